Context: an optimization exercise on an open-source flow, tuned for small area. The choices shown serve that exercise and are no tape-out recipe.
RTL that was checked went through simulation tests only; none was proved equivalent to the original.
Runs are listed by start time; runs that overlapped did not see each other's results, and the first one shown may already differ from the original design.
The series may have gaps, and a smaller design here may also do less where the tests do not look.
The RTL of runs 3, 4, 8, 9, 11 and 12 was laid out without a check of its function.
No activity file was given, so power comes from the tool's default toggle rates.

==> flow/design.v <==
module jpc_regfile (
    input  wire                          clk,
    input  wire                          rst,
    input  wire                          r1_idx_op_I,
    input  wire [4:0]                    r1_idx_I,
    input  wire                          r1_idx_valid_I,
    output wire                          r1_idx_ready_O,
    input  wire                          r1_rdata_ready_I,
    output wire [32-1:0] r1_rdata_O,
    output wire                          r1_rdata_valid_O,
    output wire                          r1_wdata_ready_O,
    input  wire [32-1:0] r1_wdata_I,
    input  wire                          r1_wdata_valid_I
);
    reg [32-1:0] regs[31:0];
    reg [3-1:0] r1_state;
    reg r1_idx_ready;
    reg [32-1:0] r1_rdata;
    reg r1_rdata_valid;
    reg r1_wdata_ready;
    assign r1_idx_ready_O   = r1_idx_ready;
    assign r1_rdata_O       = r1_rdata;
    assign r1_rdata_valid_O = r1_rdata_valid;
    assign r1_wdata_ready_O = r1_wdata_ready;
    integer i;
    always @(posedge clk or posedge rst) begin
        if (rst) begin
            for (i = 0; i < 32; i = i + 1) begin
                regs[i] <= {32{1'b0}};
            end
            r1_idx_ready   <= 1'b1;
            r1_rdata       <= {32{1'b0}};
            r1_rdata_valid <= 1'b0;
            r1_wdata_ready <= 1'b1;
            r1_state <= 3'b001;
        end else
        begin
            case (r1_state)
            3'b000: begin
                r1_idx_ready   <= 1'b1;
                r1_rdata       <= {32{1'b0}};
                r1_rdata_valid <= 1'b0;
                r1_wdata_ready <= 1'b1;
                r1_state <= 3'b001;
            end
            3'b001: begin
                if ( r1_idx_valid_I ) begin
                    r1_idx_ready   <= 1'b0;  
                    if ( r1_idx_op_I == 1'b0 ) begin
                        if ( r1_rdata_ready_I ) begin
                            r1_rdata       <= regs[r1_idx_I];
                            r1_rdata_valid <= 1'b1;
                            r1_state <= 3'b000;
                        end else begin
                            r1_rdata       <= r1_rdata;
                            r1_rdata_valid <= 1'b0;
                            r1_state <= 3'b010;
                        end
                    end else if ( r1_idx_op_I == 1'b1 ) begin
                        if ( r1_wdata_valid_I ) begin
                            if ( r1_idx_I != 5'd0 ) begin
                                regs[r1_idx_I] <= r1_wdata_I;
                            end
                            r1_state <= 3'b000;
                        end else begin
                            r1_state <= 3'b011;
                        end
                    end
                end else begin
                    r1_state <= 3'b001;
                end
            end
            3'b010: begin
                if (r1_rdata_ready_I) begin
                    r1_rdata       <= regs[r1_idx_I];
                    r1_rdata_valid <= 1'b1;
                    r1_state       <= 3'b000;
                end else begin
                    r1_rdata_valid <= 1'b0;
                    r1_state       <= 3'b010;
                end
            end
            3'b011: begin
                if (r1_wdata_valid_I) begin
                    if ( r1_idx_I != 5'd0 ) begin
                        regs[r1_idx_I] <= r1_wdata_I;
                    end
                    r1_state       <= 3'b000;
                end else begin
                    r1_state       <= 3'b011;
                end
            end
            default: begin
                r1_state <= 3'b000;
            end
            endcase
        end
    end
endmodule
==> flow/constraint.sdc <==
create_clock -name core_clock -period 5.0 [get_ports {clk}]
set_input_delay 1.0000 -clock core_clock [delete_from_list [all_inputs] [get_ports {clk}]]
set_output_delay 1.0000 -clock core_clock [all_outputs]
set_load 0.01 [all_outputs]
==> flow/config.mk <==
export PLATFORM = sky130hd
export DESIGN_NAME = jpc_regfile
export DESIGN_NICKNAME = jpc_regfile
export VERILOG_FILES = /design/flow/design.v
export SDC_FILE = /design/flow/constraint.sdc
export NUM_CORES = 4
export LEC_CHECK = 0
export CAP_MARGIN = 20
export CORE_MARGIN = 2
export CORE_UTILIZATION = 40
export SLEW_MARGIN = 20
==> flow/run.sh <==
#!/bin/bash
# synth_recipe.tcl (not shown) runs the flow's synth.tcl, then flattens the netlist and writes it again
# the make line also repeats each setting of config.mk as NAME=value (left out here)
make -C /OpenROAD-flow-scripts/flow DESIGN_CONFIG=/design/flow/config.mk WORK_HOME=/design/flow/orfs CLKGATE_MAP_FILE= SYNTH_SCRIPT=/design/flow/synth_recipe.tcl finish
==> impl_metrics.ini, run 1 <==
[critical_path]
cp.required_ns = 5.59
critical_path.startpoint_type = input pin
critical_path_peak_fanout = 18
critical_path_arrival_ns = 3.90
setup.worst_path.end_class = register
setup_cp_type = in2reg

[finish]
fill_cells = 10100
leading_cell_type_in_the_layout_fill_and_taps_excluded = sky130_fd_sc_hd__dfrtp_1
finalNetCount = 3441
final_layout_size_suffix_gt1_share_pct = 38.1
area.growth.synth_to_final_pct = 14.0
most-common-layout-cells = 1026 x sky130_fd_sc_hd__dfrtp_1, 888 x sky130_fd_sc_hd__mux2_2, 343 x sky130_fd_sc_hd__a22oi_1
final_cell_count_no_fill = 4987

[yosys]
cell_count_after_synthesis = 3357
synth_top_cell_by_area = sky130_fd_sc_hd__dfrtp_1
yosysWarningCount = 2
synth_fp_nets = 3404
synthTopCellsByArea = sky130_fd_sc_hd__dfrtp_1 57%, sky130_fd_sc_hd__mux2_2 22%, sky130_fd_sc_hd__a22oi_1 5.7%
syn_area_um2 = 45300
synth_largest_type_area_fraction_pct = 56.6
netlist_cell_types = 67
synthesis.area_per_instance_um2 = 13.5
synth-main-ff-cell = sky130_fd_sc_hd__dfrtp_1
synth.yosys.seq_area_share_pct = 56.7
synth_edf_count = 0
async_set_reset_flop_share_out_of_synthesis_pct = 100
synth-seq-cells = 1028

[placement]
routabilityCongestion = 0.853
hpwl_um = 97400
placed_cells_incl_taps = 4781
io_buffers = 76
dp_slack_ns = 1.02

[cts]
post_cts.resized_instances = 0
cts_setup_buffers = 0
cts.reportedPaths.clkPinSlew_ns = 0.06
insertion_delay_ns = 0.73
cts.sink_count = 1028
tritoncts = built
cts.htree.levels = 3
numCtsBuffers = 110
hold_buffers = 0
ctsRootBufferMaster = sky130_fd_sc_hd__clkbuf_16
cts.path.max_buffers = 3

[status]
status = complete, no violations

[global_route]
grt_first_pass_wirelength_um = 230000
number_of_antenna_violations_at_the_first_check_in_global_routing = 2
pin_count_of_the_biggest_net_entering_global_routing = 131
grt_remaining_overflow = 0
gr-usage-all-layers_pct = 27.5
number_of_global_route_vias_before_repair = 30700

[sta]
setup_total_negative_slack_ns = 0
final_min_period_over_clock_period_pct = 66.1
skew_ns = 0.0421
rsz0062_at_grt = false
worst_pin_slew_ns = 1.15
hold_viol_final = 0
slew_violations = 0
max_freq_mhz = 302
min_period_ns = 3.31
timing.final.ws_setup_ns = 1.69
relSlewSlack_pct = 23.1
finalSetupViolCount = 0

[route]
detail_route.wl_per_cell_um = 32.1
via_per_inst = 6.17
antenna_violating_nets_post_route = 0
detailroute.via_count = 30800
drt_iter0_markers = 3315
drc = 0
wl_um = 160000
drt_pass1_iterations = 5

[floorplanning]
floorplan.initialDensity_pct = 40.3
dieArea_um2 = 116000
boundaryPins = 78
core_area_um2 = 112000
die_h_um = 341
std_cell_rows = 123
die_w_um = 341

[pwr]
power.leakage_nw = 25.1
power-per-cell-area_nw_per_um2 = 415
peakVddDrop_uv = 315

[min_path]
worstHoldPathType = reg2reg

[job]
cap_violations = 0
final timing paths:
path,start,endpoint,slack [ns],cells after the start
setup / recovery,r1_idx_I[2],regs[12][11]$_DFFE_PP0P_,1.69,7
hold reg to reg,regs[1][0]$_DFFE_PP0P_,regs[1][0]$_DFFE_PP0P_,0.49,1
min in group asynchronous,rst,regs[27][11]$_DFFE_PP0P_,0.91,2
max in group asynchronous,rst,regs[27][8]$_DFFE_PP0P_,2.74,4
hold / removal,regs[1][0]$_DFFE_PP0P_,regs[1][0]$_DFFE_PP0P_,0.49,1
setup reg to reg,r1_state[0]$_DFF_PP1_,regs[13][10]$_DFFE_PP0P_,1.98,7
registers in the layout (all words and copies together) (netlist names):
name and flops:
r1_rdata_valid 1, r1_rdata 32, regs 992, r1_idx_ready 1
r1_state 2
critical path, cell delays in order:
cell,delay [ns]
sky130_fd_sc_hd__buf_2,0.37
sky130_fd_sc_hd__buf_4,0.27
sky130_fd_sc_hd__nand2_1,0.48
sky130_fd_sc_hd__nor2_4,0.99
sky130_fd_sc_hd__nand2_2,0.10
sky130_fd_sc_hd__buf_4,0.32
sky130_fd_sc_hd__mux2_2,0.33
logic make-up after synthesis:
logic type | after synthesis | share of synthesized area, %
flip-flops | 1028 | 56.7
AND/OR/NAND/NOR | 424 | 5.09
other | 1 | 0.00827
multiplexers | 1042 | 25.8
buffers and inverters | 321 | 3.33
adder cells (fa/ha/maj) | 4 | 0.110
AO/OA/AOI/OAI | 537 | 8.94
layer usage:
metal | global-route usage, % | wire length, um | up-vias
met2 | 42.9 | 73400 | 1293
met4 | 10.2 | 5980 | 0
li1 | - | - | 12600
met5 | 0 | 0 | -
met1 | 37.9 | 68100 | 16600
met3 | 5.55 | 12400 | 327
cell type report:
cell class / instances / area, um^2 / area share (%)
multi-input cells: 2008 / 18300 / 35.5
diodes: 2 / 5.00 / 0.00968
clock buffers: 183 / 3340 / 6.46
clock inverters: 20 / 218 / 0.421
flip-flops and latches: 1028 / 25700 / 49.8
inverters: 8 / 33.8 / 0.0654
repair buffers: 238 / 2150 / 4.16
well taps: 1500 / 1880 / 3.63
synthesized netlist by cell type, types with 3 or more instances:
library cell                count
sky130_fd_sc_hd__dfrtp_1     1026
sky130_fd_sc_hd__nand3_1       37
sky130_fd_sc_hd__nor2_1        42
sky130_fd_sc_hd__mux2_1       115
sky130_fd_sc_hd__nand3b_1       5
sky130_fd_sc_hd__o21ai_0       17
sky130_fd_sc_hd__a2bb2oi_1      4
sky130_fd_sc_hd__clkbuf_1     124
sky130_fd_sc_hd__ha_1           4
sky130_fd_sc_hd__a22o_1        25
sky130_fd_sc_hd__a222oi_1       4
sky130_fd_sc_hd__buf_6          5
sky130_fd_sc_hd__nor3b_1        4
sky130_fd_sc_hd__a31oi_1       10
sky130_fd_sc_hd__o21ai_1       11
sky130_fd_sc_hd__a2111oi_2     11
sky130_fd_sc_hd__a21oi_1       39
sky130_fd_sc_hd__nor2b_1        8
sky130_fd_sc_hd__o211ai_1       6
sky130_fd_sc_hd__o221ai_1       5
sky130_fd_sc_hd__mux2i_1       39
sky130_fd_sc_hd__a211oi_1       3
sky130_fd_sc_hd__nor3_1        23
sky130_fd_sc_hd__buf_4         17
sky130_fd_sc_hd__and2_1         5
sky130_fd_sc_hd__and3_1        51
sky130_fd_sc_hd__a221oi_1      12
sky130_fd_sc_hd__a2111oi_0      9
sky130_fd_sc_hd__buf_1          5
sky130_fd_sc_hd__buf_2        162
sky130_fd_sc_hd__nand2_1      126
sky130_fd_sc_hd__a32oi_1       23
sky130_fd_sc_hd__nor2_4         9
sky130_fd_sc_hd__nand2b_1       5
sky130_fd_sc_hd__nand4_1       55
sky130_fd_sc_hd__nor2_2        17
sky130_fd_sc_hd__a22oi_1      343
sky130_fd_sc_hd__nor4_1        16
sky130_fd_sc_hd__o22ai_1        4
sky130_fd_sc_hd__mux2_2       888
sky130_fd_sc_hd__inv_1          8
through the flow:
step	hold slack, ns	util [%]	total power [mW]	area (um^2)
4_1_cts	0.486	46.0	21.5	51700
3_5_place_dp	0.473	42.8	13.5	48200
6_report	0.486	45.9	21.4	51700
3_3_place_gp	0.466	42.8	13.3	48200
5_1_grt	0.499	45.9	22.2	51700
2_1_floorplan	0.449	-	12.4	45300
power by group:
group	total (mW)	leakage (nW)	internal, mW	switching (mW)
logic	2.85	9.25	1.39	1.46
registers	10.5	14.1	9.74	0.753
clock network	8.09	1.74	4.64	3.45
==> run 2: changes to the inputs <==
==> flow/design.v (replaced) <==
module jpc_regfile (
    input  wire                          clk,
    input  wire                          rst,
    input  wire                          r1_idx_op_I,
    input  wire [4:0]                    r1_idx_I,
    input  wire                          r1_idx_valid_I,
    output wire                          r1_idx_ready_O,
    input  wire                          r1_rdata_ready_I,
    output wire [32-1:0] r1_rdata_O,
    output wire                          r1_rdata_valid_O,
    output wire                          r1_wdata_ready_O,
    input  wire [32-1:0] r1_wdata_I,
    input  wire                          r1_wdata_valid_I
);
    localparam W = 32;
    reg rdy, pr, pw, rv;
    wire acc     = rdy & r1_idx_valid_I;
    wire rd_fire = ((acc & ~r1_idx_op_I) | pr) & r1_rdata_ready_I;
    wire wr_fire = ((acc &  r1_idx_op_I) | pw) & r1_wdata_valid_I;
    always @(posedge clk or posedge rst) begin
        if (rst) begin
            rdy <= 1'b1;
            pr  <= 1'b0;
            pw  <= 1'b0;
            rv  <= 1'b0;
        end else begin
            rdy <= (rdy & ~r1_idx_valid_I) | (~rdy & ~pr & ~pw);
            pr  <= ((acc & ~r1_idx_op_I) | pr) & ~r1_rdata_ready_I;
            pw  <= ((acc &  r1_idx_op_I) | pw) & ~r1_wdata_valid_I;
            rv  <= rd_fire;
        end
    end
    assign r1_idx_ready_O   = rdy;
    assign r1_rdata_valid_O = rv;
    assign r1_wdata_ready_O = 1'b1;
    reg par;
    always @(posedge clk or posedge rst) begin
        if (rst) par <= 1'b0;
        else     par <= ~par;
    end
    wire [W-1:0] col = r1_wdata_I ^ {W{par}};
    reg  [W-1:0] regs  [1:31];
    reg  [31:1]  valid;
    reg  [4:0]   idx_q;
    wire [31:1]  wr;      
    wire [31:1]  hold;    
    always @(posedge clk) idx_q <= r1_idx_I;
    genvar i;
    generate
        for (i = 1; i < 32; i = i + 1) begin : g_reg
            assign wr[i]   = wr_fire & (r1_idx_I == i);
            assign hold[i] = valid[i] & ~wr[i];
            always @(posedge clk)
                regs[i] <= ~((regs[i] | {W{wr[i]}}) & (col | {W{hold[i]}}));
            always @(posedge clk or posedge rst) begin
                if (rst) valid[i] <= 1'b0;
                else     valid[i] <= valid[i] | wr[i];
            end
        end
    endgenerate
    wire [31:1] sel;
    wire [W-1:0] terms [1:31];
    generate
        for (i = 1; i < 32; i = i + 1) begin : g_sel
            assign sel[i]   = valid[i] & (idx_q == i);
            assign terms[i] = regs[i] & {W{sel[i]}};
        end
    endgenerate
    reg [W-1:0] rsel;
    integer k;
    always @(*) begin
        rsel = {W{1'b0}};
        for (k = 1; k < 32; k = k + 1)
            rsel = rsel | terms[k];
    end
    wire psel = par & (|sel);
    assign r1_rdata_O = rsel ^ {W{psel}};
endmodule
==> impl_metrics.ini, run 2 <==
[critical_path]
setup_cp_type = reg2out
critical_path_arrival_ns = 4.10
setup.worst_path.end_class = output pin
critPathLaunch = idx_q[3]$_DFF_P_
cp.required_ns = 4.00
critical_path.reg2reg.startpoint = rdy$_DFF_PP1_
critical_path_peak_fanout = 13
critical_path.startpoint_type = register

[pwr]
peakVddDrop_uv = 296
power.leakage_nw = 16.9
power-per-cell-area_nw_per_um2 = 508

[route]
drt_iter0_markers = 5294
detail_route.wl_per_cell_um = 34.0
wl_um = 160000
drc = 0
antenna_violating_nets_post_route = 0
detailroute.via_count = 33200
via_per_inst = 7.04
drt_pass1_iterations = 8

[finish]
finalNetCount = 3508
leading_cell_type_in_the_layout_fill_and_taps_excluded = sky130_fd_sc_hd__dfxtp_1
largest-register = regs
final_cell_area_um2 = 43200
most-common-layout-cells = 993 x sky130_fd_sc_hd__dfxtp_1, 992 x sky130_fd_sc_hd__o22ai_1, 302 x sky130_fd_sc_hd__a22oi_1
largest_reg_flops = 992
fill_cells = 8423
area.growth.synth_to_final_pct = 18.9
final_layout_size_suffix_gt1_share_pct = 17.3
reg.largest.list = regs: 992 flops, valid: 31 flops, idx_q: 5 flops

[min_path]
hold_start = regs[28][28]$_DFF_P_
worstHoldPathType = reg2reg

[sta]
min_period_ns = 5.10
slew_violations = 0
worst_pin_slew_ns = 1.14
max_freq_mhz = 196
rsz0062_at_grt = true
finalSetupViolCount = 1
final_min_period_over_clock_period_pct = 102
timing.final.ws_setup_ns = -0.0999
relSlewSlack_pct = 24.1
hold_viol_final = 0
skew_ns = 0.0195

[yosys]
synthesis.area_per_instance_um2 = 10.3
synth_common_cells = 997 x sky130_fd_sc_hd__dfxtp_1, 992 x sky130_fd_sc_hd__o22ai_1, 427 x sky130_fd_sc_hd__clkbuf_1
cell_count_after_synthesis = 3533
synth-seq-cells = 1033
async_set_reset_flop_share_out_of_synthesis_pct = 3.48
synth_largest_type_area_fraction_pct = 54.9
synth-main-ff-cell = sky130_fd_sc_hd__dfxtp_1
netlist_cell_types = 40
synth_fp_nets = 3576
synth_most_common_cell = sky130_fd_sc_hd__dfxtp_1
yosysWarningCount = 2
synthTopCellsByArea = sky130_fd_sc_hd__dfxtp_1 55%, sky130_fd_sc_hd__o22ai_1 17%, sky130_fd_sc_hd__a22oi_1 6.3%
synth_edf_count = 0
syn_area_um2 = 36400
synth.yosys.seq_area_share_pct = 57.3
synth_top_cell_by_area = sky130_fd_sc_hd__dfxtp_1

[placement]
io_buffers = 76
dp_slack_ns = -0.141
hpwl_um = 94400
placed_area_um2 = 39300
routabilityCongestion = 0.991

[cts]
cts.htree.levels = 3
tritoncts = built
ctsRootBufferMaster = sky130_fd_sc_hd__clkbuf_16
cts.sink_count = 1033
cts.path.max_buffers = 3
numCtsBuffers = 102
cts.reportedPaths.clkPinSlew_ns = 0.06
insertion_delay_ns = 0.69
hold_buffers = 0

[global_route]
number_of_antenna_violations_at_the_first_check_in_global_routing = 6
gr-usage-all-layers_pct = 33.0
grt_first_pass_wirelength_um = 225000
number_of_global_route_vias_before_repair = 30800
pin_count_of_the_biggest_net_entering_global_routing = 50
grt_remaining_overflow = 0

[floorplanning]
core_area_um2 = 90000
std_cell_rows = 110
boundaryPins = 78
floorplan.initialDensity_pct = 40.4
die_w_um = 306
die_h_um = 306
dieArea_um2 = 93400

[job]
cap_violations = 0

[status]
status = finished with violations
violations = setup timing
run 2: cell count changes after synthesis, moves of 122 or more:
| cell | previous run | this run |
|---|---|---|
| sky130_fd_sc_hd__mux2_2 | 888 | 0 |
| sky130_fd_sc_hd__nand2_1 | 126 | 4 |
| sky130_fd_sc_hd__o22ai_1 | 4 | 992 |
| sky130_fd_sc_hd__clkbuf_1 | 124 | 427 |
| sky130_fd_sc_hd__and3_1 | 51 | 231 |
| sky130_fd_sc_hd__dfxtp_1 | 0 | 997 |
| sky130_fd_sc_hd__buf_2 | 162 | 26 |
| sky130_fd_sc_hd__dfrtp_1 | 1026 | 35 |
run 2: final timing paths:
check | endpoint | slack [ns] | depth (start not counted)
setup / recovery | r1_rdata_O[3] | -0.1 | 10
hold / removal | regs[28][28]$_DFF_P_ | 0.45 | 1
setup reg to reg | regs[15][24]$_DFF_P_ | 1.76 | 6
hold reg to reg | regs[28][28]$_DFF_P_ | 0.45 | 1
max in group asynchronous | par$_DFF_PP0_ | 3.84 | 3
min in group asynchronous | pw$_DFF_PP0_ | 0.75 | 3
run 2: timing repair:
action,CTS,global route
gates resized for setup,81,54
pin swaps,8,11
buffers inserted,1,3
setup endpoints to repair,32,28
gates cloned,1,1
run 2: kinds of logic (layout without fill, tap and decap cells):
logic type                Yosys count  count (layout)  synth area share, %
buffers and inverters             475             480                 5.39
other                               1               3               0.0103
AOI/OAI and AO/OA                1405            1405                 26.5
xor gates and xnor gates           64              64                 1.54
DFF                              1033            1033                 57.3
and+or+nand+nor                   555             557                 9.22
run 2: layout make-up:
type                       count  area, um^2  share of cell area (%)
clock buffer                 150        3030                    7.00
antenna                        2        5.00                  0.0116
clock inverter                29         308                   0.712
sequential                  1033       20900                    48.3
timing repair buffer         298        2750                    6.36
multi-input combinational   2027       14800                    34.2
tap                         1176        1470                    3.40
inverter                       3        11.3                  0.0260
run 2: stage by stage:
step	setup TNS, ns	total power, mW	hold WS, ns	std cells	utilization (%)
final	-0.0999	22.0	0.447	4718	48.0
after detailed placement	-0.169	14.2	0.440	4530	43.6
after global placement	-0.130	14.1	0.433	4530	43.6
after floorplan	0	12.6	0.426	3533	-
after CTS	-0.00198	21.8	0.448	4711	47.7
after global routing	-0.0255	22.6	0.456	4717	48.0
run 2: worst max-delay path, stage by stage, from the launching register on:
cell and delay (ns):
sky130_fd_sc_hd__dfxtp_4 0.40, sky130_fd_sc_hd__buf_4 0.19, sky130_fd_sc_hd__nor2b_1 0.19, sky130_fd_sc_hd__and3_4 0.21, sky130_fd_sc_hd__buf_12 0.16, sky130_fd_sc_hd__a2111oi_0 0.82, sky130_fd_sc_hd__nand3_1 0.22, sky130_fd_sc_hd__nor4_1 0.34
sky130_fd_sc_hd__buf_4 0.19, sky130_fd_sc_hd__xor2_1 0.14, sky130_fd_sc_hd__clkdlybuf4s50_1 0.55
run 2: power breakdown:
| group | total (mW) | leakage [nW] | internal (mW) | switching [mW] |
|---|---|---|---|---|
| combinational | 3.39 | 6.44 | 1.47 | 1.92 |
| clock | 7.70 | 1.64 | 4.35 | 3.36 |
| sequential | 10.9 | 8.86 | 9.96 | 0.918 |
run 2: layer usage:
metal,wire length [um],up-vias,track usage (%),share of wire [%]
li1,-,13700,-,-
met1,62700,16600,44.1,39
met2,67600,2379,48.5,42
met3,20200,541,9.08,13
met4,9960,0,17.5,6.2
met5,0,-,0,0
==> run 3: changes to the inputs <==
--- a/flow/design.v
+++ b/flow/design.v
@@ -42,8 +42,6 @@
     reg  [W-1:0] regs  [1:31];
     reg  [31:1]  valid;
-    reg  [4:0]   idx_q;
     wire [31:1]  wr;      
     wire [31:1]  hold;    
-    always @(posedge clk) idx_q <= r1_idx_I;
     genvar i;
     generate
@@ -63,5 +61,5 @@
     generate
         for (i = 1; i < 32; i = i + 1) begin : g_sel
-            assign sel[i]   = valid[i] & (idx_q == i);
+            assign sel[i]   = valid[i] & (r1_idx_I == i);
             assign terms[i] = regs[i] & {W{sel[i]}};
         end
@@ -75,4 +73,6 @@
     end
     wire psel = par & (|sel);
-    assign r1_rdata_O = rsel ^ {W{psel}};
+    reg [W-1:0] rdata_q;
+    always @(posedge clk) rdata_q <= rsel ^ {W{psel}};
+    assign r1_rdata_O = rdata_q;
 endmodule
--- a/flow/config.mk
+++ b/flow/config.mk
@@ -8,4 +8,5 @@
 export CAP_MARGIN = 20
 export CORE_MARGIN = 2
-export CORE_UTILIZATION = 40
+export CORE_UTILIZATION = 65
+export CTS_BUF_LIST = sky130_fd_sc_hd__clkbuf_4 sky130_fd_sc_hd__clkbuf_8
 export SLEW_MARGIN = 20
==> impl_metrics.ini, run 3 <==
[status]
status = complete, no violations

[cts]
numCtsBuffers = 161
cts.reportedPaths.clkPinSlew_ns = 0.06
ctsRootBufferMaster = sky130_fd_sc_hd__clkbuf_8
insertion_delay_ns = 0.84
post_cts.resized_instances = 0
cts.sink_count = 1060
cts.path.max_buffers = 3
hold_buffers = 0
cts.htree.levels = 4
tritoncts = built
cts_setup_buffers = 0

[yosys]
syn_area_um2 = 37200
synth_common_cells = 1024 x sky130_fd_sc_hd__dfxtp_1, 992 x sky130_fd_sc_hd__o22ai_1, 431 x sky130_fd_sc_hd__clkbuf_1
synthTopCellsByArea = sky130_fd_sc_hd__dfxtp_1 55%, sky130_fd_sc_hd__o22ai_1 17%, sky130_fd_sc_hd__nand3_1 4.8%
cell_count_after_synthesis = 3726
netlist_cell_types = 52
synth-seq-cells = 1060
synth_top_cell_by_area = sky130_fd_sc_hd__dfxtp_1
synth_largest_type_area_fraction_pct = 55.0
synthesis.area_per_instance_um2 = 10.0
synth-main-ff-cell = sky130_fd_sc_hd__dfxtp_1
synth_most_common_cell = sky130_fd_sc_hd__dfxtp_1
async_set_reset_flop_share_out_of_synthesis_pct = 3.40
synth_fp_nets = 3769
synth.yosys.seq_area_share_pct = 57.5
yosysWarningCount = 2
synth_edf_count = 0

[pwr]
peakVddDrop_uv = 319
power_frac_comb_pct = 14.0
power_frac_clock_pct = 35.1
power-per-cell-area_nw_per_um2 = 514
switching_power_mw = 6.20
swShare_pct = 28.2
power.leakage_nw = 16.3
internal_power_mw = 15.8
pwr-share-seq_pct = 51.0

[critical_path]
critical_path_arrival_ns = 4.33
setup.worst_path.end_class = register
slowest_delay_ns = 0.79
cp_slowest_cell = sky130_fd_sc_hd__nor3_1
cp.required_ns = 5.69
worst-r2r-cell-count = 7
path_delay_family = buffers and inverters
worstSetupPathDepth = 10
critical_path_peak_fanout = 20
cp_cell_sequence = clkdlybuf4s50_1, buf_4, nor3b_2, buf_4, and2_1, buf_4, a22o_1, nor3_1, nand4_1, xnor2_1
path_buf_inv = 4
critical_path.startpoint_type = input pin
critPathMostFrequentCell = sky130_fd_sc_hd__buf_4
setup_cp_type = in2reg

[global_route]
pin_count_of_the_biggest_net_entering_global_routing = 46
gr-usage-all-layers_pct = 49.8
number_of_antenna_violations_at_the_first_check_in_global_routing = 3
grt_remaining_overflow = 0
grt_first_pass_wirelength_um = 220000
number_of_global_route_vias_before_repair = 34200

[route]
drc = 0
wl_met1_um = 51500
wl_um = 151000
detail_route.wl_per_cell_um = 33.3
met3_wl_um = 21800
via_per_inst = 7.73
wl_met2_um = 63400
antenna_violating_nets_post_route = 0
drt_pass1_iterations = 10
detailroute.via_count = 35100
maxUsedRoutingLayer = met5
drt_iter0_markers = 5943

[sta]
final_min_period_over_clock_period_pct = 72.9
slew_violations = 0
setup_total_negative_slack_ns = 0
timing.final.ws_setup_ns = 1.36
skew_ns = 0.0330
min_period_ns = 3.64
max_freq_mhz = 275
rsz0062_at_grt = false
fin_hold_ws_ns = 0.452
relSlewSlack_pct = 20.9
worst_pin_slew_ns = 1.18
hold_viol_final = 0
finalSetupViolCount = 0

[placement]
io_buffers = 76
hpwl_um = 90000
routabilityCongestion = 1.04
dp_slack_ns = 0.588

[floorplanning]
die_w_um = 243
floorplan.initialDensity_pct = 65.9
boundaryPins = 78
dieArea_um2 = 59200
std_cell_rows = 87
die_h_um = 243
core_area_um2 = 56500

[finish]
most-common-layout-cells = 1024 x sky130_fd_sc_hd__dfxtp_1, 992 x sky130_fd_sc_hd__o22ai_1, 356 x sky130_fd_sc_hd__nand3_1
final_layout_size_suffix_gt1_share_pct = 16.4
leading_cell_type_in_the_layout_fill_and_taps_excluded = sky130_fd_sc_hd__dfxtp_1
largest-register = regs
largest_reg_flops = 992
area.growth.synth_to_final_pct = 15.0
reg.largest.list = regs: 992 flops, rdata_q: 32 flops, valid: 31 flops
utilization_pct = 75.8
finalNetCount = 3696
fill_cells = 3880

[min_path]
worstHoldPathType = reg2reg
hold_depth = 1

[job]
cap_violations = 0
==> run 3: metal layers <==
metal	track usage, %	vias up
met3	16.4	769
met4	42.0	2
li1	-	14300
met1	60.0	16800
met5	0	-
met2	72.2	3175
==> run 3: area by class of cell <==
| cell class | instances | area (um^2) | area share [%] |
|---|---|---|---|
| Clock buffer | 263 | 3290 | 7.69 |
| Timing Repair Buffer | 249 | 2160 | 5.05 |
| Antenna cell | 3 | 7.51 | 0.0175 |
| Tap cell | 756 | 946 | 2.21 |
| Inverter | 4 | 15.0 | 0.0350 |
| Sequential cell | 1060 | 21400 | 50.0 |
| Clock inverter | 26 | 244 | 0.570 |
| Multi-Input combinational cell | 2177 | 14800 | 34.5 |
==> run 3: cells by family (layout without fill, tap and decap cells) <==
logic type / after synthesis / in the layout / share of synthesized area (%)
AOI/OAI and AO/OA: 1281 / 1281 / 23.2
DFF: 1060 / 1060 / 57.5
and+or+nand+nor: 831 / 831 / 12.6
buffers and inverters: 489 / 542 / 5.16
xor gates and xnor gates: 64 / 64 / 1.51
other: 1 / 4 / 0.0101
==> run 3: power groups by stage <==
stage               sequential [mW]  combinational (mW)  clock, mW
floorplan                      11.1                1.92          0
global placement               11.2                2.79          0
detailed placement             11.3                2.93          0
CTS                            11.1                2.94       7.67
global route                   11.4                3.18       8.07
finish                         11.2                3.08       7.72
==> run 3: final timing paths <==
check                                       endpoint           startpoint  slack (ns)
worst max-delay path             rdata_q[22]$_DFF_P_          r1_idx_I[4]        1.36
worst min-delay path             regs[2][31]$_DFF_P_  regs[2][31]$_DFF_P_        0.45
worst max register to register  regs[30][14]$_DFF_P_        rdy$_DFF_PP1_        1.81
worst min register to register   regs[2][31]$_DFF_P_  regs[2][31]$_DFF_P_        0.45
max in group asynchronous              par$_DFF_PP0_                  rst        3.69
min in group asynchronous         valid[7]$_DFF_PP0_                  rst        0.67
==> run 3: stage by stage <==
stage / instances / total power [mW] / area (um^2)
after floorplan: 3726 / 13.0 / 37200
after global placement: 4242 / 14.0 / 39200
after detailed placement: 4243 / 14.2 / 39200
after CTS: 4532 / 21.8 / 42700
after global routing: 4537 / 22.6 / 42800
final: 4538 / 22.0 / 42800
==> run 4: changes to the inputs <==
--- a/flow/config.mk
+++ b/flow/config.mk
@@ -8,5 +8,5 @@
 export CAP_MARGIN = 20
 export CORE_MARGIN = 2
-export CORE_UTILIZATION = 65
+export CORE_UTILIZATION = 40
 export CTS_BUF_LIST = sky130_fd_sc_hd__clkbuf_4 sky130_fd_sc_hd__clkbuf_8
 export SLEW_MARGIN = 20
==> impl_metrics.ini, run 4 <==
[critical_path]
worstSetupPathDepth = 8
cp_cell_sequence = clkdlybuf4s50_1, and3_1, and2_1, nor4_1, nand4_1, o21ai_2, buf_4, xnor2_1
cp_slowest_cell = sky130_fd_sc_hd__and2_1
slowest_delay_ns = 1.01
critPathLaunch = r1_idx_I[2]
setup.worst_path.end_class = register
path_buf_inv = 2
path_delay_family = simple AND/OR/NAND/NOR gates
worst-r2r-cell-count = 9
regToRegEndpoint = regs[10][21]$_DFF_P_
cp.required_ns = 5.69
r2r_slack_ns = 1.92
critical_path_peak_fanout = 22
critical_path.startpoint_type = input pin
critical_path.reg2reg.startpoint = rdy$_DFF_PP1_
cp-endpoint = rdata_q[6]$_DFF_P_
setup_cp_type = in2reg
critical_path_arrival_ns = 4.46

[global_route]
gr-usage-all-layers_pct = 28.7
grt_most_used_layer = met2
grt_first_pass_wirelength_um = 206000
pin_count_of_the_biggest_net_entering_global_routing = 67
grt_remaining_overflow = 0
gr-usage-met1_pct = 39.2
number_of_global_route_vias_before_repair = 31000
global_route_met3_usage_pct = 5.93
gr-usage-met2_pct = 42.7
number_of_antenna_violations_at_the_first_check_in_global_routing = 5

[finish]
reg.largest.list = regs: 992 flops, rdata_q: 32 flops, valid: 31 flops
most-common-layout-cells = 1024 x sky130_fd_sc_hd__dfxtp_1, 992 x sky130_fd_sc_hd__o22ai_1, 356 x sky130_fd_sc_hd__nand3_1
finalNetCount = 3704
leading_cell_type_in_the_layout_fill_and_taps_excluded = sky130_fd_sc_hd__dfxtp_1
largest-register = regs
largest_reg_flops = 992
final_layout_size_suffix_gt1_share_pct = 16.6
utilization_pct = 47.6
final_cell_area_um2 = 43800
area.growth.synth_to_final_pct = 17.5

[sta]
final_min_period_over_clock_period_pct = 75.3
rsz0062_at_grt = false
hold_viol_final = 0
fin_hold_ws_ns = 0.448
slew_violations = 0
max_freq_mhz = 265
min_period_ns = 3.77
timing.final.ws_setup_ns = 1.23
setup_total_negative_slack_ns = 0
worst_pin_slew_ns = 1.18
relSlewSlack_pct = 21.3
finalSetupViolCount = 0
skew_ns = 0.0380

[yosys]
synthTopCellsByArea = sky130_fd_sc_hd__dfxtp_1 55%, sky130_fd_sc_hd__o22ai_1 17%, sky130_fd_sc_hd__nand3_1 4.8%
synth-main-ff-cell = sky130_fd_sc_hd__dfxtp_1
synth_edf_count = 0
syn_area_um2 = 37200
synth_top_cell_by_area = sky130_fd_sc_hd__dfxtp_1
synth_most_common_cell = sky130_fd_sc_hd__dfxtp_1
async_set_reset_flop_share_out_of_synthesis_pct = 3.40
synth-seq-cells = 1060
yosysWarningCount = 2
synthesis.area_per_instance_um2 = 10.0
synth.yosys.seq_area_share_pct = 57.5
cell_count_after_synthesis = 3726
synth_common_cells = 1024 x sky130_fd_sc_hd__dfxtp_1, 992 x sky130_fd_sc_hd__o22ai_1, 431 x sky130_fd_sc_hd__clkbuf_1
synth_fp_nets = 3769
synth_largest_type_area_fraction_pct = 55.0
netlist_cell_types = 52

[route]
via_per_inst = 6.56
wl_um = 140000
detailroute.via_count = 33000
drt_iter0_markers = 4397
detail_route.wl_per_cell_um = 27.8
drc = 0
drt_pass1_iterations = 6
antenna_violating_nets_post_route = 0

[cts]
ctsRootBufferMaster = sky130_fd_sc_hd__clkbuf_8
cts.path.max_buffers = 3
post_cts.resized_instances = 0
tritoncts = built
insertion_delay_ns = 0.84
cts.reportedPaths.clkPinSlew_ns = 0.06
cts_setup_buffers = 0
cts.htree.levels = 4
hold_buffers = 0
numCtsBuffers = 166
cts.sink_count = 1060

[placement]
placed_area_um2 = 39900
routabilityCongestion = 0.907
hpwl_um = 87800
dp_slack_ns = 0.561
io_buffers = 76

[pwr]
power.leakage_nw = 16.5
peakVddDrop_uv = 243
power-per-cell-area_nw_per_um2 = 502

[floorplanning]
boundaryPins = 78
die_w_um = 309
floorplan.initialDensity_pct = 40.5
dieArea_um2 = 95600
std_cell_rows = 111
die_h_um = 309
core_area_um2 = 91900

[min_path]
worstHoldPathType = reg2reg

[status]
status = complete, no violations

[job]
cap_violations = 0
[run 4: cell counts after synthesis]
Identical to the previous run, type by type.
[run 4: layout make-up]
cell class	count	area [um^2]
fillers	8726	48200
flip-flops and latches	1060	21400
multi-input cells	2177	14700
clock buffers	276	3420
repair buffers	252	2440
well taps	1243	1560
clock inverters	19	180
inverters	4	15.0
diodes	2	5.00
[run 4: metrics by stage]
step	power, mW	instances
CTS	21.9	5023
floorplan	13.0	3726
detailed placement	14.2	4728
global route	22.8	5033
finish	22.0	5033
global placement	14.0	4727
[run 4: kinds of logic (layout without fill, tap and decap cells)]
group / count (synthesis) / in the layout / synth area share [%]
XOR/XNOR: 64 / 64 / 1.51
buffers and inverters: 489 / 551 / 5.16
AND/OR/NAND/NOR: 831 / 831 / 12.6
AO/OA/AOI/OAI: 1281 / 1281 / 23.2
other: 1 / 3 / 0.0101
flip-flops: 1060 / 1060 / 57.5
[run 4: power by group]
part | internal [mW] | total [mW] | leakage (nW) | switching, mW
Combinational | 1.30 | 2.96 | 5.46 | 1.65
Sequential | 10.2 | 11.2 | 9.09 | 0.934
Clock | 4.40 | 7.85 | 1.91 | 3.45
Total | 15.9 | 22.0 | 16.5 | 6.03
[run 4: how the worst min path moves through the flow]
stage,from,endpoint,slack [ns],cells after the start
4_1_cts,regs[18][9]$_DFF_P_,regs[18][9]$_DFF_P_,0.45,1
2_1_floorplan,regs[18][10]$_DFF_P_,regs[18][10]$_DFF_P_,0.43,1
5_1_grt,regs[2][17]$_DFF_P_,regs[2][17]$_DFF_P_,0.46,1
6_report,regs[5][18]$_DFF_P_,regs[5][18]$_DFF_P_,0.45,1
3_3_place_gp,regs[5][31]$_DFF_P_,regs[5][31]$_DFF_P_,0.43,1
3_5_place_dp,regs[2][25]$_DFF_P_,regs[2][25]$_DFF_P_,0.44,1
[run 4: per-layer routing]
metal | part of all wire (%) | vias up | wire length (um)
li1 | - | 14300 | -
met1 | 42 | 16600 | 58500
met2 | 44 | 1823 | 61200
met3 | 9.7 | 321 | 13600
met4 | 4.8 | 2 | 6660
met5 | 0.0086 | - | 12
==> run 5: changes to the inputs <==
--- a/flow/design.v
+++ b/flow/design.v
@@ -48,7 +48,10 @@
         for (i = 1; i < 32; i = i + 1) begin : g_reg
             assign wr[i]   = wr_fire & (r1_idx_I == i);
-            assign hold[i] = valid[i] & ~wr[i];
+            assign hold[i] = ~wr[i];
+            wire [W-1:0] nxt;
+            jpc_regfile_wrow #(.W(W)) u_wrow (
+                .q(regs[i]), .wr(wr[i]), .hold(hold[i]), .col(col), .d(nxt));
             always @(posedge clk)
-                regs[i] <= ~((regs[i] | {W{wr[i]}}) & (col | {W{hold[i]}}));
+                regs[i] <= nxt;
             always @(posedge clk or posedge rst) begin
                 if (rst) valid[i] <= 1'b0;
@@ -58,18 +61,18 @@
     endgenerate
     wire [31:1] sel;
-    wire [W-1:0] terms [1:31];
+    wire [W-1:0] rsel;
     generate
         for (i = 1; i < 32; i = i + 1) begin : g_sel
-            assign sel[i]   = valid[i] & (r1_idx_I == i);
-            assign terms[i] = regs[i] & {W{sel[i]}};
+            assign sel[i] = valid[i] & (r1_idx_I == i);
+        end
+        for (i = 0; i < W; i = i + 1) begin : g_rbit
+            wire [31:1] col_bits;
+            genvar r;
+            for (r = 1; r < 32; r = r + 1) begin : g_r
+                assign col_bits[r] = regs[r][i];
+            end
+            jpc_regfile_rdbit u_rd (.d(col_bits), .sel(sel), .q(rsel[i]));
         end
     endgenerate
-    reg [W-1:0] rsel;
-    integer k;
-    always @(*) begin
-        rsel = {W{1'b0}};
-        for (k = 1; k < 32; k = k + 1)
-            rsel = rsel | terms[k];
-    end
     wire psel = par & (|sel);
     reg [W-1:0] rdata_q;
@@ -77,2 +80,34 @@
     assign r1_rdata_O = rdata_q;
 endmodule
+module jpc_regfile_rdbit (
+    input  wire [31:1] d,
+    input  wire [31:1] sel,
+    output wire        q
+);
+    wire [10:0] t;
+    genvar g;
+    generate
+        for (g = 0; g < 10; g = g + 1) begin : g_grp
+            jpc_regfile_aoi3 u_aoi (
+                .d(d[3*g+3:3*g+1]), .s(sel[3*g+3:3*g+1]), .y(t[g]));
+        end
+    endgenerate
+    assign t[10] = ~(d[31] & sel[31]);
+    assign q = ~(&t);
+endmodule
+module jpc_regfile_aoi3 (
+    input  wire [2:0] d,
+    input  wire [2:0] s,
+    output wire       y
+);
+    assign y = ~|(d & s);
+endmodule
+module jpc_regfile_wrow #(parameter W = 32) (
+    input  wire [W-1:0] q,
+    input  wire         wr,
+    input  wire         hold,
+    input  wire [W-1:0] col,
+    output wire [W-1:0] d
+);
+    assign d = ~((q | {W{wr}}) & (col | {W{hold}}));
+endmodule
==> flow/flow/run.sh (new file) <==
#!/bin/bash
# Layout: the standard ORFS flow (standard.sh, unchanged synthesis), with a
# clock tree built without dummy loads from one buffer type, and the smallest
# buffer on every port. Full tool output goes to standard.log here; ORFS's own
# per-step logs stay under orfs/logs/.
set -euo pipefail
CTS="-sink_clustering_enable -repair_clock_nets -dont_use_dummy_load -buf_list sky130_fd_sc_hd__clkbuf_8 -sink_clustering_size 20 -sink_clustering_max_diameter 60"
bash standard.sh "CTS_ARGS=$CTS" "BUFFER_PORTS_ARGS=-buffer_cell sky130_fd_sc_hd__buf_1" finish > standard.log 2>&1
==> flow/standard.sh (new file) <==
#!/bin/bash
# synth_recipe.tcl (not shown) runs the flow's synth.tcl, then flattens the netlist and writes it again
# the make line also repeats each setting of config.mk as NAME=value (left out here)
make -C /OpenROAD-flow-scripts/flow DESIGN_CONFIG=/design/flow/config.mk WORK_HOME=/design/flow/orfs CLKGATE_MAP_FILE= SYNTH_SCRIPT=/design/flow/synth_recipe.tcl "${@:-finish}"
--- a/flow/config.mk
+++ b/flow/config.mk
@@ -8,5 +8,6 @@
 export CAP_MARGIN = 20
 export CORE_MARGIN = 2
-export CORE_UTILIZATION = 40
-export CTS_BUF_LIST = sky130_fd_sc_hd__clkbuf_4 sky130_fd_sc_hd__clkbuf_8
+export CORE_UTILIZATION = 60
 export SLEW_MARGIN = 20
+export SYNTH_HIERARCHICAL = 1
+export SYNTH_MINIMUM_KEEP_SIZE = 0
removed: flow/run.sh
==> impl_metrics.ini, run 5 <==
[yosys]
yosysWarningCount = 9
synth.yosys.seq_area_share_pct = 61.1
synth_top_cell_by_area = sky130_fd_sc_hd__dfxtp_1
synth_edf_count = 0
netlist_cell_types = 42
cell_count_after_synthesis = 2969
synth-seq-cells = 1060
syn_area_um2 = 35000
synthTopCellsByArea = sky130_fd_sc_hd__dfxtp_1 59%, sky130_fd_sc_hd__o22ai_1 18%, sky130_fd_sc_hd__a222oi_1 9.1%
synth_fp_nets = 3012
synthesis.area_per_instance_um2 = 11.8
synth_most_common_cell = sky130_fd_sc_hd__dfxtp_1
synth_largest_type_area_fraction_pct = 58.5
synth-main-ff-cell = sky130_fd_sc_hd__dfxtp_1
async_set_reset_flop_share_out_of_synthesis_pct = 3.40
synth_common_cells = 1024 x sky130_fd_sc_hd__dfxtp_1, 992 x sky130_fd_sc_hd__o22ai_1, 320 x sky130_fd_sc_hd__a222oi_1

[route]
drt_iter0_markers = 4991
detailroute.via_count = 29500
detail_route.wl_per_cell_um = 31.5
drc = 0
drt_pass1_iterations = 14
via_per_inst = 7.75
antenna_violating_nets_post_route = 0
wl_um = 120000

[cts]
tritoncts = built
hold_buffers = 0
insertion_delay_ns = 0.77
ctsRootBufferMaster = sky130_fd_sc_hd__clkbuf_8
post_cts.resized_instances = 0
cts.sink_count = 1060
cts.reportedPaths.clkPinSlew_ns = 0.12
numCtsBuffers = 61
cts.htree.levels = 2
cts.path.max_buffers = 3
cts_setup_buffers = 0

[pwr]
peakVddDrop_uv = 332
power-per-cell-area_nw_per_um2 = 422
power.leakage_nw = 13.7
design_power_total_mw = 15.5

[sta]
slew_violations = 0
final_min_period_over_clock_period_pct = 69.2
min_period_ns = 3.46
finalSetupViolCount = 0
hold_viol_final = 0
skew_ns = 0.0633
relSlewSlack_pct = 17.4
max_freq_mhz = 289
worst_pin_slew_ns = 1.24
timing.final.ws_setup_ns = 1.54
setup_total_negative_slack_ns = 0
rsz0062_at_grt = false

[floorplanning]
core_area_um2 = 57700
dieArea_um2 = 60300
floorplan.initialDensity_pct = 60.7
die_w_um = 246
std_cell_rows = 88
boundaryPins = 78
die_h_um = 246

[critical_path]
critical_path.reg2reg.startpoint = rdy$_DFF_PP1_
critical_path_peak_fanout = 19
setup.worst_path.end_class = register
critical_path.startpoint_type = input pin
cp-endpoint = rdata_q[1]$_DFF_P_
critPathLaunch = r1_idx_I[1]
r2r_slack_ns = 1.71
worst-r2r-cell-count = 9
critical_path_arrival_ns = 4.07
cp.required_ns = 5.61
setup_cp_type = in2reg
regToRegEndpoint = regs[15][26]$_DFF_P_

[global_route]
number_of_antenna_violations_at_the_first_check_in_global_routing = 3
gr-usage-all-layers_pct = 38.6
gr-usage-met1_pct = 53.4
grt_first_pass_wirelength_um = 178000
grt_most_used_layer = met2
gr-usage-met2_pct = 58.9
global_route_met3_usage_pct = 7.54
number_of_global_route_vias_before_repair = 28100
pin_count_of_the_biggest_net_entering_global_routing = 37
grt_remaining_overflow = 0

[finish]
largest-register = regs
final_layout_size_suffix_gt1_share_pct = 7.85
leading_cell_type_in_the_layout_fill_and_taps_excluded = sky130_fd_sc_hd__dfxtp_1
final_cell_area_um2 = 36700
utilization_pct = 63.6
reg.largest.list = regs: 992 flops, rdata_q: 32 flops, valid: 31 flops
finalNetCount = 3078
area.growth.synth_to_final_pct = 4.81
largest_reg_flops = 992
most-common-layout-cells = 1024 x sky130_fd_sc_hd__dfxtp_1, 992 x sky130_fd_sc_hd__o22ai_1, 320 x sky130_fd_sc_hd__a222oi_1

[placement]
placed_area_um2 = 35800
routabilityCongestion = 0.920
dp_slack_ns = 0.899
hpwl_um = 71600
io_buffers = 76

[min_path]
worstHoldPathType = in2async

[status]
status = complete, no violations

[job]
cap_violations = 0
[run 5: cell types whose count changed after synthesis, moves of 33 or more]
| cell | before | now |
|---|---|---|
| sky130_fd_sc_hd__and3_1 | 76 | 31 |
| sky130_fd_sc_hd__nand3_1 | 356 | 5 |
| sky130_fd_sc_hd__nor2b_1 | 41 | 8 |
| sky130_fd_sc_hd__a222oi_1 | 31 | 320 |
| sky130_fd_sc_hd__nand4_1 | 107 | 64 |
| sky130_fd_sc_hd__a22oi_1 | 114 | 1 |
| sky130_fd_sc_hd__a22o_1 | 122 | 1 |
| sky130_fd_sc_hd__clkbuf_1 | 431 | 9 |
| sky130_fd_sc_hd__buf_6 | 3 | 96 |
| sky130_fd_sc_hd__buf_2 | 29 | 67 |
| sky130_fd_sc_hd__nand2b_1 | 3 | 37 |
| sky130_fd_sc_hd__nor3_1 | 61 | 3 |
[run 5: area by class of cell]
cell class                 count  area, um^2
multi-input combinational   1671       12100
inverter                      34         128
tap                          765         957
antenna                        1        2.50
sequential                  1060       21400
timing repair buffer         207        1320
fill                        4677       21000
clock buffer                  61         840
[run 5: worst max-delay path: stages]
cell and delay (ns):
sky130_fd_sc_hd__buf_1 0.51, sky130_fd_sc_hd__nor3b_1 0.20, sky130_fd_sc_hd__and3_1 0.67, sky130_fd_sc_hd__buf_4 0.44
sky130_fd_sc_hd__a222oi_1 0.37, sky130_fd_sc_hd__nand4_1 0.33, sky130_fd_sc_hd__a2111o_1 0.39, sky130_fd_sc_hd__xnor2_1 0.14
[run 5: stage by stage]
step	std cells	hold WS, ns
floorplan	2969	0.421
global placement	3735	0.428
detailed placement	3735	0.436
CTS	3796	0.305
global route	3799	0.361
finish	3799	0.314
[run 5: power by group]
| group | total (mW) | internal, mW | switching (mW) |
|---|---|---|---|
| Combinational | 1.38 | 0.685 | 0.697 |
| Sequential | 10.5 | 9.78 | 0.735 |
| Clock | 3.58 | 1.09 | 2.49 |
| Total | 15.5 | 11.6 | 3.92 |
[run 5: kinds of logic after synthesis]
kind of cell	synth area share, %
compound gates	28.2
flops	61.1
simple gates	3.84
buf+inv	5.19
xor+xnor	1.60
mux	0.0857
other cells	0.0107
[run 5: per-layer routing]
| layer | vias up | wire, um |
|---|---|---|
| met4 | 0 | 5120 |
| met2 | 1988 | 53400 |
| met3 | 337 | 13100 |
| li1 | 12500 | - |
| met1 | 14600 | 48000 |
| met5 | - | 0 |
[run 5: per-module statistics from Yosys (local to each module, per instance), excerpt]
module / area (um^2) / flops+latches
jpc_regfile_rdbit: 27.5 / 0
jpc_regfile_aoi3: 10.0 / 0
jpc_regfile: 23200 / 1060
[run 5: how the worst min path moves through the flow]
| stage | end | depth (start not counted) | from | slack, ns |
|---|---|---|---|---|
| 3_3_place_gp | regs[13][1]$_DFF_P_ | 1 | regs[13][1]$_DFF_P_ | 0.43 |
| 6_report | valid[3]$_DFF_PP0_ | 3 | rst | 0.31 |
| 3_5_place_dp | regs[4][0]$_DFF_P_ | 1 | regs[4][0]$_DFF_P_ | 0.44 |
| 2_1_floorplan | regs[10][0]$_DFF_P_ | 1 | regs[10][0]$_DFF_P_ | 0.42 |
| 4_1_cts | valid[3]$_DFF_PP0_ | 3 | rst | 0.31 |
| 5_1_grt | valid[1]$_DFF_PP0_ | 3 | rst | 0.36 |
==> run 6: changes to the inputs <==
--- a/flow/flow/run.sh
+++ b/flow/flow/run.sh
@@ -5,4 +5,4 @@
 # per-step logs stay under orfs/logs/.
 set -euo pipefail
-CTS="-sink_clustering_enable -repair_clock_nets -dont_use_dummy_load -buf_list sky130_fd_sc_hd__clkbuf_8 -sink_clustering_size 20 -sink_clustering_max_diameter 60"
+CTS="-sink_clustering_enable -repair_clock_nets -dont_use_dummy_load -buf_list sky130_fd_sc_hd__clkbuf_16 -sink_clustering_size 30 -sink_clustering_max_diameter 60"
 bash standard.sh "CTS_ARGS=$CTS" "BUFFER_PORTS_ARGS=-buffer_cell sky130_fd_sc_hd__buf_1" finish > standard.log 2>&1
--- a/flow/config.mk
+++ b/flow/config.mk
@@ -8,5 +8,5 @@
 export CAP_MARGIN = 20
 export CORE_MARGIN = 2
-export CORE_UTILIZATION = 60
+export CORE_UTILIZATION = 40
 export SLEW_MARGIN = 20
 export SYNTH_HIERARCHICAL = 1
==> impl_metrics.ini, run 6 <==
[cts]
cts.reportedPaths.clkPinSlew_ns = 0.11
numCtsBuffers = 59
cts.htree.levels = 2
tritoncts = built
hold_buffers = 0
insertion_delay_ns = 0.67
post_cts.resized_instances = 0
ctsRootBufferMaster = sky130_fd_sc_hd__clkbuf_16
cts.path.max_buffers = 3
cts_setup_buffers = 0
cts.sink_count = 1060

[yosys]
synth_edf_count = 0
synth_common_cells = 1024 x sky130_fd_sc_hd__dfxtp_1, 992 x sky130_fd_sc_hd__o22ai_1, 320 x sky130_fd_sc_hd__a222oi_1
synth_top_cell_by_area = sky130_fd_sc_hd__dfxtp_1
synth-main-ff-cell = sky130_fd_sc_hd__dfxtp_1
synth-seq-cells = 1060
yosysWarningCount = 9
syn_area_um2 = 35000
synthesis.area_per_instance_um2 = 11.8
synth_fp_nets = 3012
async_set_reset_flop_share_out_of_synthesis_pct = 3.40
cell_count_after_synthesis = 2969
synthTopCellsByArea = sky130_fd_sc_hd__dfxtp_1 59%, sky130_fd_sc_hd__o22ai_1 18%, sky130_fd_sc_hd__a222oi_1 9.1%
synth_most_common_cell = sky130_fd_sc_hd__dfxtp_1
synth.yosys.seq_area_share_pct = 61.1
netlist_cell_types = 42
synth_largest_type_area_fraction_pct = 58.5

[finish]
final_cell_area_um2 = 37900
area.growth.synth_to_final_pct = 8.15
largest-register = regs
reg.largest.list = regs: 992 flops, rdata_q: 32 flops, valid: 31 flops
most-common-layout-cells = 1024 x sky130_fd_sc_hd__dfxtp_1, 992 x sky130_fd_sc_hd__o22ai_1, 320 x sky130_fd_sc_hd__a222oi_1
finalNetCount = 3081
num_antenna_cells = 0
final_layout_size_suffix_gt1_share_pct = 7.84
largest_reg_flops = 992
leading_cell_type_in_the_layout_fill_and_taps_excluded = sky130_fd_sc_hd__dfxtp_1

[critical_path]
critical_path_peak_fanout = 22
critical_path.startpoint_type = input pin
setup_cp_type = in2reg
worst-r2r-cell-count = 8
cp_cell_sequence = buf_1, nor2_1, and3_1, buf_4, a222oi_1, nand4_1, a2111o_1, xnor2_1
path_buf_inv = 2
critical_path.reg2reg.startpoint = rdy$_DFF_PP1_
regToRegEndpoint = regs[4][1]$_DFF_P_
critical_path_arrival_ns = 4.04
cp.required_ns = 5.50
slowest_delay_ns = 0.63
r2r_slack_ns = 1.65
cp_slowest_cell = sky130_fd_sc_hd__and3_1
setup.worst_path.end_class = register
path_delay_family = simple AND/OR/NAND/NOR gates

[sta]
min_period_ns = 3.54
slew_violations = 0
max_freq_mhz = 283
final_min_period_over_clock_period_pct = 70.8
setup_total_negative_slack_ns = 0
hold_viol_final = 0
relSlewSlack_pct = 20.8
rsz0062_at_grt = false
worst_pin_slew_ns = 1.19
skew_ns = 0.0897
finalSetupViolCount = 0

[route]
drc = 0
wl_um = 129000
drt_iter0_markers = 5131
detail_route.wl_per_cell_um = 30.9
via_per_inst = 7.13
drt_pass1_iterations = 10
detailroute.via_count = 29900
antenna_violating_nets_post_route = 0

[floorplanning]
std_cell_rows = 108
core_area_um2 = 86800
die_h_um = 300
floorplan.initialDensity_pct = 40.4
boundaryPins = 78
die_w_um = 300
dieArea_um2 = 90000

[global_route]
number_of_global_route_vias_before_repair = 29200
gr-usage-all-layers_pct = 27.5
pin_count_of_the_biggest_net_entering_global_routing = 37
grt_first_pass_wirelength_um = 190000
grt_remaining_overflow = 0
number_of_antenna_violations_at_the_first_check_in_global_routing = 2

[pwr]
power_frac_comb_pct = 8.4
design_power_total_mw = 16.7
internal_power_mw = 12.6
power.leakage_nw = 14.1
switching_power_mw = 4.16
peakVddDrop_uv = 298
power_frac_clock_pct = 28.4
swShare_pct = 24.9
pwr-share-seq_pct = 63.2
power-per-cell-area_nw_per_um2 = 441

[placement]
placed_area_um2 = 36400
hpwl_um = 78200
routabilityCongestion = 0.906
io_buffers = 76

[job]
cap_violations = 0

[status]
status = complete, no violations

[min_path]
worstHoldPathType = in2async
-- run 6: cell counts after synthesis --
Identical to the previous run, type by type.
-- run 6: power groups by stage --
stage                     logic [mW]  registers [mW]  clock network (mW)
after global routing            1.52            10.7                5.10
after CTS                       1.38            10.5                4.79
final                           1.40            10.6                4.75
after detailed placement        1.38            10.7                   0
after global placement          1.29            10.7                   0
after floorplan                0.992            10.5                   0
-- run 6: how the worst max path moves through the flow --
stage / start / to / slack, ns / cells past startpoint
final: r1_idx_I[0] / rdata_q[23]$_DFF_P_ / 1.46 / 8
after global routing: r1_idx_I[0] / rdata_q[3]$_DFF_P_ / 1.41 / 8
after CTS: r1_idx_I[0] / rdata_q[23]$_DFF_P_ / 1.55 / 7
after detailed placement: r1_idx_I[0] / rdata_q[5]$_DFF_P_ / 0.88 / 7
after global placement: r1_idx_I[0] / rdata_q[11]$_DFF_P_ / 0.91 / 7
after floorplan: r1_idx_I[0] / rdata_q[0]$_DFF_P_ / 1.22 / 8
-- run 6: worst reg2reg max path: stages (launching register included) --
cell and delay [ns]:
sky130_fd_sc_hd__dfstp_2 0.58, sky130_fd_sc_hd__a31oi_1 0.12, sky130_fd_sc_hd__nand2b_1 0.23, sky130_fd_sc_hd__nor4_1 0.66
sky130_fd_sc_hd__nand2_1 0.13, sky130_fd_sc_hd__buf_4 0.33, sky130_fd_sc_hd__inv_1 0.52, sky130_fd_sc_hd__buf_4 0.44
sky130_fd_sc_hd__o22ai_1 0.16
-- run 6: cell type report --
type	instances	area (um^2)
Multi-Input combinational cell	1671	12100
Clock buffer	59	1480
Sequential cell	1060	21400
Fill cell	8070	48900
Tap cell	1155	1450
Timing Repair Buffer	212	1370
Inverter	34	128
-- run 6: kinds of logic after synthesis --
| group | after synthesis | share of synthesized area, % |
|---|---|---|
| other | 1 | 0.0107 |
| buffers and inverters | 238 | 5.19 |
| xor gates and xnor gates | 64 | 1.60 |
| AOI/OAI and AO/OA | 1357 | 28.2 |
| DFF | 1060 | 61.1 |
| muxes | 3 | 0.0857 |
| and+or+nand+nor | 246 | 3.84 |
-- run 6: layer usage --
| metal | share of wire, % | vias up | wire length (um) | GRT usage, % |
|---|---|---|---|---|
| li1 | - | 12500 | - | - |
| met1 | 39 | 14900 | 50600 | 36.3 |
| met2 | 45 | 2081 | 58300 | 43.3 |
| met3 | 11 | 385 | 14400 | 5.83 |
| met4 | 4.7 | 2 | 6080 | 12.7 |
| met5 | 0.0077 | - | 10 | 0 |
-- run 6: per-stage QoR --
step           utilization [%]  cells  setup WS [ns]  hold WS [ns]
3_5_place_dp              42.0   4132          0.879         0.437
4_1_cts                   43.7   4191           1.55         0.405
2_1_floorplan                -   2969           1.22         0.421
6_report                  43.7   4191           1.46         0.407
3_3_place_gp              42.0   4132          0.914         0.429
5_1_grt                   43.7   4191           1.41         0.456
-- run 6: per-module statistics from Yosys, one instance, submodules excluded, a selection --
module             cells inside  cell area [um^2]  copies in the design
jpc_regfile                1343             23200                     1
jpc_regfile_rdbit             4              27.5                    32
jpc_regfile_aoi3              1              10.0                   320
==> run 7: changes to the inputs <==
--- a/flow/flow/run.sh
+++ b/flow/flow/run.sh
@@ -5,4 +5,4 @@
 # per-step logs stay under orfs/logs/.
 set -euo pipefail
-CTS="-sink_clustering_enable -repair_clock_nets -dont_use_dummy_load -buf_list sky130_fd_sc_hd__clkbuf_16 -sink_clustering_size 30 -sink_clustering_max_diameter 60"
+CTS="-sink_clustering_enable -repair_clock_nets -dont_use_dummy_load -buf_list sky130_fd_sc_hd__clkbuf_8 -sink_clustering_size 16 -sink_clustering_max_diameter 45"
 bash standard.sh "CTS_ARGS=$CTS" "BUFFER_PORTS_ARGS=-buffer_cell sky130_fd_sc_hd__buf_1" finish > standard.log 2>&1
--- a/flow/config.mk
+++ b/flow/config.mk
@@ -8,5 +8,5 @@
 export CAP_MARGIN = 20
 export CORE_MARGIN = 2
-export CORE_UTILIZATION = 40
+export CORE_UTILIZATION = 60
 export SLEW_MARGIN = 20
 export SYNTH_HIERARCHICAL = 1
==> impl_metrics.ini, run 7 <==
[finish]
reg.largest.list = regs: 992 flops, rdata_q: 32 flops, valid: 31 flops
finalNetCount = 3125
leading_cell_type_in_the_layout_fill_and_taps_excluded = sky130_fd_sc_hd__dfxtp_1
largest_reg_flops = 992
most-common-layout-cells = 1024 x sky130_fd_sc_hd__dfxtp_1, 992 x sky130_fd_sc_hd__o22ai_1, 320 x sky130_fd_sc_hd__a222oi_1
area.growth.synth_to_final_pct = 6.66
largest-register = regs
final_layout_size_suffix_gt1_share_pct = 9.25
final_cell_area_um2 = 37400

[global_route]
number_of_global_route_vias_before_repair = 28600
grt_first_pass_wirelength_um = 179000
grt_remaining_overflow = 0
number_of_antenna_violations_at_the_first_check_in_global_routing = 3
pin_count_of_the_biggest_net_entering_global_routing = 37
gr-usage-all-layers_pct = 39.0

[cts]
cts.reportedPaths.clkPinSlew_ns = 0.10
numCtsBuffers = 108
ctsRootBufferMaster = sky130_fd_sc_hd__clkbuf_8
post_cts.resized_instances = 0
insertion_delay_ns = 0.77
cts_setup_buffers = 0
hold_buffers = 0
cts.sink_count = 1060
cts.path.max_buffers = 3
cts.htree.levels = 3
tritoncts = built

[yosys]
cell_count_after_synthesis = 2969
synth_largest_type_area_fraction_pct = 58.5
synth-main-ff-cell = sky130_fd_sc_hd__dfxtp_1
synthTopCellsByArea = sky130_fd_sc_hd__dfxtp_1 59%, sky130_fd_sc_hd__o22ai_1 18%, sky130_fd_sc_hd__a222oi_1 9.1%
async_set_reset_flop_share_out_of_synthesis_pct = 3.40
yosysWarningCount = 9
synth.yosys.seq_area_share_pct = 61.1
synth_common_cells = 1024 x sky130_fd_sc_hd__dfxtp_1, 992 x sky130_fd_sc_hd__o22ai_1, 320 x sky130_fd_sc_hd__a222oi_1
synth_most_common_cell = sky130_fd_sc_hd__dfxtp_1
syn_area_um2 = 35000
synth_edf_count = 0
netlist_cell_types = 42
synthesis.area_per_instance_um2 = 11.8
synth_top_cell_by_area = sky130_fd_sc_hd__dfxtp_1
synth_fp_nets = 3012
synth-seq-cells = 1060

[critical_path]
critical_path_peak_fanout = 23
critical_path.reg2reg.startpoint = rdy$_DFF_PP1_
worst-r2r-cell-count = 9
setup.worst_path.end_class = register
r2r_slack_ns = 1.70
setup_cp_type = in2reg
critical_path_arrival_ns = 4.08
cp.required_ns = 5.52
regToRegEndpoint = regs[15][29]$_DFF_P_
critical_path.startpoint_type = input pin

[sta]
worst_pin_slew_ns = 1.26
setup_total_negative_slack_ns = 0
rsz0062_at_grt = false
timing.final.ws_setup_ns = 1.44
skew_ns = 0.108
min_period_ns = 3.56
hold_viol_final = 0
max_freq_mhz = 281
slew_violations = 0
final_min_period_over_clock_period_pct = 71.1
finalSetupViolCount = 0
relSlewSlack_pct = 15.8

[floorplanning]
std_cell_rows = 88
core_area_um2 = 57700
die_w_um = 246
dieArea_um2 = 60300
floorplan.initialDensity_pct = 60.7
die_h_um = 246
boundaryPins = 78

[pwr]
pwr-share-seq_pct = 63.7
power_frac_comb_pct = 8.4
switching_power_mw = 4.14
swShare_pct = 25.0
power-per-cell-area_nw_per_um2 = 442
internal_power_mw = 12.4
power_frac_clock_pct = 27.9
peakVddDrop_uv = 295
power.leakage_nw = 14.1

[placement]
routabilityCongestion = 0.920
io_buffers = 76
placed_area_um2 = 35800
hpwl_um = 71600
dp_slack_ns = 0.899

[min_path]
worstHoldPathType = in2async

[route]
met3_wl_um = 13600
via_per_inst = 7.74
maxUsedRoutingLayer = met5
wl_met1_um = 47900
drt_pass1_iterations = 13
detailroute.via_count = 29800
drt_iter0_markers = 4914
antenna_violating_nets_post_route = 0
drc = 0
wl_um = 120000
wl_met2_um = 53100
detail_route.wl_per_cell_um = 31.3

[job]
cap_violations = 0

[status]
status = complete, no violations
-- run 7: cell counts after synthesis --
No cell type changed its count.
-- run 7: stage by stage --
| step | hold WS, ns | util [%] | power (mW) | instances |
|---|---|---|---|---|
| after floorplan | 0.421 | - | 11.5 | 2969 |
| after global placement | 0.428 | 62.1 | 11.9 | 3735 |
| after detailed placement | 0.436 | 62.1 | 12.0 | 3735 |
| after CTS | 0.328 | 64.7 | 16.5 | 3843 |
| after global routing | 0.363 | 64.8 | 17.1 | 3846 |
| final | 0.359 | 64.8 | 16.5 | 3846 |
-- run 7: modules after synthesis (local to each module, per instance), a selection --
module | cells inside | cell area, um^2
jpc_regfile_aoi3 | 1 | 10.0
jpc_regfile | 1343 | 23200
jpc_regfile_rdbit | 4 | 27.5
-- run 7: worst max path at each step --
| stage | from | endpoint | slack (ns) | cells past startpoint |
|---|---|---|---|---|
| 3_5_place_dp | r1_idx_I[1] | rdata_q[1]$_DFF_P_ | 0.90 | 8 |
| 3_3_place_gp | r1_idx_I[1] | rdata_q[26]$_DFF_P_ | 0.91 | 8 |
| 2_1_floorplan | r1_idx_I[0] | rdata_q[0]$_DFF_P_ | 1.22 | 8 |
| 4_1_cts | r1_idx_I[1] | rdata_q[26]$_DFF_P_ | 1.60 | 8 |
| 6_report | r1_idx_I[1] | rdata_q[26]$_DFF_P_ | 1.44 | 8 |
| 5_1_grt | r1_idx_I[1] | rdata_q[0]$_DFF_P_ | 1.39 | 8 |
-- run 7: logic make-up (layout without fill, tap and decap cells) --
kind of cell | after synthesis | in the layout | share of synthesized area [%]
xor gates and xnor gates | 64 | 64 | 1.60
AOI/OAI and AO/OA | 1357 | 1357 | 28.2
DFF | 1060 | 1060 | 61.1
other | 1 | 2 | 0.0107
buffers and inverters | 238 | 349 | 5.19
and+or+nand+nor | 246 | 246 | 3.84
muxes | 3 | 3 | 0.0857
-- run 7: worst max-delay path, stage by stage --
cell and delay, ns:
sky130_fd_sc_hd__buf_1 0.52, sky130_fd_sc_hd__nor3b_1 0.20, sky130_fd_sc_hd__and3_1 0.49, sky130_fd_sc_hd__buf_4 0.39
sky130_fd_sc_hd__a222oi_1 0.53, sky130_fd_sc_hd__nand4_1 0.34, sky130_fd_sc_hd__a2111o_1 0.44, sky130_fd_sc_hd__xnor2_1 0.13
-- run 7: cell type report --
class                           instances  area (um^2)
Sequential cell                      1060        21400
Fill cell                            4638        20300
Timing Repair Buffer                  207         1320
Antenna cell                            1         2.50
Tap cell                              765          957
Multi-Input combinational cell       1671        12100
Clock buffer                          108         1490
Inverter                               34          128
-- run 7: routing by layer --
layer / global-route usage [%] / vias to the layer above
li1: - / 12600
met1: 53.7 / 14800
met2: 59.1 / 2017
met3: 8.17 / 387
met4: 17.6 / 2
met5: 0 / -
-- run 7: power by group through the flow --
stage / logic [mW] / registers (mW) / clock network (mW)
CTS: 1.36 / 10.5 / 4.64
global route: 1.50 / 10.7 / 4.97
global placement: 1.28 / 10.6 / 0
detailed placement: 1.36 / 10.7 / 0
floorplan: 0.992 / 10.5 / 0
finish: 1.38 / 10.5 / 4.61
==> run 8: changes to the inputs <==
==> flow/design.v (replaced) <==
module jpc_regfile (
    input  wire                          clk,
    input  wire                          rst,
    input  wire                          r1_idx_op_I,
    input  wire [4:0]                    r1_idx_I,
    input  wire                          r1_idx_valid_I,
    output wire                          r1_idx_ready_O,
    input  wire                          r1_rdata_ready_I,
    output wire [32-1:0] r1_rdata_O,
    output wire                          r1_rdata_valid_O,
    output wire                          r1_wdata_ready_O,
    input  wire [32-1:0] r1_wdata_I,
    input  wire                          r1_wdata_valid_I
);
    localparam W = 32;
    reg rdy, pr, pw, rv;
    wire acc     = rdy & r1_idx_valid_I;
    wire rd_fire = ((acc & ~r1_idx_op_I) | pr) & r1_rdata_ready_I;
    wire wr_fire = ((acc &  r1_idx_op_I) | pw) & r1_wdata_valid_I;
    always @(posedge clk or posedge rst) begin
        if (rst) begin
            rdy <= 1'b1;
            pr  <= 1'b0;
            pw  <= 1'b0;
            rv  <= 1'b0;
        end else begin
            rdy <= (rdy & ~r1_idx_valid_I) | (~rdy & ~pr & ~pw);
            pr  <= ((acc & ~r1_idx_op_I) | pr) & ~r1_rdata_ready_I;
            pw  <= ((acc &  r1_idx_op_I) | pw) & ~r1_wdata_valid_I;
            rv  <= rd_fire;
        end
    end
    assign r1_idx_ready_O   = rdy;
    assign r1_rdata_valid_O = rv;
    assign r1_wdata_ready_O = 1'b1;
    reg [4:0] tc;        
    always @(posedge clk or posedge rst) begin
        if (rst)               tc <= 5'd0;
        else if (tc == 5'd30)  tc <= 5'd0;
        else                   tc <= tc + 5'd1;
    end
    function [4:0] mod31;
        input [4:0] a;
        input [4:0] b;
        reg   [5:0] s;
        begin
            s = a + b;
            if (s >= 6'd62)      mod31 = s - 6'd62;
            else if (s >= 6'd31) mod31 = s - 6'd31;
            else                 mod31 = s[4:0];
        end
    endfunction
    wire [4:0] pos_now  = mod31(r1_idx_I, tc);          
    wire [4:0] pos_next = mod31(r1_idx_I, tc + 5'd1);   
    wire       wr_reg  = wr_fire & (r1_idx_I != 5'd0);   
    wire       ins_now = wr_reg & ~pos_next[0];      
    reg        ins_pend;                            
    reg  [3:0] ins_k;                               
    reg  [W-1:0] wbuf;
    always @(posedge clk or posedge rst) begin
        if (rst) ins_pend <= 1'b0;
        else     ins_pend <= wr_reg & pos_next[0];
    end
    always @(posedge clk) begin
        ins_k <= pos_next[4:1] + 4'd1;
        wbuf  <= r1_wdata_I;
    end
    wire [3:0] wk   = ins_pend ? ins_k : pos_next[4:1];
    wire       wany = ins_now | ins_pend;
    wire [W-1:0] wdata = ins_pend ? wbuf : r1_wdata_I;
    wire [W-1:0] col = ~(wdata ^ {W{wk[0]}});
    reg  [W-1:0] ring [0:30];
    wire [15:0]  ld;
    wire [15:0]  keep;
    genvar p;
    generate
        for (p = 0; p < 31; p = p + 1) begin : g_pos
            if (p % 2 == 1) begin : g_copy
                always @(posedge clk)
                    ring[p] <= ring[p-1];
            end else begin : g_load
                assign ld[p/2]   = wany & (wk == p/2);
                assign keep[p/2] = ~ld[p/2];
                wire [W-1:0] nxt;
                jpc_regfile_ldrow #(.W(W)) u_ld (
                    .q(ring[(p + 30) % 31]), .ld(ld[p/2]), .keep(keep[p/2]),
                    .col(col), .d(nxt));
                always @(posedge clk)
                    ring[p] <= nxt;
            end
        end
    endgenerate
    reg  [31:1] valid;
    genvar i;
    generate
        for (i = 1; i < 32; i = i + 1) begin : g_valid
            always @(posedge clk or posedge rst) begin
                if (rst)                              valid[i] <= 1'b0;
                else if (wr_fire && r1_idx_I == i)    valid[i] <= 1'b1;
            end
        end
    endgenerate
    wire        rvalid = (r1_idx_I != 5'd0) & valid[r1_idx_I];
    wire [30:0] sel;
    wire [W-1:0] rsel;
    generate
        for (p = 0; p < 31; p = p + 1) begin : g_sel
            assign sel[p] = rvalid & (pos_now == p);
        end
        for (i = 0; i < W; i = i + 1) begin : g_rbit
            wire [30:0] col_bits;
            for (p = 0; p < 31; p = p + 1) begin : g_r
                assign col_bits[p] = ring[p][i];
            end
            jpc_regfile_rdbit u_rd (.d(col_bits), .sel(sel), .q(rsel[i]));
        end
    endgenerate
    reg [W-1:0] rdata_q;
    always @(posedge clk) rdata_q <= rsel ^ {W{rvalid & pos_now[1]}};
    assign r1_rdata_O = rdata_q;
endmodule
module jpc_regfile_ldrow #(parameter W = 32) (
    input  wire [W-1:0] q,
    input  wire         ld,
    input  wire         keep,
    input  wire [W-1:0] col,
    output wire [W-1:0] d
);
    assign d = ~((q | {W{ld}}) & (col | {W{keep}}));
endmodule
module jpc_regfile_rdbit (
    input  wire [30:0] d,
    input  wire [30:0] sel,
    output wire        q
);
    wire [10:0] t;
    genvar g;
    generate
        for (g = 0; g < 10; g = g + 1) begin : g_grp
            jpc_regfile_aoi3 u_aoi (
                .d(d[3*g+2:3*g]), .s(sel[3*g+2:3*g]), .y(t[g]));
        end
    endgenerate
    assign t[10] = ~(d[30] & sel[30]);
    assign q = ~(&t);
endmodule
module jpc_regfile_aoi3 (
    input  wire [2:0] d,
    input  wire [2:0] s,
    output wire       y
);
    assign y = ~|(d & s);
endmodule
==> impl_metrics.ini, run 8 <==
[sta]
worst_pin_slew_ns = 1.13
relSlewSlack_pct = 24.3
skew_ns = 0.0855
final_min_period_over_clock_period_pct = 90.6
finalSetupViolCount = 0
slew_violations = 0
rsz0062_at_grt = false
hold_viol_final = 0
min_period_ns = 4.53
setup_total_negative_slack_ns = 0
max_freq_mhz = 221

[critical_path]
critical_path.startpoint_type = input pin
cp.required_ns = 5.58
setup_cp_type = in2reg
worst-r2r-cell-count = 17
r2r_slack_ns = 0.48
regToRegEndpoint = rdata_q[13]$_DFF_P_
critical_path_arrival_ns = 5.10
setup.worst_path.end_class = register
critical_path_peak_fanout = 13
critical_path.reg2reg.startpoint = tc[0]$_DFF_PP0_

[cts]
ctsRootBufferMaster = sky130_fd_sc_hd__clkbuf_8
hold_buffers = 0
tritoncts = built
numCtsBuffers = 102
cts_setup_buffers = 0
cts.sink_count = 1101
cts.htree.levels = 3
cts.reportedPaths.clkPinSlew_ns = 0.08
cts.path.max_buffers = 3
insertion_delay_ns = 0.75
post_cts.resized_instances = 0

[pwr]
power.leakage_nw = 15.0
peakVddDrop_uv = 433
power-per-cell-area_nw_per_um2 = 527

[min_path]
hold_depth = 0
hold_start = ring[10][1]$_DFF_P_
worstHoldPathType = reg2reg
terminating_pin_of_the_worst_hold_path = ring[11][1]$_DFF_P_

[finish]
finalNetCount = 2975
utilization_pct = 70.0
area.growth.synth_to_final_pct = 14.7
reg.largest.list = ring: 992 flops, rdata_q: 32 flops, wbuf: 32 flops
final_layout_size_suffix_gt1_share_pct = 15.4
most-common-layout-cells = 1060 x sky130_fd_sc_hd__dfxtp_1, 512 x sky130_fd_sc_hd__o22ai_1, 320 x sky130_fd_sc_hd__a222oi_1
final_cell_area_um2 = 38700
largest-register = ring
largest_reg_flops = 992
leading_cell_type_in_the_layout_fill_and_taps_excluded = sky130_fd_sc_hd__dfxtp_1
fill_cells = 4095

[status]
status = complete, no violations

[yosys]
syn_area_um2 = 33700
synth-seq-cells = 1101
synth_most_common_cell = sky130_fd_sc_hd__dfxtp_1
synth.yosys.seq_area_share_pct = 65.9
async_set_reset_flop_share_out_of_synthesis_pct = 3.72
netlist_cell_types = 75
synth_edf_count = 0
synth_fp_nets = 2672
synthTopCellsByArea = sky130_fd_sc_hd__dfxtp_1 63%, sky130_fd_sc_hd__a222oi_1 9.5%, sky130_fd_sc_hd__o22ai_1 9.5%
synth_top_cell_by_area = sky130_fd_sc_hd__dfxtp_1
synth-main-ff-cell = sky130_fd_sc_hd__dfxtp_1
synth_common_cells = 1060 x sky130_fd_sc_hd__dfxtp_1, 512 x sky130_fd_sc_hd__o22ai_1, 320 x sky130_fd_sc_hd__a222oi_1
cell_count_after_synthesis = 2604
yosysWarningCount = 9
synth_largest_type_area_fraction_pct = 62.9
synthesis.area_per_instance_um2 = 13.0

[route]
wl_um = 117000
drc = 0
via_per_inst = 7.35
antenna_violating_nets_post_route = 0
detailroute.via_count = 26900
drt_pass1_iterations = 11
detail_route.wl_per_cell_um = 32.2
drt_iter0_markers = 5190

[placement]
routabilityCongestion = 0.895
hpwl_um = 71800
placed_area_um2 = 37200
io_buffers = 76

[global_route]
number_of_global_route_vias_before_repair = 26300
grt_remaining_overflow = 0
grt_first_pass_wirelength_um = 170000
gr-usage-all-layers_pct = 39.9
pin_count_of_the_biggest_net_entering_global_routing = 42
number_of_antenna_violations_at_the_first_check_in_global_routing = 0

[floorplanning]
core_area_um2 = 55300
std_cell_rows = 86
floorplan.initialDensity_pct = 61.0
die_h_um = 241
die_w_um = 241
boundaryPins = 78
dieArea_um2 = 58200

[job]
cap_violations = 0
[run 8: layer usage]
metal / GRT usage (%) / routed length [um] / part of all wire, %
met1: 51.6 / 44700 / 38
met2: 61.3 / 52200 / 44
met3: 10.9 / 14100 / 12
met4: 20.8 / 6490 / 5.5
met5: 0 / 0 / 0
[run 8: critical path, stage by stage]
cell and delay, ns:
sky130_fd_sc_hd__buf_1 0.10, sky130_fd_sc_hd__buf_4 0.24, sky130_fd_sc_hd__ha_1 0.22, sky130_fd_sc_hd__inv_1 0.06
sky130_fd_sc_hd__fa_1 0.51, sky130_fd_sc_hd__inv_1 0.16, sky130_fd_sc_hd__ha_1 0.24, sky130_fd_sc_hd__nand2_1 0.10
sky130_fd_sc_hd__o31ai_2 0.46, sky130_fd_sc_hd__a211oi_1 0.26, sky130_fd_sc_hd__o41a_1 0.46, sky130_fd_sc_hd__nor2_2 0.43
sky130_fd_sc_hd__and2_4 0.45, sky130_fd_sc_hd__buf_4 0.28, sky130_fd_sc_hd__o22ai_1 0.11
[run 8: worst max-delay path by stage]
stage	from	to	slack [ns]	cells past startpoint
floorplan	r1_idx_I[0]	rdata_q[10]$_DFF_P_	0.11	16
global placement	r1_idx_I[0]	rdata_q[18]$_DFF_P_	-0.32	16
detailed placement	r1_idx_I[0]	ring[2][10]$_DFF_P_	-0.19	15
CTS	tc[0]$_DFF_PP0_	rdata_q[31]$_DFF_P_	0.55	16
global route	tc[0]$_DFF_PP0_	rdata_q[7]$_DFF_P_	0.23	18
finish	r1_idx_I[0]	ring[2][3]$_DFF_P_	0.47	15
[run 8: area by class of cell]
cell class | count | area, um^2 | share of cell area (%)
multi-input cells | 1363 | 10800 | 27.9
clock buffers | 102 | 1400 | 3.63
diodes | 1 | 2.50 | 0.00646
inverters | 18 | 67.6 | 0.175
repair buffers | 321 | 3230 | 8.35
well taps | 748 | 936 | 2.42
flip-flops and latches | 1101 | 22200 | 57.5
[run 8: logic make-up (layout without fill, tap and decap cells)]
group	Yosys count	count (layout)	share of synthesized area (%)
xor+xnor	78	78	2.09
simple gates	262	262	4.22
flops	1101	1101	65.9
compound gates	948	948	21.9
fa+ha+maj	25	25	0.971
other cells	1	2	0.0111
buf+inv	140	441	3.08
mux	49	49	1.78
[run 8: per-module statistics from Yosys, one instance, submodules excluded, a selection]
module / area [um^2] / cells
jpc_regfile_rdbit: 27.5 / 4
jpc_regfile: 25600 / 1548
jpc_regfile_aoi3: 10.0 / 1
[run 8: through the flow]
stage / setup WS [ns] / std cells / hold slack (ns) / power [mW]
3_5_place_dp: -0.189 / 3549 / 0.335 / 15.8
5_1_grt: 0.232 / 3653 / 0.303 / 21.1
4_1_cts: 0.548 / 3651 / 0.299 / 20.3
3_3_place_gp: -0.320 / 3545 / 0.332 / 15.6
2_1_floorplan: 0.113 / 2604 / 0.330 / 14.4
6_report: 0.472 / 3654 / 0.290 / 20.4
[run 8: power breakdown]
part	total (mW)	internal, mW	switching [mW]
clock network	4.58	1.81	2.77
logic	2.75	1.25	1.50
registers	13.1	11.5	1.54
total	20.4	14.6	5.81
==> run 9: changes to the inputs <==
--- a/flow/design.v
+++ b/flow/design.v
@@ -51,5 +51,4 @@
         end
     endfunction
-    wire [4:0] pos_now  = mod31(r1_idx_I, tc);          
     wire [4:0] pos_next = mod31(r1_idx_I, tc + 5'd1);   
     wire       wr_reg  = wr_fire & (r1_idx_I != 5'd0);   
@@ -101,10 +100,15 @@
         end
     endgenerate
-    wire        rvalid = (r1_idx_I != 5'd0) & valid[r1_idx_I];
+    reg  [4:0]  rpos;      
+    reg         rvalid;    
+    always @(posedge clk) begin
+        rpos   <= pos_next;
+        rvalid <= (r1_idx_I != 5'd0) & valid[r1_idx_I];
+    end
     wire [30:0] sel;
     wire [W-1:0] rsel;
     generate
         for (p = 0; p < 31; p = p + 1) begin : g_sel
-            assign sel[p] = rvalid & (pos_now == p);
+            assign sel[p] = rvalid & (rpos == p);
         end
         for (i = 0; i < W; i = i + 1) begin : g_rbit
@@ -116,7 +120,5 @@
         end
     endgenerate
-    reg [W-1:0] rdata_q;
-    always @(posedge clk) rdata_q <= rsel ^ {W{rvalid & pos_now[1]}};
-    assign r1_rdata_O = rdata_q;
+    assign r1_rdata_O = rsel ^ {W{rvalid & rpos[1]}};
 endmodule
 module jpc_regfile_ldrow #(parameter W = 32) (
==> impl_metrics.ini, run 9 <==
[pwr]
power_frac_clock_pct = 22.9
design_power_total_mw = 19.4
pwr-share-seq_pct = 64.3
internal_power_mw = 14.0
power-per-cell-area_nw_per_um2 = 529
power_frac_comb_pct = 12.8
switching_power_mw = 5.44
power.leakage_nw = 13.9
swShare_pct = 28.0
peakVddDrop_uv = 313

[finish]
area.growth.synth_to_final_pct = 11.0
final_layout_size_suffix_gt1_share_pct = 12.1
most-common-layout-cells = 1034 x sky130_fd_sc_hd__dfxtp_1, 512 x sky130_fd_sc_hd__o22ai_1, 320 x sky130_fd_sc_hd__a222oi_1
reg.largest.list = ring: 992 flops, wbuf: 32 flops, valid: 31 flops
leading_cell_type_in_the_layout_fill_and_taps_excluded = sky130_fd_sc_hd__dfxtp_1
largest-register = ring
finalNetCount = 2820
largest_reg_flops = 992

[route]
via_per_inst = 7.52
detail_route.wl_per_cell_um = 33.0
detailroute.via_count = 26000
drc = 0
drt_pass1_iterations = 15
wl_um = 114000
antenna_violating_nets_post_route = 0
drt_iter0_markers = 4706

[critical_path]
path_buf_inv = 2
cp_cell_sequence = nand2b_1, nor2_4, buf_12, a222oi_1, nand4_1, a2111o_1, xnor2_1, buf_1
critical_path_peak_fanout = 24
slowest_delay_ns = 0.67
setup_cp_type = reg2out
setup.worst_path.end_class = output pin
critical_path.startpoint_type = register
critical_path.reg2reg.startpoint = tc[0]$_DFF_PP0_
regToRegEndpoint = ring[30][26]$_DFF_P_
cp_slowest_cell = sky130_fd_sc_hd__nand2b_1
r2r_slack_ns = 0.54
path_delay_family = simple AND/OR/NAND/NOR gates
critical_path_arrival_ns = 3.74
worst-r2r-cell-count = 13
cp.required_ns = 4.00

[job]
cap_violations = 0

[yosys]
synth.yosys.seq_area_share_pct = 65.6
synth-main-ff-cell = sky130_fd_sc_hd__dfxtp_1
netlist_cell_types = 71
async_set_reset_flop_share_out_of_synthesis_pct = 3.81
synthTopCellsByArea = sky130_fd_sc_hd__dfxtp_1 62%, sky130_fd_sc_hd__a222oi_1 9.7%, sky130_fd_sc_hd__o22ai_1 9.7%
synth_common_cells = 1034 x sky130_fd_sc_hd__dfxtp_1, 512 x sky130_fd_sc_hd__o22ai_1, 320 x sky130_fd_sc_hd__a222oi_1
synthesis.area_per_instance_um2 = 12.9
synth_fp_nets = 2626
synth_most_common_cell = sky130_fd_sc_hd__dfxtp_1
syn_area_um2 = 33100
synth_top_cell_by_area = sky130_fd_sc_hd__dfxtp_1
yosysWarningCount = 9
cell_count_after_synthesis = 2566
synth_largest_type_area_fraction_pct = 62.5
synth_edf_count = 0
synth-seq-cells = 1075

[sta]
setup_total_negative_slack_ns = 0
hold_viol_final = 0
slew_violations = 0
relSlewSlack_pct = 25.9
min_period_ns = 4.74
rsz0062_at_grt = false
final_min_period_over_clock_period_pct = 94.8
finalSetupViolCount = 0
worst_pin_slew_ns = 1.11
max_freq_mhz = 211
skew_ns = 0.0795
timing.final.ws_setup_ns = 0.261

[cts]
insertion_delay_ns = 0.73
hold_buffers = 0
cts.path.max_buffers = 3
post_cts.resized_instances = 0
cts.htree.levels = 3
cts_setup_buffers = 0
ctsRootBufferMaster = sky130_fd_sc_hd__clkbuf_8
tritoncts = built
cts.sink_count = 1075
cts.reportedPaths.clkPinSlew_ns = 0.10
numCtsBuffers = 100

[min_path]
terminating_pin_of_the_worst_hold_path = ring[13][28]$_DFF_P_
hold_start = ring[12][28]$_DFF_P_
worstHoldPathType = reg2reg
hold_depth = 0

[floorplanning]
floorplan.initialDensity_pct = 60.4
dieArea_um2 = 57100
std_cell_rows = 86
core_area_um2 = 54900
boundaryPins = 78
die_h_um = 239
die_w_um = 239

[placement]
routabilityCongestion = 0.875
hpwl_um = 67100
io_buffers = 76
dp_slack_ns = 0.103

[global_route]
pin_count_of_the_biggest_net_entering_global_routing = 50
number_of_antenna_violations_at_the_first_check_in_global_routing = 2
number_of_global_route_vias_before_repair = 25900
grt_first_pass_wirelength_um = 166000
gr-usage-all-layers_pct = 39.4
grt_remaining_overflow = 0

[status]
status = complete, no violations
==> run 9: cell types whose count changed in the layout (fill, tap and decap cells not counted), moves of 15 or more <==
| cell | before | now |
|---|---|---|
| sky130_fd_sc_hd__nand2_2 | 16 | 1 |
| sky130_fd_sc_hd__xnor2_1 | 37 | 57 |
| sky130_fd_sc_hd__buf_12 | 82 | 46 |
| sky130_fd_sc_hd__xor2_1 | 38 | 6 |
| sky130_fd_sc_hd__nor2_4 | 16 | 31 |
| sky130_fd_sc_hd__nor3_4 | 17 | 2 |
| sky130_fd_sc_hd__buf_4 | 157 | 96 |
| sky130_fd_sc_hd__and2_2 | 15 | 0 |
| sky130_fd_sc_hd__dfxtp_1 | 1060 | 1034 |
==> run 9: Yosys stat by module, one instance, submodules excluded, excerpt <==
| module | flops+latches | copies in the design | cell area (um^2) | cells inside |
|---|---|---|---|---|
| jpc_regfile | 1075 | 1 | 25000 | 1510 |
| jpc_regfile_aoi3 | 0 | 320 | 10.0 | 1 |
| jpc_regfile_rdbit | 0 | 32 | 27.5 | 4 |
==> run 9: through the flow <==
stage / area (um^2) / std cells / hold slack, ns / util (%)
2_1_floorplan: 33100 / 2566 / 0.330 / -
3_3_place_gp: 35300 / 3358 / 0.333 / 64.3
5_1_grt: 36800 / 3463 / 0.309 / 67.0
6_report: 36800 / 3463 / 0.298 / 67.0
4_1_cts: 36800 / 3462 / 0.305 / 67.0
3_5_place_dp: 35400 / 3362 / 0.336 / 64.5
==> run 9: worst max path at each step <==
stage | to | start | cells after the start
after global routing | r1_rdata_O[7] | rpos[2]$_DFF_P_ | 9
after CTS | r1_rdata_O[13] | rpos[3]$_DFF_P_ | 8
after detailed placement | ring[30][19]$_DFF_P_ | r1_idx_I[0] | 12
after floorplan | ring[0][10]$_DFF_P_ | r1_idx_I[0] | 12
after global placement | ring[30][21]$_DFF_P_ | r1_idx_I[0] | 12
final | r1_rdata_O[13] | rpos[3]$_DFF_P_ | 8
==> run 9: cell type report <==
cell class                 instances  area [um^2]
sequential                      1075        21700
fill                            4163        18100
multi-input combinational       1349        10800
timing repair buffer             220         1980
clock buffer                     100         1380
tap                              704          881
inverter                          14         55.1
antenna                            1         2.50
==> run 9: cell families (layout without fill, tap and decap cells) <==
group	Yosys count	after routing	synth area share, %
and+or+nand+nor	247	247	3.79
xor gates and xnor gates	74	74	2.21
DFF	1075	1075	65.6
muxes	42	42	1.53
AOI/OAI and AO/OA	968	968	23.0
other	1	2	0.0113
buffers and inverters	142	334	3.16
adders and majority gates	17	17	0.665
==> run 9: power by group through the flow <==
stage	Sequential, mW	Combinational (mW)	Clock, mW
2_1_floorplan	12.2	1.68	0
3_3_place_gp	12.5	2.37	0
3_5_place_dp	12.6	2.45	0
4_1_cts	12.4	2.46	4.49
5_1_grt	12.7	2.67	4.81
6_report	12.5	2.50	4.45
==> run 9: layer usage <==
layer / GRT usage [%] / vias up / routed length, um
met5: 0 / - / 0
met4: 19.7 / 0 / 6260
met3: 11.2 / 400 / 14600
met2: 58.8 / 1860 / 49100
met1: 52.7 / 12900 / 44400
li1: - / 10900 / -
==> run 10: changes to the inputs <==
==> flow/design.v: back to that of run 5 <==
--- a/flow/flow/run.sh
+++ b/flow/flow/run.sh
@@ -5,4 +5,4 @@
 # per-step logs stay under orfs/logs/.
 set -euo pipefail
-CTS="-sink_clustering_enable -repair_clock_nets -dont_use_dummy_load -buf_list sky130_fd_sc_hd__clkbuf_8 -sink_clustering_size 16 -sink_clustering_max_diameter 45"
+CTS="-sink_clustering_enable -repair_clock_nets -dont_use_dummy_load -buf_list sky130_fd_sc_hd__clkbuf_8 -sink_clustering_size 18 -sink_clustering_max_diameter 60"
 bash standard.sh "CTS_ARGS=$CTS" "BUFFER_PORTS_ARGS=-buffer_cell sky130_fd_sc_hd__buf_1" finish > standard.log 2>&1
==> impl_metrics.ini, run 10 <==
[cts]
post_cts.resized_instances = 0
cts.path.max_buffers = 3
numCtsBuffers = 70
insertion_delay_ns = 0.71
hold_buffers = 0
cts_setup_buffers = 0
cts.htree.levels = 3
cts.reportedPaths.clkPinSlew_ns = 0.10
cts.sink_count = 1060
tritoncts = built
ctsRootBufferMaster = sky130_fd_sc_hd__clkbuf_8

[sta]
rsz0062_at_grt = false
min_period_ns = 3.57
fin_hold_ws_ns = 0.396
max_freq_mhz = 280
slew_violations = 0
relSlewSlack_pct = 17.5
final_min_period_over_clock_period_pct = 71.3
timing.final.ws_setup_ns = 1.43
finalSetupViolCount = 0
hold_viol_final = 0
setup_total_negative_slack_ns = 0
skew_ns = 0.0659
worst_pin_slew_ns = 1.24

[critical_path]
setup.worst_path.end_class = register
cp_cell_sequence = buf_1, and3b_1, and3_1, a222oi_1, nand4_1, a2111o_1, xnor2_1
path_buf_inv = 1
critical_path.startpoint_type = input pin
path_delay_family = simple AND/OR/NAND/NOR gates
critical_path_arrival_ns = 4.08
setup_cp_type = in2reg
cp_slowest_cell = sky130_fd_sc_hd__a222oi_1
critical_path_peak_fanout = 20
slowest_delay_ns = 0.72
cp.required_ns = 5.51

[global_route]
grt_first_pass_wirelength_um = 178000
gr-usage-all-layers_pct = 38.8
number_of_antenna_violations_at_the_first_check_in_global_routing = 3
grt_remaining_overflow = 0
pin_count_of_the_biggest_net_entering_global_routing = 37
number_of_global_route_vias_before_repair = 28200

[yosys]
synthTopCellsByArea = sky130_fd_sc_hd__dfxtp_1 59%, sky130_fd_sc_hd__o22ai_1 18%, sky130_fd_sc_hd__a222oi_1 9.1%
async_set_reset_flop_share_out_of_synthesis_pct = 3.40
synth_largest_type_area_fraction_pct = 58.5
synth-main-ff-cell = sky130_fd_sc_hd__dfxtp_1
synth.yosys.seq_area_share_pct = 61.1
netlist_cell_types = 42
yosysWarningCount = 9
synth_fp_nets = 3012
synthesis.area_per_instance_um2 = 11.8
synth-seq-cells = 1060
syn_area_um2 = 35000
cell_count_after_synthesis = 2969
synth_common_cells = 1024 x sky130_fd_sc_hd__dfxtp_1, 992 x sky130_fd_sc_hd__o22ai_1, 320 x sky130_fd_sc_hd__a222oi_1
synth_most_common_cell = sky130_fd_sc_hd__dfxtp_1
synth_edf_count = 0
synth_top_cell_by_area = sky130_fd_sc_hd__dfxtp_1

[placement]
dp_slack_ns = 0.899
routabilityCongestion = 0.920
hpwl_um = 71600
placed_cells_incl_taps = 3735
io_buffers = 76

[finish]
reg.largest.list = regs: 992 flops, rdata_q: 32 flops, valid: 31 flops
area.growth.synth_to_final_pct = 5.21
final_layout_size_suffix_gt1_share_pct = 8.12
largest-register = regs
largest_reg_flops = 992
most-common-layout-cells = 1024 x sky130_fd_sc_hd__dfxtp_1, 992 x sky130_fd_sc_hd__o22ai_1, 320 x sky130_fd_sc_hd__a222oi_1
final_cell_count_no_fill = 3809
leading_cell_type_in_the_layout_fill_and_taps_excluded = sky130_fd_sc_hd__dfxtp_1
finalNetCount = 3088

[floorplanning]
std_cell_rows = 88
die_w_um = 246
dieArea_um2 = 60300
die_h_um = 246
core_area_um2 = 57700
boundaryPins = 78
floorplan.initialDensity_pct = 60.7

[route]
drt_pass1_iterations = 14
detailroute.via_count = 29400
wl_um = 120000
antenna_violating_nets_post_route = 0
via_per_inst = 7.73
drt_iter0_markers = 4735
drc = 0
detail_route.wl_per_cell_um = 31.5

[pwr]
design_power_total_mw = 15.7
peakVddDrop_uv = 322
power.leakage_nw = 13.8
power-per-cell-area_nw_per_um2 = 426

[status]
status = complete, no violations

[min_path]
worstHoldPathType = in2async

[job]
cap_violations = 0
==> run 10: changes by cell type after synthesis, sizes merged, moves of 32 or more <==
cell,delta
buf,+79
mux2i,-32
nor2,-34
o21bai,-33
o22ai,+480
xnor2,-35
==> run 10: routing by layer <==
| layer | vias to the layer above | GRT usage (%) | part of all wire, % |
|---|---|---|---|
| met4 | 0 | 18.0 | 4.4 |
| li1 | 12500 | - | - |
| met2 | 1897 | 58.8 | 45 |
| met5 | - | 0 | 0 |
| met1 | 14700 | 53.0 | 40 |
| met3 | 343 | 8.49 | 11 |
==> run 10: modules after synthesis, one instance, submodules excluded, a selection <==
module	cells inside	copies in the design	cell area [um^2]	flip-flops and latches
jpc_regfile_aoi3	1	320	10.0	0
jpc_regfile_rdbit	4	32	27.5	0
jpc_regfile	1343	1	23200	1060
==> run 10: kinds of logic (layout without fill, tap and decap cells) <==
logic type,count (synthesis),count (layout),share of synthesized area [%]
other cells,1,2,0.0107
simple gates,246,246,3.84
compound gates,1357,1357,28.2
buf+inv,238,312,5.19
flops,1060,1060,61.1
xor+xnor,64,64,1.60
mux,3,3,0.0857
==> run 10: final cells by class <==
class                   count  area, um^2
multi-input cells        1671       12100
well taps                 765         957
repair buffers            208        1340
inverters                  34         128
clock buffers              70         963
fillers                  4660       20800
flip-flops and latches   1060       21400
diodes                      1        2.50
==> run 10: final timing paths <==
check	end	slack [ns]	start	cells past startpoint
setup reg to reg	regs[15][29]$_DFF_P_	1.71	rdy$_DFF_PP1_	9
max in group asynchronous	valid[27]$_DFF_PP0_	4.21	rst	3
hold / removal	valid[3]$_DFF_PP0_	0.40	rst	3
setup / recovery	rdata_q[24]$_DFF_P_	1.43	r1_idx_I[1]	7
min in group core_clock	regs[18][30]$_DFF_P_	0.45	regs[18][30]$_DFF_P_	1
hold reg to reg	regs[18][30]$_DFF_P_	0.45	regs[18][30]$_DFF_P_	1
==> run 10: through the flow <==
stage	instance area, um^2	utilization [%]
final	36900	63.9
after global routing	36900	63.9
after CTS	36800	63.8
after detailed placement	35800	62.1
after global placement	35800	62.1
after floorplan	35000	-
==> run 10: power breakdown <==
group | total (mW) | switching (mW) | internal (mW) | leakage (nW)
Combinational | 1.38 | 0.697 | 0.685 | 3.71
Sequential | 10.5 | 0.735 | 9.78 | 9.57
Clock | 3.80 | 2.54 | 1.27 | 0.503
==> run 10: worst register-to-register path: cells and delay by family (launching register included) <==
kind / cells / cell delay (ns)
DFF: 1 / 0.57
AOI/OAI and AO/OA: 2 / 0.26
buffers and inverters: 3 / 1.45
and+or+nand+nor: 4 / 0.93
==> run 11: changes to the inputs <==
==> flow/design.v (replaced) <==
module jpc_regfile (
    input  wire                          clk,
    input  wire                          rst,
    input  wire                          r1_idx_op_I,
    input  wire [4:0]                    r1_idx_I,
    input  wire                          r1_idx_valid_I,
    output wire                          r1_idx_ready_O,
    input  wire                          r1_rdata_ready_I,
    output wire [32-1:0] r1_rdata_O,
    output wire                          r1_rdata_valid_O,
    output wire                          r1_wdata_ready_O,
    input  wire [32-1:0] r1_wdata_I,
    input  wire                          r1_wdata_valid_I
);
    localparam W = 32;
    reg rdy, pr, pw, rv;
    wire acc     = rdy & r1_idx_valid_I;
    wire rd_fire = ((acc & ~r1_idx_op_I) | pr) & r1_rdata_ready_I;
    wire wr_fire = ((acc &  r1_idx_op_I) | pw) & r1_wdata_valid_I;
    always @(posedge clk or posedge rst) begin
        if (rst) begin
            rdy <= 1'b1;
            pr  <= 1'b0;
            pw  <= 1'b0;
            rv  <= 1'b0;
        end else begin
            rdy <= (rdy & ~r1_idx_valid_I) | (~rdy & ~pr & ~pw);
            pr  <= ((acc & ~r1_idx_op_I) | pr) & ~r1_rdata_ready_I;
            pw  <= ((acc &  r1_idx_op_I) | pw) & ~r1_wdata_valid_I;
            rv  <= rd_fire;
        end
    end
    assign r1_idx_ready_O   = rdy;
    assign r1_rdata_valid_O = rv;
    assign r1_wdata_ready_O = 1'b1;
    reg [4:0] tc;        
    always @(posedge clk or posedge rst) begin
        if (rst)               tc <= 5'd0;
        else if (tc == 5'd30)  tc <= 5'd0;
        else                   tc <= tc + 5'd1;
    end
    wire [5:0] psum  = r1_idx_I + tc;
    wire [5:0] psum1 = r1_idx_I + tc + 6'd1;
    wire [4:0] pos_next = psum1[5] ? psum1[4:0] : psum[4:0];
    wire       wr_reg  = wr_fire & (r1_idx_I != 5'd0);   
    wire       ins_now = wr_reg & ~pos_next[0];      
    reg        ins_pend;                            
    reg  [3:0] ins_k;                               
    reg  [W-1:0] wbuf;
    always @(posedge clk or posedge rst) begin
        if (rst) ins_pend <= 1'b0;
        else     ins_pend <= wr_reg & pos_next[0];
    end
    always @(posedge clk) begin
        ins_k <= pos_next[4:1] + 4'd1;
        wbuf  <= r1_wdata_I;
    end
    wire         wpol  = ins_pend ? ins_k[0] : pos_next[1];
    wire [W-1:0] wdata = ins_pend ? wbuf : r1_wdata_I;
    wire [W-1:0] col   = ~(wdata ^ {W{wpol}});
    reg  [W-1:0] ring [0:30];
    wire [15:0]  ld;
    wire [15:0]  keep;
    genvar p;
    generate
        for (p = 0; p < 31; p = p + 1) begin : g_pos
            if (p % 2 == 1) begin : g_copy
                always @(posedge clk)
                    ring[p] <= ring[p-1];
            end else begin : g_load
                assign ld[p/2]   = (ins_now  & (pos_next[4:1] == p/2)) |
                                   (ins_pend & (ins_k == p/2));
                assign keep[p/2] = ~ld[p/2];
                wire [W-1:0] nxt;
                jpc_regfile_ldrow #(.W(W)) u_ld (
                    .q(ring[(p + 30) % 31]), .ld(ld[p/2]), .keep(keep[p/2]),
                    .col(col), .d(nxt));
                always @(posedge clk)
                    ring[p] <= nxt;
            end
        end
    endgenerate
    reg  [31:1] valid;
    genvar i;
    generate
        for (i = 1; i < 32; i = i + 1) begin : g_valid
            always @(posedge clk or posedge rst) begin
                if (rst)                              valid[i] <= 1'b0;
                else if (wr_fire && r1_idx_I == i)    valid[i] <= 1'b1;
            end
        end
    endgenerate
    reg  [4:0]  rpos;      
    reg         rvalid;    
    always @(posedge clk) begin
        rpos   <= pos_next;
        rvalid <= (r1_idx_I != 5'd0) & valid[r1_idx_I];
    end
    wire [30:0] sel;
    wire [W-1:0] rsel;
    generate
        for (p = 0; p < 31; p = p + 1) begin : g_sel
            assign sel[p] = rvalid & (rpos == p);
        end
        for (i = 0; i < W; i = i + 1) begin : g_rbit
            wire [30:0] col_bits;
            for (p = 0; p < 31; p = p + 1) begin : g_r
                assign col_bits[p] = ring[p][i];
            end
            jpc_regfile_rdbit u_rd (.d(col_bits), .sel(sel), .q(rsel[i]));
        end
    endgenerate
    assign r1_rdata_O = rsel ^ {W{rvalid & rpos[1]}};
endmodule
module jpc_regfile_ldrow #(parameter W = 32) (
    input  wire [W-1:0] q,
    input  wire         ld,
    input  wire         keep,
    input  wire [W-1:0] col,
    output wire [W-1:0] d
);
    assign d = ~((q | {W{ld}}) & (col | {W{keep}}));
endmodule
module jpc_regfile_rdbit (
    input  wire [30:0] d,
    input  wire [30:0] sel,
    output wire        q
);
    wire [10:0] t;
    genvar g;
    generate
        for (g = 0; g < 10; g = g + 1) begin : g_grp
            jpc_regfile_aoi3 u_aoi (
                .d(d[3*g+2:3*g]), .s(sel[3*g+2:3*g]), .y(t[g]));
        end
    endgenerate
    assign t[10] = ~(d[30] & sel[30]);
    assign q = ~(&t);
endmodule
module jpc_regfile_aoi3 (
    input  wire [2:0] d,
    input  wire [2:0] s,
    output wire       y
);
    assign y = ~|(d & s);
endmodule
==> impl_metrics.ini, run 11 <==
[critical_path]
critical_path.startpoint_type = register
slowest_delay_ns = 1.00
path_delay_family = simple AND/OR/NAND/NOR gates
path_buf_inv = 1
cp.required_ns = 4.00
critical_path_peak_fanout = 32
critical_path_arrival_ns = 3.90
cp_cell_sequence = nor2b_1, nand2_1, nor2_4, a222oi_1, nand4_1, a2111o_1, xnor2_1, buf_1
setup.worst_path.end_class = output pin
cp_slowest_cell = sky130_fd_sc_hd__nor2_4
setup_cp_type = reg2out

[sta]
setup_total_negative_slack_ns = 0
worst_pin_slew_ns = 1.21
relSlewSlack_pct = 19.2
hold_viol_final = 0
slew_violations = 0
min_period_ns = 4.90
final_min_period_over_clock_period_pct = 98.0
skew_ns = 0.0821
finalSetupViolCount = 0
max_freq_mhz = 204
rsz0062_at_grt = false

[floorplanning]
core_area_um2 = 55100
std_cell_rows = 86
die_w_um = 240
die_h_um = 240
floorplan.initialDensity_pct = 60.6
boundaryPins = 78
dieArea_um2 = 57500

[finish]
utilization_pct = 66.0
reg.largest.list = ring: 992 flops, wbuf: 32 flops, valid: 31 flops
area_of_all_sequential_standard_cells_um2 = 21700
largest_reg_flops = 992
area.growth.synth_to_final_pct = 9.03
fill_cells = 4346
final_cell_count_no_fill = 3547
largest-register = ring
finalNetCount = 2858
num_antenna_cells = 0
leading_cell_type_in_the_layout_fill_and_taps_excluded = sky130_fd_sc_hd__dfxtp_1
most-common-layout-cells = 1033 x sky130_fd_sc_hd__dfxtp_1, 512 x sky130_fd_sc_hd__o22ai_1, 320 x sky130_fd_sc_hd__a222oi_1
final_layout_size_suffix_gt1_share_pct = 10.9
multi_input_gate_area_um2 = 11100

[min_path]
worstHoldPathType = reg2reg

[global_route]
gr-usage-all-layers_pct = 38.1
global_route_met3_usage_pct = 9.45
grt_most_used_layer = met2
number_of_antenna_violations_at_the_first_check_in_global_routing = 0
pin_count_of_the_biggest_net_entering_global_routing = 41
grt_remaining_overflow = 0
gr-usage-met1_pct = 51.0
number_of_global_route_vias_before_repair = 25400
gr-usage-met2_pct = 59.3
grt_first_pass_wirelength_um = 163000

[route]
drc = 0
detailroute.via_count = 25900
via_per_inst = 7.31
drt_iter0_markers = 4490
drt_pass1_iterations = 10
detail_route.wl_per_cell_um = 31.1
wl_um = 110000
antenna_violating_nets_post_route = 0

[pwr]
pwr-share-seq_pct = 66.9
design_power_total_mw = 19.6
power.leakage_nw = 13.8
power_frac_clock_pct = 19.6
switching_power_mw = 5.58
internal_power_mw = 14.0
power_frac_comb_pct = 13.5
power-per-cell-area_nw_per_um2 = 538
swShare_pct = 28.5
peakVddDrop_uv = 331

[placement]
hpwl_um = 67500
routabilityCongestion = 0.845
io_buffers = 76
placed_cells_incl_taps = 3475

[yosys]
synth_top_cell_by_area = sky130_fd_sc_hd__dfxtp_1
synth_most_common_cell = sky130_fd_sc_hd__dfxtp_1
synth_largest_type_area_fraction_pct = 62.0
synth-main-ff-cell = sky130_fd_sc_hd__dfxtp_1
synth-seq-cells = 1075
syn_area_um2 = 33400
synth.yosys.seq_area_share_pct = 65.1
synthesis.area_per_instance_um2 = 12.6
synthTopCellsByArea = sky130_fd_sc_hd__dfxtp_1 62%, sky130_fd_sc_hd__o22ai_1 9.9%, sky130_fd_sc_hd__a222oi_1 9.6%
synth_common_cells = 1034 x sky130_fd_sc_hd__dfxtp_1, 528 x sky130_fd_sc_hd__o22ai_1, 320 x sky130_fd_sc_hd__a222oi_1
yosysWarningCount = 9
netlist_cell_types = 63
synth_edf_count = 0
cell_count_after_synthesis = 2648
synth_fp_nets = 2705
async_set_reset_flop_share_out_of_synthesis_pct = 3.81

[cts]
post_cts.resized_instances = 0
cts_setup_buffers = 0
ctsRootBufferMaster = sky130_fd_sc_hd__clkbuf_8
cts.reportedPaths.clkPinSlew_ns = 0.10
cts.path.max_buffers = 3
tritoncts = built
insertion_delay_ns = 0.71
cts.htree.levels = 3
numCtsBuffers = 71
cts.sink_count = 1075
hold_buffers = 0

[status]
status = complete, no violations

[job]
cap_violations = 0
run 11: cell types whose count changed in the layout (fill, tap and decap cells not counted), sizes merged, moves of 16 or more:
| cell | before | now |
|---|---|---|
| xnor2 | 32 | 107 |
| inv | 32 | 9 |
| xor2 | 32 | 4 |
| o21ai | 1 | 49 |
| and3 | 31 | 4 |
| o21bai | 0 | 33 |
| nor2 | 14 | 53 |
| nand2b | 37 | 9 |
| nand2 | 66 | 93 |
| o22ai | 992 | 528 |
| o22a | 0 | 16 |
run 11: routing by layer:
metal / routed length (um) / vias to the layer above
met2: 49100 / 1698
met4: 4700 / 0
li1: - / 11100
met1: 43000 / 12900
met5: 0 / -
met3: 13400 / 318
run 11: layout make-up:
type | count | area share, %
clock buffer | 71 | 2.69
multi-input combinational | 1431 | 30.4
timing repair buffer | 213 | 4.54
tap | 748 | 2.57
sequential | 1075 | 59.7
inverter | 9 | 0.0928
run 11: Yosys stat by module (local to each module, per instance), a selection:
module | times used | area, um^2
jpc_regfile | 1 | 25300
jpc_regfile_aoi3 | 320 | 10.0
jpc_regfile_rdbit | 32 | 27.5
run 11: power by group through the flow:
stage | sequential [mW] | combinational, mW | clock, mW
2_1_floorplan | 12.7 | 1.82 | 0
3_3_place_gp | 13.1 | 2.51 | 0
3_5_place_dp | 13.2 | 2.59 | 0
4_1_cts | 13.0 | 2.60 | 3.86
5_1_grt | 13.4 | 2.84 | 4.17
6_report | 13.1 | 2.64 | 3.83
run 11: final timing paths:
check	from	to	slack, ns	depth (start not counted)
max in group asynchronous	rst	valid[26]$_DFFE_PP0P_	3.82	3
worst min register to register	ring[2][1]$_DFF_P_	ring[3][1]$_DFF_P_	0.31	0
worst min-delay path	ring[2][1]$_DFF_P_	ring[3][1]$_DFF_P_	0.31	0
worst max register to register	tc[0]$_DFF_PP0_	ring[6][30]$_DFF_P_	0.97	11
min in group asynchronous	rst	valid[11]$_DFFE_PP0P_	0.43	2
worst max-delay path	rvalid$_DFF_P_	r1_rdata_O[0]	0.1	8
run 11: kinds of logic after synthesis:
group / count (synthesis) / synth area share [%]
AO/OA/AOI/OAI: 1015 / 23.4
XOR/XNOR: 111 / 2.94
adder cells (fa/ha/maj): 14 / 0.547
buffers and inverters: 142 / 3.18
flip-flops: 1075 / 65.1
multiplexers: 11 / 0.600
other: 1 / 0.0112
AND/OR/NAND/NOR: 279 / 4.17
run 11: worst register-to-register path: cells and delay by family, from the launching register on:
kind                     cells  cell delay [ns]
buffers and inverters        1             0.25
AO/OA/AOI/OAI                3             1.34
AND/OR/NAND/NOR              5             1.18
flip-flops                   1             0.44
adder cells (fa/ha/maj)      2             0.69
run 11: metrics by stage:
| stage | hold WS [ns] | setup WS, ns | instance area, um^2 |
|---|---|---|---|
| floorplan | 0.330 | 0.695 | 33400 |
| global placement | 0.332 | 0.305 | 35400 |
| detailed placement | 0.336 | 0.261 | 35400 |
| CTS | 0.307 | 0.181 | 36400 |
| global route | 0.316 | 0.0501 | 36400 |
| finish | 0.307 | 0.0987 | 36400 |
==> run 12: changes to the inputs <==
--- a/flow/config.mk
+++ b/flow/config.mk
@@ -6,8 +6,8 @@
 export NUM_CORES = 4
 export LEC_CHECK = 0
-export CAP_MARGIN = 20
+export CAP_MARGIN = 5
 export CORE_MARGIN = 2
 export CORE_UTILIZATION = 60
-export SLEW_MARGIN = 20
+export SLEW_MARGIN = 5
 export SYNTH_HIERARCHICAL = 1
 export SYNTH_MINIMUM_KEEP_SIZE = 0
==> impl_metrics.ini, run 12 <==
[cts]
cts.sink_count = 1075
numCtsBuffers = 71
cts.htree.levels = 3
tritoncts = built
insertion_delay_ns = 0.70
ctsRootBufferMaster = sky130_fd_sc_hd__clkbuf_8
cts.path.max_buffers = 3
cts.reportedPaths.clkPinSlew_ns = 0.10
hold_buffers = 0

[yosys]
synthTopCellsByArea = sky130_fd_sc_hd__dfxtp_1 62%, sky130_fd_sc_hd__o22ai_1 9.9%, sky130_fd_sc_hd__a222oi_1 9.6%
combinational_family_with_the_most_area_after_synthesis = compound AO/OA/AOI/OAI gates
synthesis.area_per_instance_um2 = 12.6
synth_top_cell_by_area = sky130_fd_sc_hd__dfxtp_1
synth_common_cells = 1034 x sky130_fd_sc_hd__dfxtp_1, 528 x sky130_fd_sc_hd__o22ai_1, 320 x sky130_fd_sc_hd__a222oi_1
synth.yosys.seq_area_share_pct = 65.1
synth_largest_type_area_fraction_pct = 62.0
syn_area_um2 = 33400
synth.mux.area_fraction_pct = 0.600
async_set_reset_flop_share_out_of_synthesis_pct = 3.81
cell_count_after_synthesis = 2648
synth_most_common_cell = sky130_fd_sc_hd__dfxtp_1
synth-seq-cells = 1075
netlist_cell_types = 63
synth_edf_count = 0
synth-main-ff-cell = sky130_fd_sc_hd__dfxtp_1
synth_compound_area_share_pct = 23.4
synth_xor_area_share_pct = 2.94
share_of_synthesized_cell_area_in_full_adder_half_adder_and_majority_cells_pct = 0.547
synth_simple_gate_area_share_pct = 4.17
synth_fp_nets = 2705
yosysWarningCount = 9

[route]
via_per_inst = 7.33
detail_route.wl_per_cell_um = 31.1
antenna_violating_nets_post_route = 0
drt_pass1_iterations = 11
met3_wl_um = 13100
wl_um = 110000
wl_met1_um = 43300
drc = 0
wl_met2_um = 49500
detailroute.via_count = 26000
drt_iter0_markers = 4546
maxUsedRoutingLayer = met4

[sta]
worst_pin_slew_ns = 1.24
final_min_period_over_clock_period_pct = 98.1
hold_viol_final = 0
relSlewSlack_pct = 17.5
timing.final.ws_setup_ns = 0.0933
finalSetupViolCount = 0
slew_violations = 0
max_freq_mhz = 204
min_period_ns = 4.91
setup_total_negative_slack_ns = 0
skew_ns = 0.0807
rsz0062_at_grt = false

[critical_path]
setup.worst_path.end_class = output pin
critical_path_arrival_ns = 3.91
cp-endpoint = r1_rdata_O[7]
critical_path.reg2reg.startpoint = tc[0]$_DFF_PP0_
r2r_slack_ns = 0.97
critical_path_peak_fanout = 32
critical_path.startpoint_type = register
worst-r2r-cell-count = 11
critPathLaunch = rvalid$_DFF_P_
cp.required_ns = 4.00
setup_cp_type = reg2out
regToRegEndpoint = ring[22][30]$_DFF_P_

[pwr]
design_power_total_mw = 19.6
peakVddDrop_uv = 329
power.leakage_nw = 13.8
power-per-cell-area_nw_per_um2 = 538

[global_route]
pin_count_of_the_biggest_net_entering_global_routing = 41
number_of_global_route_vias_before_repair = 25400
grt_remaining_overflow = 0
number_of_antenna_violations_at_the_first_check_in_global_routing = 0
grt_first_pass_wirelength_um = 163000
gr-usage-all-layers_pct = 38.1

[finish]
num_antenna_cells = 0
largest-register = ring
area.growth.synth_to_final_pct = 8.99
reg.largest.list = ring: 992 flops, wbuf: 32 flops, valid: 31 flops
final_layout_size_suffix_gt1_share_pct = 10.9
finalNetCount = 2857
largest_reg_flops = 992
most-common-layout-cells = 1033 x sky130_fd_sc_hd__dfxtp_1, 512 x sky130_fd_sc_hd__o22ai_1, 320 x sky130_fd_sc_hd__a222oi_1
leading_cell_type_in_the_layout_fill_and_taps_excluded = sky130_fd_sc_hd__dfxtp_1

[floorplanning]
die_h_um = 240
dieArea_um2 = 57500
boundaryPins = 78
core_area_um2 = 55100
floorplan.initialDensity_pct = 60.6
std_cell_rows = 86
die_w_um = 240

[placement]
dp_slack_ns = 0.261
hpwl_um = 67500
routabilityCongestion = 0.845
io_buffers = 76

[status]
status = complete, no violations

[min_path]
worstHoldPathType = reg2reg
hold_start = ring[2][1]$_DFF_P_
hold_depth = 0

[job]
cap_violations = 0
## run 12: cell counts after synthesis
Identical to the previous run, type by type.
## run 12: critical path: stages, from the launching register on
cell and delay [ns]:
sky130_fd_sc_hd__dfxtp_1 0.51, sky130_fd_sc_hd__nor2b_1 0.29, sky130_fd_sc_hd__nand2_1 0.28, sky130_fd_sc_hd__nor2_4 1.01
sky130_fd_sc_hd__a222oi_1 0.45, sky130_fd_sc_hd__nand4_1 0.24, sky130_fd_sc_hd__a2111o_1 0.17, sky130_fd_sc_hd__xnor2_1 0.14
sky130_fd_sc_hd__buf_1 0.18
## run 12: per-module statistics from Yosys (local to each module, per instance), excerpt
module / area (um^2) / copies in the design / flip-flops and latches / cells inside
jpc_regfile: 25300 / 1 / 1075 / 1592
jpc_regfile_rdbit: 27.5 / 32 / 0 / 4
jpc_regfile_aoi3: 10.0 / 320 / 0 / 1
## run 12: per-layer routing
metal / GRT usage [%] / vias to the layer above
met1: 51.0 / 12900
met3: 9.45 / 309
met2: 59.3 / 1743
li1: - / 11100
met5: 0 / -
met4: 15.6 / 0
## run 12: logic make-up (layout without fill, tap and decap cells)
logic type | count (synthesis) | after routing
fa+ha+maj | 14 | 14
compound gates | 1015 | 1015
buf+inv | 142 | 292
mux | 11 | 11
simple gates | 279 | 279
xor+xnor | 111 | 111
flops | 1075 | 1075
other cells | 1 | 1
## run 12: power by group
part           switching (mW)  leakage, nW  internal (mW)
clock                    2.55        0.510           1.29
sequential               1.60         9.13           11.5
combinational            1.43         4.16           1.21
total                    5.58         13.8           14.0
## run 12: how the worst min path moves through the flow
stage	slack, ns	to
2_1_floorplan	0.33	ring[13][0]$_DFF_P_
3_3_place_gp	0.33	ring[25][11]$_DFF_P_
5_1_grt	0.32	ring[3][1]$_DFF_P_
4_1_cts	0.31	ring[3][1]$_DFF_P_
6_report	0.31	ring[3][1]$_DFF_P_
3_5_place_dp	0.34	ring[1][28]$_DFF_P_
## run 12: timing repair
| item | CTS | global route |
|---|---|---|
| buffers inserted | 0 | 0 |
| resized for setup | 0 | 1 |
| setup endpoints to repair | 0 | 3 |
## run 12: cell type report
cell class	instances	area, um^2
Clock buffer	71	977
Fill cell	4347	18700
Inverter	9	33.8
Multi-Input combinational cell	1431	11100
Sequential cell	1075	21700
Tap cell	748	936
Timing Repair Buffer	212	1630
## run 12: metrics by stage
step | hold slack (ns) | area, um^2 | util [%] | cells
after floorplan | 0.330 | 33400 | - | 2648
final | 0.311 | 36400 | 66.0 | 3546
after global placement | 0.332 | 35400 | 64.2 | 3475
after CTS | 0.307 | 36400 | 66.0 | 3546
after detailed placement | 0.336 | 35400 | 64.2 | 3475
after global routing | 0.316 | 36400 | 66.0 | 3546
==> run 13: changes to the inputs <==
--- a/flow/design.v
+++ b/flow/design.v
@@ -56,7 +56,8 @@
         wbuf  <= r1_wdata_I;
     end
-    wire         wpol  = ins_pend ? ins_k[0] : pos_next[1];
+    wire [3:0] wk   = ins_pend ? ins_k : pos_next[4:1];
+    wire       wany = ins_now | ins_pend;
     wire [W-1:0] wdata = ins_pend ? wbuf : r1_wdata_I;
-    wire [W-1:0] col   = ~(wdata ^ {W{wpol}});
+    wire [W-1:0] col = ~(wdata ^ {W{wk[0]}});
     reg  [W-1:0] ring [0:30];
     wire [15:0]  ld;
@@ -69,6 +70,5 @@
                     ring[p] <= ring[p-1];
             end else begin : g_load
-                assign ld[p/2]   = (ins_now  & (pos_next[4:1] == p/2)) |
-                                   (ins_pend & (ins_k == p/2));
+                assign ld[p/2]   = wany & (wk == p/2);
                 assign keep[p/2] = ~ld[p/2];
                 wire [W-1:0] nxt;
--- a/flow/config.mk
+++ b/flow/config.mk
@@ -6,8 +6,8 @@
 export NUM_CORES = 4
 export LEC_CHECK = 0
-export CAP_MARGIN = 5
+export CAP_MARGIN = 20
 export CORE_MARGIN = 2
 export CORE_UTILIZATION = 60
-export SLEW_MARGIN = 5
+export SLEW_MARGIN = 20
 export SYNTH_HIERARCHICAL = 1
 export SYNTH_MINIMUM_KEEP_SIZE = 0
==> impl_metrics.ini, run 13 <==
[sta]
final_min_period_over_clock_period_pct = 96.7
rsz0062_at_grt = false
relSlewSlack_pct = 28.4
skew_ns = 0.0596
max_freq_mhz = 207
min_period_ns = 4.83
hold_viol_final = 0
worst_pin_slew_ns = 1.07
finalSetupViolCount = 0
slew_violations = 0
setup_total_negative_slack_ns = 0

[global_route]
gr-usage-met2_pct = 60.8
grt_remaining_overflow = 0
global_route_met3_usage_pct = 11.0
gr-usage-met1_pct = 52.6
number_of_global_route_vias_before_repair = 25600
gr-usage-all-layers_pct = 40.2
number_of_antenna_violations_at_the_first_check_in_global_routing = 1
grt_first_pass_wirelength_um = 166000
grt_most_used_layer = met2
pin_count_of_the_biggest_net_entering_global_routing = 41

[finish]
most-common-layout-cells = 1034 x sky130_fd_sc_hd__dfxtp_1, 512 x sky130_fd_sc_hd__o22ai_1, 320 x sky130_fd_sc_hd__a222oi_1
area.growth.synth_to_final_pct = 9.73
largest_reg_flops = 992
final_layout_size_suffix_gt1_share_pct = 11.5
leading_cell_type_in_the_layout_fill_and_taps_excluded = sky130_fd_sc_hd__dfxtp_1
reg.largest.list = ring: 992 flops, wbuf: 32 flops, valid: 31 flops
final_cell_count_no_fill = 3425
largest-register = ring
finalNetCount = 2787

[yosys]
synth_largest_type_area_fraction_pct = 63.1
async_set_reset_flop_share_out_of_synthesis_pct = 3.81
synth_edf_count = 0
synth-main-ff-cell = sky130_fd_sc_hd__dfxtp_1
synth_most_common_cell = sky130_fd_sc_hd__dfxtp_1
synth.yosys.seq_area_share_pct = 66.3
synth_common_cells = 1034 x sky130_fd_sc_hd__dfxtp_1, 512 x sky130_fd_sc_hd__o22ai_1, 320 x sky130_fd_sc_hd__a222oi_1
synthesis.area_per_instance_um2 = 12.9
syn_area_um2 = 32800
cell_count_after_synthesis = 2543
synth-seq-cells = 1075
synth_compound_area_share_pct = 22.4
share_of_synthesized_cell_area_in_full_adder_half_adder_and_majority_cells_pct = 0.557
yosysWarningCount = 9
synth_top_cell_by_area = sky130_fd_sc_hd__dfxtp_1
netlist_cell_types = 62
synth_xor_area_share_pct = 2.08
combinational_family_with_the_most_area_after_synthesis = compound AO/OA/AOI/OAI gates
synth_simple_gate_area_share_pct = 3.86
synth_fp_nets = 2600
synth.mux.area_fraction_pct = 1.75
synthTopCellsByArea = sky130_fd_sc_hd__dfxtp_1 63%, sky130_fd_sc_hd__a222oi_1 9.8%, sky130_fd_sc_hd__o22ai_1 9.8%

[critical_path]
critical_path.startpoint_type = register
critical_path_peak_fanout = 20
cp_slowest_cell = sky130_fd_sc_hd__nor2_4
cp_cell_sequence = nor2b_1, nand2_1, nor2_4, buf_4, a222oi_1, nand4_1, a2111o_1, xnor2_1, buf_1
setup.worst_path.end_class = output pin
worst-r2r-cell-count = 12
slowest_delay_ns = 0.87
setup_cp_type = reg2out
critical_path_arrival_ns = 3.83
regToRegEndpoint = ring[28][30]$_DFF_P_
r2r_slack_ns = 0.69
critical_path.reg2reg.startpoint = tc[0]$_DFF_PP0_
cp.required_ns = 4.00

[cts]
cts.path.max_buffers = 3
cts_setup_buffers = 0
cts.sink_count = 1075
insertion_delay_ns = 0.70
tritoncts = built
post_cts.resized_instances = 0
numCtsBuffers = 71
hold_buffers = 0
cts.htree.levels = 3
ctsRootBufferMaster = sky130_fd_sc_hd__clkbuf_8
cts.reportedPaths.clkPinSlew_ns = 0.10

[route]
drc = 0
antenna_violating_nets_post_route = 0
detailroute.via_count = 26100
detail_route.wl_per_cell_um = 33.8
via_per_inst = 7.61
drt_iter0_markers = 4804
wl_um = 116000
drt_pass1_iterations = 13

[placement]
placed_cells_incl_taps = 3353
io_buffers = 76
hpwl_um = 68100
routabilityCongestion = 0.873

[status]
status = complete, no violations

[job]
cap_violations = 0

[min_path]
worstHoldPathType = in2async

[floorplanning]
die_w_um = 238
die_h_um = 238
floorplan.initialDensity_pct = 60.8
dieArea_um2 = 56500
boundaryPins = 78
std_cell_rows = 85
core_area_um2 = 53900

[pwr]
power-per-cell-area_nw_per_um2 = 537
peakVddDrop_uv = 357
power.leakage_nw = 13.6
-- run 13: cell count changes in the layout (fill, tap and decap cells not counted), moves of 12 or more --
cell	previous run	this run
sky130_fd_sc_hd__or3_2	0	12
sky130_fd_sc_hd__o22ai_4	16	0
sky130_fd_sc_hd__nand2_1	92	53
sky130_fd_sc_hd__mux2i_1	2	37
sky130_fd_sc_hd__nor3_2	1	16
sky130_fd_sc_hd__o21ai_1	35	2
sky130_fd_sc_hd__o22a_2	16	0
sky130_fd_sc_hd__xor2_1	3	39
sky130_fd_sc_hd__xnor2_1	107	39
sky130_fd_sc_hd__buf_4	110	127
-- run 13: cell type report --
class                   instances  area (um^2)
diodes                          1         2.50
clock buffers                  71          977
repair buffers                237         1920
multi-input cells            1329        10400
inverters                      16         60.1
fillers                      4099        17900
flip-flops and latches       1075        21700
well taps                     696          871
-- run 13: layer usage --
metal | vias up | share of wire (%)
met5 | - | 0
met4 | 0 | 6.2
met3 | 471 | 13
met2 | 1959 | 43
met1 | 12800 | 38
li1 | 10800 | -
-- run 13: worst max path at each step --
stage                                from                   end  slack (ns)  cells past startpoint
after floorplan               r1_idx_I[0]   ring[0][10]$_DFF_P_        0.60                     10
after global placement        r1_idx_I[1]  ring[28][30]$_DFF_P_        0.10                     12
after detailed placement      r1_idx_I[1]  ring[28][30]$_DFF_P_        0.06                     12
after CTS                 rpos[2]$_DFF_P_         r1_rdata_O[5]        0.25                      8
after global routing       rvalid$_DFF_P_         r1_rdata_O[8]        0.04                      9
final                      rvalid$_DFF_P_         r1_rdata_O[8]        0.17                      9
-- run 13: worst max-delay path: cells and delay by family, from the launching register on --
kind	cells	cell delay [ns]
AOI/OAI and AO/OA	2	0.37
DFF	1	0.47
buffers and inverters	2	0.52
and+or+nand+nor	4	1.63
xor gates and xnor gates	1	0.15
-- run 13: per-stage QoR --
stage | hold slack (ns) | setup slack (ns) | utilization, % | total power [mW] | cell area, um^2
6_report | 0.162 | 0.166 | 66.7 | 19.3 | 36000
4_1_cts | 0.116 | 0.253 | 66.7 | 19.2 | 36000
3_3_place_gp | 0.332 | 0.102 | 64.9 | 15.3 | 35000
2_1_floorplan | 0.330 | 0.597 | - | 14.3 | 32800
3_5_place_dp | 0.337 | 0.0589 | 64.9 | 15.5 | 35000
5_1_grt | 0.133 | 0.0362 | 66.7 | 20.1 | 36000
-- run 13: cell families (layout without fill, tap and decap cells) --
group,Yosys count,after routing
flip-flops,1075,1075
adder cells (fa/ha/maj),14,14
AND/OR/NAND/NOR,245,245
AO/OA/AOI/OAI,944,944
buffers and inverters,139,324
XOR/XNOR,78,78
multiplexers,47,47
other,1,2
-- run 13: power by group --
group          internal, mW  leakage [nW]  total, mW  switching (mW)
registers              11.4          9.28       13.0            1.54
logic                  1.14          3.81       2.53            1.39
clock network          1.29         0.510       3.83            2.54
total                  13.9          13.6       19.3            5.48
-- run 13: per-module statistics from Yosys, one instance, submodules excluded, a selection --
module	cell area [um^2]	flops+latches	cells inside	times used
jpc_regfile_rdbit	27.5	0	4	32
jpc_regfile_aoi3	10.0	0	1	320
jpc_regfile	24700	1075	1487	1
==> run 14: changes to the inputs <==
--- a/flow/design.v
+++ b/flow/design.v
@@ -43,21 +43,36 @@
     wire [5:0] psum1 = r1_idx_I + tc + 6'd1;
     wire [4:0] pos_next = psum1[5] ? psum1[4:0] : psum[4:0];
-    wire       wr_reg  = wr_fire & (r1_idx_I != 5'd0);   
-    wire       ins_now = wr_reg & ~pos_next[0];      
-    reg        ins_pend;                            
-    reg  [3:0] ins_k;                               
-    reg  [W-1:0] wbuf;
+    wire       wr_reg = wr_fire & (r1_idx_I != 5'd0);   
+    wire [4:0] pos1 = (pos_next == 5'd30) ? 5'd0 : pos_next + 5'd1;
+    reg        ins1;       
+    reg        ins2a;      
+    reg        ins2;       
+    reg  [3:0] ins_k;      
+    reg        ins_pol;    
     always @(posedge clk or posedge rst) begin
-        if (rst) ins_pend <= 1'b0;
-        else     ins_pend <= wr_reg & pos_next[0];
+        if (rst) begin
+            ins1  <= 1'b0;
+            ins2a <= 1'b0;
+            ins2  <= 1'b0;
+        end else begin
+            ins1  <= wr_reg & ~pos1[0];
+            ins2a <= wr_reg &  pos1[0];
+            ins2  <= ins2a;
+        end
     end
     always @(posedge clk) begin
-        ins_k <= pos_next[4:1] + 4'd1;
-        wbuf  <= r1_wdata_I;
+        if (wr_reg) begin
+            ins_k   <= pos1[0] ? pos1[4:1] + 4'd1 : pos1[4:1];
+            ins_pol <= ~pos1[1];    
+        end
     end
-    wire [3:0] wk   = ins_pend ? ins_k : pos_next[4:1];
-    wire       wany = ins_now | ins_pend;
-    wire [W-1:0] wdata = ins_pend ? wbuf : r1_wdata_I;
-    wire [W-1:0] col = ~(wdata ^ {W{wk[0]}});
+    wire         done = ~rdy & ~pr & ~pw;
+    reg  [W-1:0] wbuf;
+    wire [W-1:0] wbuf_nxt;
+    jpc_regfile_ldrow #(.W(W)) u_wbuf (
+        .q(wbuf), .ld(~done), .keep(done), .col(~r1_wdata_I), .d(wbuf_nxt));
+    always @(posedge clk) wbuf <= wbuf_nxt;
+    wire         wany = ins1 | ins2;
+    wire [W-1:0] col  = wbuf ^ {W{ins_pol}};
     reg  [W-1:0] ring [0:30];
     wire [15:0]  ld;
@@ -70,5 +85,5 @@
                     ring[p] <= ring[p-1];
             end else begin : g_load
-                assign ld[p/2]   = wany & (wk == p/2);
+                assign ld[p/2]   = wany & (ins_k == p/2);
                 assign keep[p/2] = ~ld[p/2];
                 wire [W-1:0] nxt;
--- a/flow/config.mk
+++ b/flow/config.mk
@@ -9,4 +9,5 @@
 export CORE_MARGIN = 2
 export CORE_UTILIZATION = 60
+export GPL_TIMING_DRIVEN = 0
 export SLEW_MARGIN = 20
 export SYNTH_HIERARCHICAL = 1
==> impl_metrics.ini, run 14 <==
[cts]
hold_buffers = 0
cts.htree.levels = 3
cts.path.max_buffers = 3
numCtsBuffers = 70
cts.sink_count = 1078
tritoncts = built
ctsRootBufferMaster = sky130_fd_sc_hd__clkbuf_8
cts.reportedPaths.clkPinSlew_ns = 0.10
cts_setup_buffers = 0
insertion_delay_ns = 0.72
post_cts.resized_instances = 1

[floorplanning]
dieArea_um2 = 56600
core_area_um2 = 53900
die_h_um = 238
die_w_um = 238
boundaryPins = 78
floorplan.initialDensity_pct = 60.9
std_cell_rows = 85

[yosys]
synth_top_cell_by_area = sky130_fd_sc_hd__dfxtp_1
synth_largest_type_area_fraction_pct = 62.8
async_set_reset_flop_share_out_of_synthesis_pct = 3.99
netlist_cell_types = 63
synth_most_common_cell = sky130_fd_sc_hd__dfxtp_1
synthTopCellsByArea = sky130_fd_sc_hd__dfxtp_1 63%, sky130_fd_sc_hd__o22ai_1 10%, sky130_fd_sc_hd__a222oi_1 9.8%
synth.yosys.seq_area_share_pct = 66.5
yosysWarningCount = 9
synthesis.area_per_instance_um2 = 12.8
synth_common_cells = 1030 x sky130_fd_sc_hd__dfxtp_1, 544 x sky130_fd_sc_hd__o22ai_1, 320 x sky130_fd_sc_hd__a222oi_1
cell_count_after_synthesis = 2565
synth_fp_nets = 2624
synth-main-ff-cell = sky130_fd_sc_hd__dfxtp_1
synth_edf_count = 5
synth-seq-cells = 1078
syn_area_um2 = 32800

[finish]
largest-register = ring
largest_reg_flops = 992
leading_cell_type_in_the_layout_fill_and_taps_excluded = sky130_fd_sc_hd__dfxtp_1
most-common-layout-cells = 1030 x sky130_fd_sc_hd__dfxtp_1, 544 x sky130_fd_sc_hd__o22ai_1, 320 x sky130_fd_sc_hd__a222oi_1
multi_input_gate_area_um2 = 10300
area.growth.synth_to_final_pct = 11.7
area_of_all_sequential_standard_cells_um2 = 21800
reg.largest.list = ring: 992 flops, wbuf: 32 flops, valid: 31 flops
fill_cells = 3977
final_layout_size_suffix_gt1_share_pct = 11.5
finalNetCount = 2820

[critical_path]
setup_cp_type = reg2out
critical_path_arrival_ns = 3.76
setup.worst_path.end_class = output pin
critical_path_peak_fanout = 12
cp.required_ns = 4.00
critical_path.startpoint_type = register

[placement]
routabilityCongestion = 0.877
io_buffers = 76
hpwl_um = 75400

[pwr]
design_power_total_mw = 20.4
power-per-cell-area_nw_per_um2 = 555
power.leakage_nw = 14.4
peakVddDrop_uv = 352

[sta]
rsz0062_at_grt = false
final_min_period_over_clock_period_pct = 95.3
min_period_ns = 4.76
setup_total_negative_slack_ns = 0
finalSetupViolCount = 0
skew_ns = 0.0420
worst_pin_slew_ns = 1.13
hold_viol_final = 0
max_freq_mhz = 210
slew_violations = 0
relSlewSlack_pct = 24.9

[route]
detailroute.via_count = 25900
detail_route.wl_per_cell_um = 34.1
drt_iter0_markers = 5247
antenna_violating_nets_post_route = 0
drc = 0
via_per_inst = 7.50
wl_um = 118000
drt_pass1_iterations = 10

[global_route]
grt_first_pass_wirelength_um = 169000
number_of_global_route_vias_before_repair = 25900
number_of_antenna_violations_at_the_first_check_in_global_routing = 1
pin_count_of_the_biggest_net_entering_global_routing = 36
gr-usage-all-layers_pct = 41.1
grt_remaining_overflow = 0

[job]
cap_violations = 0

[min_path]
worstHoldPathType = in2async

[status]
status = complete, no violations
run 14: layer usage:
layer / track usage [%] / share of wire (%) / up-vias
met5: 0 / 0 / -
met4: 25.0 / 7.0 / 0
met3: 12.5 / 13 / 527
met2: 62.3 / 43 / 2011
met1: 51.9 / 36 / 12600
li1: - / - / 10700
run 14: worst max-delay path, cell delays in order, from the launching register on:
cell and delay [ns]:
sky130_fd_sc_hd__dfxtp_1 0.42, sky130_fd_sc_hd__nand2b_1 0.15, sky130_fd_sc_hd__clkbuf_2 0.40, sky130_fd_sc_hd__nor2_4 0.23, sky130_fd_sc_hd__buf_16 0.22, sky130_fd_sc_hd__buf_16 0.17
sky130_fd_sc_hd__a222oi_1 0.34, sky130_fd_sc_hd__nand4_1 0.15, sky130_fd_sc_hd__a2111o_1 0.42, sky130_fd_sc_hd__xnor2_1 0.36, sky130_fd_sc_hd__buf_1 0.20
run 14: metrics by stage:
stage	util (%)	setup slack, ns	hold WS, ns	cell area [um^2]	std cells
floorplan	-	0.457	0.330	32800	2565
global placement	63.0	-1.40	0.333	34000	3337
detailed placement	66.2	-0.0777	0.335	35700	3387
CTS	67.9	0.135	0.171	36600	3455
global route	68.0	0.0781	0.185	36700	3457
finish	68.0	0.235	0.191	36700	3457
run 14: cell type report:
type,count,share of cell area [%]
sequential,1078,59.6
inverter,62,0.635
buffer,116,2.55
clock buffer,70,2.63
tap,696,2.37
timing repair buffer,126,4.16
multi-input combinational,1307,28.1
antenna,2,0.0136
run 14: power breakdown:
part,internal [mW],switching (mW),total [mW]
Combinational,1.47,2.21,3.68
Clock,1.27,2.60,3.86
Sequential,11.3,1.53,12.8
run 14: worst paths after layout:
check	from	to	slack (ns)	depth (start not counted)
hold / removal	rst	valid[28]$_DFFE_PP0P_	0.19	2
min in group core_clock	ring[20][8]$_DFF_P_	ring[21][8]$_DFF_P_	0.34	0
setup reg to reg	tc[0]$_DFF_PP0_	ins_k[3]$_DFFE_PP_	0.68	13
max in group asynchronous	rst	valid[11]$_DFFE_PP0P_	4.33	3
hold reg to reg	ring[20][8]$_DFF_P_	ring[21][8]$_DFF_P_	0.34	0
setup / recovery	rpos[3]$_DFF_P_	r1_rdata_O[0]	0.24	10
run 14: per-module statistics from Yosys, one instance, submodules excluded, excerpt:
module / cells inside / flops+latches
jpc_regfile: 1471 / 1078
jpc_regfile_aoi3: 1 / 0
jpc_regfile_rdbit: 4 / 0
run 14: logic make-up (layout without fill, tap and decap cells):
kind of cell	count (synthesis)	count (layout)	synth area share (%)
buf+inv	180	374	3.56
flops	1078	1078	66.5
other cells	1	3	0.0114
xor+xnor	77	77	2.18
mux	13	13	0.712
simple gates	233	233	3.57
fa+ha+maj	16	16	0.632
compound gates	967	967	22.8
==> run 15: changes to the inputs <==
--- a/flow/config.mk
+++ b/flow/config.mk
@@ -9,5 +9,4 @@
 export CORE_MARGIN = 2
 export CORE_UTILIZATION = 60
-export GPL_TIMING_DRIVEN = 0
 export SLEW_MARGIN = 20
 export SYNTH_HIERARCHICAL = 1
==> impl_metrics.ini, run 15 <==
[yosys]
synth_most_common_cell = sky130_fd_sc_hd__dfxtp_1
synth_largest_type_area_fraction_pct = 62.8
synth_fp_nets = 2624
syn_area_um2 = 32800
synthesis.area_per_instance_um2 = 12.8
netlist_cell_types = 63
yosysWarningCount = 9
synth_common_cells = 1030 x sky130_fd_sc_hd__dfxtp_1, 544 x sky130_fd_sc_hd__o22ai_1, 320 x sky130_fd_sc_hd__a222oi_1
synth_top_cell_by_area = sky130_fd_sc_hd__dfxtp_1
cell_count_after_synthesis = 2565
async_set_reset_flop_share_out_of_synthesis_pct = 3.99
synth.yosys.seq_area_share_pct = 66.5
synthTopCellsByArea = sky130_fd_sc_hd__dfxtp_1 63%, sky130_fd_sc_hd__o22ai_1 10%, sky130_fd_sc_hd__a222oi_1 9.8%
synth-seq-cells = 1078
synth_edf_count = 5
synth-main-ff-cell = sky130_fd_sc_hd__dfxtp_1

[critical_path]
slowest_delay_ns = 0.77
regToRegEndpoint = ins_k[3]$_DFFE_PP_
cp_cell_sequence = nor2b_1, nand2_1, nor2_4, buf_4, a222oi_1, nand4_1, a2111o_1, xnor2_1, buf_1
critical_path_peak_fanout = 21
path_buf_inv = 2
cp.required_ns = 4.00
cp_slowest_cell = sky130_fd_sc_hd__nor2_4
path_delay_family = simple AND/OR/NAND/NOR gates
worst-r2r-cell-count = 14
critical_path.reg2reg.startpoint = tc[0]$_DFF_PP0_
critical_path.startpoint_type = register
critical_path_arrival_ns = 3.73
critPathLaunch = rvalid$_DFF_P_
setup.worst_path.end_class = output pin
r2r_slack_ns = 0.87
setup_cp_type = reg2out

[finish]
fill_cells = 4106
finalNetCount = 2737
largest-register = ring
largest_reg_flops = 992
most-common-layout-cells = 1030 x sky130_fd_sc_hd__dfxtp_1, 544 x sky130_fd_sc_hd__o22ai_1, 320 x sky130_fd_sc_hd__a222oi_1
leading_cell_type_in_the_layout_fill_and_taps_excluded = sky130_fd_sc_hd__dfxtp_1
utilization_pct = 65.6
area.growth.synth_to_final_pct = 7.64
final_layout_size_suffix_gt1_share_pct = 9.75
final_cell_count_no_fill = 3376
reg.largest.list = ring: 992 flops, wbuf: 32 flops, valid: 31 flops

[cts]
cts_setup_buffers = 0
cts.sink_count = 1078
cts.path.max_buffers = 3
insertion_delay_ns = 0.71
numCtsBuffers = 71
ctsRootBufferMaster = sky130_fd_sc_hd__clkbuf_8
cts.reportedPaths.clkPinSlew_ns = 0.11
cts.htree.levels = 3
hold_buffers = 0
post_cts.resized_instances = 0
tritoncts = built

[sta]
min_period_ns = 4.73
slew_violations = 0
timing.final.ws_setup_ns = 0.267
final_min_period_over_clock_period_pct = 94.7
skew_ns = 0.0601
finalSetupViolCount = 0
setup_total_negative_slack_ns = 0
hold_viol_final = 0
max_freq_mhz = 211
rsz0062_at_grt = false
relSlewSlack_pct = 17.6
worst_pin_slew_ns = 1.23

[global_route]
pin_count_of_the_biggest_net_entering_global_routing = 44
grt_first_pass_wirelength_um = 164000
gr-usage-all-layers_pct = 39.8
number_of_global_route_vias_before_repair = 24900
grt_remaining_overflow = 0
number_of_antenna_violations_at_the_first_check_in_global_routing = 1

[pwr]
peakVddDrop_uv = 338
design_power_total_mw = 20.2
power-per-cell-area_nw_per_um2 = 573
power.leakage_nw = 13.7

[placement]
hpwl_um = 61100
routabilityCongestion = 0.842
dp_slack_ns = 0.200
io_buffers = 76
placed_cells_incl_taps = 3300

[floorplanning]
die_h_um = 238
core_area_um2 = 53900
std_cell_rows = 85
die_w_um = 238
floorplan.initialDensity_pct = 60.9
dieArea_um2 = 56600
boundaryPins = 78

[route]
wl_met1_um = 44000
maxUsedRoutingLayer = met4
wl_um = 114000
drt_pass1_iterations = 10
detail_route.wl_per_cell_um = 33.9
detailroute.via_count = 25400
wl_met2_um = 49400
via_per_inst = 7.53
met3_wl_um = 14900
drc = 0
antenna_violating_nets_post_route = 0
drt_iter0_markers = 4641

[min_path]
hold_start = ring[22][30]$_DFF_P_
terminating_pin_of_the_worst_hold_path = ring[23][30]$_DFF_P_
hold_depth = 0
worstHoldPathType = reg2reg

[status]
status = complete, no violations

[job]
cap_violations = 0
==> run 15: cell types whose count changed in the layout (fill, tap and decap cells not counted), sizes merged <==
cell    change
buf        -80
clkinv      +8
inv         -8
clkbuf      -3
diode       +2
==> run 15: metrics by stage <==
step	hold slack, ns	instance area, um^2
global route	0.333	35300
CTS	0.319	35300
global placement	0.333	34200
floorplan	0.330	32800
finish	0.318	35300
detailed placement	0.336	34300
==> run 15: cell type report <==
| cell class | count | area (um^2) | area share [%] |
|---|---|---|---|
| antenna | 4 | 10.0 | 0.0283 |
| clock buffer | 71 | 977 | 2.76 |
| inverter | 62 | 234 | 0.662 |
| multi-input combinational | 1307 | 10300 | 29.1 |
| sequential | 1078 | 21800 | 61.8 |
| tap | 696 | 871 | 2.46 |
| timing repair buffer | 158 | 1130 | 3.21 |
==> run 15: layer usage <==
layer	vias to the layer above	track usage [%]
met5	-	0
li1	10600	-
met1	12500	53.0
met4	0	19.6
met3	425	11.6
met2	1868	59.5
==> run 15: power by group <==
group          leakage (nW)  internal, mW  total, mW  switching, mW
Sequential             9.16          11.3       12.8           1.50
Combinational          4.08          1.45       3.60           2.15
Clock                 0.511          1.29       3.87           2.58
Total                  13.7          14.0       20.2           6.23
==> run 15: worst max-delay path by stage <==
stage / end / slack, ns / cells after the start
final: r1_rdata_O[0] / 0.27 / 9
after global routing: r1_rdata_O[9] / 0.20 / 9
after CTS: r1_rdata_O[12] / 0.32 / 8
after detailed placement: ins_k[3]$_DFFE_PP_ / 0.20 / 15
after global placement: ins_k[3]$_DFFE_PP_ / 0.34 / 15
after floorplan: ins_k[3]$_DFFE_PP_ / 0.46 / 13
==> run 15: logic make-up (layout without fill, tap and decap cells) <==
group                      Yosys count  in the layout  share of synthesized area (%)
xor gates and xnor gates            77             77                           2.18
AOI/OAI and AO/OA                  967            967                           22.8
and+or+nand+nor                    233            233                           3.57
DFF                               1078           1078                           66.5
other                                1              5                         0.0114
adders and majority gates           16             16                          0.632
muxes                               13             13                          0.712
buffers and inverters              180            291                           3.56
==> run 15: per-module statistics from Yosys (local to each module, per instance), excerpt <==
module             copies in the design  flops+latches  cells inside
jpc_regfile_rdbit                    32              0             4
jpc_regfile                           1           1078          1471
jpc_regfile_aoi3                    320              0             1
==> run 16: changes to the inputs <==
--- a/flow/config.mk
+++ b/flow/config.mk
@@ -8,5 +8,5 @@
 export CAP_MARGIN = 20
 export CORE_MARGIN = 2
-export CORE_UTILIZATION = 60
+export CORE_UTILIZATION = 75
 export SLEW_MARGIN = 20
 export SYNTH_HIERARCHICAL = 1
==> impl_metrics.ini, run 16 <==
[global_route]
number_of_global_route_vias_before_repair = 26200
gr-usage-all-layers_pct = 49.5
grt_remaining_overflow = 0
pin_count_of_the_biggest_net_entering_global_routing = 44
grt_first_pass_wirelength_um = 163000
number_of_antenna_violations_at_the_first_check_in_global_routing = 0

[critical_path]
regToRegEndpoint = ins_k[3]$_DFFE_PP_
critical_path.startpoint_type = register
cp_cell_sequence = nand2b_1, nor2_4, buf_4, a222oi_1, nand4_1, a2111o_1, xnor2_1, buf_1
critical_path_arrival_ns = 3.82
setup_cp_type = reg2out
r2r_slack_ns = 0.78
cp.required_ns = 4.00
slowest_delay_ns = 0.70
setup.worst_path.end_class = output pin
critical_path_peak_fanout = 25
worst-r2r-cell-count = 13
critical_path.reg2reg.startpoint = tc[0]$_DFF_PP0_
cp_slowest_cell = sky130_fd_sc_hd__nand2b_1

[floorplanning]
die_w_um = 213
floorplan.initialDensity_pct = 76.1
dieArea_um2 = 45500
boundaryPins = 78
core_area_um2 = 43200
die_h_um = 213
std_cell_rows = 76

[sta]
skew_ns = 0.0451
rsz0062_at_grt = false
min_period_ns = 4.82
final_min_period_over_clock_period_pct = 96.4
slew_violations = 0
hold_viol_final = 0
finalSetupViolCount = 0
worst_pin_slew_ns = 1.13
max_freq_mhz = 208
relSlewSlack_pct = 24.5
setup_total_negative_slack_ns = 0

[yosys]
synth_largest_type_area_fraction_pct = 62.8
synthTopCellsByArea = sky130_fd_sc_hd__dfxtp_1 63%, sky130_fd_sc_hd__o22ai_1 10%, sky130_fd_sc_hd__a222oi_1 9.8%
synth_top_cell_by_area = sky130_fd_sc_hd__dfxtp_1
synth.yosys.seq_area_share_pct = 66.5
synth-main-ff-cell = sky130_fd_sc_hd__dfxtp_1
synthesis.area_per_instance_um2 = 12.8
syn_area_um2 = 32800
synth_fp_nets = 2624
yosysWarningCount = 9
synth_common_cells = 1030 x sky130_fd_sc_hd__dfxtp_1, 544 x sky130_fd_sc_hd__o22ai_1, 320 x sky130_fd_sc_hd__a222oi_1
netlist_cell_types = 63
synth_edf_count = 5
synth_most_common_cell = sky130_fd_sc_hd__dfxtp_1
synth-seq-cells = 1078
cell_count_after_synthesis = 2565
async_set_reset_flop_share_out_of_synthesis_pct = 3.99

[cts]
hold_buffers = 0
cts.path.max_buffers = 3
numCtsBuffers = 70
insertion_delay_ns = 0.70
tritoncts = built
ctsRootBufferMaster = sky130_fd_sc_hd__clkbuf_8
cts_setup_buffers = 0
cts.htree.levels = 3
post_cts.resized_instances = 0
cts.reportedPaths.clkPinSlew_ns = 0.10
cts.sink_count = 1078

[placement]
io_buffers = 76
hpwl_um = 61000
routabilityCongestion = 0.887
placed_cells_incl_taps = 3192

[pwr]
swShare_pct = 30.9
pwr-share-seq_pct = 63.5
power_frac_clock_pct = 18.7
design_power_total_mw = 20.2
internal_power_mw = 14.0
peakVddDrop_uv = 513
power.leakage_nw = 13.8
power-per-cell-area_nw_per_um2 = 577
power_frac_comb_pct = 17.7
switching_power_mw = 6.24

[route]
via_per_inst = 8.14
wl_um = 113000
detail_route.wl_per_cell_um = 34.8
detailroute.via_count = 26500
drc = 0
drt_iter0_markers = 6039
antenna_violating_nets_post_route = 0
drt_pass1_iterations = 16

[finish]
leading_cell_type_in_the_layout_fill_and_taps_excluded = sky130_fd_sc_hd__dfxtp_1
largest_reg_flops = 992
most-common-layout-cells = 1030 x sky130_fd_sc_hd__dfxtp_1, 544 x sky130_fd_sc_hd__o22ai_1, 320 x sky130_fd_sc_hd__a222oi_1
final_cell_count_no_fill = 3262
final_layout_size_suffix_gt1_share_pct = 9.53
finalNetCount = 2738
num_antenna_cells = 0
area.growth.synth_to_final_pct = 6.74
reg.largest.list = ring: 992 flops, wbuf: 32 flops, valid: 31 flops
largest-register = ring

[min_path]
hold_start = ring[26][3]$_DFF_P_
worstHoldPathType = reg2reg
hold_depth = 0
terminating_pin_of_the_worst_hold_path = ring[27][3]$_DFF_P_

[status]
status = complete, no violations

[job]
cap_violations = 0
[run 16: changes by cell type in the layout (fill, tap and decap cells not counted), sizes merged]
cell    change
buf         +2
clkbuf      -1
inv         +4
diode       -4
clkinv      -4
[run 16: cell type report]
cell class,count,area [um^2]
inverter,62,233
fill,2634,8120
multi-input combinational,1307,10300
timing repair buffer,160,978
tap,585,732
clock buffer,70,963
sequential,1078,21800
[run 16: critical path: cells and delay by family, from the launching register on]
kind | cells | cell delay [ns]
AND/OR/NAND/NOR | 3 | 1.05
flip-flops | 1 | 0.37
AO/OA/AOI/OAI | 2 | 0.91
buffers and inverters | 2 | 0.59
XOR/XNOR | 1 | 0.22
[run 16: Yosys stat by module, one instance, submodules excluded, excerpt]
module | area, um^2 | cells inside | times used | flops+latches
jpc_regfile | 24500 | 1471 | 1 | 1078
jpc_regfile_aoi3 | 10.0 | 1 | 320 | 0
jpc_regfile_rdbit | 27.5 | 4 | 32 | 0
[run 16: routing by layer]
metal | global-route usage, % | routed length, um
met1 | 65.4 | 38800
met2 | 67.8 | 45100
met3 | 20.4 | 21100
met4 | 29.6 | 8590
met5 | 0 | 0
[run 16: per-stage QoR]
step                      hold WS, ns  worst slack [ns]  cell area, um^2  util [%]
final                           0.325             0.182            35100      81.2
after global routing            0.323             0.112            35100      81.2
after CTS                       0.321             0.311            34900      80.8
after detailed placement        0.336             0.153            33900      78.6
after global placement          0.333             0.295            33900      78.5
after floorplan                 0.330             0.457            32800         -
[run 16: how the worst max path moves through the flow]
stage                          startpoint  cells past startpoint                 end
after floorplan               r1_idx_I[0]                     13  ins_k[3]$_DFFE_PP_
after global placement        r1_idx_I[0]                     14  ins_k[3]$_DFFE_PP_
after detailed placement      r1_idx_I[0]                     14  ins_k[3]$_DFFE_PP_
after CTS                 rpos[2]$_DFF_P_                      8      r1_rdata_O[14]
after global routing       rvalid$_DFF_P_                      9       r1_rdata_O[9]
final                     rpos[2]$_DFF_P_                      8      r1_rdata_O[10]
[run 16: kinds of logic after synthesis]
group                    Yosys count  synth area share (%)
buffers and inverters            180                  3.56
flip-flops                      1078                  66.5
XOR/XNOR                          77                  2.18
multiplexers                      13                 0.712
AND/OR/NAND/NOR                  233                  3.57
AO/OA/AOI/OAI                    967                  22.8
adder cells (fa/ha/maj)           16                 0.632
other                              1                0.0114
[run 16: power groups by stage]
stage	Sequential, mW	Clock [mW]	Combinational (mW)
floorplan	12.4	0	2.44
global placement	12.7	0	3.29
detailed placement	12.9	0	3.41
CTS	12.7	3.75	3.43
global route	13.1	4.04	3.79
finish	12.8	3.78	3.59
==> run 17: changes to the inputs <==
--- a/flow/design.v
+++ b/flow/design.v
@@ -106,9 +106,15 @@
         end
     endgenerate
-    reg  [4:0]  rpos;      
-    reg         rvalid;    
+    wire        wvalid = (r1_idx_I != 5'd0) & valid[r1_idx_I];
+    reg  [7:0]  rhi;
+    reg  [3:0]  rlo;
+    reg         rneg;
+    integer j;
     always @(posedge clk) begin
-        rpos   <= pos_next;
-        rvalid <= (r1_idx_I != 5'd0) & valid[r1_idx_I];
+        for (j = 0; j < 8; j = j + 1)
+            rhi[j] <= wvalid & (pos_next[4:2] == j);
+        for (j = 0; j < 4; j = j + 1)
+            rlo[j] <= (pos_next[1:0] == j);
+        rneg <= wvalid & pos_next[1];
     end
     wire [30:0] sel;
@@ -116,5 +122,5 @@
     generate
         for (p = 0; p < 31; p = p + 1) begin : g_sel
-            assign sel[p] = rvalid & (rpos == p);
+            assign sel[p] = rhi[p/4] & rlo[p%4];
         end
         for (i = 0; i < W; i = i + 1) begin : g_rbit
@@ -126,5 +132,5 @@
         end
     endgenerate
-    assign r1_rdata_O = rsel ^ {W{rvalid & rpos[1]}};
+    assign r1_rdata_O = rsel ^ {W{rneg}};
 endmodule
 module jpc_regfile_ldrow #(parameter W = 32) (
==> impl_metrics.ini, run 17 <==
[critical_path]
setup_cp_type = reg2out
worstSetupPathDepth = 6
critPathLaunch = rlo[0]$_DFF_P_
worst-r2r-cell-count = 12
r2r_slack_ns = 1.13
regToRegEndpoint = ins_k[3]$_DFFE_PP_
cp-endpoint = r1_rdata_O[31]
path_buf_inv = 1
cp_slowest_cell = sky130_fd_sc_hd__and2_2
critical_path_arrival_ns = 3.37
critical_path.reg2reg.startpoint = tc[0]$_DFF_PP0_
critical_path.startpoint_type = register
critical_path_peak_fanout = 32
cp.required_ns = 4.00
slowest_delay_ns = 1.04
setup.worst_path.end_class = output pin
cp_cell_sequence = and2_2, a222oi_1, nand4_1, a2111o_1, xor2_1, buf_1
path_delay_family = simple AND/OR/NAND/NOR gates

[floorplanning]
die_h_um = 214
std_cell_rows = 76
die_w_um = 214
boundaryPins = 78
floorplan.initialDensity_pct = 76.4
core_area_um2 = 43300
dieArea_um2 = 45800

[sta]
max_freq_mhz = 229
finalSetupViolCount = 0
setup_total_negative_slack_ns = 0
final_min_period_over_clock_period_pct = 87.5
relSlewSlack_pct = 9.22
slew_violations = 0
hold_viol_final = 0
min_period_ns = 4.37
worst_pin_slew_ns = 1.36
skew_ns = 0.0824
rsz0062_at_grt = false

[yosys]
cell_count_after_synthesis = 2566
synth.yosys.seq_area_share_pct = 66.5
synthesis.area_per_instance_um2 = 12.9
synth_most_common_cell = sky130_fd_sc_hd__dfxtp_1
synth_top_cell_by_area = sky130_fd_sc_hd__dfxtp_1
yosysWarningCount = 9
synth_fp_nets = 2627
synth-seq-cells = 1085
syn_area_um2 = 33100
synth_edf_count = 5
netlist_cell_types = 68
synth_largest_type_area_fraction_pct = 62.8
synth-main-ff-cell = sky130_fd_sc_hd__dfxtp_1
synth_common_cells = 1037 x sky130_fd_sc_hd__dfxtp_1, 544 x sky130_fd_sc_hd__o22ai_1, 320 x sky130_fd_sc_hd__a222oi_1
async_set_reset_flop_share_out_of_synthesis_pct = 3.96
synthTopCellsByArea = sky130_fd_sc_hd__dfxtp_1 63%, sky130_fd_sc_hd__o22ai_1 10%, sky130_fd_sc_hd__a222oi_1 9.7%

[pwr]
pwr-share-seq_pct = 64.4
peakVddDrop_uv = 441
power-per-cell-area_nw_per_um2 = 576
switching_power_mw = 6.10
swShare_pct = 30.5
power.leakage_nw = 14.1
design_power_total_mw = 20.0
power_frac_comb_pct = 16.4
internal_power_mw = 13.9
power_frac_clock_pct = 19.2

[global_route]
grt_remaining_overflow = 0
gr-usage-all-layers_pct = 46.8
pin_count_of_the_biggest_net_entering_global_routing = 43
number_of_global_route_vias_before_repair = 26400
number_of_antenna_violations_at_the_first_check_in_global_routing = 3
grt_first_pass_wirelength_um = 161000

[finish]
final_layout_size_suffix_gt1_share_pct = 8.18
finalNetCount = 2705
utilization_pct = 80.3
most-common-layout-cells = 1036 x sky130_fd_sc_hd__dfxtp_1, 544 x sky130_fd_sc_hd__o22ai_1, 320 x sky130_fd_sc_hd__a222oi_1
leading_cell_type_in_the_layout_fill_and_taps_excluded = sky130_fd_sc_hd__dfxtp_1
largest-register = ring
reg.largest.list = ring: 992 flops, wbuf: 32 flops, valid: 31 flops
area.growth.synth_to_final_pct = 5.10
largest_reg_flops = 992

[cts]
insertion_delay_ns = 0.72
numCtsBuffers = 71
post_cts.resized_instances = 0
cts.reportedPaths.clkPinSlew_ns = 0.10
tritoncts = built
cts.htree.levels = 3
cts.path.max_buffers = 3
hold_buffers = 0
ctsRootBufferMaster = sky130_fd_sc_hd__clkbuf_8
cts_setup_buffers = 0
cts.sink_count = 1085

[placement]
io_buffers = 76
hpwl_um = 56500
routabilityCongestion = 0.897

[route]
via_per_inst = 8.12
detailroute.via_count = 26200
antenna_violating_nets_post_route = 0
drc = 0
drt_pass1_iterations = 11
wl_um = 110000
detail_route.wl_per_cell_um = 34.0
drt_iter0_markers = 6123

[status]
status = complete, no violations

[job]
cap_violations = 0

[min_path]
worstHoldPathType = in2async
[run 17: changes by cell type in the layout (fill, tap and decap cells not counted), moves of 7 or more]
cell,previous run,this run
sky130_fd_sc_hd__o21bai_1,31,17
sky130_fd_sc_hd__xnor2_1,36,7
sky130_fd_sc_hd__nor2_4,31,0
sky130_fd_sc_hd__nand2_1,56,41
sky130_fd_sc_hd__and2_4,0,7
sky130_fd_sc_hd__a21o_1,1,18
sky130_fd_sc_hd__xor2_1,12,42
sky130_fd_sc_hd__buf_4,79,45
sky130_fd_sc_hd__and2_2,0,24
[run 17: worst min-delay path by stage]
stage / slack [ns] / cells after the start / from / to
finish: 0.11 / 2 / rst / rv$_DFF_PP0_
global route: 0.1 / 2 / rst / rv$_DFF_PP0_
CTS: 0.1 / 2 / rst / rv$_DFF_PP0_
detailed placement: 0.34 / 0 / ring[24][23]$_DFF_P_ / ring[25][23]$_DFF_P_
global placement: 0.33 / 0 / ring[28][14]$_DFF_P_ / ring[29][14]$_DFF_P_
floorplan: 0.33 / 0 / ring[12][0]$_DFF_P_ / ring[13][0]$_DFF_P_
[run 17: power groups by stage]
stage | Sequential [mW] | Combinational (mW) | Clock (mW)
floorplan | 12.4 | 2.27 | 0
global placement | 12.8 | 3.00 | 0
detailed placement | 12.9 | 3.13 | 0
CTS | 12.8 | 3.14 | 3.80
global route | 13.1 | 3.47 | 4.12
finish | 12.9 | 3.27 | 3.84
[run 17: layer usage]
metal	wire length, um	GRT usage (%)	up-vias	part of all wire, %
met1	37500	58.5	12600	34
met4	8790	32.1	4	8.0
met2	45700	67.8	2377	42
met3	17800	17.2	662	16
li1	-	-	10600	-
met5	49	0	-	0.045
[run 17: cells by family (layout without fill, tap and decap cells)]
| kind of cell | Yosys count | after routing | synth area share, % |
|---|---|---|---|
| DFF | 1085 | 1085 | 66.5 |
| AOI/OAI and AO/OA | 972 | 972 | 22.8 |
| and+or+nand+nor | 221 | 221 | 3.69 |
| buffers and inverters | 180 | 256 | 3.56 |
| xor gates and xnor gates | 75 | 75 | 2.01 |
| adders and majority gates | 18 | 18 | 0.704 |
| muxes | 14 | 14 | 0.749 |
| other | 1 | 2 | 0.0113 |
[run 17: through the flow]
stage | std cells | cell area [um^2] | setup slack, ns | hold slack [ns]
3_5_place_dp | 3156 | 33600 | 0.410 | 0.336
3_3_place_gp | 3155 | 33600 | 0.600 | 0.332
4_1_cts | 3227 | 34600 | 0.761 | 0.0975
5_1_grt | 3227 | 34800 | 0.598 | 0.0959
2_1_floorplan | 2566 | 33100 | 0.905 | 0.330
6_report | 3228 | 34800 | 0.626 | 0.110
[run 17: layout make-up]
class | count | area, um^2
clock buffers | 71 | 977
diodes | 1 | 2.50
flip-flops and latches | 1085 | 22000
well taps | 585 | 732
fillers | 2609 | 8510
multi-input cells | 1301 | 10200
repair buffers | 121 | 623
inverters | 64 | 240
[run 17: per-module statistics from Yosys (local to each module, per instance), a selection]
module | flops+latches | times used
jpc_regfile_aoi3 | 0 | 320
jpc_regfile | 1085 | 1
jpc_regfile_rdbit | 0 | 32
==> run 18: changes to the inputs <==
--- a/flow/flow/run.sh
+++ b/flow/flow/run.sh
@@ -5,4 +5,4 @@
 # per-step logs stay under orfs/logs/.
 set -euo pipefail
-CTS="-sink_clustering_enable -repair_clock_nets -dont_use_dummy_load -buf_list sky130_fd_sc_hd__clkbuf_8 -sink_clustering_size 18 -sink_clustering_max_diameter 60"
+CTS="-sink_clustering_enable -repair_clock_nets -dont_use_dummy_load -buf_list sky130_fd_sc_hd__clkbuf_4 -sink_clustering_size 10 -sink_clustering_max_diameter 50"
 bash standard.sh "CTS_ARGS=$CTS" "BUFFER_PORTS_ARGS=-buffer_cell sky130_fd_sc_hd__buf_1" finish > standard.log 2>&1
==> impl_metrics.ini, run 18 <==
[status]
status = complete, no violations

[sta]
timing.final.ws_setup_ns = 0.418
min_period_ns = 4.58
skew_ns = 0.122
hold_viol_final = 0
rsz0062_at_grt = false
final_min_period_over_clock_period_pct = 91.6
max_freq_mhz = 218
relSlewSlack_pct = 6.24
setup_total_negative_slack_ns = 0
finalSetupViolCount = 0
fin_hold_ws_ns = 0.218
slew_violations = 0
worst_pin_slew_ns = 1.41

[critical_path]
cp.required_ns = 4.00
critical_path_arrival_ns = 3.58
critical_path.startpoint_type = register
setup.worst_path.end_class = output pin
critical_path_peak_fanout = 32
r2r_slack_ns = 1.15
critical_path.reg2reg.startpoint = tc[0]$_DFF_PP0_
worst-r2r-cell-count = 12
setup_cp_type = reg2out
regToRegEndpoint = ins_k[3]$_DFFE_PP_

[finish]
fill_cells = 2645
reg.largest.list = ring: 992 flops, wbuf: 32 flops, valid: 31 flops
finalNetCount = 2754
multi_input_gate_area_um2 = 10200
largest-register = ring
leading_cell_type_in_the_layout_fill_and_taps_excluded = sky130_fd_sc_hd__dfxtp_1
area.growth.synth_to_final_pct = 4.95
final_layout_size_suffix_gt1_share_pct = 9.77
final_cell_area_um2 = 34700
most-common-layout-cells = 1036 x sky130_fd_sc_hd__dfxtp_1, 544 x sky130_fd_sc_hd__o22ai_1, 320 x sky130_fd_sc_hd__a222oi_1
largest_reg_flops = 992
area_of_all_sequential_standard_cells_um2 = 22000

[yosys]
synth_xor_area_share_pct = 2.01
synthTopCellsByArea = sky130_fd_sc_hd__dfxtp_1 63%, sky130_fd_sc_hd__o22ai_1 10%, sky130_fd_sc_hd__a222oi_1 9.7%
syn_area_um2 = 33100
synth_edf_count = 5
cell_count_after_synthesis = 2566
synth_most_common_cell = sky130_fd_sc_hd__dfxtp_1
synth_common_cells = 1037 x sky130_fd_sc_hd__dfxtp_1, 544 x sky130_fd_sc_hd__o22ai_1, 320 x sky130_fd_sc_hd__a222oi_1
share_of_synthesized_cell_area_in_full_adder_half_adder_and_majority_cells_pct = 0.704
synth-seq-cells = 1085
synth.mux.area_fraction_pct = 0.749
netlist_cell_types = 68
synth.yosys.seq_area_share_pct = 66.5
combinational_family_with_the_most_area_after_synthesis = compound AO/OA/AOI/OAI gates
synth_compound_area_share_pct = 22.8
synth_simple_gate_area_share_pct = 3.69
synth_fp_nets = 2627
async_set_reset_flop_share_out_of_synthesis_pct = 3.96
yosysWarningCount = 9
synth_largest_type_area_fraction_pct = 62.8
synth-main-ff-cell = sky130_fd_sc_hd__dfxtp_1
synth_top_cell_by_area = sky130_fd_sc_hd__dfxtp_1
synthesis.area_per_instance_um2 = 12.9

[placement]
placed_area_um2 = 33600
routabilityCongestion = 0.897
io_buffers = 76
hpwl_um = 56500
dp_slack_ns = 0.410

[pwr]
power-per-cell-area_nw_per_um2 = 571
design_power_total_mw = 19.8
peakVddDrop_uv = 401
power.leakage_nw = 14.1

[global_route]
number_of_global_route_vias_before_repair = 26800
number_of_antenna_violations_at_the_first_check_in_global_routing = 4
grt_first_pass_wirelength_um = 162000
pin_count_of_the_biggest_net_entering_global_routing = 43
grt_remaining_overflow = 0
gr-usage-all-layers_pct = 46.9

[min_path]
terminating_pin_of_the_worst_hold_path = pr$_DFF_PP0_
worstHoldPathType = in2reg
hold_depth = 2
hold_start = r1_rdata_ready_I

[floorplanning]
std_cell_rows = 76
core_area_um2 = 43300
die_w_um = 214
dieArea_um2 = 45800
die_h_um = 214
floorplan.initialDensity_pct = 76.4
boundaryPins = 78

[route]
detail_route.wl_per_cell_um = 33.5
wl_um = 110000
drt_pass1_iterations = 15
antenna_violating_nets_post_route = 0
wl_met1_um = 36800
maxUsedRoutingLayer = met4
detailroute.via_count = 26400
via_per_inst = 8.06
met3_wl_um = 19000
drc = 0
wl_met2_um = 45600
drt_iter0_markers = 5912

[cts]
cts.path.max_buffers = 3
hold_buffers = 1
numCtsBuffers = 118
ctsRootBufferMaster = sky130_fd_sc_hd__clkbuf_4
cts.htree.levels = 3
cts.sink_count = 1085
post_cts.resized_instances = 0
cts.reportedPaths.clkPinSlew_ns = 0.10
tritoncts = built
insertion_delay_ns = 0.95
cts_setup_buffers = 0

[job]
cap_violations = 0
## run 18: worst max-delay path by stage
| stage | from | endpoint | slack, ns | cells after the start |
|---|---|---|---|---|
| after global routing | rlo[0]$_DFF_P_ | r1_rdata_O[31] | 0.36 | 6 |
| after detailed placement | r1_idx_I[0] | ins_k[3]$_DFFE_PP_ | 0.41 | 13 |
| after CTS | rlo[0]$_DFF_P_ | r1_rdata_O[31] | 0.52 | 6 |
| after global placement | r1_idx_I[0] | ins_k[3]$_DFFE_PP_ | 0.60 | 13 |
| final | rlo[0]$_DFF_P_ | r1_rdata_O[31] | 0.42 | 6 |
| after floorplan | r1_idx_I[0] | ins_k[3]$_DFFE_PP_ | 0.90 | 12 |
## run 18: routing by layer
layer / GRT usage [%] / up-vias
met1: 58.6 / 12400
met3: 17.5 / 677
met5: 0 / -
li1: - / 10700
met2: 68.0 / 2614
met4: 31.5 / 0
## run 18: Yosys stat by module (local to each module, per instance), a selection
module / flip-flops and latches / cell area [um^2]
jpc_regfile_rdbit: 0 / 27.5
jpc_regfile: 1085 / 24700
jpc_regfile_aoi3: 0 / 10.0
## run 18: critical path, stage by stage (launching register included)
cell and delay, ns:
sky130_fd_sc_hd__dfxtp_1 0.45, sky130_fd_sc_hd__and2_2 0.98, sky130_fd_sc_hd__a222oi_1 0.37, sky130_fd_sc_hd__nand4_1 0.22, sky130_fd_sc_hd__a2111o_1 0.21, sky130_fd_sc_hd__xor2_1 0.20
sky130_fd_sc_hd__buf_1 0.20
## run 18: final cells by class
cell class                      count  area share [%]
Tap cell                          585            2.11
Sequential cell                  1085            63.4
Clock buffer                      118            2.55
Timing Repair Buffer              123            1.90
Inverter                           64           0.692
Antenna cell                        2          0.0144
Multi-Input combinational cell   1301            29.4
## run 18: cells by family after synthesis
family | Yosys count
xor gates and xnor gates | 75
other | 1
AOI/OAI and AO/OA | 972
DFF | 1085
and+or+nand+nor | 221
buffers and inverters | 180
muxes | 14
adders and majority gates | 18
## run 18: through the flow
stage               cells  utilization, %
floorplan            2566               -
detailed placement   3156            77.7
finish               3278            80.2
CTS                  3275            79.8
global route         3278            80.2
global placement     3155            77.6
## run 18: report_power, final
group | internal (mW) | switching [mW]
registers | 11.3 | 1.57
logic | 1.30 | 1.96
clock network | 1.08 | 2.59
==> run 19: changes to the inputs <==
--- a/flow/flow/run.sh
+++ b/flow/flow/run.sh
@@ -5,4 +5,4 @@
 # per-step logs stay under orfs/logs/.
 set -euo pipefail
-CTS="-sink_clustering_enable -repair_clock_nets -dont_use_dummy_load -buf_list sky130_fd_sc_hd__clkbuf_4 -sink_clustering_size 10 -sink_clustering_max_diameter 50"
+CTS="-sink_clustering_enable -repair_clock_nets -dont_use_dummy_load -buf_list sky130_fd_sc_hd__clkbuf_8 -sink_clustering_size 18 -sink_clustering_max_diameter 60"
 bash standard.sh "CTS_ARGS=$CTS" "BUFFER_PORTS_ARGS=-buffer_cell sky130_fd_sc_hd__buf_1" finish > standard.log 2>&1
--- a/flow/config.mk
+++ b/flow/config.mk
@@ -8,5 +8,5 @@
 export CAP_MARGIN = 20
 export CORE_MARGIN = 2
-export CORE_UTILIZATION = 75
+export CORE_UTILIZATION = 70
 export SLEW_MARGIN = 20
 export SYNTH_HIERARCHICAL = 1
==> impl_metrics.ini, run 19 <==
[route]
detail_route.wl_per_cell_um = 34.5
drt_iter0_markers = 5309
wl_um = 112000
antenna_violating_nets_post_route = 0
detailroute.via_count = 26000
drt_pass1_iterations = 10
via_per_inst = 7.99
drc = 0

[cts]
hold_buffers = 0
numCtsBuffers = 70
post_cts.resized_instances = 0
tritoncts = built
cts.reportedPaths.clkPinSlew_ns = 0.11
cts.path.max_buffers = 3
ctsRootBufferMaster = sky130_fd_sc_hd__clkbuf_8
cts.sink_count = 1085
cts_setup_buffers = 0
cts.htree.levels = 3
insertion_delay_ns = 0.68

[critical_path]
critical_path_peak_fanout = 32
worst-r2r-cell-count = 12
cp.required_ns = 4.00
r2r_slack_ns = 0.94
critPathLaunch = rlo[0]$_DFF_P_
path_delay_family = simple AND/OR/NAND/NOR gates
slowest_delay_ns = 1.05
cp_slowest_cell = sky130_fd_sc_hd__and2_2
setup.worst_path.end_class = output pin
cp-endpoint = r1_rdata_O[31]
path_buf_inv = 1
regToRegEndpoint = ins_k[3]$_DFFE_PP_
cp_cell_sequence = and2_2, a222oi_1, nand4_1, a2111o_1, xor2_1, buf_1
critical_path.startpoint_type = register
critical_path_arrival_ns = 3.35
setup_cp_type = reg2out
critical_path.reg2reg.startpoint = tc[0]$_DFF_PP0_
worstSetupPathDepth = 6

[placement]
placed_cells_incl_taps = 3189
hpwl_um = 58500
io_buffers = 76
routabilityCongestion = 0.901
dp_slack_ns = 0.383
placed_area_um2 = 33800

[sta]
final_min_period_over_clock_period_pct = 87.0
finalSetupViolCount = 0
relSlewSlack_pct = 12.3
setup_total_negative_slack_ns = 0
slew_violations = 0
hold_viol_final = 0
worst_pin_slew_ns = 1.32
rsz0062_at_grt = false
min_period_ns = 4.35
skew_ns = 0.0398
timing.final.ws_setup_ns = 0.648
max_freq_mhz = 230

[yosys]
netlist_cell_types = 68
synth_largest_type_area_fraction_pct = 62.8
yosysWarningCount = 9
syn_area_um2 = 33100
synth_edf_count = 5
synthTopCellsByArea = sky130_fd_sc_hd__dfxtp_1 63%, sky130_fd_sc_hd__o22ai_1 10%, sky130_fd_sc_hd__a222oi_1 9.7%
synth_most_common_cell = sky130_fd_sc_hd__dfxtp_1
synth-seq-cells = 1085
async_set_reset_flop_share_out_of_synthesis_pct = 3.96
synth_xor_area_share_pct = 2.01
synth.mux.area_fraction_pct = 0.749
cell_count_after_synthesis = 2566
synth_fp_nets = 2627
share_of_synthesized_cell_area_in_full_adder_half_adder_and_majority_cells_pct = 0.704
synth_common_cells = 1037 x sky130_fd_sc_hd__dfxtp_1, 544 x sky130_fd_sc_hd__o22ai_1, 320 x sky130_fd_sc_hd__a222oi_1
synth-main-ff-cell = sky130_fd_sc_hd__dfxtp_1
synthesis.area_per_instance_um2 = 12.9
synth_compound_area_share_pct = 22.8
synth_simple_gate_area_share_pct = 3.69
synth.yosys.seq_area_share_pct = 66.5
synth_top_cell_by_area = sky130_fd_sc_hd__dfxtp_1
combinational_family_with_the_most_area_after_synthesis = compound AO/OA/AOI/OAI gates

[global_route]
grt_first_pass_wirelength_um = 164000
number_of_antenna_violations_at_the_first_check_in_global_routing = 0
gr-usage-all-layers_pct = 44.6
pin_count_of_the_biggest_net_entering_global_routing = 44
grt_remaining_overflow = 0
number_of_global_route_vias_before_repair = 25600

[finish]
largest-register = ring
fill_cells = 3182
final_cell_area_um2 = 34800
largest_reg_flops = 992
most-common-layout-cells = 1036 x sky130_fd_sc_hd__dfxtp_1, 544 x sky130_fd_sc_hd__o22ai_1, 320 x sky130_fd_sc_hd__a222oi_1
final_layout_size_suffix_gt1_share_pct = 8.45
leading_cell_type_in_the_layout_fill_and_taps_excluded = sky130_fd_sc_hd__dfxtp_1
reg.largest.list = ring: 992 flops, wbuf: 32 flops, valid: 31 flops
final_cell_count_no_fill = 3259
num_antenna_cells = 0
area.growth.synth_to_final_pct = 5.31
finalNetCount = 2715

[min_path]
hold_depth = 0
worstHoldPathType = reg2reg

[pwr]
power-per-cell-area_nw_per_um2 = 573
peakVddDrop_uv = 470
power.leakage_nw = 14.1

[status]
status = complete, no violations

[floorplanning]
die_w_um = 221
dieArea_um2 = 49000
std_cell_rows = 79
core_area_um2 = 46600
floorplan.initialDensity_pct = 71.0
die_h_um = 221
boundaryPins = 78

[job]
cap_violations = 0
==> run 19: cell type report <==
type	count	area [um^2]	share of cell area, %
flip-flops and latches	1085	22000	63.1
repair buffers	132	706	2.03
clock buffers	70	963	2.77
multi-input cells	1301	10200	29.2
inverters	64	243	0.697
well taps	607	759	2.18
==> run 19: metrics by stage <==
step | utilization [%] | total power [mW] | hold WS [ns]
3_5_place_dp | 72.6 | 16.1 | 0.335
6_report | 74.8 | 20.0 | 0.334
2_1_floorplan | - | 14.7 | 0.330
5_1_grt | 74.8 | 20.7 | 0.346
3_3_place_gp | 72.3 | 15.8 | 0.333
4_1_cts | 74.6 | 19.8 | 0.342
==> run 19: cells by family (layout without fill, tap and decap cells) <==
kind of cell | Yosys count | count (layout)
other cells | 1 | 1
compound gates | 972 | 972
flops | 1085 | 1085
mux | 14 | 14
fa+ha+maj | 18 | 18
simple gates | 221 | 221
buf+inv | 180 | 266
xor+xnor | 75 | 75
==> run 19: worst min path at each step <==
stage                          from              endpoint  slack [ns]
6_report         ring[6][7]$_DFF_P_    ring[7][7]$_DFF_P_        0.33
4_1_cts         ring[10][0]$_DFF_P_   ring[11][0]$_DFF_P_        0.34
3_5_place_dp        ins2a$_DFF_PP0_        ins2$_DFF_PP0_        0.33
2_1_floorplan   ring[12][0]$_DFF_P_   ring[13][0]$_DFF_P_        0.33
5_1_grt        ring[18][30]$_DFF_P_  ring[19][30]$_DFF_P_        0.35
3_3_place_gp     ring[6][7]$_DFF_P_    ring[7][7]$_DFF_P_        0.33
==> run 19: Yosys stat by module (local to each module, per instance), excerpt <==
module,flops+latches,area (um^2),cells inside,copies in the design
jpc_regfile,1085,24700,1472,1
jpc_regfile_rdbit,0,27.5,4,32
jpc_regfile_aoi3,0,10.0,1,320
==> run 19: metal layers <==
layer	wire [um]	global-route usage, %	vias up
met2	46000	63.6	2346
met5	0	0	-
met1	39600	58.6	12500
li1	-	-	10600
met4	8170	26.3	0
met3	18600	16.0	583
==> run 19: power breakdown <==
group	internal [mW]	switching [mW]
clock	1.27	2.55
sequential	11.3	1.53
combinational	1.32	1.98

==> afterwards: timing with drivers on the ports <==
In the flow no input, the clock included, has a driving cell. The finished layouts below were timed again as built, in two steps. Step 1: set_driving_cell puts a clkbuf_16 on clk and a buf_2 on each other input, an assumption about the parent block. Step 2, shift: input delay + t, output delay - t, t = (earliest + latest rising clock arrival at the registers) / 2. This alone moves slack from input paths to output paths. Slacks: ideal ports / drivers / drivers and shift; pairs: ideal ports / drivers.
| run | shift t [ns] | slack for setup (ns) | latest minus earliest clock arrival (ns) | worst data-port slew with drivers (ns) |
|---|---|---|---|---|
| run 1 | 0.780 | 1.693 / 1.740 / 0.960 | 0.049 / 0.049 | 0.12 |
| run 2 | 0.742 | -0.100 / -0.166 / 0.576 | 0.027 / 0.027 | 0.15 |
| run 3 | 0.882 | 1.357 / 1.390 / 0.508 | 0.036 / 0.036 | 0.05 |
| run 4 | 0.888 | 1.233 / 1.252 / 0.364 | 0.049 / 0.048 | 0.08 |
| run 5 | 0.792 | 1.542 / 1.574 / 0.782 | 0.064 / 0.064 | 0.04 |
| run 6 | 0.696 | 1.460 / 1.500 / 0.804 | 0.090 / 0.090 | 0.05 |
| run 7 | 0.761 | 1.444 / 1.477 / 0.715 | 0.124 / 0.125 | 0.05 |
| run 8 | 0.760 | 0.472 / 0.481 / -0.252 | 0.094 / 0.094 | 0.05 |
| run 9 | 0.740 | 0.261 / 0.203 / 0.028 | 0.096 / 0.096 | 0.05 |
| run 10 | 0.738 | 1.433 / 1.467 / 0.728 | 0.070 / 0.069 | 0.04 |
| run 11 | 0.727 | 0.099 / 0.038 / 0.255 | 0.082 / 0.082 | 0.09 |
| run 12 | 0.724 | 0.093 / 0.033 / 0.259 | 0.081 / 0.081 | 0.09 |
| run 13 | 0.728 | 0.166 / 0.104 / -0.067 | 0.064 / 0.065 | 0.05 |
| run 14 | 0.752 | 0.235 / 0.176 / -0.054 | 0.056 / 0.056 | 0.04 |
| run 15 | 0.746 | 0.267 / 0.205 / 0.172 | 0.060 / 0.060 | 0.05 |
| run 16 | 0.729 | 0.182 / 0.125 / 0.102 | 0.057 / 0.056 | 0.04 |
| run 17 | 0.732 | 0.626 / 0.566 / 0.432 | 0.098 / 0.099 | 0.05 |
| run 18 | 0.944 | 0.418 / 0.364 / 0.451 | 0.121 / 0.121 | 0.05 |
| run 19 | 0.732 | 0.648 / 0.588 / 0.310 | 0.072 / 0.071 | 0.04 |
With both steps, setup timing fails in run 8, run 13 and run 14, where it was met with ideal ports. For run 4, which loses most, drivers alone change the setup slack by +0.019 ns; drivers and shift together by -0.869 ns.
